Background: an optimization exercise with open tools, aiming at small area. Do not read the settings as production practice.
Only simulation tests tie the RTL to the original design; equivalence was not proved.
Order is by start time. A run may have started before the one above it ended, and the first run may already hold edits.
Some runs may be left out. An edit can pass the tests and still lose a function that they never use.
Power figures rest on the tool's default switching activity, not on a simulated workload.

### flow/design.v
module reset_generator (
    input clk,
    input rst_n,
    output reg rst_sync_n   
);
    reg rst_reg;
    always @(posedge clk or negedge rst_n) begin
        if (!rst_n) begin
            rst_reg <= 1'b0;
        end
        else begin
            rst_reg <= 1'b1;
        end
    end
    always @(posedge clk or negedge rst_n) begin
        if (!rst_n) begin
            rst_sync_n <= 1'b0;
        end
        else begin
            rst_sync_n <= rst_reg;
        end
    end
endmodule
module scl_generator (
    input clk,
    input rst_n,
    input scl_en,
    input scl_wait,   
    input [7:0] scl_div,   
    output reg scl_stretched,   
    input scl_i,
    output reg scl_o
);
    reg [8:0] scl_cnt;
    always @(posedge clk or negedge rst_n) begin
        if (!rst_n) begin
            scl_cnt <= 9'b0;
        end
        else if (!scl_en) begin   
            scl_cnt <= 9'b0;
        end
        else if (scl_wait || scl_stretched) begin   
            scl_cnt <= scl_cnt;
        end
        else if (scl_cnt == {1'b0, scl_div}) begin   
            scl_cnt <= 9'h100;
        end
        else if (scl_cnt == {1'b1, scl_div}) begin   
            scl_cnt <= 9'b0;
        end
        else begin
            scl_cnt <= scl_cnt + 1;
        end
    end
    always @(*) begin
        scl_o = ~scl_cnt[8];
    end
    always @(posedge clk or negedge rst_n) begin
        if (!rst_n) begin
            scl_stretched <= 1'b0;
        end
        else if (scl_o != scl_i) begin
            scl_stretched <= 1'b1;
        end
        else begin
            scl_stretched <= 1'b0;
        end
    end
endmodule
module I2C_read (
    input clk,
    input rst_n,
    input rd_en,   
    input is_byte,   
    output reg rd_ld,   
    output reg data_o,   
    output reg get_start,   
    output reg get_stop,   
    output reg bus_err,   
    output reg rd_finish,   
    input scl_i,   
    input sda_i   
);
    reg scl_last, scl_fall;
    always @(posedge clk or negedge rst_n) begin
        if (!rst_n) begin
            scl_last <= 1'b1;
        end
        else begin
            scl_last <= scl_i;
        end
    end
    always @(*) begin
        scl_fall = rd_en && scl_last && (~scl_i);
    end
    reg sda_last;
    always @(posedge clk or negedge rst_n) begin
        if (!rst_n) begin
            sda_last <= 1'b1;
        end
        else begin
            sda_last <= sda_i;
        end
    end
    always @(*) begin
        get_start = rd_en && scl_i && sda_last && (~sda_i);
        get_stop  = rd_en && scl_i && (~sda_last) && sda_i;
    end
    reg [2:0] bit_cnt;
    always @(posedge clk or negedge rst_n) begin
        if (!rst_n) begin
            bit_cnt <= 3'b000;
        end
        else if (!rd_en) begin   
            bit_cnt <= 3'b000;
        end
        else if (scl_fall) begin   
            if (!is_byte) begin   
                bit_cnt <= 3'b000;
            end
            else begin   
                if (bit_cnt == 3'b111) begin
                    bit_cnt <= 3'b000;
                end
                else begin
                    bit_cnt <= bit_cnt + 1;
                end
            end
        end
        else begin
            bit_cnt <= bit_cnt;
        end
    end
    always @(posedge clk or negedge rst_n) begin
        if (!rst_n) begin
            data_o <= 1'b0;
        end
        else if (rd_en && scl_i) begin
            data_o <= sda_i;
        end
        else begin
            data_o <= data_o;
        end
    end
    always @(*) begin
        rd_ld = rd_en && scl_fall;
    end
    always @(*) begin
        if (!rd_en) begin   
            bus_err = 1'b0;
        end
        else if (get_start || get_stop) begin
            if (is_byte && (bit_cnt == 3'b000)) begin
                bus_err = 1'b0;
            end
            else begin
                bus_err = 1'b1;
            end
        end
        else begin
            bus_err = 1'b0;
        end
    end
    always @(posedge clk or negedge rst_n) begin
        if (!rst_n) begin
            rd_finish <= 1'b0;
        end
        else if (!rd_en) begin   
            rd_finish <= 1'b0;
        end
        else if (!is_byte) begin
            if ((bit_cnt == 3'b000) && scl_fall) begin
                rd_finish <= 1'b1;
            end
            else begin
                rd_finish <= 1'b0;
            end
        end
        else begin
            if ((bit_cnt == 3'b111) && scl_fall) begin
                rd_finish <= 1'b1;
            end
            else begin
                rd_finish <= 1'b0;
            end
        end
    end
endmodule
module I2C_write (
    input clk,
    input rst_n,
    input wr_en,   
    input is_data,   
    input is_byte,   
    output reg wr_ld,   
    input command_i,   
    input data_i,   
    output reg data_o,   
    output reg get_start,   
    output reg get_stop,   
    output reg bus_err,   
    output reg wr_err,   
    output reg wr_finish,   
    input scl_i,   
    input sda_i,   
    output reg sda_o
);
    reg scl_last, scl_fall, scl_rise;
    always @(posedge clk or negedge rst_n) begin
        if (!rst_n) begin
            scl_last <= 1'b1;
        end
        else begin
            scl_last <= scl_i;
        end
    end
    always @(*) begin
        scl_fall = wr_en && scl_last && (~scl_i);
        scl_rise = wr_en && (~scl_last) && scl_i;
    end
    reg sda_last;
    always @(posedge clk or negedge rst_n) begin
        if (!rst_n) begin
            sda_last <= 1'b1;
        end
        else begin
            sda_last <= sda_i;
        end
    end
    always @(*) begin
        get_start = wr_en && scl_i && sda_last && (~sda_i);
        get_stop  = wr_en && scl_i && (~sda_last) && sda_i;
    end
    reg [2:0] bit_cnt;
    always @(posedge clk or negedge rst_n) begin
        if (!rst_n) begin
            bit_cnt <= 3'b000;
        end
        else if (!wr_en) begin   
            bit_cnt <= 3'b000;
        end
        else if (scl_fall) begin   
            if (is_data && is_byte) begin   
                if (bit_cnt == 3'b111) begin
                    bit_cnt <= 3'b000;
                end
                else begin
                    bit_cnt <= bit_cnt + 1;
                end
            end
            else begin   
                bit_cnt <= 3'b000;
            end
        end
        else begin
            bit_cnt <= bit_cnt;
        end
    end
    always @(posedge clk or negedge rst_n) begin
        if (!rst_n) begin
            sda_o <= 1'b1;
        end
        else if (!wr_en) begin
            sda_o <= 1'b1;
        end
        else if (!scl_i) begin
            if (is_data) begin   
                sda_o <= data_i;
            end
            else begin   
                if (command_i) begin   
                    sda_o <= 1'b1;
                end
                else begin   
                    sda_o <= 1'b0;
                end
            end
        end
        else begin
            if (is_data) begin
                sda_o <= sda_o;
            end
            else begin
                if (command_i) begin   
                    sda_o <= 1'b0;
                end
                else begin   
                    sda_o <= 1'b1;
                end
            end
        end
    end
    reg data_i_reg;
    always @(posedge clk or negedge rst_n) begin
        if (!rst_n) begin
            data_i_reg <= 1'b0;
        end
        else if (wr_ld) begin
            data_i_reg <= data_i;
        end
        else begin
            data_i_reg <= data_i_reg;
        end
    end
    always @(posedge clk or negedge rst_n) begin
        if (!rst_n) begin
            data_o <= 1'b0;
        end
        else if (wr_en && is_data && scl_i) begin
            data_o <= sda_i;
        end
        else begin
            data_o <= data_o;
        end
    end
    always @(*) begin
        wr_ld = wr_en && scl_rise;
    end
    always @(*) begin
        bus_err = wr_en && is_data && (get_start || get_stop);
    end
    always @(posedge clk or negedge rst_n) begin
        if (!rst_n) begin
            wr_err <= 1'b0;
        end
        else if (!wr_en) begin   
            wr_err <= 1'b0;
        end
        else if (is_data && scl_fall && (data_o != data_i_reg)) begin
            wr_err <= 1'b1;
        end
        else begin
            wr_err <= wr_err;
        end
    end
    always @(posedge clk or negedge rst_n) begin
        if (!rst_n) begin
            wr_finish <= 1'b0;
        end
        else if (!wr_en) begin   
            wr_finish <= 1'b0;
        end
        else if (is_data && is_byte) begin
            if ((bit_cnt == 3'b111) && scl_fall) begin
                wr_finish <= 1'b1;
            end
            else begin
                wr_finish <= 1'b0;
            end
        end
        else begin
            if ((bit_cnt == 3'b000) && scl_fall) begin
                wr_finish <= 1'b1;
            end
            else begin
                wr_finish <= 1'b0;
            end
        end
    end
endmodule
module I2C_slave (
    input clk,
    input rst_n,
    input slave_en,
    input rd_clr,   
    input wr_rdy,   
    output reg rd_reg_full,   
    output reg wr_reg_empty,   
    input [6:0] local_addr,   
    input [7:0] byte_wr_i,   
    output reg [7:0] byte_rd_o,   
    output reg addr_match,   
    output reg trans_dir,   
    output reg get_nack,   
    output reg trans_stop,   
    output reg bus_err,   
    output reg byte_wait,   
    input scl_i,   
    output reg scl_o,
    input sda_i,   
    output sda_o
);
    reg rd_en, rd_is_byte;
    wire rd_ld, rd_data_o, rd_get_start, rd_get_stop, rd_bus_err, rd_finish;
    I2C_read U_slave_read (
        .clk      (clk),
        .rst_n    (rst_n),
        .rd_en    (rd_en),
        .is_byte  (rd_is_byte),
        .rd_ld    (rd_ld),
        .data_o   (rd_data_o),
        .get_start(rd_get_start),
        .get_stop (rd_get_stop),
        .bus_err  (rd_bus_err),
        .rd_finish(rd_finish),
        .scl_i    (scl_i),
        .sda_i    (sda_i)
    );
    reg wr_en, wr_is_byte, wr_data_i;
    wire wr_ld, wr_data_o, wr_get_start, wr_get_stop, wr_bus_err, wr_err, wr_finish;
    I2C_write U_slave_write (
        .clk      (clk),
        .rst_n    (rst_n),
        .wr_en    (wr_en),
        .is_data  (1'b1),
        .is_byte  (wr_is_byte),
        .wr_ld    (wr_ld),
        .command_i(1'b0),
        .data_i   (wr_data_i),
        .data_o   (wr_data_o),
        .get_start(wr_get_start),
        .get_stop (wr_get_stop),
        .bus_err  (wr_bus_err),
        .wr_err   (wr_err),
        .wr_finish(wr_finish),
        .scl_i    (scl_i),
        .sda_i    (sda_i),
        .sda_o    (sda_o)
    );
    reg scl_last, scl_fall;
    always @(posedge clk or negedge rst_n) begin
        if (!rst_n) begin
            scl_last <= 1'b1;
        end
        else begin
            scl_last <= scl_i;
        end
    end
    always @(*) begin
        scl_fall = slave_en && scl_last && (~scl_i);
    end
    reg sda_last, get_start, get_stop;
    always @(posedge clk or negedge rst_n) begin
        if (!rst_n) begin
            sda_last <= 1'b1;
        end
        else begin
            sda_last <= sda_i;
        end
    end
    always @(*) begin
        get_start = slave_en && scl_i && sda_last && (~sda_i);
        get_stop  = slave_en && scl_i && (~sda_last) && sda_i;
    end
    reg [7:0] rd_shifter, wr_shifter;
    reg rd_copy;
    always @(posedge clk or negedge rst_n) begin
        if (!rst_n) begin
            rd_reg_full <= 1'b0;
            rd_shifter  <= 8'b0;
            byte_rd_o   <= 8'b0;
        end
        else if (!slave_en) begin
            rd_reg_full <= 1'b0;
            rd_shifter  <= 8'b0;
            byte_rd_o   <= 8'b0;
        end
        else if (rd_copy) begin   
            rd_reg_full <= 1'b1;
            rd_shifter  <= rd_shifter;
            byte_rd_o   <= rd_shifter;
        end
        else if (rd_clr) begin   
            rd_reg_full <= 1'b0;
            rd_shifter  <= rd_shifter;
            byte_rd_o   <= byte_rd_o;
        end
        else if (rd_ld) begin
            rd_shifter <= {rd_shifter[6:0], rd_data_o};
        end
        else begin
            rd_reg_full <= rd_reg_full;
            rd_shifter  <= rd_shifter;
            byte_rd_o   <= byte_rd_o;
        end
    end
    reg [7:0] byte_wr_reg;
    reg       wr_copy;
    always @(posedge clk or negedge rst_n) begin
        if (!rst_n) begin
            wr_reg_empty <= 1'b1;
            wr_shifter   <= 8'b0;
            byte_wr_reg  <= 8'b0;
        end
        else if ((~slave_en) || get_start || get_stop) begin
            wr_reg_empty <= 1'b1;
            wr_shifter   <= 8'b0;
            byte_wr_reg  <= 8'b0;
        end
        else if (wr_rdy) begin   
            wr_reg_empty <= 1'b0;
            wr_shifter   <= wr_shifter;
            byte_wr_reg  <= byte_wr_i;
        end
        else if (wr_copy) begin   
            wr_reg_empty <= 1'b1;
            wr_shifter   <= byte_wr_reg;
            byte_wr_reg  <= byte_wr_reg;
        end
        else if (wr_ld) begin
            wr_shifter <= {wr_shifter[6:0], 1'b0};
        end
        else begin
            wr_reg_empty <= wr_reg_empty;
            wr_shifter   <= wr_shifter;
            byte_wr_reg  <= byte_wr_reg;
        end
    end
    always @(*) begin
        if (wr_is_byte) begin
            wr_data_i = wr_shifter[7];
        end
        else begin
            wr_data_i = 1'b0;   
        end
    end
    parameter IDLE = 10'h000;
    parameter START = 10'h001;
    parameter ADDRESS = 10'h002;
    parameter ADDRESS_ACK = 10'h004;
    parameter READ_DATA = 10'h008;
    parameter WRITE_ACK = 10'h010;
    parameter WAIT_READ = 10'h020;
    parameter WAIT_WRITE = 10'h040;
    parameter WRITE_DATA = 10'h080;
    parameter CHECK_ACK = 10'h100;
    parameter WAIT_STOP = 10'h200;
    reg [9:0] state_next;
    reg [9:0] state_current;
    always @(posedge clk or negedge rst_n) begin
        if (!rst_n) begin
            state_current <= IDLE;
        end
        else begin
            state_current <= state_next;
        end
    end
    always @(*) begin
        case (state_current)
            IDLE: begin
                if (slave_en && get_start) begin
                    state_next = START;
                end
                else begin
                    state_next = IDLE;
                end
            end
            START: begin
                if (get_start) begin
                    state_next = START;
                end
                else if (get_stop) begin
                    state_next = IDLE;
                end
                else if (scl_fall) begin
                    state_next = ADDRESS;
                end
                else begin
                    state_next = START;
                end
            end
            ADDRESS: begin
                if (rd_get_start) begin
                    state_next = START;
                end
                else if (rd_get_stop) begin
                    state_next = IDLE;
                end
                else if (!rd_finish) begin
                    state_next = ADDRESS;
                end
                else if (addr_match) begin
                    state_next = ADDRESS_ACK;
                end
                else begin
                    state_next = WAIT_STOP;
                end
            end
            ADDRESS_ACK: begin
                if (!wr_finish) begin
                    state_next = ADDRESS_ACK;
                end
                else if (trans_dir) begin
                    state_next = WAIT_WRITE;
                end
                else begin
                    state_next = READ_DATA;
                end
            end
            READ_DATA: begin
                if (rd_get_start) begin
                    state_next = START;
                end
                else if (rd_get_stop) begin
                    state_next = IDLE;
                end
                else if (!rd_finish) begin
                    state_next = READ_DATA;
                end
                else begin
                    state_next = WRITE_ACK;
                end
            end
            WRITE_ACK: begin   
                if (!wr_finish) begin
                    state_next = WRITE_ACK;
                end
                else if (!rd_reg_full) begin
                    state_next = READ_DATA;
                end
                else begin
                    state_next = WAIT_READ;
                end
            end
            WAIT_READ: begin   
                if (!rd_reg_full) begin
                    state_next = READ_DATA;
                end
                else begin
                    state_next = WAIT_READ;
                end
            end
            WAIT_WRITE: begin   
                if (!wr_reg_empty) begin
                    state_next = WRITE_DATA;
                end
                else begin
                    state_next = WAIT_WRITE;
                end
            end
            WRITE_DATA: begin   
                if (wr_get_start) begin
                    state_next = START;
                end
                else if (wr_get_stop) begin
                    state_next = IDLE;
                end
                else if (!wr_finish) begin
                    state_next = WRITE_DATA;
                end
                else begin
                    state_next = CHECK_ACK;
                end
            end
            CHECK_ACK: begin
                if (rd_get_start) begin
                    state_next = START;
                end
                else if (rd_get_stop) begin
                    state_next = IDLE;
                end
                else if (!rd_finish) begin
                    state_next = CHECK_ACK;
                end
                else if (get_nack) begin
                    state_next = WAIT_STOP;
                end
                else if (!wr_reg_empty) begin
                    state_next = WRITE_DATA;
                end
                else begin
                    state_next = WAIT_WRITE;
                end
            end
            WAIT_STOP: begin
                if (get_stop) begin
                    state_next = IDLE;
                end
                else begin
                    state_next = WAIT_STOP;
                end
            end
            default: begin
                state_next = IDLE;
            end
        endcase
    end
    always @(*) begin
        case (state_current)
            IDLE, START, WAIT_READ, WAIT_WRITE, WAIT_STOP: begin
                {rd_en, rd_is_byte, wr_en, wr_is_byte} = 4'b00_00;
            end
            ADDRESS, READ_DATA: begin
                {rd_en, rd_is_byte, wr_en, wr_is_byte} = 4'b11_00;
            end
            ADDRESS_ACK, WRITE_ACK: begin
                {rd_en, rd_is_byte, wr_en, wr_is_byte} = 4'b00_10;
            end
            WRITE_DATA: begin
                {rd_en, rd_is_byte, wr_en, wr_is_byte} = 4'b00_11;
            end
            CHECK_ACK: begin
                {rd_en, rd_is_byte, wr_en, wr_is_byte} = 4'b10_00;
            end
            default: begin
                {rd_en, rd_is_byte, wr_en, wr_is_byte} = 4'b00_00;
            end
        endcase
    end
    always @(*) begin
        if (((state_current == WRITE_ACK) && wr_finish)
            || (state_current == WAIT_READ)) begin
            if (!rd_reg_full) begin
                rd_copy = 1'b1;
            end
            else begin
                rd_copy = 1'b0;
            end
        end
        else begin
            rd_copy = 1'b0;
        end
    end
    always @(*) begin
        if (((state_current == CHECK_ACK) && rd_finish && (~get_nack))
            || (state_current == WAIT_WRITE)) begin
            if (!wr_reg_empty) begin
                wr_copy = 1'b1;
            end
            else begin
                wr_copy = 1'b0;
            end
        end
        else begin
            wr_copy = 1'b0;
        end
    end
    always @(*) begin
        if (state_current == ADDRESS) begin
            if (rd_shifter[7:1] == local_addr) begin
                addr_match = 1'b1;
            end
            else begin
                addr_match = 1'b0;
            end
        end
        else begin
            addr_match = 1'b0;
        end
    end
    always @(posedge clk or negedge rst_n) begin
        if (!rst_n) begin
            trans_dir <= 1'b0;
        end
        else if ((~slave_en) || get_start || get_stop) begin
            trans_dir <= 1'b0;
        end
        else if (addr_match) begin
            trans_dir <= rd_shifter[0];
        end
        else begin
            trans_dir <= trans_dir;
        end
    end
    always @(*) begin
        if ((state_current == CHECK_ACK) && rd_finish) begin
            if (rd_shifter[0]) begin
                get_nack = 1'b1;
            end
            else begin
                get_nack = 1'b0;
            end
        end
        else begin
            get_nack = 1'b0;
        end
    end
    always @(*) begin
        trans_stop = get_stop;
    end
    always @(*) begin
        bus_err = wr_bus_err || rd_bus_err;
    end
    always @(*) begin
        if ((state_current == WAIT_READ) || (state_current == WAIT_WRITE)) begin
            byte_wait = 1'b1;
        end
        else begin
            byte_wait = 1'b0;
        end
    end
    always @(*) begin
        if ((state_current == WAIT_READ) || (state_current == WAIT_WRITE)) begin
            scl_o = 1'b0;
        end
        else begin
            scl_o = 1'b1;
        end
    end
endmodule
module I2C_master (
    input clk,
    input rst_n,
    input master_en,
    input [7:0] scl_div,   
    input start_trans,   
    input stop_trans,   
    input rd_clr,   
    input wr_rdy,   
    output reg rd_reg_full,   
    output reg wr_reg_empty,   
    input [7:0] byte_wr_i,   
    output reg [7:0] byte_rd_o,   
    output reg trans_start,   
    output reg addr_match,   
    output reg trans_dir,   
    output reg get_nack,   
    output reg trans_stop,   
    output reg bus_err,   
    output reg byte_wait,   
    output reg arbit_fail,   
    input scl_i,   
    output scl_o,
    input sda_i,   
    output sda_o
);
    reg scl_en, scl_wait;
    wire scl_stretched;
    scl_generator U_master_scl (
        .clk          (clk),
        .rst_n        (rst_n),
        .scl_en       (scl_en),
        .scl_wait     (scl_wait),
        .scl_div      (scl_div),
        .scl_stretched(scl_stretched),
        .scl_i        (scl_i),
        .scl_o        (scl_o)
    );
    reg rd_en, rd_is_byte;
    wire rd_ld, rd_data_o, rd_get_start, rd_get_stop, rd_bus_err, rd_finish;
    I2C_read U_master_read (
        .clk      (clk),
        .rst_n    (rst_n),
        .rd_en    (rd_en),
        .is_byte  (rd_is_byte),
        .rd_ld    (rd_ld),
        .data_o   (rd_data_o),
        .get_start(rd_get_start),
        .get_stop (rd_get_stop),
        .bus_err  (rd_bus_err),
        .rd_finish(rd_finish),
        .scl_i    (scl_i),
        .sda_i    (sda_i)
    );
    reg wr_en, wr_is_data, wr_is_byte, wr_data_i, wr_command_i;
    wire wr_ld, wr_data_o, wr_get_start, wr_get_stop, wr_bus_err, wr_err, wr_finish;
    I2C_write U_master_write (
        .clk      (clk),
        .rst_n    (rst_n),
        .wr_en    (wr_en),
        .is_data  (wr_is_data),
        .is_byte  (wr_is_byte),
        .wr_ld    (wr_ld),
        .command_i(wr_command_i),
        .data_i   (wr_data_i),
        .data_o   (wr_data_o),
        .get_start(wr_get_start),
        .get_stop (wr_get_stop),
        .bus_err  (wr_bus_err),
        .wr_err   (wr_err),
        .wr_finish(wr_finish),
        .scl_i    (scl_i),
        .sda_i    (sda_i),
        .sda_o    (sda_o)
    );
    reg [7:0] rd_shifter, wr_shifter;
    reg rd_copy;
    always @(posedge clk or negedge rst_n) begin
        if (!rst_n) begin
            rd_reg_full <= 1'b0;
            rd_shifter  <= 8'b0;
            byte_rd_o   <= 8'b0;
        end
        else if (!master_en) begin
            rd_reg_full <= 1'b0;
            rd_shifter  <= 8'b0;
            byte_rd_o   <= 8'b0;
        end
        else if (rd_copy) begin   
            rd_reg_full <= 1'b1;
            rd_shifter  <= rd_shifter;
            byte_rd_o   <= rd_shifter;
        end
        else if (rd_clr) begin   
            rd_reg_full <= 1'b0;
            rd_shifter  <= rd_shifter;
            byte_rd_o   <= byte_rd_o;
        end
        else if (rd_ld) begin
            rd_shifter <= {rd_shifter[6:0], rd_data_o};
        end
        else begin
            rd_reg_full <= rd_reg_full;
            rd_shifter  <= rd_shifter;
            byte_rd_o   <= byte_rd_o;
        end
    end
    reg [7:0] byte_wr_reg;
    reg       wr_copy;
    always @(posedge clk or negedge rst_n) begin
        if (!rst_n) begin
            wr_reg_empty <= 1'b1;
            wr_shifter   <= 8'b0;
            byte_wr_reg  <= 8'b0;
        end
        else if ((~master_en) || trans_start || trans_stop) begin
            wr_reg_empty <= 1'b1;
            wr_shifter   <= 8'b0;
            byte_wr_reg  <= 8'b0;
        end
        else if (wr_rdy) begin   
            wr_reg_empty <= 1'b0;
            wr_shifter   <= wr_shifter;
            byte_wr_reg  <= byte_wr_i;
        end
        else if (wr_copy) begin   
            wr_reg_empty <= 1'b1;
            wr_shifter   <= byte_wr_reg;
            byte_wr_reg  <= byte_wr_reg;
        end
        else if (wr_ld) begin
            wr_shifter <= {wr_shifter[6:0], 1'b0};
        end
        else begin
            wr_reg_empty <= wr_reg_empty;
            wr_shifter   <= wr_shifter;
            byte_wr_reg  <= byte_wr_reg;
        end
    end
    reg wr_bit;
    always @(*) begin
        if (wr_is_byte) begin
            wr_data_i = wr_shifter[7];
        end
        else begin
            wr_data_i = wr_bit;
        end
    end
    parameter IDLE = 14'h0000;
    parameter START = 14'h0001;
    parameter WAIT_ADDRESS = 14'h0002;
    parameter LOAD_ADDRESS = 14'h0004;
    parameter ADDRESS = 14'h0008;
    parameter ADDRESS_ACK = 14'h0010;
    parameter READ_DATA = 14'h0020;
    parameter WRITE_ACK = 14'h0040;
    parameter WRITE_NACK = 14'h0080;
    parameter WAIT_READ = 14'h0100;
    parameter WAIT_WRITE = 14'h0200;
    parameter WRITE_DATA = 14'h0400;
    parameter CHECK_ACK = 14'h0800;
    parameter WAIT = 14'h1000;
    parameter STOP = 14'h2000;
    reg [13:0] state_next;
    reg [13:0] state_current;
    always @(posedge clk or negedge rst_n) begin
        if (!rst_n) begin
            state_current <= IDLE;
        end
        else begin
            state_current <= state_next;
        end
    end
    always @(*) begin
        case (state_current)
            IDLE: begin
                if (master_en) begin
                    state_next = START;
                end
                else begin
                    state_next = IDLE;
                end
            end
            START: begin
                if (!wr_finish) begin
                    state_next = START;
                end
                else begin
                    state_next = WAIT_ADDRESS;
                end
            end
            WAIT_ADDRESS: begin   
                if (!wr_reg_empty) begin
                    state_next = LOAD_ADDRESS;
                end
                else begin
                    state_next = WAIT_ADDRESS;
                end
            end
            LOAD_ADDRESS: begin
                state_next = ADDRESS;
            end
            ADDRESS: begin
                if (wr_bus_err || wr_err) begin   
                    state_next = IDLE;
                end
                else if (!wr_finish) begin
                    state_next = ADDRESS;
                end
                else begin
                    state_next = ADDRESS_ACK;
                end
            end
            ADDRESS_ACK: begin
                if (rd_bus_err) begin
                    state_next = IDLE;
                end
                else if (!rd_finish) begin
                    state_next = ADDRESS_ACK;
                end
                else if (get_nack) begin
                    state_next = WAIT;
                end
                else if (trans_dir) begin
                    state_next = READ_DATA;
                end
                else begin
                    state_next = WAIT_WRITE;
                end
            end
            READ_DATA: begin
                if (rd_bus_err) begin
                    state_next = IDLE;
                end
                else if (!rd_finish) begin
                    state_next = READ_DATA;
                end
                else if (start_trans || stop_trans) begin
                    state_next = WRITE_NACK;
                end
                else begin
                    state_next = WRITE_ACK;
                end
            end
            WRITE_ACK: begin   
                if (!wr_finish) begin
                    state_next = WRITE_ACK;
                end
                else if (!rd_reg_full) begin
                    state_next = READ_DATA;
                end
                else begin
                    state_next = WAIT_READ;
                end
            end
            WRITE_NACK: begin
                if (!wr_finish) begin
                    state_next = WRITE_NACK;
                end
                else if (start_trans) begin
                    state_next = START;
                end
                else if (stop_trans) begin
                    state_next = STOP;
                end
                else begin
                    state_next = WAIT;
                end
            end
            WAIT_READ: begin   
                if (!rd_reg_full) begin
                    state_next = READ_DATA;
                end
                else begin
                    state_next = WAIT_READ;
                end
            end
            WAIT_WRITE: begin   
                if (start_trans) begin
                    state_next = START;
                end
                else if (stop_trans) begin
                    state_next = STOP;
                end
                else if (!wr_reg_empty) begin
                    state_next = WRITE_DATA;
                end
                else begin
                    state_next = WAIT_WRITE;
                end
            end
            WRITE_DATA: begin
                if (wr_bus_err || wr_err) begin   
                    state_next = IDLE;
                end
                else if (!wr_finish) begin
                    state_next = WRITE_DATA;
                end
                else begin
                    state_next = CHECK_ACK;
                end
            end
            CHECK_ACK: begin
                if (rd_bus_err) begin
                    state_next = IDLE;
                end
                else if (!rd_finish) begin
                    state_next = CHECK_ACK;
                end
                else if (get_nack) begin
                    state_next = WAIT;
                end
                else if (!wr_reg_empty) begin
                    state_next = WRITE_DATA;
                end
                else begin
                    state_next = WAIT_WRITE;
                end
            end
            WAIT: begin
                if (start_trans) begin
                    state_next = START;
                end
                else if (stop_trans) begin
                    state_next = STOP;
                end
                else begin
                    state_next = WAIT;
                end
            end
            STOP: begin
                if (!wr_finish) begin
                    state_next = STOP;
                end
                else begin
                    state_next = IDLE;
                end
            end
            default: begin
                state_next = IDLE;
            end
        endcase
    end
    always @(*) begin
        case (state_current)
            IDLE, WAIT_ADDRESS, LOAD_ADDRESS, WAIT_READ, WAIT_WRITE, WAIT: begin
                {rd_en, rd_is_byte, wr_en, wr_is_data, wr_is_byte} = 5'b00_000;
                wr_command_i = 1'b0;
                wr_bit = 1'b0;
            end
            START: begin
                {rd_en, rd_is_byte, wr_en, wr_is_data, wr_is_byte} = 5'b00_100;
                wr_command_i = 1'b1;
                wr_bit = 1'b0;
            end
            ADDRESS, WRITE_DATA: begin
                {rd_en, rd_is_byte, wr_en, wr_is_data, wr_is_byte} = 5'b00_111;
                wr_command_i = 1'b0;
                wr_bit = 1'b0;
            end
            ADDRESS_ACK, CHECK_ACK: begin
                {rd_en, rd_is_byte, wr_en, wr_is_data, wr_is_byte} = 5'b10_000;
                wr_command_i = 1'b0;
                wr_bit = 1'b0;
            end
            READ_DATA: begin
                {rd_en, rd_is_byte, wr_en, wr_is_data, wr_is_byte} = 5'b11_000;
                wr_command_i = 1'b0;
                wr_bit = 1'b0;
            end
            WRITE_ACK: begin
                {rd_en, rd_is_byte, wr_en, wr_is_data, wr_is_byte} = 5'b00_110;
                wr_command_i = 1'b0;
                wr_bit = 1'b0;
            end
            WRITE_NACK: begin
                {rd_en, rd_is_byte, wr_en, wr_is_data, wr_is_byte} = 5'b00_110;
                wr_command_i = 1'b0;
                wr_bit = 1'b1;
            end
            STOP: begin
                {rd_en, rd_is_byte, wr_en, wr_is_data, wr_is_byte} = 5'b00_100;
                wr_command_i = 1'b0;
                wr_bit = 1'b0;
            end
            default: begin
                {rd_en, rd_is_byte, wr_en, wr_is_data, wr_is_byte} = 5'b00_000;
                wr_command_i = 1'b0;
                wr_bit = 1'b0;
            end
        endcase
    end
    always @(*) begin
        if (((state_current == WRITE_ACK) && wr_finish)
            || (state_current == WAIT_READ)) begin
            if (!rd_reg_full) begin
                rd_copy = 1'b1;
            end
            else begin
                rd_copy = 1'b0;
            end
        end
        else begin
            rd_copy = 1'b0;
        end
    end
    always @(*) begin
        if (((state_current == CHECK_ACK) && rd_finish && (~get_nack))
            || (state_current == WAIT_WRITE)
            || (state_current == WAIT_ADDRESS)) begin
            if (!wr_reg_empty) begin
                wr_copy = 1'b1;
            end
            else begin
                wr_copy = 1'b0;
            end
        end
        else if (state_current == LOAD_ADDRESS) begin
            wr_copy = 1'b1;
        end
        else begin
            wr_copy = 1'b0;
        end
    end
    always @(*) begin
        if ((state_current == START) && wr_finish) begin
            trans_start = 1'b1;
        end
        else begin
            trans_start = 1'b0;
        end
    end
    always @(*) begin
        if ((state_current == ADDRESS_ACK) && rd_finish && (~get_nack)) begin
            addr_match = 1'b1;
        end
        else begin
            addr_match = 1'b0;
        end
    end
    always @(posedge clk or negedge rst_n) begin
        if (!rst_n) begin
            trans_dir <= 1'b0;
        end
        else if ((~master_en) || trans_start || trans_stop) begin
            trans_dir <= 1'b0;
        end
        else if (state_current == LOAD_ADDRESS) begin
            trans_dir <= wr_shifter[0];
        end
        else begin
            trans_dir <= trans_dir;
        end
    end
    always @(*) begin
        if (((state_current == CHECK_ACK) || (state_current == ADDRESS_ACK))
            && rd_finish) begin
            if (rd_shifter[0]) begin
                get_nack = 1'b1;
            end
            else begin
                get_nack = 1'b0;
            end
        end
        else begin
            get_nack = 1'b0;
        end
    end
    always @(*) begin
        if ((state_current == STOP) && wr_finish) begin
            trans_stop = 1'b1;
        end
        else begin
            trans_stop = 1'b0;
        end
    end
    always @(*) begin
        bus_err = wr_bus_err || rd_bus_err;
    end
    always @(*) begin
        if ((state_current == WAIT_READ)
        || (state_current == WAIT_WRITE)
        || (state_current == WAIT_ADDRESS)) begin
            byte_wait = 1'b1;
        end
        else begin
            byte_wait = 1'b0;
        end
    end
    always @(posedge clk or negedge rst_n) begin
        if (!rst_n) begin
            arbit_fail <= 1'b0;
        end
        else if (!master_en) begin   
            arbit_fail <= 1'b0;
        end
        else if (wr_err) begin
            arbit_fail <= 1'b1;
        end
        else begin
            arbit_fail <= arbit_fail;
        end
    end
    always @(*) begin
        scl_en = master_en;
    end
    always @(*) begin
        if ((state_current == WAIT_READ)
        || (state_current == WAIT_WRITE)
        || (state_current == WAIT_ADDRESS)
        || (state_current == LOAD_ADDRESS)) begin
            scl_wait = 1'b1;
        end
        else begin
            scl_wait = 1'b0;
        end
    end
endmodule
module I2C_controller (
    input clk,
    input rst_n,
    input enable,
    input [7:0] set_scl_div,   
    output reg [7:0] scl_div,   
    input start_trans,   
    input stop_trans,   
    input rd_clr,   
    input wr_rdy,   
    output reg rd_reg_full,   
    output reg wr_reg_empty,   
    input [6:0] set_local_addr,
    output reg [6:0] local_addr,
    input [7:0] byte_wr_i,   
    output reg [7:0] byte_rd_o,   
    output reg bus_busy,   
    output reg is_master,   
    output reg trans_start,   
    output reg addr_match,   
    output reg trans_dir,   
    output reg get_nack,   
    output reg bus_err,   
    output reg byte_wait,   
    output reg arbit_fail,   
    output reg trans_stop,   
    input scl_i,
    output reg scl_o,
    input sda_i,
    output reg sda_o
);
    wire rst_sync_n;
    reset_generator U_reset (
        .clk       (clk),
        .rst_n     (rst_n),
        .rst_sync_n(rst_sync_n)
    );
    reg        slave_en;
    wire [7:0] s_byte_rd_o;
    wire s_rd_reg_full, s_wr_reg_empty;
    wire s_addr_match, s_trans_dir, s_get_nack, s_trans_stop, s_bus_err, s_byte_wait;
    wire s_scl_o, s_sda_o;
    I2C_slave U_slave (
        .clk         (clk),
        .rst_n       (rst_sync_n),
        .slave_en    (slave_en),
        .rd_clr      (rd_clr),
        .wr_rdy      (wr_rdy),
        .rd_reg_full (s_rd_reg_full),
        .wr_reg_empty(s_wr_reg_empty),
        .local_addr  (local_addr),
        .byte_wr_i   (byte_wr_i),
        .byte_rd_o   (s_byte_rd_o),
        .addr_match  (s_addr_match),
        .trans_dir   (s_trans_dir),
        .get_nack    (s_get_nack),
        .trans_stop  (s_trans_stop),
        .bus_err     (s_bus_err),
        .byte_wait   (s_byte_wait),
        .scl_i       (scl_i),
        .scl_o       (s_scl_o),
        .sda_i       (sda_i),
        .sda_o       (s_sda_o)
    );
    reg        master_en;
    wire [7:0] m_byte_rd_o;
    wire m_rd_reg_full, m_wr_reg_empty;
    wire m_trans_start, m_addr_match, m_trans_dir, m_get_nack, m_trans_stop, m_bus_err,
         m_byte_wait, m_arbit_fail;
    wire m_scl_o, m_sda_o;
    I2C_master u_master (
        .clk         (clk),
        .rst_n       (rst_sync_n),
        .master_en   (master_en),
        .scl_div     (scl_div),
        .start_trans (start_trans),
        .stop_trans  (stop_trans),
        .rd_clr      (rd_clr),
        .wr_rdy      (wr_rdy),
        .rd_reg_full (m_rd_reg_full),
        .wr_reg_empty(m_wr_reg_empty),
        .byte_wr_i   (byte_wr_i),
        .byte_rd_o   (m_byte_rd_o),
        .trans_start (m_trans_start),
        .addr_match  (m_addr_match),
        .trans_dir   (m_trans_dir),
        .get_nack    (m_get_nack),
        .trans_stop  (m_trans_stop),
        .bus_err     (m_bus_err),
        .byte_wait   (m_byte_wait),
        .arbit_fail  (m_arbit_fail),
        .scl_i       (scl_i),
        .scl_o       (m_scl_o),
        .sda_i       (sda_i),
        .sda_o       (m_sda_o)
    );
    always @(*) begin
        trans_start = m_trans_start;
        arbit_fail  = m_arbit_fail;
    end
    always @(*) begin
        if (is_master) begin
            byte_rd_o = m_byte_rd_o;
            rd_reg_full = m_rd_reg_full;
            wr_reg_empty = m_wr_reg_empty;
            addr_match = m_addr_match;
            trans_dir = m_trans_dir;
            get_nack = m_get_nack;
            trans_stop = m_trans_stop;
            bus_err = m_bus_err;
            byte_wait = m_byte_wait;
            scl_o = m_scl_o;
            sda_o = m_sda_o;
        end
        else begin
            byte_rd_o = s_byte_rd_o;
            rd_reg_full = s_rd_reg_full;
            wr_reg_empty = s_wr_reg_empty;
            addr_match = s_addr_match;
            trans_dir = s_trans_dir;
            get_nack = s_get_nack;
            trans_stop = s_trans_stop;
            bus_err = s_bus_err;
            byte_wait = s_byte_wait;
            scl_o = s_scl_o;
            sda_o = s_sda_o;
        end
    end
    reg sda_last, get_start, get_stop;
    always @(posedge clk or negedge rst_sync_n) begin
        if (!rst_sync_n) begin
            sda_last <= 1'b1;
        end
        else begin
            sda_last <= sda_i;
        end
    end
    always @(*) begin
        get_start = scl_i && sda_last && (~sda_i);
        get_stop  = scl_i && (~sda_last) && sda_i;
    end
    reg [6:0] addr_reg;
    always @(posedge clk or negedge rst_sync_n) begin
        if (!rst_sync_n) begin
            addr_reg <= 7'b100_1001;
        end
        else begin
            addr_reg <= set_local_addr;
        end
    end
    always @(posedge clk or negedge rst_sync_n) begin
        if (!rst_sync_n) begin
            local_addr <= 7'b100_1001;
        end
        else if (!enable) begin   
            local_addr <= addr_reg;
        end
        else begin
            local_addr <= local_addr;
        end
    end
    reg [7:0] scl_div_reg;
    always @(posedge clk or negedge rst_sync_n) begin
        if (!rst_sync_n) begin
            scl_div_reg <= 7'h01;
        end
        else begin
            scl_div_reg <= set_scl_div;
        end
    end
    always @(posedge clk or negedge rst_sync_n) begin
        if (!rst_sync_n) begin
            scl_div <= 8'h01;
        end
        else if (!enable) begin   
            if (scl_div_reg == 8'b0) begin
                scl_div <= 8'h01;
            end
            else begin
                scl_div <= scl_div_reg;
            end
        end
        else begin
            scl_div <= scl_div;
        end
    end
    parameter IDLE = 2'b00;
    parameter SLAVE = 2'b01;
    parameter MASTER = 2'b10;
    reg [1:0] state_next;
    reg [1:0] state_current;
    always @(posedge clk or negedge rst_sync_n) begin
        if (!rst_sync_n) begin
            state_current <= IDLE;
        end
        else begin
            state_current <= state_next;
        end
    end
    always @(*) begin
        case (state_current)
            IDLE: begin
                if (!enable) begin
                    state_next = IDLE;
                end
                else begin
                    state_next = SLAVE;
                end
            end
            SLAVE: begin
                if (!enable) begin
                    state_next = IDLE;
                end
                else if ((~bus_busy) && start_trans) begin
                    state_next = MASTER;
                end
                else begin
                    state_next = SLAVE;
                end
            end
            MASTER: begin
                if (!enable) begin
                    state_next = IDLE;
                end
                else if (arbit_fail || trans_stop) begin
                    state_next = SLAVE;
                end
                else begin
                    state_next = MASTER;
                end
            end
            default: begin
                state_next = IDLE;
            end
        endcase
    end
    always @(*) begin
        case (state_current)
            IDLE: begin
                {master_en, slave_en} = 2'b00;
            end
            SLAVE: begin
                {master_en, slave_en} = 2'b01;
            end
            MASTER: begin
                {master_en, slave_en} = 2'b10;
            end
            default: begin
                {master_en, slave_en} = 2'b00;
            end
        endcase
    end
    always @(posedge clk or negedge rst_sync_n) begin
        if (!rst_sync_n) begin
            bus_busy <= 1'b0;
        end
        else if (get_start) begin
            bus_busy <= 1'b1;
        end
        else if (get_stop) begin
            bus_busy <= 1'b0;
        end
        else begin
            bus_busy <= bus_busy;
        end
    end
    always @(*) begin
        is_master = master_en;
    end
endmodule
### flow/run.sh
#!/bin/bash
# synth_recipe.tcl (not shown) runs the flow's synth.tcl, then flattens the netlist and writes it again
# the make line also repeats each setting of config.mk as NAME=value (left out here)
make -C /OpenROAD-flow-scripts/flow DESIGN_CONFIG=/design/flow/config.mk WORK_HOME=/design/flow/orfs CLKGATE_MAP_FILE= SYNTH_SCRIPT=/design/flow/synth_recipe.tcl finish
### flow/config.mk
export PLATFORM = sky130hd
export DESIGN_NAME = I2C_controller
export DESIGN_NICKNAME = I2C_controller
export VERILOG_FILES = /design/flow/design.v
export SDC_FILE = /design/flow/constraint.sdc
export NUM_CORES = 4
export LEC_CHECK = 0
export CAP_MARGIN = 20
export CORE_MARGIN = 2
export CORE_UTILIZATION = 40
export SLEW_MARGIN = 20
### flow/constraint.sdc
create_clock -name core_clock -period 10.0 [get_ports {clk}]
set_input_delay 2.0000 -clock core_clock [delete_from_list [all_inputs] [get_ports {clk}]]
set_output_delay 2.0000 -clock core_clock [all_outputs]
set_load 0.01 [all_outputs]
==> reports/qor.yml, run 1 <==
outcome:
  outcome: "complete, no violations"
setup_path:
  crit_buf_inv: 2
  critical-path-top-delay-family: "buffers and inverters"
  end_kind: "output port"
  worstPathCellList: "clkdlybuf4s50_1 > nand2_1 > a211oi_2 > a21oi_1 > o21ai_0 > clkdlybuf4s50_1"
  cp_data_required_time_ps: 8000
  crit_top_cell: "clkdlybuf4s50_1"
  crit_type: "input pin to output port"
  worstPathMaxFanout: 18
  critPathMaxStageDelay_ps: 870
  critical_path_arrival_ps: 4680
  critPathLaunchType: "input pin"
  crit_slowest_cell: "clkdlybuf4s50_1"
synthesis:
  synth_cell_types: 72
  syn_area_per_cell_um2: 9.84
  syn-num-nets: 895
  ys_warn_count: 7
  ys_seq_area_share_pct: 49.6
  synthesis.area_um2: 8370
  synth_top_flop_cell: "dfrtp_1"
  synthArstFlopShare_pct: 100
  syn_inst: 850
  synth_edf_count: 0
  ys_ff_latch: 165
drt:
  drtPass1Iterations: 5
  wl_per_cell_um: 18.2
  dr_total_vias: 6646
  drc_errors: 0
  avgViaCountPerCell: 5.61
  drt-initial-drc-count: 550
  drt-total-wl_mm: 21.5
  ant_nets: 0
sta:
  max-slew-margin-rel_pct: 30.7
  max_freq_mhz: 150
  drv_slew: 0
  rsz0062_at_grt: "false"
  finalCriticalPeriod_ps: 6680
  final-hold-violation-count: 0
  fin_skew_ps: 14.9
  worstMarginPinSlew_ps: 1040
  setup_tns_ps: 0
  setup_viol: 0
  holdWs_ps: 312
  period_share_pct: 66.8
cts:
  clk_pin_slew_ps: 70
  htreeDepth: 4
  cts_tree: "yes"
  cts_buffers: 17
  numClockSinks: 165
  cts_root_buf: "clkbuf_16"
  cts_hold_buf: 0
  cts_resized: 0
  post_cts_buffers: 0
  clock_latency_ps: 440
  clockBufferDepth: 2
floorplanning:
  die_w_um: 149
  initial_utilization_pct: 41.1
  fp-row-count: 52
  io-pin-count: 69
  die_y_um: 149
  core_area_um2: 20400
  die_area_um2: 22100
job:
  cap_viol_max_count: 0
hold_path:
  hp-class: "flop to async pin"
power:
  pwr-share-comb_pct: 14.0
  seqPwrFrac_pct: 45.0
  swShare_pct: 30.3
  vdd_drop_max_mv: 0.107
  clock_power_share_pct: 40.9
  p_int_mw: 1.13
  powerDensity_nw_per_um2: 165
  switching_power_mw: 0.492
  power_leakage_nw: 4.29
layout:
  largest_register_ffs: 16
  drive_above_1_share_pct: 10.7
  ff_latch_area_um2: 4150
  antenna_cells: 0
  multi_input_area_um2: 3950
  areaGrowthSynthToFinish_pct: 17.9
  nets: 947
  fillCellCount: 1910
grt:
  grt_first_pass_wirelength_mm: 34.9
  antenna_found_initial: 0
  grt_overflow_total: 0
  grt_max_degree: 75
  grt_usage_pct: 20.2
  grt_pass1_vias: 6297
place:
  io_buffers: 68
  dpl.hpwl_mm: 15.2
  place_congestion: 0.908
-- worst register-to-register path: cells and delay by family, from the launching register on --
kind	cells	cell delay, ps
AOI/OAI and AO/OA	2	420
DFF	1	470
and+or+nand+nor	4	1880
-- cell usage in the layout, fill, tap and decap left out, types with 4 or more instances in the layout --
cell | synthesis | final
a211oi_1 | 5 | 5
nand3_1 | 33 | 33
dfstp_2 | 14 | 14
a211o_1 | 4 | 4
clkdlybuf4s50_1 | 0 | 68
nor2_1 | 72 | 72
clkbuf_16 | 0 | 17
mux2_2 | 17 | 17
and3_1 | 7 | 7
inv_1 | 19 | 19
o41ai_1 | 5 | 5
or3_1 | 4 | 4
nor3b_1 | 5 | 5
nor3_1 | 11 | 11
a31oi_1 | 9 | 9
nand2b_1 | 23 | 23
nor4b_1 | 10 | 10
ha_1 | 13 | 13
nor4_1 | 10 | 9
buf_4 | 0 | 8
nand4_1 | 13 | 13
inv_8 | 0 | 5
a22oi_1 | 4 | 4
a21oi_1 | 57 | 57
dfrtp_1 | 151 | 150
nor2b_1 | 15 | 15
o21ai_1 | 5 | 5
o21ai_0 | 51 | 51
o21a_1 | 4 | 4
or2_2 | 4 | 4
mux2i_1 | 35 | 35
nand2_1 | 109 | 109
xor2_1 | 11 | 11
clkinv_8 | 0 | 4
and2_1 | 5 | 5
xnor2_1 | 15 | 15
-- metrics by stage --
stage	power [mW]	utilization (%)	worst slack, ps	instances	instance area, um2
after detailed placement	0.970	45.4	3320	1153	9250
after CTS	1.64	48.4	3310	1185	9860
after floorplan	0.898	-	4840	850	8370
after global routing	1.70	48.4	3130	1185	9860
after global placement	0.970	45.4	3400	1153	9250
final	1.63	48.4	3320	1185	9860
-- final cells by class --
class / instances / share of cell area, %
Inverter: 19 / 0.723
Clock buffer: 18 / 4.45
Multi-Input combinational cell: 623 / 40.0
Sequential cell: 165 / 42.1
Clock inverter: 14 / 1.75
Tap cell: 270 / 3.43
Timing Repair Buffer: 76 / 7.51
-- metal layers --
metal  GRT usage, %  vias to the layer above  routed length (um)
met5              0                        -                   0
met4           7.71                        0                 572
met3           3.47                       39                1030
met2           28.5                      208                9340
met1           31.0                     3246               10600
li1               -                     3153                   -
-- synthesized netlist by cell type (3+ instances only) --
| library cell | instances | area (um2) |
|---|---|---|
| nor4_4 | 3 | 63.8 |
| o211a_1 | 3 | 30.0 |
| o21ai_1 | 5 | 25.0 |
| nor2b_1 | 15 | 93.8 |
| a211oi_1 | 5 | 37.5 |
| o31ai_1 | 3 | 22.5 |
| buf_6 | 3 | 33.8 |
| or4_1 | 3 | 22.5 |
| inv_1 | 19 | 71.3 |
| and3_1 | 7 | 43.8 |
| a31oi_1 | 9 | 56.3 |
| a22oi_1 | 4 | 30.0 |
| dfrtp_1 | 151 | 3780 |
| buf_1 | 3 | 11.3 |
| ha_1 | 13 | 163 |
| buf_2 | 9 | 45.0 |
| nand3_1 | 33 | 165 |
| nand4_1 | 13 | 81.3 |
| nand2_1 | 109 | 409 |
| clkbuf_1 | 27 | 101 |
| mux2i_1 | 35 | 350 |
| dfstp_2 | 14 | 368 |
| nor4b_1 | 10 | 87.6 |
| o32ai_1 | 3 | 26.3 |
| o21ai_0 | 51 | 255 |
| or4_4 | 3 | 33.8 |
| nor3_1 | 11 | 55.1 |
| nor2_1 | 72 | 270 |
| o21a_1 | 4 | 30.0 |
| a32oi_1 | 3 | 26.3 |
| xor2_1 | 11 | 96.3 |
| o41ai_1 | 5 | 43.8 |
| nand4b_1 | 3 | 26.3 |
| mux2_2 | 17 | 191 |
| nor3b_1 | 5 | 37.5 |
| xnor2_1 | 15 | 131 |
| a211o_1 | 4 | 35.0 |
| a21oi_1 | 57 | 285 |
| nand2b_1 | 23 | 144 |
| and2_1 | 5 | 31.3 |
| o211ai_1 | 3 | 22.5 |
| a32o_1 | 3 | 30.0 |
| or3_1 | 4 | 25.0 |
| or2_2 | 4 | 25.0 |
| nor4_1 | 10 | 62.6 |
-- logic make-up (layout without fill, tap and decap cells) --
logic type / count (synthesis) / in the layout / synth area share [%]
other: 1 / 1 / 0.0448
xor gates and xnor gates: 26 / 26 / 2.72
DFF: 165 / 165 / 49.6
buffers and inverters: 62 / 127 / 3.32
adders and majority gates: 13 / 13 / 1.94
AOI/OAI and AO/OA: 181 / 181 / 13.8
and+or+nand+nor: 350 / 350 / 22.1
muxes: 52 / 52 / 6.48
-- path summary, 6_finish.rpt --
kind | depth (start not counted) | slack (ps) | from | to
worst max-delay path | 6 | 3320 | scl_i | bus_err
worst min-delay path | 0 | 310 | U_reset.rst_sync_n | U_slave.byte_wr_reg[5]
worst max register to register | 6 | 7160 | U_slave.state_current[4] | U_slave.wr_shifter[6]
worst min register to register | 0 | 310 | U_reset.rst_sync_n | U_slave.byte_wr_reg[5]
max in group asynchronous | 2 | 7680 | U_reset.rst_sync_n | U_slave.byte_rd_o[1]
min in group core_clock | 0 | 350 | U_reset.rst_reg | U_reset.rst_sync_n
-- power by group through the flow --
stage	Combinational, mW	Sequential, mW	Clock [mW]
floorplan	0.161	0.737	0
global placement	0.226	0.744	0
detailed placement	0.226	0.744	0
CTS	0.226	0.732	0.681
global route	0.248	0.737	0.713
finish	0.228	0.732	0.665
==> inputs of run 2 (changes only) <==
--- a/flow/config.mk
+++ b/flow/config.mk
@@ -6,4 +6,5 @@
 export NUM_CORES = 4
 export LEC_CHECK = 0
+export ABC_AREA = 1
 export CAP_MARGIN = 20
 export CORE_MARGIN = 2
==> reports/qor.yml, run 2 <==
setup_path:
  worstPathMaxFanout: 11
  critical-path-top-delay-family: "buffers and inverters"
  crit_type: "input pin to output port"
  crit_buf_inv: 3
  critPathLaunchType: "input pin"
  crit_slowest_cell: "clkdlybuf4s50_1"
  critPathMaxStageDelay_ps: 730
  critical_path_arrival_ps: 4280
  cp_data_required_time_ps: 8000
  end_kind: "output port"
  worstPathCellList: "clkdlybuf4s50_1 > nand3_1 > nand2_1 > nand2_1 > o21ai_0 > nand2_1 > inv_1 > clkdlybuf4s50_1"
  crit_top_cell: "nand2_1"
layout:
  drive_above_1_share_pct: 10.7
  largest_register_ffs: 16
  nets: 1115
  final_cell_mix: "nand2_1 (213), dfrtp_1 (150), inv_1 (148)"
  finish.instance_area_um2: 9810
  areaGrowthSynthToFinish_pct: 18.1
  final_common_cell: "nand2_1"
  fin_cells: 1353
  antenna_cells: 0
sta:
  rsz0062_at_grt: "false"
  final-hold-violation-count: 0
  worstMarginPinSlew_ps: 1020
  setup_tns_ps: 0
  max_freq_mhz: 159
  setup_viol: 0
  fin_skew_ps: 15.5
  finalWorstSetupSlack_ps: 3720
  period_share_pct: 62.8
  finalCriticalPeriod_ps: 6280
  drv_slew: 0
  max-slew-margin-rel_pct: 32.1
power:
  finalPower_mw: 1.61
  clock_power_share_pct: 39.4
  power_leakage_nw: 4.82
  seqPwrFrac_pct: 45.2
  powerDensity_nw_per_um2: 164
  vdd_drop_max_mv: 0.119
  switching_power_mw: 0.498
  pwr-share-comb_pct: 15.5
  p_int_mw: 1.11
  swShare_pct: 31.0
floorplanning:
  initial_utilization_pct: 40.9
  fp-row-count: 52
  io-pin-count: 69
  die_y_um: 148
  core_area_um2: 20300
  die_area_um2: 21900
  die_w_um: 148
drt:
  ant_nets: 0
  drtPass1Iterations: 5
  drt-initial-drc-count: 490
  wl_per_cell_um: 14.8
  dr_total_vias: 6742
  avgViaCountPerCell: 4.98
  drc_errors: 0
  drt-total-wl_mm: 20.0
place:
  pre_cts_slack_ps: 3740
  place_congestion: 0.865
  io_buffers: 68
  dpl.hpwl_mm: 14.8
  dp_cells: 1321
  placed_area_um2: 9250
synthesis:
  synth_xor_area_share_pct: 2.00
  synth_top_family_by_area: "simple AND/OR/NAND/NOR gates"
  synth.area.top_cells: "dfrtp_1 (45%), nand2_1 (9.6%), inv_1 (6.7%), nand3_1 (5.0%), o21ai_0 (4.5%)"
  synth_edf_count: 0
  ys_warn_count: 7
  synth_top_flop_cell: "dfrtp_1"
  ys_ff_latch: 165
  synth_simple_gate_area_share_pct: 26.1
  synthesis.area_um2: 8310
  synthArstFlopShare_pct: 100
  synthMuxAreaShare_pct: 1.48
  ys_seq_area_share_pct: 49.9
  synth_cell_types: 48
  yosysTopAreaCellShare_pct: 45.5
  syn_area_per_cell_um2: 8.31
  synthMostInstantiatedCell: "nand2_1"
  syn_inst: 999
  synth_area_leader_cell: "dfrtp_1"
  synth-compound-area-share_pct: 10.1
  synth_commonest_cells: "nand2_1 (213), dfrtp_1 (151), inv_1 (148), nor2_1 (91), nand3_1 (83)"
  syn-num-nets: 1044
  synth_fa_ha_area_share_pct: 1.96
grt:
  grt_usage_pct: 19.1
  grt_max_degree: 69
  grt_overflow_total: 0
  grt_first_pass_wirelength_mm: 33.0
  antenna_found_initial: 0
  grt_pass1_vias: 6459
cts:
  clockBufferDepth: 2
  cts_root_buf: "clkbuf_16"
  cts_resized: 0
  clk_pin_slew_ps: 70
  clock_latency_ps: 440
  post_cts_buffers: 0
  cts_tree: "yes"
  cts_hold_buf: 0
  cts_buffers: 17
  numClockSinks: 165
  htreeDepth: 4
job:
  cap_viol_max_count: 0
outcome:
  outcome: "complete, no violations"
hold_path:
  hp-class: "flop to flop"
-- run 2: cell families after synthesis --
group	Yosys count
muxes	11
AOI/OAI and AO/OA	148
adders and majority gates	13
DFF	165
xor gates and xnor gates	19
buffers and inverters	176
and+or+nand+nor	466
other	1
-- run 2: worst paths after layout --
| check | start | to | slack (ps) | cells past startpoint |
|---|---|---|---|---|
| max reg2reg | state_current[0] | U_slave.wr_shifter[3] | 7440 | 11 |
| max | scl_i | bus_err | 3720 | 8 |
| min reg2reg | U_reset.rst_reg | U_reset.rst_sync_n | 350 | 0 |
| max in group asynchronous | U_reset.rst_sync_n | U_slave.U_slave_read.data_o | 7700 | 2 |
| min | U_reset.rst_reg | U_reset.rst_sync_n | 350 | 0 |
| min in group asynchronous | U_reset.rst_sync_n | u_master.wr_shifter[4] | 460 | 0 |
-- run 2: layout make-up --
type / count / area, um2
fill: 2032 / 10500
sequential: 165 / 4150
multi-input combinational: 658 / 3470
timing repair buffer: 71 / 703
inverter: 157 / 589
clock buffer: 18 / 429
tap: 270 / 338
clock inverter: 14 / 134
-- run 2: through the flow --
step | utilization, % | hold WS [ps]
floorplan | - | 331
global placement | 45.5 | 334
detailed placement | 45.5 | 339
CTS | 48.3 | 356
global route | 48.3 | 357
finish | 48.3 | 352
-- run 2: per-layer routing --
metal / track usage, % / vias to the layer above / share of wire [%]
met5: 0 / - / 0
met4: 5.10 / 0 / 0.82
met3: 4.29 / 15 / 4.5
met2: 28.7 / 152 / 45
met1: 27.8 / 3197 / 50
li1: - / 3378 / -
-- run 2: power groups by stage --
stage / registers, mW / clock network [mW] / logic (mW)
3_3_place_gp: 0.740 / 0 / 0.248
5_1_grt: 0.732 / 0.679 / 0.278
3_5_place_dp: 0.740 / 0 / 0.249
6_report: 0.727 / 0.633 / 0.249
4_1_cts: 0.728 / 0.645 / 0.250
2_1_floorplan: 0.738 / 0 / 0.161
==> inputs of run 3 (changes only) <==
==> flow/design.v (replaced) <==
module reset_generator (
    input clk,
    input rst_n,
    output reg rst_sync_n   
);
    reg rst_reg;
    always @(posedge clk or negedge rst_n) begin
        if (!rst_n) begin
            rst_reg <= 1'b0;
        end
        else begin
            rst_reg <= 1'b1;
        end
    end
    always @(posedge clk or negedge rst_n) begin
        if (!rst_n) begin
            rst_sync_n <= 1'b0;
        end
        else begin
            rst_sync_n <= rst_reg;
        end
    end
endmodule
module I2C_controller (
    input clk,
    input rst_n,
    input enable,
    input [7:0] set_scl_div,
    output reg [7:0] scl_div,
    input start_trans,
    input stop_trans,
    input rd_clr,
    input wr_rdy,
    output rd_reg_full,
    output wr_reg_empty,
    input [6:0] set_local_addr,
    output reg [6:0] local_addr,
    input [7:0] byte_wr_i,
    output [7:0] byte_rd_o,
    output reg bus_busy,
    output is_master,
    output trans_start,
    output addr_match,
    output trans_dir,
    output get_nack,
    output bus_err,
    output byte_wait,
    output reg arbit_fail,
    output trans_stop,
    input scl_i,
    output scl_o,
    input sda_i,
    output sda_o
);
    wire rst_sync_n;
    reset_generator U_reset (
        .clk       (clk),
        .rst_n     (rst_n),
        .rst_sync_n(rst_sync_n)
    );
    reg scl_last, sda_last;
    always @(posedge clk or negedge rst_sync_n) begin
        if (!rst_sync_n) begin
            scl_last <= 1'b1;
            sda_last <= 1'b1;
        end
        else begin
            scl_last <= scl_i;
            sda_last <= sda_i;
        end
    end
    wire fall  = scl_last & ~scl_i;
    wire rise  = ~scl_last & scl_i;
    wire cond_start = scl_i & sda_last & ~sda_i;
    wire cond_stop  = scl_i & ~sda_last & sda_i;
    wire cond_any   = cond_start | cond_stop;
    reg [6:0] addr_reg;
    reg [7:0] scl_div_reg;
    always @(posedge clk or negedge rst_sync_n) begin
        if (!rst_sync_n) begin
            addr_reg    <= 7'b100_1001;
            local_addr  <= 7'b100_1001;
            scl_div_reg <= 8'h01;
            scl_div     <= 8'h01;
        end
        else begin
            addr_reg    <= set_local_addr;
            scl_div_reg <= set_scl_div;
            if (!enable) begin
                local_addr <= addr_reg;
                scl_div    <= (scl_div_reg == 8'b0) ? 8'h01 : scl_div_reg;
            end
        end
    end
    reg M, S, pM;
    wire m_trans_stop;
    wire go_master = S & ~bus_busy & start_trans;
    wire m_leave   = arbit_fail | m_trans_stop;
    always @(posedge clk or negedge rst_sync_n) begin
        if (!rst_sync_n) begin
            M  <= 1'b0;
            S  <= 1'b0;
            pM <= 1'b0;
        end
        else begin
            M  <= enable & (go_master | (M & ~m_leave));
            S  <= enable & ((~M & ~S) | (S & ~go_master) | (M & m_leave));
            pM <= M;
        end
    end
    assign is_master = M;
    always @(posedge clk or negedge rst_sync_n) begin
        if (!rst_sync_n) bus_busy <= 1'b0;
        else if (cond_start) bus_busy <= 1'b1;
        else if (cond_stop) bus_busy <= 1'b0;
    end
    reg       rrf, wre, td;
    reg [7:0] rs, bro, ws, bwr;
    wire m_rrf = pM & rrf;
    wire s_rrf = ~pM & rrf;
    wire m_wre = ~pM | wre;
    wire s_wre = pM | wre;
    wire [7:0] m_rs = pM ? rs : 8'b0;
    wire [7:0] s_rs = pM ? 8'b0 : rs;
    wire [7:0] m_ws = pM ? ws : 8'b0;
    wire [7:0] s_ws = pM ? 8'b0 : ws;
    localparam [3:0] S_IDLE = 4'd0, S_START = 4'd1, S_ADDRESS = 4'd2, S_ADDRESS_ACK = 4'd3,
                     S_READ_DATA = 4'd4, S_WRITE_ACK = 4'd5, S_WAIT_READ = 4'd6,
                     S_WAIT_WRITE = 4'd7, S_WRITE_DATA = 4'd8, S_CHECK_ACK = 4'd9,
                     S_WAIT_STOP = 4'd10;
    reg [3:0] ss, ss_next;
    wire s_rd_en   = (ss == S_ADDRESS) | (ss == S_READ_DATA) | (ss == S_CHECK_ACK);
    wire s_rd_byte = (ss == S_ADDRESS) | (ss == S_READ_DATA);
    wire s_wr_en   = (ss == S_ADDRESS_ACK) | (ss == S_WRITE_ACK) | (ss == S_WRITE_DATA);
    wire s_wr_byte = (ss == S_WRITE_DATA);
    wire s_wait    = (ss == S_WAIT_READ) | (ss == S_WAIT_WRITE);
    reg [2:0] s_cnt;
    reg s_rd_data, s_rd_fin, s_wr_fin, s_sda;
    wire s_cnt0 = (s_cnt == 3'd0);
    wire s_cnt7 = (s_cnt == 3'd7);
    always @(posedge clk or negedge rst_sync_n) begin
        if (!rst_sync_n) begin
            s_cnt     <= 3'd0;
            s_rd_data <= 1'b0;
            s_rd_fin  <= 1'b0;
            s_wr_fin  <= 1'b0;
            s_sda     <= 1'b1;
        end
        else begin
            if (!(s_rd_en | s_wr_en)) s_cnt <= 3'd0;
            else if (fall) s_cnt <= (s_rd_byte | s_wr_byte) ? s_cnt + 3'd1 : 3'd0;
            if (s_rd_en & scl_i) s_rd_data <= sda_i;
            s_rd_fin <= s_rd_en & fall & (s_rd_byte ? s_cnt7 : s_cnt0);
            s_wr_fin <= s_wr_en & fall & (s_wr_byte ? s_cnt7 : s_cnt0);
            if (!s_wr_en) s_sda <= 1'b1;
            else if (!scl_i) s_sda <= s_wr_byte & s_ws[7];
        end
    end
    wire s_rd_start = s_rd_en & cond_start;
    wire s_rd_stop  = s_rd_en & cond_stop;
    wire s_rd_berr  = s_rd_en & cond_any & ~(s_rd_byte & s_cnt0);
    wire s_wr_start = s_wr_en & cond_start;
    wire s_wr_stop  = s_wr_en & cond_stop;
    wire s_wr_berr  = s_wr_en & cond_any;
    wire s_get_start = S & cond_start;
    wire s_get_stop  = S & cond_stop;
    wire s_addr_match = (ss == S_ADDRESS) & (pM ? (local_addr == 7'd0) : (rs[7:1] == local_addr));
    wire s_get_nack   = (ss == S_CHECK_ACK) & s_rd_fin & s_rs[0];
    wire s_trans_dir  = ~pM & td;
    always @(*) begin
        ss_next = ss;
        case (ss)
            S_IDLE: if (S & cond_start) ss_next = S_START;
            S_START: begin
                if (s_get_start) ss_next = S_START;
                else if (s_get_stop) ss_next = S_IDLE;
                else if (S & fall) ss_next = S_ADDRESS;
            end
            S_ADDRESS: begin
                if (s_rd_start) ss_next = S_START;
                else if (s_rd_stop) ss_next = S_IDLE;
                else if (s_rd_fin) ss_next = s_addr_match ? S_ADDRESS_ACK : S_WAIT_STOP;
            end
            S_ADDRESS_ACK: if (s_wr_fin) ss_next = s_trans_dir ? S_WAIT_WRITE : S_READ_DATA;
            S_READ_DATA: begin
                if (s_rd_start) ss_next = S_START;
                else if (s_rd_stop) ss_next = S_IDLE;
                else if (s_rd_fin) ss_next = S_WRITE_ACK;
            end
            S_WRITE_ACK: if (s_wr_fin) ss_next = s_rrf ? S_WAIT_READ : S_READ_DATA;
            S_WAIT_READ: if (!s_rrf) ss_next = S_READ_DATA;
            S_WAIT_WRITE: if (!s_wre) ss_next = S_WRITE_DATA;
            S_WRITE_DATA: begin
                if (s_wr_start) ss_next = S_START;
                else if (s_wr_stop) ss_next = S_IDLE;
                else if (s_wr_fin) ss_next = S_CHECK_ACK;
            end
            S_CHECK_ACK: begin
                if (s_rd_start) ss_next = S_START;
                else if (s_rd_stop) ss_next = S_IDLE;
                else if (s_rd_fin) ss_next = s_get_nack ? S_WAIT_STOP :
                                             (!s_wre ? S_WRITE_DATA : S_WAIT_WRITE);
            end
            S_WAIT_STOP: if (s_get_stop) ss_next = S_IDLE;
            default: ss_next = S_IDLE;
        endcase
    end
    always @(posedge clk or negedge rst_sync_n) begin
        if (!rst_sync_n) ss <= S_IDLE;
        else ss <= ss_next;
    end
    wire s_rd_copy = (((ss == S_WRITE_ACK) & s_wr_fin) | (ss == S_WAIT_READ)) & ~s_rrf;
    wire s_wr_copy = (((ss == S_CHECK_ACK) & s_rd_fin & ~s_get_nack) | (ss == S_WAIT_WRITE)) & ~s_wre;
    wire s_rd_ld = s_rd_en & fall;
    wire s_wr_ld = s_wr_en & rise;
    localparam [3:0] M_IDLE = 4'd0, M_START = 4'd1, M_WAIT_ADDRESS = 4'd2, M_LOAD_ADDRESS = 4'd3,
                     M_ADDRESS = 4'd4, M_ADDRESS_ACK = 4'd5, M_READ_DATA = 4'd6,
                     M_WRITE_ACK = 4'd7, M_WRITE_NACK = 4'd8, M_WAIT_READ = 4'd9,
                     M_WAIT_WRITE = 4'd10, M_WRITE_DATA = 4'd11, M_CHECK_ACK = 4'd12,
                     M_WAIT = 4'd13, M_STOP = 4'd14;
    reg [3:0] ms, ms_next;
    wire m_rd_en   = (ms == M_ADDRESS_ACK) | (ms == M_CHECK_ACK) | (ms == M_READ_DATA);
    wire m_rd_byte = (ms == M_READ_DATA);
    wire m_wr_byte = (ms == M_ADDRESS) | (ms == M_WRITE_DATA);
    wire m_wr_data = m_wr_byte | (ms == M_WRITE_ACK) | (ms == M_WRITE_NACK);
    wire m_wr_cmd  = (ms == M_START) | (ms == M_STOP);
    wire m_wr_en   = m_wr_data | m_wr_cmd;
    wire m_command = (ms == M_START);
    wire m_wr_bit  = (ms == M_WRITE_NACK);
    wire m_wait    = (ms == M_WAIT_READ) | (ms == M_WAIT_WRITE) | (ms == M_WAIT_ADDRESS);
    wire m_scl_wait = m_wait | (ms == M_LOAD_ADDRESS);
    reg [8:0] scl_cnt;
    reg scl_stretched;
    wire m_scl_o = ~scl_cnt[8];
    always @(posedge clk or negedge rst_sync_n) begin
        if (!rst_sync_n) begin
            scl_cnt <= 9'b0;
            scl_stretched <= 1'b0;
        end
        else begin
            if (!M) scl_cnt <= 9'b0;
            else if (m_scl_wait | scl_stretched) scl_cnt <= scl_cnt;
            else if (scl_cnt == {1'b0, scl_div}) scl_cnt <= 9'h100;
            else if (scl_cnt == {1'b1, scl_div}) scl_cnt <= 9'b0;
            else scl_cnt <= scl_cnt + 9'd1;
            scl_stretched <= m_scl_o ^ scl_i;
        end
    end
    reg [2:0] m_cnt;
    reg m_rd_data, m_rd_fin, m_wr_fin, m_sda, m_data_i_reg, m_wr_dato, m_wr_err;
    wire m_cnt0 = (m_cnt == 3'd0);
    wire m_cnt7 = (m_cnt == 3'd7);
    wire m_data_i = m_wr_byte ? m_ws[7] : m_wr_bit;
    always @(posedge clk or negedge rst_sync_n) begin
        if (!rst_sync_n) begin
            m_cnt        <= 3'd0;
            m_rd_data    <= 1'b0;
            m_rd_fin     <= 1'b0;
            m_wr_fin     <= 1'b0;
            m_sda        <= 1'b1;
            m_data_i_reg <= 1'b0;
            m_wr_dato    <= 1'b0;
            m_wr_err     <= 1'b0;
        end
        else begin
            if (!(m_rd_en | m_wr_en)) m_cnt <= 3'd0;
            else if (fall) m_cnt <= (m_rd_byte | m_wr_byte) ? m_cnt + 3'd1 : 3'd0;
            if (m_rd_en & scl_i) m_rd_data <= sda_i;
            m_rd_fin <= m_rd_en & fall & (m_rd_byte ? m_cnt7 : m_cnt0);
            m_wr_fin <= m_wr_en & fall & (m_wr_byte ? m_cnt7 : m_cnt0);
            if (!m_wr_en) m_sda <= 1'b1;
            else if (m_wr_data) begin
                if (!scl_i) m_sda <= m_data_i;
            end
            else m_sda <= m_command ^ scl_i;
            if (m_wr_en & rise) m_data_i_reg <= m_data_i;
            if (m_wr_data & scl_i) m_wr_dato <= sda_i;
            if (!m_wr_en) m_wr_err <= 1'b0;
            else if (m_wr_data & fall & (m_wr_dato != m_data_i_reg)) m_wr_err <= 1'b1;
        end
    end
    wire m_rd_berr = m_rd_en & cond_any & ~(m_rd_byte & m_cnt0);
    wire m_wr_berr = m_wr_data & cond_any;
    wire m_get_nack = ((ms == M_CHECK_ACK) | (ms == M_ADDRESS_ACK)) & m_rd_fin & m_rs[0];
    wire m_trans_start = (ms == M_START) & m_wr_fin;
    assign m_trans_stop = (ms == M_STOP) & m_wr_fin;
    wire m_addr_match = (ms == M_ADDRESS_ACK) & m_rd_fin & ~m_get_nack;
    wire m_trans_dir = pM & td;
    always @(*) begin
        ms_next = ms;
        case (ms)
            M_IDLE: if (M) ms_next = M_START;
            M_START: if (m_wr_fin) ms_next = M_WAIT_ADDRESS;
            M_WAIT_ADDRESS: if (!m_wre) ms_next = M_LOAD_ADDRESS;
            M_LOAD_ADDRESS: ms_next = M_ADDRESS;
            M_ADDRESS: begin
                if (m_wr_berr | m_wr_err) ms_next = M_IDLE;
                else if (m_wr_fin) ms_next = M_ADDRESS_ACK;
            end
            M_ADDRESS_ACK: begin
                if (m_rd_berr) ms_next = M_IDLE;
                else if (m_rd_fin) ms_next = m_get_nack ? M_WAIT :
                                             (m_trans_dir ? M_READ_DATA : M_WAIT_WRITE);
            end
            M_READ_DATA: begin
                if (m_rd_berr) ms_next = M_IDLE;
                else if (m_rd_fin) ms_next = (start_trans | stop_trans) ? M_WRITE_NACK : M_WRITE_ACK;
            end
            M_WRITE_ACK: if (m_wr_fin) ms_next = m_rrf ? M_WAIT_READ : M_READ_DATA;
            M_WRITE_NACK: if (m_wr_fin) ms_next = start_trans ? M_START : (stop_trans ? M_STOP : M_WAIT);
            M_WAIT_READ: if (!m_rrf) ms_next = M_READ_DATA;
            M_WAIT_WRITE: begin
                if (start_trans) ms_next = M_START;
                else if (stop_trans) ms_next = M_STOP;
                else if (!m_wre) ms_next = M_WRITE_DATA;
            end
            M_WRITE_DATA: begin
                if (m_wr_berr | m_wr_err) ms_next = M_IDLE;
                else if (m_wr_fin) ms_next = M_CHECK_ACK;
            end
            M_CHECK_ACK: begin
                if (m_rd_berr) ms_next = M_IDLE;
                else if (m_rd_fin) ms_next = m_get_nack ? M_WAIT :
                                             (!m_wre ? M_WRITE_DATA : M_WAIT_WRITE);
            end
            M_WAIT: begin
                if (start_trans) ms_next = M_START;
                else if (stop_trans) ms_next = M_STOP;
            end
            M_STOP: if (m_wr_fin) ms_next = M_IDLE;
            default: ms_next = M_IDLE;
        endcase
    end
    always @(posedge clk or negedge rst_sync_n) begin
        if (!rst_sync_n) ms <= M_IDLE;
        else ms <= ms_next;
    end
    wire m_rd_copy = (((ms == M_WRITE_ACK) & m_wr_fin) | (ms == M_WAIT_READ)) & ~m_rrf;
    wire m_wr_copy = ((((ms == M_CHECK_ACK) & m_rd_fin & ~m_get_nack) | (ms == M_WAIT_WRITE) |
                       (ms == M_WAIT_ADDRESS)) & ~m_wre)
                     | (ms == M_LOAD_ADDRESS);
    wire m_rd_ld = m_rd_en & fall;
    wire m_wr_ld = m_wr_en & rise;
    always @(posedge clk or negedge rst_sync_n) begin
        if (!rst_sync_n) arbit_fail <= 1'b0;
        else if (!M) arbit_fail <= 1'b0;
        else if (m_wr_err) arbit_fail <= 1'b1;
    end
    wire       c_rrf  = M ? m_rrf : s_rrf;
    wire       c_wre  = M ? m_wre : s_wre;
    wire       c_td   = M ? m_trans_dir : s_trans_dir;
    wire       c_keep = M ? pM : ~pM;
    wire [7:0] c_rs   = c_keep ? rs  : 8'b0;
    wire [7:0] c_bro  = c_keep ? bro : 8'b0;
    wire [7:0] c_ws   = c_keep ? ws  : 8'b0;
    wire [7:0] c_bwr  = c_keep ? bwr : 8'b0;
    wire c_rd_copy = M ? m_rd_copy : s_rd_copy;
    wire c_rd_ld   = M ? m_rd_ld : s_rd_ld;
    wire c_rd_data = M ? m_rd_data : s_rd_data;
    wire c_wr_clr  = M ? (m_trans_start | m_trans_stop) : cond_any;
    wire c_wr_copy = M ? m_wr_copy : s_wr_copy;
    wire c_wr_ld   = M ? m_wr_ld : s_wr_ld;
    wire c_td_clr  = M ? (m_trans_start | m_trans_stop) : cond_any;
    wire c_td_ld   = M ? (ms == M_LOAD_ADDRESS) : s_addr_match;
    wire c_td_val  = M ? c_ws[0] : c_rs[0];
    wire en = M | S;
    always @(posedge clk or negedge rst_sync_n) begin
        if (!rst_sync_n) begin
            rrf <= 1'b0;
            rs  <= 8'b0;
            bro <= 8'b0;
            wre <= 1'b1;
            ws  <= 8'b0;
            bwr <= 8'b0;
            td  <= 1'b0;
        end
        else if (!en) begin
            rrf <= 1'b0;
            rs  <= 8'b0;
            bro <= 8'b0;
            wre <= 1'b1;
            ws  <= 8'b0;
            bwr <= 8'b0;
            td  <= 1'b0;
        end
        else begin
            if (c_rd_copy) begin
                rrf <= 1'b1;
                rs  <= c_rs;
                bro <= c_rs;
            end
            else if (rd_clr) begin
                rrf <= 1'b0;
                rs  <= c_rs;
                bro <= c_bro;
            end
            else begin
                rrf <= c_rrf;
                rs  <= c_rd_ld ? {c_rs[6:0], c_rd_data} : c_rs;
                bro <= c_bro;
            end
            if (c_wr_clr) begin
                wre <= 1'b1;
                ws  <= 8'b0;
                bwr <= 8'b0;
            end
            else if (wr_rdy) begin
                wre <= 1'b0;
                ws  <= c_ws;
                bwr <= byte_wr_i;
            end
            else if (c_wr_copy) begin
                wre <= 1'b1;
                ws  <= c_bwr;
                bwr <= c_bwr;
            end
            else begin
                wre <= c_wre;
                ws  <= c_wr_ld ? {c_ws[6:0], 1'b0} : c_ws;
                bwr <= c_bwr;
            end
            if (c_td_clr) td <= 1'b0;
            else if (c_td_ld) td <= c_td_val;
            else td <= c_td;
        end
    end
    wire vis = M ? pM : ~pM;   
    assign byte_rd_o    = vis ? bro : 8'b0;
    assign rd_reg_full  = vis & rrf;
    assign wr_reg_empty = ~vis | wre;
    assign trans_dir    = vis & td;
    assign trans_start  = m_trans_start;
    assign addr_match   = M ? m_addr_match : s_addr_match;
    assign get_nack     = M ? m_get_nack : s_get_nack;
    assign trans_stop   = M ? m_trans_stop : s_get_stop;
    assign bus_err      = M ? (m_wr_berr | m_rd_berr) : (s_wr_berr | s_rd_berr);
    assign byte_wait    = M ? m_wait : s_wait;
    assign scl_o        = M ? m_scl_o : ~s_wait;
    assign sda_o        = M ? m_sda : s_sda;
endmodule
--- a/flow/config.mk
+++ b/flow/config.mk
@@ -6,5 +6,4 @@
 export NUM_CORES = 4
 export LEC_CHECK = 0
-export ABC_AREA = 1
 export CAP_MARGIN = 20
 export CORE_MARGIN = 2
==> reports/qor.yml, run 3 <==
place:
  placed_area_um2: 6990
  pre_cts_slack_ps: 3740
  place_congestion: 0.941
  dp_cells: 874
  io_buffers: 68
  dpl.hpwl_mm: 11.7
setup_path:
  worstPathMaxFanout: 16
  cp_data_required_time_ps: 8000
  critical_path_arrival_ps: 4300
  end_kind: "output port"
  critPathMaxStageDelay_ps: 880
  crit_top_cell: "clkdlybuf4s50_1"
  worstPathCellList: "clkdlybuf4s50_1 > o311ai_1 > nor2_1 > a21oi_1 > o21ai_0 > clkdlybuf4s50_1"
  critPathLaunchType: "input pin"
  crit_slowest_cell: "clkdlybuf4s50_1"
  crit_type: "input pin to output port"
synthesis:
  synth_commonest_cells: "dfrtp_1 (96), nor2_1 (88), nand2_1 (40), a21oi_1 (39), o21ai_0 (30)"
  synth.area.top_cells: "dfrtp_1 (39%), dfstp_2 (5.5%), nor2_1 (5.3%), mux2_2 (3.6%), a21oi_1 (3.1%)"
  yosysTopAreaCellShare_pct: 38.6
  syn_area_per_cell_um2: 9.49
  synthArstFlopShare_pct: 100
  synth_edf_count: 0
  synth_area_leader_cell: "dfrtp_1"
  synthesis.area_um2: 6220
  syn_inst: 656
  syn-num-nets: 695
  synthMostInstantiatedCell: "dfrtp_1"
  synth_top_flop_cell: "dfrtp_1"
  ys_ff_latch: 109
  synth_cell_types: 84
  ys_seq_area_share_pct: 44.1
  ys_warn_count: 2
sta:
  max_freq_mhz: 159
  worstMarginPinSlew_ps: 954
  finalWorstSetupSlack_ps: 3700
  period_share_pct: 63.0
  finalCriticalPeriod_ps: 6300
  setup_viol: 0
  rsz0062_at_grt: "false"
  drv_slew: 0
  final-hold-violation-count: 0
  fin_skew_ps: 5.59
  setup_tns_ps: 0
  max-slew-margin-rel_pct: 36.2
  holdWs_ps: 318
drt:
  drt-initial-drc-count: 472
  drtPass1Iterations: 5
  wl_per_cell_um: 18.5
  avgViaCountPerCell: 5.78
  ant_nets: 0
  dr_total_vias: 5146
  drt-total-wl_mm: 16.5
  drc_errors: 0
layout:
  final_cell_mix: "dfrtp_1 (95), nor2_1 (88), clkdlybuf4s50_1 (68)"
  finish.instance_area_um2: 7310
  finish.utilization_pct: 48.1
  areaGrowthSynthToFinish_pct: 17.4
  drive_above_1_share_pct: 11.8
  nets: 737
  antenna_cells: 0
  fillCellCount: 1452
  largest_register_ffs: 16
  fin_cells: 891
  final_common_cell: "dfrtp_1"
power:
  vdd_drop_max_mv: 0.117
  powerDensity_nw_per_um2: 213
  finalPower_mw: 1.56
  power_leakage_nw: 2.90
outcome:
  outcome: "complete, no violations"
grt:
  grt_usage_pct: 20.7
  grt_max_degree: 63
  grt_first_pass_wirelength_mm: 27.0
  grt_overflow_total: 0
  antenna_found_initial: 0
  grt_pass1_vias: 4987
floorplanning:
  initial_utilization_pct: 40.9
  die_y_um: 129
  core_area_um2: 15200
  io-pin-count: 69
  die_area_um2: 16600
  die_w_um: 129
  fp-row-count: 45
cts:
  clockBufferDepth: 2
  htreeDepth: 3
  cts_hold_buf: 0
  numClockSinks: 109
  cts_resized: 0
  cts_tree: "yes"
  cts_root_buf: "clkbuf_16"
  cts_buffers: 9
  clk_pin_slew_ps: 80
  clock_latency_ps: 350
  post_cts_buffers: 0
hold_path:
  hp-class: "flop to async pin"
job:
  cap_viol_max_count: 0
==> run 3: layer usage <==
metal  wire length (um)  up-vias  global-route usage (%)  share of wire (%)
li1                   -     2447                       -                  -
met1               7820     2535                    29.9                 47
met2               7480      151                    31.6                 45
met3               1020       13                    5.36                6.2
met4                200        0                    4.28                1.2
met5                  0        -                       0                  0
==> run 3: where the power goes <==
group	total [mW]	leakage [nW]	internal [mW]	switching, mW
Clock	0.360	0.150	0.178	0.182
Sequential	0.604	1.39	0.491	0.113
Combinational	0.595	1.36	0.256	0.339
==> run 3: cells by family after synthesis <==
family | count (synthesis) | synth area share (%)
adders and majority gates | 7 | 1.41
buffers and inverters | 60 | 4.10
other | 1 | 0.0602
xor gates and xnor gates | 24 | 3.50
DFF | 109 | 44.1
AOI/OAI and AO/OA | 156 | 18.1
and+or+nand+nor | 258 | 21.5
muxes | 41 | 7.26
==> run 3: layout make-up <==
type | instances | area, um2 | share of cell area, %
inverters | 16 | 60.1 | 0.822
flip-flops and latches | 109 | 2750 | 37.6
clock buffers | 9 | 225 | 3.08
multi-input cells | 487 | 3230 | 44.2
well taps | 188 | 235 | 3.22
repair buffers | 75 | 733 | 10.0
clock inverters | 7 | 75.1 | 1.03
==> run 3: worst max-delay path, delay by kind of cell <==
family	cells	cell delay [ps]
buf+inv	2	1460
compound gates	3	570
simple gates	1	250
==> run 3: path summary, 6_finish.rpt <==
path / start / endpoint / slack, ps / cells past startpoint
worst min register to register: U_reset.rst_sync_n / bro[6] / 320 / 0
max in group asynchronous: rst_n / U_reset.rst_sync_n / 8060 / 1
worst max register to register: ms[1] / td / 7170 / 7
worst min-delay path: U_reset.rst_sync_n / bro[6] / 320 / 0
min in group core_clock: U_reset.rst_reg / U_reset.rst_sync_n / 360 / 0
worst max-delay path: scl_i / bus_err / 3700 / 6
==> inputs of run 4 (changes only) <==
--- a/flow/design.v
+++ b/flow/design.v
@@ -136,5 +136,7 @@
     wire s_wait    = (ss == S_WAIT_READ) | (ss == S_WAIT_WRITE);
     reg [2:0] s_cnt;
-    reg s_rd_data, s_rd_fin, s_wr_fin, s_sda;
+    reg s_rd_data, s_fin, s_sda;
+    wire s_rd_fin = s_fin;
+    wire s_wr_fin = s_fin;
     wire s_cnt0 = (s_cnt == 3'd0);
     wire s_cnt7 = (s_cnt == 3'd7);
@@ -143,6 +145,5 @@
             s_cnt     <= 3'd0;
             s_rd_data <= 1'b0;
-            s_rd_fin  <= 1'b0;
-            s_wr_fin  <= 1'b0;
+            s_fin     <= 1'b0;
             s_sda     <= 1'b1;
         end
@@ -151,6 +152,5 @@
             else if (fall) s_cnt <= (s_rd_byte | s_wr_byte) ? s_cnt + 3'd1 : 3'd0;
             if (s_rd_en & scl_i) s_rd_data <= sda_i;
-            s_rd_fin <= s_rd_en & fall & (s_rd_byte ? s_cnt7 : s_cnt0);
-            s_wr_fin <= s_wr_en & fall & (s_wr_byte ? s_cnt7 : s_cnt0);
+            s_fin <= (s_rd_en | s_wr_en) & fall & ((s_rd_byte | s_wr_byte) ? s_cnt7 : s_cnt0);
             if (!s_wr_en) s_sda <= 1'b1;
             else if (!scl_i) s_sda <= s_wr_byte & s_ws[7];
@@ -248,5 +248,7 @@
     end
     reg [2:0] m_cnt;
-    reg m_rd_data, m_rd_fin, m_wr_fin, m_sda, m_data_i_reg, m_wr_dato, m_wr_err;
+    reg m_rd_data, m_fin, m_sda, m_data_i_reg, m_wr_dato, m_wr_err;
+    wire m_rd_fin = m_fin;
+    wire m_wr_fin = m_fin;
     wire m_cnt0 = (m_cnt == 3'd0);
     wire m_cnt7 = (m_cnt == 3'd7);
@@ -256,6 +258,5 @@
             m_cnt        <= 3'd0;
             m_rd_data    <= 1'b0;
-            m_rd_fin     <= 1'b0;
-            m_wr_fin     <= 1'b0;
+            m_fin        <= 1'b0;
             m_sda        <= 1'b1;
             m_data_i_reg <= 1'b0;
@@ -267,6 +268,5 @@
             else if (fall) m_cnt <= (m_rd_byte | m_wr_byte) ? m_cnt + 3'd1 : 3'd0;
             if (m_rd_en & scl_i) m_rd_data <= sda_i;
-            m_rd_fin <= m_rd_en & fall & (m_rd_byte ? m_cnt7 : m_cnt0);
-            m_wr_fin <= m_wr_en & fall & (m_wr_byte ? m_cnt7 : m_cnt0);
+            m_fin <= (m_rd_en | m_wr_en) & fall & ((m_rd_byte | m_wr_byte) ? m_cnt7 : m_cnt0);
             if (!m_wr_en) m_sda <= 1'b1;
             else if (m_wr_data) begin
--- a/flow/config.mk
+++ b/flow/config.mk
@@ -6,4 +6,5 @@
 export NUM_CORES = 4
 export LEC_CHECK = 0
+export ABC_AREA = 1
 export CAP_MARGIN = 20
 export CORE_MARGIN = 2
==> reports/qor.yml, run 4 <==
power:
  power_leakage_nw: 3.52
  powerDensity_nw_per_um2: 199
  clock_power_share_pct: 26.0
  seqPwrFrac_pct: 37.5
  switching_power_mw: 0.599
  p_int_mw: 0.852
  swShare_pct: 41.3
  pwr-share-comb_pct: 36.5
  vdd_drop_max_mv: 0.111
synthesis:
  synthMostInstantiatedCell: "nand2_1"
  synth.area.top_cells: "dfrtp_1 (38%), nand2_1 (14%), nor2_1 (6.4%), dfstp_2 (5.6%), inv_1 (5.5%)"
  syn_area_per_cell_um2: 7.36
  synth_edf_count: 0
  synth_commonest_cells: "nand2_1 (230), nor2_1 (105), dfrtp_1 (94), inv_1 (89)"
  synth_simple_gate_area_share_pct: 32.4
  synthesis.area_um2: 6120
  ys_seq_area_share_pct: 44.0
  synthArstFlopShare_pct: 100
  syn-num-nets: 871
  yosysTopAreaCellShare_pct: 38.4
  synth_area_leader_cell: "dfrtp_1"
  ys_ff_latch: 107
  synth_top_flop_cell: "dfrtp_1"
  synth_top_family_by_area: "simple AND/OR/NAND/NOR gates"
  synthMuxAreaShare_pct: 0
  synth-compound-area-share_pct: 12.4
  synth_cell_types: 49
  synth_xor_area_share_pct: 2.00
  synth_fa_ha_area_share_pct: 1.43
  ys_warn_count: 2
  syn_inst: 832
cts:
  clock_latency_ps: 360
  htreeDepth: 3
  numClockSinks: 107
  post_cts_buffers: 0
  cts_resized: 0
  cts_root_buf: "clkbuf_16"
  clk_pin_slew_ps: 80
  cts_buffers: 9
  cts_tree: "yes"
  clockBufferDepth: 2
  cts_hold_buf: 0
layout:
  nets: 935
  areaGrowthSynthToFinish_pct: 19.3
  antenna_cells: 0
  multi_input_area_um2: 2960
  final_cell_mix: "nand2_1 (230), nor2_1 (105), dfrtp_1 (93)"
  largest_register_ffs: 16
  ff_latch_area_um2: 2700
  drive_above_1_share_pct: 10.2
  finish.instance_area_um2: 7300
  fillCellCount: 1531
  final_common_cell: "nand2_1"
place:
  dpl.hpwl_mm: 11.9
  place_congestion: 0.953
  pre_cts_slack_ps: 3750
  placed_area_um2: 6980
  io_buffers: 68
drt:
  drc_errors: 0
  ant_nets: 0
  wl_per_cell_um: 14.6
  drtPass1Iterations: 7
  dr_total_vias: 5517
  drt-total-wl_mm: 15.9
  drt-initial-drc-count: 472
  avgViaCountPerCell: 5.07
job:
  cap_viol_max_count: 0
grt:
  grt_usage_pct: 20.3
  grt_max_degree: 57
  grt_overflow_total: 0
  antenna_found_initial: 0
  grt_pass1_vias: 5196
  grt_first_pass_wirelength_mm: 26.1
outcome:
  outcome: "complete, no violations"
setup_path:
  critPathLaunchType: "input pin"
  worstPathMaxFanout: 10
  r2r_end: "ws[7]"
  rr_worst_depth: 12
  cp-startpoint: "scl_i"
  cp-endpoint: "bus_err"
  crit_type: "input pin to output port"
  end_kind: "output port"
  cp_data_required_time_ps: 8000
  reg2reg_from: "pM"
  r2r_slack_ps: 7440
  critical_path_arrival_ps: 4290
sta:
  period_share_pct: 62.9
  final-hold-violation-count: 0
  rsz0062_at_grt: "false"
  finalWorstSetupSlack_ps: 3710
  drv_slew: 0
  setup_tns_ps: 0
  worstMarginPinSlew_ps: 712
  setup_viol: 0
  fin_skew_ps: 8.79
  finalCriticalPeriod_ps: 6290
  max-slew-margin-rel_pct: 52.5
  max_freq_mhz: 159
floorplanning:
  fp-row-count: 45
  initial_utilization_pct: 40.6
  core_area_um2: 15100
  die_y_um: 128
  die_w_um: 128
  io-pin-count: 69
  die_area_um2: 16300
hold_path:
  hp-class: "flop to flop"
run 4: routing by layer:
metal	track usage, %	up-vias	wire length, um
met4	4.85	0	244
met2	31.6	135	7170
li1	-	2791	-
met5	0	-	0
met1	28.7	2575	7680
met3	5.13	16	829
run 4: per-stage QoR:
step	hold slack, ps	total power [mW]	utilization [%]	instances
2_1_floorplan	331	0.919	-	832
3_3_place_gp	335	1.08	46.2	1073
3_5_place_dp	346	1.08	46.2	1073
4_1_cts	366	1.46	48.4	1089
5_1_grt	370	1.55	48.4	1089
6_report	359	1.45	48.4	1089
run 4: final cells by class:
cell class | instances | share of cell area, %
clock buffers | 9 | 3.09
clock inverters | 7 | 1.35
inverters | 103 | 5.33
multi-input cells | 605 | 40.5
flip-flops and latches | 107 | 37.0
well taps | 188 | 3.22
repair buffers | 70 | 9.53
run 4: critical path, cell delays in order:
cell and delay (ps):
clkdlybuf4s50_1 750, nand3_1 220, nand2_2 190, inv_1 110, nor2_2 150, nor3_1 70
a21oi_1 210, clkdlybuf4s50_1 570
run 4: worst min-delay path by stage:
stage / startpoint / to / slack [ps] / cells after the start
after CTS: U_reset.rst_reg / U_reset.rst_sync_n / 370 / 0
after global routing: U_reset.rst_reg / U_reset.rst_sync_n / 370 / 0
after global placement: U_reset.rst_reg / U_reset.rst_sync_n / 330 / 0
final: U_reset.rst_reg / U_reset.rst_sync_n / 360 / 0
after detailed placement: U_reset.rst_reg / U_reset.rst_sync_n / 350 / 0
after floorplan: U_reset.rst_reg / U_reset.rst_sync_n / 330 / 0
run 4: cells by family (layout without fill, tap and decap cells):
family | Yosys count | count (layout)
xor+xnor | 14 | 14
buf+inv | 120 | 189
fa+ha+maj | 7 | 7
compound gates | 133 | 133
flops | 107 | 107
simple gates | 450 | 450
other cells | 1 | 1
run 4: power by group through the flow:
stage,registers [mW],logic (mW),clock network (mW)
5_1_grt,0.553,0.594,0.407
3_5_place_dp,0.552,0.526,0
2_1_floorplan,0.538,0.381,0
6_report,0.544,0.529,0.378
4_1_cts,0.545,0.528,0.389
3_3_place_gp,0.552,0.528,0
==> inputs of run 5 (changes only) <==
==> flow/flow/run.sh (new file) <==
#!/bin/bash
set -euo pipefail
cd "$(dirname "$0")/.."
bash standard.sh \
  BUFFER_PORTS_ARGS="-buffer_cell sky130_fd_sc_hd__buf_1" \
  CTS_ARGS="-sink_clustering_enable -repair_clock_nets -dont_use_dummy_load -buf_list sky130_fd_sc_hd__clkbuf_8" \
  finish > flow_make.log 2>&1
==> flow/standard.sh (new file) <==
#!/bin/bash
# synth_recipe.tcl (not shown) runs the flow's synth.tcl, then flattens the netlist and writes it again
# the make line also repeats each setting of config.mk as NAME=value (left out here)
make -C /OpenROAD-flow-scripts/flow DESIGN_CONFIG=/design/flow/config.mk WORK_HOME=/design/flow/orfs CLKGATE_MAP_FILE= SYNTH_SCRIPT=/design/flow/synth_recipe.tcl "${@:-finish}"
--- a/flow/config.mk
+++ b/flow/config.mk
@@ -6,5 +6,4 @@
 export NUM_CORES = 4
 export LEC_CHECK = 0
-export ABC_AREA = 1
 export CAP_MARGIN = 20
 export CORE_MARGIN = 2
removed: flow/run.sh
==> reports/qor.yml, run 5 <==
synthesis:
  synth_xor_area_share_pct: 3.46
  synth_top_flop_cell: "dfrtp_1"
  synth-compound-area-share_pct: 19.3
  synth_top_family_by_area: "compound AO/OA/AOI/OAI gates"
  synth_cell_types: 74
  synth_edf_count: 0
  synth_simple_gate_area_share_pct: 19.1
  yosysTopAreaCellShare_pct: 38.7
  ys_ff_latch: 107
  syn_inst: 633
  synthMostInstantiatedCell: "dfrtp_1"
  syn_area_per_cell_um2: 9.61
  syn-num-nets: 672
  ys_seq_area_share_pct: 44.3
  synth.area.top_cells: "dfrtp_1 (39%), dfstp_2 (5.6%), mux2_2 (4.3%), nor2_1 (4.3%), mux2i_1 (3.9%)"
  synthesis.area_um2: 6080
  synthArstFlopShare_pct: 100
  synth_commonest_cells: "dfrtp_1 (94), nor2_1 (69), o21ai_0 (34), nand2_1 (31)"
  synth_fa_ha_area_share_pct: 1.44
  synthMuxAreaShare_pct: 8.39
  synth_area_leader_cell: "dfrtp_1"
  ys_warn_count: 2
layout:
  finish.utilization_pct: 43.7
  antenna_cells: 0
  areaGrowthSynthToFinish_pct: 7.92
  largest_register_ffs: 16
  fillCellCount: 1503
  final_common_cell: "dfrtp_1"
  drive_above_1_share_pct: 9.96
  nets: 714
  final_cell_mix: "dfrtp_1 (93), nor2_1 (69), buf_1 (68)"
grt:
  grt_first_pass_wirelength_mm: 24.5
  antenna_found_initial: 0
  grt_max_degree: 83
  grt_overflow_total: 0
  grt_pass1_vias: 4723
  grt_usage_pct: 18.9
cts:
  cts_root_buf: "clkbuf_8"
  clock_latency_ps: 370
  cts_buffers: 9
  cts_hold_buf: 0
  cts_tree: "yes"
  htreeDepth: 3
  cts_resized: 0
  clk_pin_slew_ps: 90
  numClockSinks: 107
  clockBufferDepth: 2
  post_cts_buffers: 0
setup_path:
  crit_type: "input pin to output port"
  reg2reg_from: "ms[2]"
  critPathLaunchType: "input pin"
  cp-startpoint: "scl_i"
  end_kind: "output port"
  cp_data_required_time_ps: 8000
  critical_path_arrival_ps: 3550
  worstPathMaxFanout: 15
sta:
  final-hold-violation-count: 0
  drv_slew: 0
  finalCriticalPeriod_ps: 5550
  rsz0062_at_grt: "false"
  finalWorstSetupSlack_ps: 4450
  fin_skew_ps: 22.7
  max-slew-margin-rel_pct: 35.1
  worstMarginPinSlew_ps: 966
  setup_viol: 0
  period_share_pct: 55.5
  max_freq_mhz: 180
  setup_tns_ps: 0
floorplanning:
  die_y_um: 127
  die_w_um: 127
  die_area_um2: 16200
  core_area_um2: 15000
  fp-row-count: 45
  initial_utilization_pct: 40.5
  io-pin-count: 69
drt:
  drtPass1Iterations: 5
  dr_wl_met2_mm: 7.08
  ant_nets: 0
  dr_wl_met3_um: 806
  top_layer: "met4"
  wl_met1_mm: 6.91
  avgViaCountPerCell: 5.80
  dr_total_vias: 4992
  drt-initial-drc-count: 646
  drt-total-wl_mm: 15.1
  wl_per_cell_um: 17.5
  drc_errors: 0
place:
  place_congestion: 0.905
  io_buffers: 68
  pre_cts_slack_ps: 4460
  dpl.hpwl_mm: 10.8
power:
  vdd_drop_max_mv: 0.109
  power_leakage_nw: 2.68
  finalPower_mw: 1.25
  powerDensity_nw_per_um2: 191
job:
  cap_viol_max_count: 0
outcome:
  outcome: "complete, no violations"
hold_path:
  hp-class: "flop to async pin"
-- run 5: changes by cell type after synthesis, sizes merged, moves of 18 or more --
cell    before  now
mux2         0   24
a21oi       49   26
nand3       58   18
nor2b        0   19
inv        102   15
nor2       116   71
nand2      250   31
mux2i        0   24
o21ai       61   38
clkbuf       7   25
-- run 5: routing by layer --
metal | up-vias | GRT usage [%]
li1 | 2366 | -
met1 | 2450 | 26.1
met2 | 155 | 30.2
met3 | 21 | 3.73
met4 | 0 | 6.21
met5 | - | 0
-- run 5: power by group --
group	switching (mW)	internal, mW	total, mW
Combinational	0.291	0.194	0.485
Sequential	0.0799	0.482	0.562
Clock	0.125	0.0811	0.206
-- run 5: path summary, 6_finish.rpt --
kind | cells past startpoint | end | slack, ps
min reg2reg | 0 | bwr[7] | 230
min in group core_clock | 0 | U_reset.rst_sync_n | 350
min | 0 | bwr[7] | 230
max | 5 | bus_err | 4450
max reg2reg | 6 | ws[6] | 7130
max in group asynchronous | 1 | U_reset.rst_sync_n | 8440
-- run 5: final cells by class --
| class | instances | area [um2] | share of cell area [%] |
|---|---|---|---|
| Timing Repair Buffer | 73 | 297 | 4.52 |
| Inverter | 15 | 56.3 | 0.858 |
| Sequential cell | 107 | 2700 | 41.1 |
| Tap cell | 188 | 235 | 3.58 |
| Multi-Input combinational cell | 469 | 3150 | 48.1 |
| Clock buffer | 9 | 124 | 1.89 |
-- run 5: kinds of logic (layout without fill, tap and decap cells) --
kind of cell / after synthesis / count (layout)
buf+inv: 57 / 97
fa+ha+maj: 7 / 7
other cells: 1 / 1
simple gates: 225 / 225
flops: 107 / 107
mux: 48 / 48
compound gates: 164 / 164
xor+xnor: 24 / 24
-- run 5: worst max-delay path: stages --
cell     delay, ps
buf_1          460
and3b_1        450
or2_2          270
o311a_1        200
buf_1          160
-- run 5: metrics by stage --
stage                     hold slack (ps)  instances  instance area (um2)
after floorplan                       331        633                 6080
final                                 229        861                 6560
after global routing                  265        861                 6560
after detailed placement              232        852                 6430
after global placement                228        852                 6430
after CTS                             236        861                 6560
==> inputs of run 6 (changes only) <==
==> flow/flow/run.sh (replaced) <==
#!/bin/bash
# The standard layout (standard.sh), with three changes that only affect
# cell sizes, never the registers:
#  - synthesis maps the logic with an area-oriented ABC script (flow/abc_area.script)
#    instead of ORFS's delay-oriented one: a copy of ORFS's scripts folder whose
#    abc_speed.script is replaced is used for the synth step only
#  - port buffers use sky130_fd_sc_hd__buf_1
#  - clock tree synthesis uses clkbuf_8 and no dummy loads
# Each step's full output goes to its own log file in the work folder.
set -euo pipefail
cd "$(dirname "$0")/.."
WORK=$PWD
rm -rf "$WORK/synth_scripts"
cp -r "$FLOW_HOME/scripts" "$WORK/synth_scripts"
cp "$WORK/flow/abc_area.script" "$WORK/synth_scripts/abc_speed.script"
bash standard.sh SCRIPTS_DIR="$WORK/synth_scripts" synth > "$WORK/log_synth.log" 2>&1
bash standard.sh \
  BUFFER_PORTS_ARGS="-buffer_cell sky130_fd_sc_hd__buf_1" \
  CTS_ARGS="${CTS_ARGS_OVERRIDE:--sink_clustering_enable -repair_clock_nets -dont_use_dummy_load -buf_list sky130_fd_sc_hd__clkbuf_8}" \
  finish > "$WORK/log_layout.log" 2>&1
==> flow/flow/abc_area.script (new file) <==
strash
ifraig
scorr
dc2
strash
&get -n
&dch -f
&nf -R 1000 -p
&put
==> reports/qor.yml, run 6 <==
layout:
  final_cell_mix: "dfrtp_1 (93), nor2_1 (78), buf_1 (68)"
  final_common_cell: "dfrtp_1"
  fin_cells: 850
  antenna_cells: 0
  nets: 715
  largest_register_ffs: 16
  drive_above_1_share_pct: 4.60
  areaGrowthSynthToFinish_pct: 12.2
  finish.instance_area_um2: 6110
synthesis:
  synth_top_family_by_area: "simple AND/OR/NAND/NOR gates"
  synth.area.top_cells: "dfrtp_1 (43%), dfstp_2 (6.3%), a21oi_1 (5.5%), nor2_1 (5.4%), nand2_1 (4.5%)"
  synth_commonest_cells: "dfrtp_1 (94), nor2_1 (78), nand2_1 (66), a21oi_1 (60)"
  synth_edf_count: 0
  synth_top_flop_cell: "dfrtp_1"
  synth_xor_area_share_pct: 2.09
  synthesis.area_um2: 5450
  ys_ff_latch: 107
  synth-compound-area-share_pct: 19.4
  synthArstFlopShare_pct: 100
  synthMostInstantiatedCell: "dfrtp_1"
  ys_warn_count: 2
  synth_simple_gate_area_share_pct: 22.5
  syn_inst: 590
  syn-num-nets: 629
  syn_area_per_cell_um2: 9.24
  yosysTopAreaCellShare_pct: 43.2
  synthMuxAreaShare_pct: 3.86
  synth_fa_ha_area_share_pct: 1.61
  ys_seq_area_share_pct: 49.4
  synth_area_leader_cell: "dfrtp_1"
  synth_cell_types: 51
cts:
  htreeDepth: 3
  cts_buffers: 9
  clock_latency_ps: 380
  clockBufferDepth: 2
  numClockSinks: 107
  cts_hold_buf: 0
  clk_pin_slew_ps: 100
  cts_resized: 0
  post_cts_buffers: 0
  cts_root_buf: "clkbuf_8"
  cts_tree: "yes"
grt:
  grt_pass1_vias: 4522
  grt_usage_pct: 21.4
  grt_overflow_total: 0
  antenna_found_initial: 0
  grt_max_degree: 67
  grt_first_pass_wirelength_mm: 24.3
drt:
  drc_errors: 0
  drt-total-wl_mm: 14.7
  wl_per_cell_um: 17.3
  drtPass1Iterations: 5
  avgViaCountPerCell: 5.62
  drt-initial-drc-count: 345
  dr_total_vias: 4778
  ant_nets: 0
setup_path:
  rr_worst_depth: 9
  crit_type: "input pin to output port"
  critPathLaunchType: "input pin"
  r2r_slack_ps: 6850
  critical_path_arrival_ps: 4050
  cp_data_required_time_ps: 8000
  critical-path-top-delay-family: "simple AND/OR/NAND/NOR gates"
  crit_slowest_cell: "buf_1"
  crit_buf_inv: 2
  worstPathMaxFanout: 14
  critPathMaxStageDelay_ps: 430
  reg2reg_from: "ms[0]"
  end_kind: "output port"
  worstPathCellList: "buf_1 > nand2_1 > or2_0 > and2_0 > a21oi_1 > nand2_1 > a21oi_1 > a21o_1 > buf_1"
  r2r_end: "ws[5]"
floorplanning:
  initial_utilization_pct: 41.0
  fp-row-count: 42
  die_y_um: 121
  die_area_um2: 14600
  core_area_um2: 13300
  io-pin-count: 69
  die_w_um: 121
sta:
  setup_tns_ps: 0
  fin_skew_ps: 28.1
  worstMarginPinSlew_ps: 968
  setup_viol: 0
  holdWs_ps: 313
  max_freq_mhz: 165
  drv_slew: 0
  rsz0062_at_grt: "false"
  finalCriticalPeriod_ps: 6050
  final-hold-violation-count: 0
  period_share_pct: 60.5
  max-slew-margin-rel_pct: 35.4
power:
  power_leakage_nw: 2.47
  vdd_drop_max_mv: 0.103
  clock_power_share_pct: 17.0
  powerDensity_nw_per_um2: 205
  switching_power_mw: 0.507
  p_int_mw: 0.748
  pwr-share-comb_pct: 38.5
  finalPower_mw: 1.26
  swShare_pct: 40.4
  seqPwrFrac_pct: 44.4
place:
  place_congestion: 0.949
  dpl.hpwl_mm: 10.9
  placed_area_um2: 5990
  dp_cells: 841
  io_buffers: 68
outcome:
  outcome: "complete, no violations"
hold_path:
  hp-class: "flop to async pin"
job:
  cap_viol_max_count: 0
## run 6: cell types whose count changed after synthesis, sizes merged, moves of 16 or more
cell	change
nand2	+35
a21oi	+34
buf	-17
clkbuf	-25
clkinv	+16
mux2i	-21
## run 6: per-layer routing
| metal | vias to the layer above | share of wire, % | track usage [%] |
|---|---|---|---|
| met5 | - | 0 | 0 |
| met2 | 128 | 48 | 33.9 |
| li1 | 2305 | - | - |
| met3 | 17 | 4.5 | 4.81 |
| met4 | 0 | 1.7 | 7.19 |
| met1 | 2328 | 46 | 29.2 |
## run 6: stage by stage
step                utilization (%)  setup WS, ps
floorplan                         -          4960
global placement               45.0          4160
detailed placement             45.0          3970
CTS                            46.0          3970
global route                   46.0          3750
finish                         46.0          3950
## run 6: power by group through the flow
stage          Sequential [mW]  Combinational (mW)  Clock, mW
2_1_floorplan            0.555               0.336          0
5_1_grt                  0.568               0.540      0.243
4_1_cts                  0.557               0.481      0.225
3_5_place_dp             0.565               0.479          0
6_report                 0.558               0.484      0.214
3_3_place_gp             0.564               0.480          0
## run 6: cell type report
type,instances,area [um2]
Fill cell,1321,7180
Clock buffer,9,124
Inverter,16,60.1
Timing Repair Buffer,75,308
Tap cell,176,220
Multi-Input combinational cell,467,2700
Sequential cell,107,2700
## run 6: worst max path at each step
| stage | startpoint | endpoint | slack, ps | cells past startpoint |
|---|---|---|---|---|
| finish | scl_i | bus_err | 3950 | 9 |
| global route | scl_i | bus_err | 3750 | 9 |
| CTS | scl_i | bus_err | 3970 | 9 |
| detailed placement | scl_i | bus_err | 3970 | 9 |
| global placement | scl_i | bus_err | 4160 | 9 |
| floorplan | sda_i | bus_err | 4960 | 7 |
## run 6: kinds of logic after synthesis
kind of cell | Yosys count
simple gates | 260
compound gates | 167
flops | 107
mux | 19
buf+inv | 16
xor+xnor | 13
fa+ha+maj | 7
other cells | 1
==> inputs of run 7 (changes only) <==
--- a/flow/flow/run.sh
+++ b/flow/flow/run.sh
@@ -11,4 +11,6 @@
 cd "$(dirname "$0")/.."
 WORK=$PWD
+mkdir -p "$WORK/tmp"
+export TMPDIR="$WORK/tmp"
 rm -rf "$WORK/synth_scripts"
 cp -r "$FLOW_HOME/scripts" "$WORK/synth_scripts"
--- a/flow/config.mk
+++ b/flow/config.mk
@@ -9,3 +9,4 @@
 export CORE_MARGIN = 2
 export CORE_UTILIZATION = 40
+export GPL_TIMING_DRIVEN = 0
 export SLEW_MARGIN = 20
==> reports/qor.yml, run 7 <==
sta:
  worstMarginPinSlew_ps: 982
  finalCriticalPeriod_ps: 6160
  setup_viol: 0
  final-hold-violation-count: 0
  fin_skew_ps: 46.6
  max_freq_mhz: 162
  drv_slew: 0
  period_share_pct: 61.6
  rsz0062_at_grt: "false"
  max-slew-margin-rel_pct: 34.6
  setup_tns_ps: 0
cts:
  numClockSinks: 107
  clk_pin_slew_ps: 120
  post_cts_buffers: 0
  clock_latency_ps: 390
  cts_hold_buf: 0
  clockBufferDepth: 2
  cts_root_buf: "clkbuf_8"
  htreeDepth: 3
  cts_resized: 0
  cts_buffers: 9
  cts_tree: "yes"
drt:
  drc_errors: 0
  wl_met1_mm: 6.51
  wl_per_cell_um: 16.8
  dr_wl_met2_mm: 6.74
  dr_wl_met3_um: 787
  drt-total-wl_mm: 14.2
  top_layer: "met4"
  ant_nets: 0
  drt-initial-drc-count: 475
  dr_total_vias: 4809
  avgViaCountPerCell: 5.66
  drtPass1Iterations: 5
synthesis:
  synthesis.area_um2: 5450
  syn-num-nets: 629
  synthArstFlopShare_pct: 100
  ys_warn_count: 2
  synth_edf_count: 0
  synth_area_leader_cell: "dfrtp_1"
  synth_commonest_cells: "dfrtp_1 (94), nor2_1 (78), nand2_1 (66), a21oi_1 (60)"
  synth_top_flop_cell: "dfrtp_1"
  ys_ff_latch: 107
  synth.area.top_cells: "dfrtp_1 (43%), dfstp_2 (6.3%), a21oi_1 (5.5%), nor2_1 (5.4%), nand2_1 (4.5%)"
  ys_seq_area_share_pct: 49.4
  syn_area_per_cell_um2: 9.24
  synth_cell_types: 51
  syn_inst: 590
  yosysTopAreaCellShare_pct: 43.2
  synthMostInstantiatedCell: "dfrtp_1"
layout:
  nets: 715
  antenna_cells: 0
  drive_above_1_share_pct: 5.04
  areaGrowthSynthToFinish_pct: 13.3
  final_cell_mix: "dfrtp_1 (92), nor2_1 (78), buf_1 (68)"
  fillCellCount: 1336
  final_common_cell: "dfrtp_1"
  finish.utilization_pct: 46.4
  largest_register_ffs: 16
setup_path:
  critical_path_arrival_ps: 4160
  critPathLaunchType: "input pin"
  r2r_slack_ps: 6670
  crit_type: "input pin to output port"
  worstPathMaxFanout: 14
  cp_data_required_time_ps: 8000
  end_kind: "output port"
  rr_worst_depth: 8
power:
  swShare_pct: 39.9
  power_leakage_nw: 2.49
  clock_power_share_pct: 17.1
  powerDensity_nw_per_um2: 202
  finalPower_mw: 1.25
  pwr-share-comb_pct: 38.0
  switching_power_mw: 0.497
  vdd_drop_max_mv: 0.0902
  p_int_mw: 0.750
  seqPwrFrac_pct: 45.0
grt:
  grt_first_pass_wirelength_mm: 23.8
  grt_overflow_total: 0
  grt_max_degree: 47
  grt_usage_pct: 20.6
  antenna_found_initial: 0
  grt_pass1_vias: 4636
job:
  cap_viol_max_count: 0
floorplanning:
  core_area_um2: 13300
  io-pin-count: 69
  die_w_um: 121
  die_area_um2: 14600
  fp-row-count: 42
  initial_utilization_pct: 41.0
  die_y_um: 121
place:
  io_buffers: 68
  place_congestion: 0.926
  dpl.hpwl_mm: 10.5
outcome:
  outcome: "complete, no violations"
hold_path:
  hp-class: "flop to async pin"
## run 7: per-stage QoR
| stage | hold slack [ps] | worst slack [ps] | instance area [um2] | instances |
|---|---|---|---|---|
| floorplan | 331 | 4960 | 5450 | 590 |
| global placement | 341 | 3770 | 5930 | 834 |
| detailed placement | 291 | 3840 | 6050 | 841 |
| CTS | 303 | 3830 | 6170 | 850 |
| global route | 330 | 3610 | 6170 | 850 |
| finish | 286 | 3840 | 6170 | 850 |
## run 7: power groups by stage
stage | sequential (mW) | clock, mW | combinational (mW)
floorplan | 0.555 | 0 | 0.336
finish | 0.561 | 0.213 | 0.474
CTS | 0.560 | 0.222 | 0.471
detailed placement | 0.568 | 0 | 0.469
global placement | 0.571 | 0 | 0.450
global route | 0.570 | 0.237 | 0.530
## run 7: path summary, 6_finish.rpt
kind / startpoint / to
worst max-delay path: scl_i / bus_err
worst min-delay path: U_reset.rst_sync_n / addr_reg[4]
worst max register to register: ms[0] / ws[5]
worst min register to register: U_reset.rst_sync_n / addr_reg[4]
max in group asynchronous: rst_n / U_reset.rst_sync_n
min in group core_clock: U_reset.rst_reg / U_reset.rst_sync_n
## run 7: worst max-delay path: stages
cell     delay [ps]
buf_1           490
nand2_1         140
or2_0           380
and2_0          300
a21oi_1         200
nand2_1         150
a21oi_1         220
a21o_1          130
buf_1           150
## run 7: logic make-up (layout without fill, tap and decap cells)
logic type                 after synthesis  count (layout)  share of synthesized area, %
other                                    1               1                        0.0688
xor gates and xnor gates                13              13                          2.09
muxes                                   19              19                          3.86
adders and majority gates                7               7                          1.61
and+or+nand+nor                        260             260                          22.5
DFF                                    107             107                          49.4
AOI/OAI and AO/OA                      167             167                          19.4
buffers and inverters                   16             100                          1.10
## run 7: per-layer routing
metal	track usage (%)	up-vias
met4	6.03	0
met5	0	-
li1	-	2314
met1	27.9	2309
met2	33.2	168
met3	4.48	18
## run 7: cell type report
class                   instances  area, um2  area share (%)
well taps                     176        220            3.57
clock buffers                   9        124            2.01
flip-flops and latches        107       2700            43.7
multi-input cells             467       2720            44.0
repair buffers                 75        355            5.76
inverters                      16       60.1           0.973
==> inputs of run 8 (changes only) <==
--- a/flow/config.mk
+++ b/flow/config.mk
@@ -6,7 +6,7 @@
 export NUM_CORES = 4
 export LEC_CHECK = 0
-export CAP_MARGIN = 20
+export CAP_MARGIN = 0
 export CORE_MARGIN = 2
 export CORE_UTILIZATION = 40
 export GPL_TIMING_DRIVEN = 0
-export SLEW_MARGIN = 20
+export SLEW_MARGIN = 0
==> reports/qor.yml, run 8 <==
layout:
  areaGrowthSynthToFinish_pct: 12.3
  antenna_cells: 0
  final_common_cell: "dfrtp_1"
  drive_above_1_share_pct: 4.33
  multi_input_area_um2: 2720
  finish.utilization_pct: 46.0
  fillCellCount: 1312
  largest_register_ffs: 16
  final_cell_mix: "dfrtp_1 (93), nor2_1 (78), buf_1 (68)"
  nets: 711
  ff_latch_area_um2: 2700
drt:
  dr_total_vias: 4822
  drt-initial-drc-count: 518
  wl_per_cell_um: 16.8
  avgViaCountPerCell: 5.70
  drc_errors: 0
  drt-total-wl_mm: 14.2
  drtPass1Iterations: 5
  ant_nets: 0
cts:
  numClockSinks: 107
  cts_root_buf: "clkbuf_8"
  cts_tree: "yes"
  post_cts_buffers: 0
  htreeDepth: 3
  cts_resized: 0
  clk_pin_slew_ps: 110
  clockBufferDepth: 2
  cts_hold_buf: 0
  cts_buffers: 9
  clock_latency_ps: 380
synthesis:
  synthArstFlopShare_pct: 100
  synth_area_leader_cell: "dfrtp_1"
  syn_inst: 590
  yosysTopAreaCellShare_pct: 43.2
  synth_top_flop_cell: "dfrtp_1"
  syn_area_per_cell_um2: 9.24
  synth.area.top_cells: "dfrtp_1 (43%), dfstp_2 (6.3%), a21oi_1 (5.5%), nor2_1 (5.4%), nand2_1 (4.5%)"
  ys_seq_area_share_pct: 49.4
  ys_warn_count: 2
  ys_ff_latch: 107
  syn-num-nets: 629
  synth_edf_count: 0
  synth_commonest_cells: "dfrtp_1 (94), nor2_1 (78), nand2_1 (66), a21oi_1 (60)"
  synth_cell_types: 51
  synthesis.area_um2: 5450
  synthMostInstantiatedCell: "dfrtp_1"
floorplanning:
  io-pin-count: 69
  initial_utilization_pct: 41.0
  fp-row-count: 42
  die_w_um: 121
  core_area_um2: 13300
  die_y_um: 121
  die_area_um2: 14600
grt:
  grt_pass1_vias: 4536
  grt_usage_pct: 20.5
  grt_overflow_total: 0
  use_met1_pct: 28.5
  grt_max_degree: 61
  antenna_found_initial: 0
  use_met2_pct: 32.3
  grt_first_pass_wirelength_mm: 23.6
  use_met3_pct: 4.29
  grt_busiest_layer: "met2"
outcome:
  outcome: "complete, no violations"
setup_path:
  worstPathMaxFanout: 14
  cp-startpoint: "scl_i"
  crit_buf_inv: 2
  critical-path-top-delay-family: "simple AND/OR/NAND/NOR gates"
  cp_data_required_time_ps: 8000
  crit_type: "input pin to output port"
  crit_slowest_cell: "buf_1"
  end_kind: "output port"
  r2r_slack_ps: 6720
  critPathLaunchType: "input pin"
  critical_path_arrival_ps: 4230
  reg2reg_from: "ms[0]"
  critPathMaxStageDelay_ps: 500
  worstPathCellList: "buf_1 > nand2_1 > or2_0 > and2_0 > a21oi_1 > nand2_1 > a21oi_1 > a21o_1 > buf_1"
power:
  vdd_drop_max_mv: 0.0953
  powerDensity_nw_per_um2: 203
  power_leakage_nw: 2.46
place:
  place_congestion: 0.926
  dpl.hpwl_mm: 10.3
  io_buffers: 68
sta:
  rsz0062_at_grt: "false"
  holdWs_ps: 366
  fin_skew_ps: 26.1
  setup_tns_ps: 0
  drv_slew: 0
  finalCriticalPeriod_ps: 6230
  setup_viol: 0
  period_share_pct: 62.3
  final-hold-violation-count: 0
  worstMarginPinSlew_ps: 1230
  max_freq_mhz: 161
  max-slew-margin-rel_pct: 17.8
hold_path:
  min_from: "U_reset.rst_reg"
  hp-class: "flop to flop"
job:
  cap_viol_max_count: 0
==> run 8: changes by cell type in the layout (fill, tap and decap cells not counted) <==
cell / change
buf_4: -1
dfrtp_2: -1
dfrtp_1: +1
buf_12: -1
buf_6: -2
==> run 8: cells by family (layout without fill, tap and decap cells) <==
family	count (synthesis)	count (layout)	synth area share [%]
DFF	107	107	49.4
muxes	19	19	3.86
and+or+nand+nor	260	260	22.5
adders and majority gates	7	7	1.61
buffers and inverters	16	96	1.10
other	1	1	0.0688
AOI/OAI and AO/OA	167	167	19.4
xor gates and xnor gates	13	13	2.09
==> run 8: final timing paths <==
check | end | cells after the start
max | bus_err | 9
min | U_reset.rst_sync_n | 0
max reg2reg | ws[5] | 8
min reg2reg | U_reset.rst_sync_n | 0
max in group asynchronous | U_reset.rst_sync_n | 1
min in group asynchronous | addr_reg[5] | 0
==> run 8: routing by layer <==
metal / part of all wire, % / vias up
met5: 0 / -
met2: 48 / 171
met3: 5.3 / 14
met4: 1.4 / 0
li1: - / 2304
met1: 46 / 2333
==> run 8: layout make-up <==
cell class                 count  area share, %
inverter                      16          0.981
multi-input combinational    467           44.3
timing repair buffer          71           4.99
tap                          176           3.60
clock buffer                   9           2.02
sequential                   107           44.1
==> run 8: per-stage QoR <==
step | instances | total power [mW] | area (um2) | setup slack [ps]
6_report | 846 | 1.25 | 6120 | 3770
5_1_grt | 846 | 1.33 | 6120 | 3550
4_1_cts | 846 | 1.25 | 6120 | 3780
3_5_place_dp | 837 | 1.03 | 5990 | 3790
3_3_place_gp | 834 | 1.02 | 5930 | 3770
2_1_floorplan | 590 | 0.891 | 5450 | 4960
==> run 8: power by group <==
part | internal (mW) | total, mW | switching (mW)
sequential | 0.495 | 0.563 | 0.0680
clock | 0.0812 | 0.214 | 0.133
combinational | 0.170 | 0.468 | 0.297
total | 0.747 | 1.25 | 0.498
==> inputs of run 9 (changes only) <==
--- a/flow/flow/run.sh
+++ b/flow/flow/run.sh
@@ -19,4 +19,4 @@
 bash standard.sh \
   BUFFER_PORTS_ARGS="-buffer_cell sky130_fd_sc_hd__buf_1" \
-  CTS_ARGS="${CTS_ARGS_OVERRIDE:--sink_clustering_enable -repair_clock_nets -dont_use_dummy_load -buf_list sky130_fd_sc_hd__clkbuf_8}" \
+  CTS_ARGS="${CTS_ARGS_OVERRIDE:--sink_clustering_enable -sink_clustering_size 40 -sink_clustering_max_diameter 200 -repair_clock_nets -dont_use_dummy_load -buf_list sky130_fd_sc_hd__clkbuf_8}" \
   finish > "$WORK/log_layout.log" 2>&1
--- a/flow/config.mk
+++ b/flow/config.mk
@@ -6,7 +6,6 @@
 export NUM_CORES = 4
 export LEC_CHECK = 0
-export CAP_MARGIN = 0
+export CAP_MARGIN = 20
 export CORE_MARGIN = 2
 export CORE_UTILIZATION = 40
-export GPL_TIMING_DRIVEN = 0
-export SLEW_MARGIN = 0
+export SLEW_MARGIN = 20
==> reports/qor.yml, run 9 <==
drt:
  drt-total-wl_mm: 14.7
  drtPass1Iterations: 5
  ant_nets: 0
  dr_total_vias: 4778
  drt-initial-drc-count: 345
  drc_errors: 0
  avgViaCountPerCell: 5.62
  wl_per_cell_um: 17.3
power:
  powerDensity_nw_per_um2: 205
  vdd_drop_max_mv: 0.103
  power_leakage_nw: 2.47
layout:
  areaGrowthSynthToFinish_pct: 12.2
  nets: 715
  drive_above_1_share_pct: 4.60
  antenna_cells: 0
  final_cell_mix: "dfrtp_1 (93), nor2_1 (78), buf_1 (68)"
  largest_register_ffs: 16
  fin_cells: 850
  final_common_cell: "dfrtp_1"
synthesis:
  synthArstFlopShare_pct: 100
  synth_commonest_cells: "dfrtp_1 (94), nor2_1 (78), nand2_1 (66), a21oi_1 (60)"
  synth_edf_count: 0
  syn_inst: 590
  synthesis.area_um2: 5450
  synthMostInstantiatedCell: "dfrtp_1"
  synth_area_leader_cell: "dfrtp_1"
  synth_cell_types: 51
  ys_warn_count: 2
  syn-num-nets: 629
  ys_seq_area_share_pct: 49.4
  synth.area.top_cells: "dfrtp_1 (43%), dfstp_2 (6.3%), a21oi_1 (5.5%), nor2_1 (5.4%), nand2_1 (4.5%)"
  synth_top_flop_cell: "dfrtp_1"
  yosysTopAreaCellShare_pct: 43.2
  ys_ff_latch: 107
  syn_area_per_cell_um2: 9.24
sta:
  setup_tns_ps: 0
  worstMarginPinSlew_ps: 968
  max-slew-margin-rel_pct: 35.4
  rsz0062_at_grt: "false"
  period_share_pct: 60.5
  finalCriticalPeriod_ps: 6050
  drv_slew: 0
  final-hold-violation-count: 0
  setup_viol: 0
  fin_skew_ps: 28.1
  max_freq_mhz: 165
grt:
  grt_usage_pct: 21.4
  grt_max_degree: 67
  antenna_found_initial: 0
  grt_first_pass_wirelength_mm: 24.3
  grt_overflow_total: 0
  grt_pass1_vias: 4522
cts:
  clock_latency_ps: 380
  cts_hold_buf: 0
  htreeDepth: 3
  numClockSinks: 107
  post_cts_buffers: 0
  cts_tree: "yes"
  cts_resized: 0
  cts_buffers: 9
  cts_root_buf: "clkbuf_8"
  clk_pin_slew_ps: 100
  clockBufferDepth: 2
setup_path:
  critPathLaunchType: "input pin"
  reg2reg_from: "ms[0]"
  r2r_end: "ws[5]"
  worstPathMaxFanout: 14
  rr_worst_depth: 9
  cp_data_required_time_ps: 8000
  end_kind: "output port"
  crit_type: "input pin to output port"
  r2r_slack_ps: 6850
  critical_path_arrival_ps: 4050
hold_path:
  hp-class: "flop to async pin"
floorplanning:
  die_w_um: 121
  fp-row-count: 42
  io-pin-count: 69
  die_area_um2: 14600
  die_y_um: 121
  initial_utilization_pct: 41.0
  core_area_um2: 13300
place:
  dpl.hpwl_mm: 10.9
  dp_cells: 841
  io_buffers: 68
  place_congestion: 0.949
job:
  cap_viol_max_count: 0
outcome:
  outcome: "complete, no violations"
## run 9: worst max path at each step
stage | from | endpoint | cells past startpoint
global route | scl_i | bus_err | 9
finish | scl_i | bus_err | 9
detailed placement | scl_i | bus_err | 9
global placement | scl_i | bus_err | 9
floorplan | sda_i | bus_err | 7
CTS | scl_i | bus_err | 9
## run 9: kinds of logic after synthesis
kind of cell               count (synthesis)  synth area share, %
AOI/OAI and AO/OA                        167                 19.4
xor gates and xnor gates                  13                 2.09
adders and majority gates                  7                 1.61
buffers and inverters                     16                 1.10
DFF                                      107                 49.4
muxes                                     19                 3.86
other                                      1               0.0688
and+or+nand+nor                          260                 22.5
## run 9: metrics by stage
| step | hold slack [ps] | instance area [um2] | util [%] | total power [mW] | setup WS (ps) |
|---|---|---|---|---|---|
| 2_1_floorplan | 331 | 5450 | - | 0.891 | 4960 |
| 3_3_place_gp | 314 | 5990 | 45.0 | 1.04 | 4160 |
| 3_5_place_dp | 325 | 5990 | 45.0 | 1.04 | 3970 |
| 4_1_cts | 339 | 6110 | 46.0 | 1.26 | 3970 |
| 5_1_grt | 363 | 6110 | 46.0 | 1.35 | 3750 |
| 6_report | 313 | 6110 | 46.0 | 1.26 | 3950 |
## run 9: layout make-up
| class | instances | area [um2] |
|---|---|---|
| Inverter | 16 | 60.1 |
| Multi-Input combinational cell | 467 | 2700 |
| Sequential cell | 107 | 2700 |
| Tap cell | 176 | 220 |
| Timing Repair Buffer | 75 | 308 |
| Fill cell | 1321 | 7180 |
| Clock buffer | 9 | 124 |
## run 9: power breakdown
part	switching (mW)	internal (mW)	total, mW
sequential	0.0622	0.495	0.558
combinational	0.313	0.171	0.484
clock	0.133	0.0812	0.214
total	0.507	0.748	1.26
## run 9: routing by layer
layer  vias to the layer above  wire, um  global-route usage (%)  share of wire [%]
li1                       2305         -                       -                  -
met3                        17       658                    4.81                4.5
met5                         -         0                       0                  0
met2                       128      7080                    33.9                 48
met1                      2328      6680                    29.2                 46
met4                         0       249                    7.19                1.7
## run 9: critical path: stages
cell     delay (ps)
buf_1           430
nand2_1         130
or2_0           380
and2_0          280
a21oi_1         190
nand2_1         120
a21oi_1         220
a21o_1          130
buf_1           150
==> inputs of run 10 (changes only) <==
--- a/flow/flow/run.sh
+++ b/flow/flow/run.sh
@@ -19,4 +19,4 @@
 bash standard.sh \
   BUFFER_PORTS_ARGS="-buffer_cell sky130_fd_sc_hd__buf_1" \
-  CTS_ARGS="${CTS_ARGS_OVERRIDE:--sink_clustering_enable -sink_clustering_size 40 -sink_clustering_max_diameter 200 -repair_clock_nets -dont_use_dummy_load -buf_list sky130_fd_sc_hd__clkbuf_8}" \
+  CTS_ARGS="${CTS_ARGS_OVERRIDE:--sink_clustering_enable -sink_clustering_size 60 -sink_clustering_max_diameter 300 -repair_clock_nets -dont_use_dummy_load -buf_list sky130_fd_sc_hd__clkbuf_16}" \
   finish > "$WORK/log_layout.log" 2>&1
==> reports/qor.yml, run 10 <==
place:
  dpl.hpwl_mm: 10.9
  place_congestion: 0.949
  dp_cells: 841
  pre_cts_slack_ps: 3970
  io_buffers: 68
power:
  powerDensity_nw_per_um2: 216
  vdd_drop_max_mv: 0.0860
  p_int_mw: 0.826
  swShare_pct: 38.5
  switching_power_mw: 0.517
  clock_power_share_pct: 22.4
  finalPower_mw: 1.34
  seqPwrFrac_pct: 41.6
  pwr-share-comb_pct: 36.0
  power_leakage_nw: 2.52
sta:
  finalCriticalPeriod_ps: 6020
  worstMarginPinSlew_ps: 980
  final-hold-violation-count: 0
  setup_viol: 0
  fin_skew_ps: 18.2
  max_freq_mhz: 166
  setup_tns_ps: 0
  drv_slew: 0
  period_share_pct: 60.2
  max-slew-margin-rel_pct: 34.6
  finalWorstSetupSlack_ps: 3980
  rsz0062_at_grt: "false"
synthesis:
  synth_edf_count: 0
  synth_top_flop_cell: "dfrtp_1"
  synth.area.top_cells: "dfrtp_1 (43%), dfstp_2 (6.3%), a21oi_1 (5.5%), nor2_1 (5.4%), nand2_1 (4.5%)"
  yosysTopAreaCellShare_pct: 43.2
  synthesis.area_um2: 5450
  ys_warn_count: 2
  synthMostInstantiatedCell: "dfrtp_1"
  synth_cell_types: 51
  ys_ff_latch: 107
  ys_seq_area_share_pct: 49.4
  syn_inst: 590
  syn-num-nets: 629
  synth_area_leader_cell: "dfrtp_1"
  synth_commonest_cells: "dfrtp_1 (94), nor2_1 (78), nand2_1 (66), a21oi_1 (60)"
  syn_area_per_cell_um2: 9.24
  synthArstFlopShare_pct: 100
layout:
  drive_above_1_share_pct: 4.60
  fin_cells: 850
  largest_register_ffs: 16
  final_common_cell: "dfrtp_1"
  multi_input_area_um2: 2700
  finish.utilization_pct: 46.7
  nets: 715
  final_cell_mix: "dfrtp_1 (93), nor2_1 (78), buf_1 (68)"
  fillCellCount: 1302
  areaGrowthSynthToFinish_pct: 14.0
  antenna_cells: 0
  ff_latch_area_um2: 2700
cts:
  clk_pin_slew_ps: 70
  htreeDepth: 3
  numClockSinks: 107
  cts_tree: "yes"
  cts_root_buf: "clkbuf_16"
  cts_resized: 0
  clockBufferDepth: 2
  clock_latency_ps: 350
  post_cts_buffers: 0
  cts_hold_buf: 0
  cts_buffers: 9
floorplanning:
  die_y_um: 121
  initial_utilization_pct: 41.0
  die_area_um2: 14600
  fp-row-count: 42
  io-pin-count: 69
  die_w_um: 121
  core_area_um2: 13300
setup_path:
  crit_buf_inv: 2
  worstPathMaxFanout: 14
  crit_slowest_cell: "buf_1"
  critical-path-top-delay-family: "simple AND/OR/NAND/NOR gates"
  worstPathCellList: "buf_1 > nand2_1 > or2_0 > and2_0 > a21oi_1 > nand2_1 > a21oi_1 > a21o_1 > buf_1"
  critPathMaxStageDelay_ps: 430
  rr_worst_depth: 9
  worst-path-stages: 9
  cp_data_required_time_ps: 8000
  end_kind: "output port"
  critPathLaunchType: "input pin"
  crit_type: "input pin to output port"
  critical_path_arrival_ps: 4020
grt:
  grt_max_degree: 67
  grt_usage_pct: 21.4
  grt_overflow_total: 0
  grt_first_pass_wirelength_mm: 24.3
  antenna_found_initial: 0
  grt_pass1_vias: 4519
outcome:
  outcome: "complete, no violations"
drt:
  dr_total_vias: 4790
  drt-total-wl_mm: 14.7
  drtPass1Iterations: 5
  drc_errors: 0
  drt-initial-drc-count: 353
  wl_per_cell_um: 17.3
  avgViaCountPerCell: 5.64
  ant_nets: 0
job:
  cap_viol_max_count: 0
hold_path:
  hp-class: "flop to async pin"
==> run 10: cell counts after synthesis <==
Identical to the previous run, type by type.
==> run 10: cell type report <==
| type | instances | share of cell area [%] |
|---|---|---|
| multi-input cells | 467 | 43.5 |
| flip-flops and latches | 107 | 43.4 |
| repair buffers | 75 | 4.95 |
| clock buffers | 9 | 3.62 |
| well taps | 176 | 3.54 |
| inverters | 16 | 0.966 |
==> run 10: kinds of logic after synthesis <==
group,synth area share (%)
AOI/OAI and AO/OA,19.4
xor gates and xnor gates,2.09
adders and majority gates,1.61
buffers and inverters,1.10
DFF,49.4
muxes,3.86
other,0.0688
and+or+nand+nor,22.5
==> run 10: per-layer routing <==
layer / wire [um] / part of all wire [%] / track usage [%]
met1: 6710 / 46 / 29.3
met4: 308 / 2.1 / 6.98
met5: 0 / 0 / 0
met2: 7020 / 48 / 33.9
met3: 665 / 4.5 / 4.67
==> run 10: per-stage QoR <==
| stage | hold slack (ps) | area, um2 |
|---|---|---|
| 4_1_cts | 336 | 6210 |
| 3_5_place_dp | 325 | 5990 |
| 2_1_floorplan | 331 | 5450 |
| 5_1_grt | 359 | 6210 |
| 3_3_place_gp | 314 | 5990 |
| 6_report | 306 | 6210 |
==> run 10: path summary, 6_finish.rpt <==
| path | to | slack [ps] | startpoint |
|---|---|---|---|
| hold / removal | addr_reg[5] | 310 | U_reset.rst_sync_n |
| max in group asynchronous | U_reset.rst_sync_n | 8440 | rst_n |
| min in group core_clock | U_reset.rst_sync_n | 360 | U_reset.rst_reg |
| setup reg to reg | ws[5] | 6820 | ms[0] |
| setup / recovery | bus_err | 3980 | scl_i |
| hold reg to reg | addr_reg[5] | 310 | U_reset.rst_sync_n |
==> run 10: power by group through the flow <==
stage,Clock [mW],Combinational [mW],Sequential (mW)
2_1_floorplan,0,0.336,0.555
3_3_place_gp,0,0.480,0.564
3_5_place_dp,0,0.479,0.565
4_1_cts,0.313,0.481,0.558
5_1_grt,0.331,0.540,0.568
6_report,0.301,0.484,0.558
==> inputs of run 11 (changes only) <==
--- a/flow/design.v
+++ b/flow/design.v
@@ -61,12 +61,9 @@
     reg scl_last, sda_last;
     always @(posedge clk or negedge rst_sync_n) begin
-        if (!rst_sync_n) begin
-            scl_last <= 1'b1;
-            sda_last <= 1'b1;
-        end
-        else begin
-            scl_last <= scl_i;
-            sda_last <= sda_i;
-        end
+        if (!rst_sync_n) sda_last <= 1'b1;
+        else sda_last <= sda_i;
+    end
+    always @(posedge clk) begin
+        scl_last <= scl_i | ~rst_sync_n;
     end
     wire fall  = scl_last & ~scl_i;
@@ -77,14 +74,20 @@
     reg [6:0] addr_reg;
     reg [7:0] scl_div_reg;
-    always @(posedge clk or negedge rst_sync_n) begin
+    always @(posedge clk) begin
         if (!rst_sync_n) begin
             addr_reg    <= 7'b100_1001;
-            local_addr  <= 7'b100_1001;
             scl_div_reg <= 8'h01;
-            scl_div     <= 8'h01;
         end
         else begin
             addr_reg    <= set_local_addr;
             scl_div_reg <= set_scl_div;
+        end
+    end
+    always @(posedge clk or negedge rst_sync_n) begin
+        if (!rst_sync_n) begin
+            local_addr  <= 7'b100_1001;
+            scl_div     <= 8'h01;
+        end
+        else begin
             if (!enable) begin
                 local_addr <= addr_reg;
@@ -144,5 +147,4 @@
         if (!rst_sync_n) begin
             s_cnt     <= 3'd0;
-            s_rd_data <= 1'b0;
             s_fin     <= 1'b0;
             s_sda     <= 1'b1;
@@ -151,5 +153,4 @@
             if (!(s_rd_en | s_wr_en)) s_cnt <= 3'd0;
             else if (fall) s_cnt <= (s_rd_byte | s_wr_byte) ? s_cnt + 3'd1 : 3'd0;
-            if (s_rd_en & scl_i) s_rd_data <= sda_i;
             s_fin <= (s_rd_en | s_wr_en) & fall & ((s_rd_byte | s_wr_byte) ? s_cnt7 : s_cnt0);
             if (!s_wr_en) s_sda <= 1'b1;
@@ -157,4 +158,8 @@
         end
     end
+    always @(posedge clk) begin
+        if (!rst_sync_n) s_rd_data <= 1'b0;
+        else if (s_rd_en & scl_i) s_rd_data <= sda_i;
+    end
     wire s_rd_start = s_rd_en & cond_start;
     wire s_rd_stop  = s_rd_en & cond_stop;
@@ -233,15 +238,23 @@
     reg scl_stretched;
     wire m_scl_o = ~scl_cnt[8];
+    reg [8:0] scl_cnt_next;
+    always @(*) begin
+        if (!M) scl_cnt_next = 9'b0;
+        else if (m_scl_wait | scl_stretched) scl_cnt_next = scl_cnt;
+        else if (scl_cnt == {1'b0, scl_div}) scl_cnt_next = 9'h100;
+        else if (scl_cnt == {1'b1, scl_div}) scl_cnt_next = 9'b0;
+        else scl_cnt_next = scl_cnt + 9'd1;
+    end
     always @(posedge clk or negedge rst_sync_n) begin
+        if (!rst_sync_n) scl_cnt[8] <= 1'b0;
+        else scl_cnt[8] <= scl_cnt_next[8];
+    end
+    always @(posedge clk) begin
         if (!rst_sync_n) begin
-            scl_cnt <= 9'b0;
+            scl_cnt[7:0] <= 8'b0;
             scl_stretched <= 1'b0;
         end
         else begin
-            if (!M) scl_cnt <= 9'b0;
-            else if (m_scl_wait | scl_stretched) scl_cnt <= scl_cnt;
-            else if (scl_cnt == {1'b0, scl_div}) scl_cnt <= 9'h100;
-            else if (scl_cnt == {1'b1, scl_div}) scl_cnt <= 9'b0;
-            else scl_cnt <= scl_cnt + 9'd1;
+            scl_cnt[7:0] <= scl_cnt_next[7:0];
             scl_stretched <= m_scl_o ^ scl_i;
         end
@@ -257,15 +270,10 @@
         if (!rst_sync_n) begin
             m_cnt        <= 3'd0;
-            m_rd_data    <= 1'b0;
             m_fin        <= 1'b0;
             m_sda        <= 1'b1;
-            m_data_i_reg <= 1'b0;
-            m_wr_dato    <= 1'b0;
-            m_wr_err     <= 1'b0;
         end
         else begin
             if (!(m_rd_en | m_wr_en)) m_cnt <= 3'd0;
             else if (fall) m_cnt <= (m_rd_byte | m_wr_byte) ? m_cnt + 3'd1 : 3'd0;
-            if (m_rd_en & scl_i) m_rd_data <= sda_i;
             m_fin <= (m_rd_en | m_wr_en) & fall & ((m_rd_byte | m_wr_byte) ? m_cnt7 : m_cnt0);
             if (!m_wr_en) m_sda <= 1'b1;
@@ -274,4 +282,15 @@
             end
             else m_sda <= m_command ^ scl_i;
+        end
+    end
+    always @(posedge clk) begin
+        if (!rst_sync_n) begin
+            m_rd_data    <= 1'b0;
+            m_data_i_reg <= 1'b0;
+            m_wr_dato    <= 1'b0;
+            m_wr_err     <= 1'b0;
+        end
+        else begin
+            if (m_rd_en & scl_i) m_rd_data <= sda_i;
             if (m_wr_en & rise) m_data_i_reg <= m_data_i;
             if (m_wr_data & scl_i) m_wr_dato <= sda_i;
@@ -371,6 +390,4 @@
             bro <= 8'b0;
             wre <= 1'b1;
-            ws  <= 8'b0;
-            bwr <= 8'b0;
             td  <= 1'b0;
         end
@@ -380,6 +397,4 @@
             bro <= 8'b0;
             wre <= 1'b1;
-            ws  <= 8'b0;
-            bwr <= 8'b0;
             td  <= 1'b0;
         end
@@ -400,24 +415,8 @@
                 bro <= c_bro;
             end
-            if (c_wr_clr) begin
-                wre <= 1'b1;
-                ws  <= 8'b0;
-                bwr <= 8'b0;
-            end
-            else if (wr_rdy) begin
-                wre <= 1'b0;
-                ws  <= c_ws;
-                bwr <= byte_wr_i;
-            end
-            else if (c_wr_copy) begin
-                wre <= 1'b1;
-                ws  <= c_bwr;
-                bwr <= c_bwr;
-            end
-            else begin
-                wre <= c_wre;
-                ws  <= c_wr_ld ? {c_ws[6:0], 1'b0} : c_ws;
-                bwr <= c_bwr;
-            end
+            if (c_wr_clr) wre <= 1'b1;
+            else if (wr_rdy) wre <= 1'b0;
+            else if (c_wr_copy) wre <= 1'b1;
+            else wre <= c_wre;
             if (c_td_clr) td <= 1'b0;
             else if (c_td_ld) td <= c_td_val;
@@ -425,4 +424,22 @@
         end
     end
+    always @(posedge clk) begin
+        if (!rst_sync_n || !en || c_wr_clr) begin
+            ws  <= 8'b0;
+            bwr <= 8'b0;
+        end
+        else if (wr_rdy) begin
+            ws  <= c_ws;
+            bwr <= byte_wr_i;
+        end
+        else if (c_wr_copy) begin
+            ws  <= c_bwr;
+            bwr <= c_bwr;
+        end
+        else begin
+            ws  <= c_wr_ld ? {c_ws[6:0], 1'b0} : c_ws;
+            bwr <= c_bwr;
+        end
+    end
     wire vis = M ? pM : ~pM;   
     assign byte_rd_o    = vis ? bro : 8'b0;
--- a/flow/flow/run.sh
+++ b/flow/flow/run.sh
@@ -19,4 +19,4 @@
 bash standard.sh \
   BUFFER_PORTS_ARGS="-buffer_cell sky130_fd_sc_hd__buf_1" \
-  CTS_ARGS="${CTS_ARGS_OVERRIDE:--sink_clustering_enable -sink_clustering_size 60 -sink_clustering_max_diameter 300 -repair_clock_nets -dont_use_dummy_load -buf_list sky130_fd_sc_hd__clkbuf_16}" \
+  CTS_ARGS="${CTS_ARGS_OVERRIDE:--sink_clustering_enable -repair_clock_nets -dont_use_dummy_load -buf_list sky130_fd_sc_hd__clkbuf_8}" \
   finish > "$WORK/log_layout.log" 2>&1
==> reports/qor.yml, run 11 <==
outcome:
  outcome: "complete, no violations"
drt:
  drtPass1Iterations: 5
  dr_total_vias: 4841
  avgViaCountPerCell: 5.63
  drt-total-wl_mm: 14.4
  drt-initial-drc-count: 507
  ant_nets: 0
  drc_errors: 0
  wl_per_cell_um: 16.7
synthesis:
  synth_top_family_by_area: "simple AND/OR/NAND/NOR gates"
  ys_warn_count: 2
  ys_ff_latch: 107
  syn_inst: 601
  synth-compound-area-share_pct: 19.4
  synth_fa_ha_area_share_pct: 1.65
  synth_commonest_cells: "nor2_1 (77), nand2_1 (57), dfrtp_1 (53), a21oi_1 (51), dfxtp_1 (46)"
  synth_area_leader_cell: "dfrtp_1"
  synthArstFlopShare_pct: 57.0
  synth_edf_count: 0
  synthesis.area_um2: 5300
  synth_xor_area_share_pct: 2.15
  yosysTopAreaCellShare_pct: 25.0
  synthMostInstantiatedCell: "nor2_1"
  syn-num-nets: 640
  ys_seq_area_share_pct: 46.3
  synth.area.top_cells: "dfrtp_1 (25%), dfxtp_1 (17%), nor2_1 (5.5%), a21oi_1 (4.8%), nand2_1 (4.0%)"
  synth_top_flop_cell: "dfrtp_1"
  synthMuxAreaShare_pct: 3.78
  synth_cell_types: 49
  syn_area_per_cell_um2: 8.82
  synth_simple_gate_area_share_pct: 25.5
grt:
  grt_pass1_vias: 4639
  use_met2_pct: 32.9
  grt_usage_pct: 21.1
  grt_first_pass_wirelength_mm: 23.8
  antenna_found_initial: 0
  use_met3_pct: 4.07
  grt_busiest_layer: "met2"
  grt_overflow_total: 0
  grt_max_degree: 52
  use_met1_pct: 28.2
place:
  io_buffers: 68
  placed_area_um2: 5830
  place_congestion: 0.928
  dpl.hpwl_mm: 10.7
hold_path:
  hp-class: "flop to async pin"
cts:
  cts_hold_buf: 0
  clock_latency_ps: 400
  clockBufferDepth: 2
  cts_tree: "yes"
  cts_resized: 0
  htreeDepth: 3
  cts_buffers: 9
  post_cts_buffers: 0
  cts_root_buf: "clkbuf_8"
  clk_pin_slew_ps: 120
  numClockSinks: 107
floorplanning:
  io-pin-count: 69
  core_area_um2: 13100
  die_w_um: 119
  die_area_um2: 14200
  fp-row-count: 42
  die_y_um: 119
  initial_utilization_pct: 40.5
setup_path:
  crit_type: "input pin to output port"
  worstPathMaxFanout: 12
  cp_data_required_time_ps: 8000
  end_kind: "output port"
  r2r_end: "ss[3]"
  critPathLaunchType: "input pin"
  rr_worst_depth: 10
  r2r_slack_ps: 6980
  critical_path_arrival_ps: 3860
  reg2reg_from: "ss[2]"
sta:
  period_share_pct: 58.6
  final-hold-violation-count: 0
  rsz0062_at_grt: "false"
  setup_viol: 0
  drv_slew: 0
  max_freq_mhz: 171
  max-slew-margin-rel_pct: 33.7
  finalCriticalPeriod_ps: 5860
  worstMarginPinSlew_ps: 994
  fin_skew_ps: 43.5
  setup_tns_ps: 0
layout:
  final_common_cell: "nor2_1"
  drive_above_1_share_pct: 3.65
  finish.instance_area_um2: 5960
  largest_register_ffs: 16
  areaGrowthSynthToFinish_pct: 12.3
  antenna_cells: 0
  final_cell_mix: "nor2_1 (77), buf_1 (68), nand2_1 (57)"
  nets: 725
  fillCellCount: 1359
  ff_latch_area_um2: 2460
  multi_input_area_um2: 2800
power:
  vdd_drop_max_mv: 0.0954
  powerDensity_nw_per_um2: 208
  power_leakage_nw: 2.31
job:
  cap_viol_max_count: 0
[run 11: per-stage QoR]
step           std cells  hold slack (ps)  power, mW  util (%)  worst slack (ps)
3_3_place_gp         851              294       1.03      44.6              4210
6_report             860              295       1.24      45.5              4140
2_1_floorplan        601              331      0.879         -              4960
3_5_place_dp         851              300       1.03      44.6              4150
5_1_grt              860              351       1.34      45.5              3950
4_1_cts              860              313       1.25      45.5              4140
[run 11: worst max-delay path by stage]
stage | from | endpoint | slack [ps]
6_report | scl_i | bus_err | 4140
5_1_grt | scl_i | bus_err | 3950
4_1_cts | scl_i | bus_err | 4140
3_5_place_dp | scl_i | bus_err | 4150
3_3_place_gp | scl_i | bus_err | 4210
2_1_floorplan | scl_i | bus_err | 4960
[run 11: final cells by class]
type                            instances  area share [%]
Tap cell                              176            3.70
Clock buffer                            9            2.08
Timing Repair Buffer                   74            5.04
Multi-Input combinational cell        479            47.0
Inverter                               15           0.945
Sequential cell                       107            41.3
[run 11: cells by family (layout without fill, tap and decap cells)]
group / count (synthesis) / in the layout
AOI/OAI and AO/OA: 161 / 161
xor gates and xnor gates: 13 / 13
adders and majority gates: 7 / 7
buffers and inverters: 15 / 98
DFF: 107 / 107
muxes: 18 / 18
other: 1 / 1
and+or+nand+nor: 279 / 279
[run 11: critical path: stages]
cell and delay, ps:
buf_1 350, nand2_1 120, nor2_1 360, nor2_1 190, a21o_1 230, nor2_1 220
a21o_1 120, a21o_1 110, buf_1 150
[run 11: metal layers]
layer | share of wire (%) | up-vias | routed length, um
li1 | - | 2343 | -
met1 | 46 | 2315 | 6590
met2 | 46 | 148 | 6570
met3 | 4.5 | 35 | 649
met4 | 3.9 | 0 | 563
met5 | 0 | - | 0
[run 11: power by group]
group | internal, mW | total (mW) | leakage, nW | switching (mW)
combinational | 0.166 | 0.467 | 1.09 | 0.300
sequential | 0.491 | 0.560 | 1.16 | 0.0688
clock | 0.0811 | 0.215 | 0.0647 | 0.134
total | 0.739 | 1.24 | 2.31 | 0.503
==> inputs of run 12 (changes only) <==
--- a/flow/config.mk
+++ b/flow/config.mk
@@ -8,4 +8,4 @@
 export CAP_MARGIN = 20
 export CORE_MARGIN = 2
-export CORE_UTILIZATION = 40
+export CORE_UTILIZATION = 65
 export SLEW_MARGIN = 20
==> reports/qor.yml, run 12 <==
outcome:
  outcome: "complete, no violations"
drt:
  wl_per_cell_um: 17.3
  drt-total-wl_mm: 13.6
  wl_met1_mm: 5.63
  ant_nets: 0
  drt-initial-drc-count: 438
  top_layer: "met4"
  avgViaCountPerCell: 6.38
  dr_wl_met2_mm: 6.66
  dr_wl_met3_um: 963
  drc_errors: 0
  drtPass1Iterations: 5
  dr_total_vias: 5019
grt:
  antenna_found_initial: 0
  grt_usage_pct: 31.7
  grt_first_pass_wirelength_mm: 21.9
  grt_pass1_vias: 4631
  grt_max_degree: 47
  grt_overflow_total: 0
sta:
  finalCriticalPeriod_ps: 5900
  rsz0062_at_grt: "false"
  max-slew-margin-rel_pct: 32.4
  drv_slew: 0
  worstMarginPinSlew_ps: 1000
  setup_tns_ps: 0
  max_freq_mhz: 169
  period_share_pct: 59.0
  final-hold-violation-count: 0
  fin_skew_ps: 32.2
  setup_viol: 0
setup_path:
  crit_type: "input pin to output port"
  cp-startpoint: "scl_i"
  reg2reg_from: "pM"
  cp_data_required_time_ps: 8000
  critical_path_arrival_ps: 3900
  end_kind: "output port"
  critPathLaunchType: "input pin"
  worstPathMaxFanout: 12
floorplanning:
  core_area_um2: 7810
  fp-row-count: 32
  die_y_um: 94.3
  die_w_um: 94.3
  initial_utilization_pct: 67.9
  die_area_um2: 8900
  io-pin-count: 69
synthesis:
  synth_area_leader_cell: "dfrtp_1"
  synth_top_flop_cell: "dfrtp_1"
  syn_inst: 601
  syn-num-nets: 640
  synthesis.area_um2: 5300
  ys_seq_area_share_pct: 46.3
  synth_cell_types: 49
  synthArstFlopShare_pct: 57.0
  yosysTopAreaCellShare_pct: 25.0
  synthMostInstantiatedCell: "nor2_1"
  ys_ff_latch: 107
  syn_area_per_cell_um2: 8.82
  synth_commonest_cells: "nor2_1 (77), nand2_1 (57), dfrtp_1 (53), a21oi_1 (51), dfxtp_1 (46)"
  synth_edf_count: 0
  ys_warn_count: 2
  synth.area.top_cells: "dfrtp_1 (25%), dfxtp_1 (17%), nor2_1 (5.5%), a21oi_1 (4.8%), nand2_1 (4.0%)"
job:
  cap_viol_max_count: 0
layout:
  drive_above_1_share_pct: 3.80
  final_common_cell: "nor2_1"
  fin_cells: 787
  final_cell_mix: "nor2_1 (77), buf_1 (68), nand2_1 (57)"
  nets: 726
  finish.utilization_pct: 75.2
  largest_register_ffs: 16
  areaGrowthSynthToFinish_pct: 10.7
  antenna_cells: 0
cts:
  clk_pin_slew_ps: 110
  cts_hold_buf: 0
  htreeDepth: 3
  post_cts_buffers: 0
  cts_root_buf: "clkbuf_8"
  clock_latency_ps: 370
  numClockSinks: 107
  cts_resized: 0
  cts_buffers: 9
  cts_tree: "yes"
  clockBufferDepth: 2
place:
  dp_cells: 777
  io_buffers: 68
  place_congestion: 0.983
  dpl.hpwl_mm: 10.0
power:
  p_int_mw: 0.739
  finalPower_mw: 1.23
  pwr-share-comb_pct: 37.4
  switching_power_mw: 0.492
  swShare_pct: 40.0
  powerDensity_nw_per_um2: 210
  seqPwrFrac_pct: 45.5
  clock_power_share_pct: 17.1
  power_leakage_nw: 2.31
  vdd_drop_max_mv: 0.127
hold_path:
  hp-class: "flop to async pin"
[run 12: cell counts after synthesis]
No cell type changed its count.
[run 12: area by class of cell]
type	instances	area, um2
Timing Repair Buffer	75	308
Multi-Input combinational cell	479	2800
Sequential cell	107	2460
Fill cell	586	1940
Clock buffer	9	124
Tap cell	102	128
Inverter	15	56.3
[run 12: power by group through the flow]
stage,Clock [mW],Combinational (mW),Sequential [mW]
final,0.210,0.460,0.560
after floorplan,0,0.326,0.553
after global routing,0.226,0.516,0.567
after global placement,0,0.439,0.562
after CTS,0.214,0.451,0.557
after detailed placement,0,0.449,0.566
[run 12: path summary, 6_finish.rpt]
kind / end / slack [ps] / cells past startpoint
min reg2reg: bro[5] / 120 / 0
max: bus_err / 4100 / 9
max in group asynchronous: U_reset.rst_sync_n / 8470 / 1
max reg2reg: ws[1] / 7120 / 10
min: bro[5] / 120 / 0
min in group core_clock: U_reset.rst_sync_n / 380 / 0
[run 12: logic make-up after synthesis]
logic type	Yosys count	synth area share (%)
AO/OA/AOI/OAI	161	19.4
XOR/XNOR	13	2.15
adder cells (fa/ha/maj)	7	1.65
buffers and inverters	15	1.06
flip-flops	107	46.3
multiplexers	18	3.78
other	1	0.0707
AND/OR/NAND/NOR	279	25.5
[run 12: per-layer routing]
layer	GRT usage (%)	up-vias
li1	-	2343
met1	41.8	2390
met2	53.0	246
met3	5.70	40
met4	11.0	0
met5	0	-
[run 12: critical path: stages]
cell     delay, ps
buf_1          360
nand2_1        120
nor2_1         350
nor2_1         200
a21o_1         240
nor2_1         230
a21o_1         130
a21o_1         100
buf_1          160
[run 12: through the flow]
step | cell area [um2] | hold WS [ps] | setup WS, ps
floorplan | 5300 | 331 | 4960
global placement | 5740 | 111 | 4240
detailed placement | 5740 | 115 | 4150
CTS | 5860 | 125 | 4140
global route | 5870 | 147 | 3940
finish | 5870 | 120 | 4100
==> inputs of run 13 (changes only) <==
--- a/flow/design.v
+++ b/flow/design.v
@@ -37,5 +37,5 @@
     output reg [6:0] local_addr,
     input [7:0] byte_wr_i,
-    output [7:0] byte_rd_o,
+    output reg [7:0] byte_rd_o,
     output reg bus_busy,
     output is_master,
@@ -60,9 +60,9 @@
     );
     reg scl_last, sda_last;
-    always @(posedge clk or negedge rst_sync_n) begin
+    always @(posedge clk or negedge rst_sync_n) begin   
         if (!rst_sync_n) sda_last <= 1'b1;
         else sda_last <= sda_i;
     end
-    always @(posedge clk) begin
+    always @(posedge clk) begin   
         scl_last <= scl_i | ~rst_sync_n;
     end
@@ -74,5 +74,5 @@
     reg [6:0] addr_reg;
     reg [7:0] scl_div_reg;
-    always @(posedge clk) begin
+    always @(posedge clk) begin   
         if (!rst_sync_n) begin
             addr_reg    <= 7'b100_1001;
@@ -84,14 +84,12 @@
         end
     end
-    always @(posedge clk or negedge rst_sync_n) begin
+    always @(posedge clk or negedge rst_sync_n) begin   
         if (!rst_sync_n) begin
-            local_addr  <= 7'b100_1001;
-            scl_div     <= 8'h01;
+            local_addr <= 7'b100_1001;
+            scl_div    <= 8'h01;
         end
-        else begin
-            if (!enable) begin
-                local_addr <= addr_reg;
-                scl_div    <= (scl_div_reg == 8'b0) ? 8'h01 : scl_div_reg;
-            end
+        else if (!enable) begin
+            local_addr <= addr_reg;
+            scl_div    <= (scl_div_reg == 8'b0) ? 8'h01 : scl_div_reg;
         end
     end
@@ -100,18 +98,20 @@
     wire go_master = S & ~bus_busy & start_trans;
     wire m_leave   = arbit_fail | m_trans_stop;
-    always @(posedge clk or negedge rst_sync_n) begin
+    wire M_next    = enable & (go_master | (M & ~m_leave));
+    always @(posedge clk or negedge rst_sync_n) begin   
         if (!rst_sync_n) begin
-            M  <= 1'b0;
-            S  <= 1'b0;
-            pM <= 1'b0;
+            M <= 1'b0;
+            S <= 1'b0;
         end
         else begin
-            M  <= enable & (go_master | (M & ~m_leave));
-            S  <= enable & ((~M & ~S) | (S & ~go_master) | (M & m_leave));
-            pM <= M;
+            M <= M_next;
+            S <= enable & ((~M & ~S) | (S & ~go_master) | (M & m_leave));
         end
     end
+    always @(posedge clk) begin   
+        pM <= M;
+    end
     assign is_master = M;
-    always @(posedge clk or negedge rst_sync_n) begin
+    always @(posedge clk or negedge rst_sync_n) begin   
         if (!rst_sync_n) bus_busy <= 1'b0;
         else if (cond_start) bus_busy <= 1'b1;
@@ -119,5 +119,5 @@
     end
     reg       rrf, wre, td;
-    reg [7:0] rs, bro, ws, bwr;
+    reg [7:0] rs, ws, bwr;
     wire m_rrf = pM & rrf;
     wire s_rrf = ~pM & rrf;
@@ -144,22 +144,18 @@
     wire s_cnt0 = (s_cnt == 3'd0);
     wire s_cnt7 = (s_cnt == 3'd7);
-    always @(posedge clk or negedge rst_sync_n) begin
-        if (!rst_sync_n) begin
-            s_cnt     <= 3'd0;
-            s_fin     <= 1'b0;
-            s_sda     <= 1'b1;
-        end
-        else begin
-            if (!(s_rd_en | s_wr_en)) s_cnt <= 3'd0;
-            else if (fall) s_cnt <= (s_rd_byte | s_wr_byte) ? s_cnt + 3'd1 : 3'd0;
-            s_fin <= (s_rd_en | s_wr_en) & fall & ((s_rd_byte | s_wr_byte) ? s_cnt7 : s_cnt0);
-            if (!s_wr_en) s_sda <= 1'b1;
-            else if (!scl_i) s_sda <= s_wr_byte & s_ws[7];
-        end
+    always @(posedge clk) begin   
+        if (!(s_rd_en | s_wr_en)) s_cnt <= 3'd0;
+        else if (fall) s_cnt <= (s_rd_byte | s_wr_byte) ? s_cnt + 3'd1 : 3'd0;
+        s_fin <= (s_rd_en | s_wr_en) & fall & ((s_rd_byte | s_wr_byte) ? s_cnt7 : s_cnt0);
     end
-    always @(posedge clk) begin
+    always @(posedge clk) begin   
         if (!rst_sync_n) s_rd_data <= 1'b0;
         else if (s_rd_en & scl_i) s_rd_data <= sda_i;
     end
+    always @(posedge clk or negedge rst_sync_n) begin   
+        if (!rst_sync_n) s_sda <= 1'b1;
+        else if (!s_wr_en) s_sda <= 1'b1;
+        else if (!scl_i) s_sda <= s_wr_byte & s_ws[7];
+    end
     wire s_rd_start = s_rd_en & cond_start;
     wire s_rd_stop  = s_rd_en & cond_stop;
@@ -211,5 +207,5 @@
         endcase
     end
-    always @(posedge clk or negedge rst_sync_n) begin
+    always @(posedge clk or negedge rst_sync_n) begin   
         if (!rst_sync_n) ss <= S_IDLE;
         else ss <= ss_next;
@@ -238,25 +234,13 @@
     reg scl_stretched;
     wire m_scl_o = ~scl_cnt[8];
-    reg [8:0] scl_cnt_next;
-    always @(*) begin
-        if (!M) scl_cnt_next = 9'b0;
-        else if (m_scl_wait | scl_stretched) scl_cnt_next = scl_cnt;
-        else if (scl_cnt == {1'b0, scl_div}) scl_cnt_next = 9'h100;
-        else if (scl_cnt == {1'b1, scl_div}) scl_cnt_next = 9'b0;
-        else scl_cnt_next = scl_cnt + 9'd1;
-    end
-    always @(posedge clk or negedge rst_sync_n) begin
-        if (!rst_sync_n) scl_cnt[8] <= 1'b0;
-        else scl_cnt[8] <= scl_cnt_next[8];
+    always @(posedge clk) begin   
+        if (!M) scl_cnt <= 9'b0;
+        else if (m_scl_wait | scl_stretched) scl_cnt <= scl_cnt;
+        else if (scl_cnt == {1'b0, scl_div}) scl_cnt <= 9'h100;
+        else if (scl_cnt == {1'b1, scl_div}) scl_cnt <= 9'b0;
+        else scl_cnt <= scl_cnt + 9'd1;
     end
-    always @(posedge clk) begin
-        if (!rst_sync_n) begin
-            scl_cnt[7:0] <= 8'b0;
-            scl_stretched <= 1'b0;
-        end
-        else begin
-            scl_cnt[7:0] <= scl_cnt_next[7:0];
-            scl_stretched <= m_scl_o ^ scl_i;
-        end
+    always @(posedge clk) begin   
+        scl_stretched <= rst_sync_n & (m_scl_o ^ scl_i);
     end
     reg [2:0] m_cnt;
@@ -267,27 +251,21 @@
     wire m_cnt7 = (m_cnt == 3'd7);
     wire m_data_i = m_wr_byte ? m_ws[7] : m_wr_bit;
-    always @(posedge clk or negedge rst_sync_n) begin
-        if (!rst_sync_n) begin
-            m_cnt        <= 3'd0;
-            m_fin        <= 1'b0;
-            m_sda        <= 1'b1;
-        end
-        else begin
-            if (!(m_rd_en | m_wr_en)) m_cnt <= 3'd0;
-            else if (fall) m_cnt <= (m_rd_byte | m_wr_byte) ? m_cnt + 3'd1 : 3'd0;
-            m_fin <= (m_rd_en | m_wr_en) & fall & ((m_rd_byte | m_wr_byte) ? m_cnt7 : m_cnt0);
-            if (!m_wr_en) m_sda <= 1'b1;
-            else if (m_wr_data) begin
-                if (!scl_i) m_sda <= m_data_i;
-            end
-            else m_sda <= m_command ^ scl_i;
-        end
+    always @(posedge clk) begin   
+        if (!(m_rd_en | m_wr_en)) m_cnt <= 3'd0;
+        else if (fall) m_cnt <= (m_rd_byte | m_wr_byte) ? m_cnt + 3'd1 : 3'd0;
+        m_fin <= (m_rd_en | m_wr_en) & fall & ((m_rd_byte | m_wr_byte) ? m_cnt7 : m_cnt0);
+        if (!m_wr_en) m_sda <= 1'b1;
+        else if (m_wr_data) begin
+            if (!scl_i) m_sda <= m_data_i;
+        end
+        else m_sda <= m_command ^ scl_i;
+        if (!m_wr_en) m_wr_err <= 1'b0;
+        else if (m_wr_data & fall & (m_wr_dato != m_data_i_reg)) m_wr_err <= 1'b1;
     end
-    always @(posedge clk) begin
+    always @(posedge clk) begin   
         if (!rst_sync_n) begin
             m_rd_data    <= 1'b0;
             m_data_i_reg <= 1'b0;
             m_wr_dato    <= 1'b0;
-            m_wr_err     <= 1'b0;
         end
         else begin
@@ -295,6 +273,4 @@
             if (m_wr_en & rise) m_data_i_reg <= m_data_i;
             if (m_wr_data & scl_i) m_wr_dato <= sda_i;
-            if (!m_wr_en) m_wr_err <= 1'b0;
-            else if (m_wr_data & fall & (m_wr_dato != m_data_i_reg)) m_wr_err <= 1'b1;
         end
     end
@@ -351,5 +327,5 @@
         endcase
     end
-    always @(posedge clk or negedge rst_sync_n) begin
+    always @(posedge clk or negedge rst_sync_n) begin   
         if (!rst_sync_n) ms <= M_IDLE;
         else ms <= ms_next;
@@ -357,9 +333,8 @@
     wire m_rd_copy = (((ms == M_WRITE_ACK) & m_wr_fin) | (ms == M_WAIT_READ)) & ~m_rrf;
     wire m_wr_copy = ((((ms == M_CHECK_ACK) & m_rd_fin & ~m_get_nack) | (ms == M_WAIT_WRITE) |
-                       (ms == M_WAIT_ADDRESS)) & ~m_wre)
-                     | (ms == M_LOAD_ADDRESS);
+                       (ms == M_WAIT_ADDRESS)) & ~m_wre) | (ms == M_LOAD_ADDRESS);
     wire m_rd_ld = m_rd_en & fall;
     wire m_wr_ld = m_wr_en & rise;
-    always @(posedge clk or negedge rst_sync_n) begin
+    always @(posedge clk or negedge rst_sync_n) begin   
         if (!rst_sync_n) arbit_fail <= 1'b0;
         else if (!M) arbit_fail <= 1'b0;
@@ -371,5 +346,4 @@
     wire       c_keep = M ? pM : ~pM;
     wire [7:0] c_rs   = c_keep ? rs  : 8'b0;
-    wire [7:0] c_bro  = c_keep ? bro : 8'b0;
     wire [7:0] c_ws   = c_keep ? ws  : 8'b0;
     wire [7:0] c_bwr  = c_keep ? bwr : 8'b0;
@@ -384,9 +358,7 @@
     wire c_td_val  = M ? c_ws[0] : c_rs[0];
     wire en = M | S;
-    always @(posedge clk or negedge rst_sync_n) begin
+    always @(posedge clk or negedge rst_sync_n) begin   
         if (!rst_sync_n) begin
             rrf <= 1'b0;
-            rs  <= 8'b0;
-            bro <= 8'b0;
             wre <= 1'b1;
             td  <= 1'b0;
@@ -394,25 +366,11 @@
         else if (!en) begin
             rrf <= 1'b0;
-            rs  <= 8'b0;
-            bro <= 8'b0;
             wre <= 1'b1;
             td  <= 1'b0;
         end
         else begin
-            if (c_rd_copy) begin
-                rrf <= 1'b1;
-                rs  <= c_rs;
-                bro <= c_rs;
-            end
-            else if (rd_clr) begin
-                rrf <= 1'b0;
-                rs  <= c_rs;
-                bro <= c_bro;
-            end
-            else begin
-                rrf <= c_rrf;
-                rs  <= c_rd_ld ? {c_rs[6:0], c_rd_data} : c_rs;
-                bro <= c_bro;
-            end
+            if (c_rd_copy) rrf <= 1'b1;
+            else if (rd_clr) rrf <= 1'b0;
+            else rrf <= c_rrf;
             if (c_wr_clr) wre <= 1'b1;
             else if (wr_rdy) wre <= 1'b0;
@@ -424,6 +382,9 @@
         end
     end
-    always @(posedge clk) begin
-        if (!rst_sync_n || !en || c_wr_clr) begin
+    always @(posedge clk) begin   
+        if (!en) rs <= 8'b0;
+        else if (!c_rd_copy & !rd_clr & c_rd_ld) rs <= {c_rs[6:0], c_rd_data};
+        else rs <= c_rs;
+        if (!en || c_wr_clr) begin
             ws  <= 8'b0;
             bwr <= 8'b0;
@@ -442,6 +403,11 @@
         end
     end
+    wire bro_keep = (enable & M & ~m_leave) | (S & ~(enable & go_master));
+    always @(posedge clk or negedge rst_sync_n) begin   
+        if (!rst_sync_n) byte_rd_o <= 8'b0;
+        else if (!bro_keep) byte_rd_o <= 8'b0;
+        else if (c_rd_copy) byte_rd_o <= c_rs;
+    end
     wire vis = M ? pM : ~pM;   
-    assign byte_rd_o    = vis ? bro : 8'b0;
     assign rd_reg_full  = vis & rrf;
     assign wr_reg_empty = ~vis | wre;
--- a/flow/config.mk
+++ b/flow/config.mk
@@ -8,4 +8,4 @@
 export CAP_MARGIN = 20
 export CORE_MARGIN = 2
-export CORE_UTILIZATION = 65
+export CORE_UTILIZATION = 40
 export SLEW_MARGIN = 20
==> reports/qor.yml, run 13 <==
setup_path:
  reg2reg_from: "ms[0]"
  rr_worst_depth: 8
  crit_type: "input pin to output port"
  critPathLaunchType: "input pin"
  critical_path_arrival_ps: 3750
  r2r_end: "ws[1]"
  cp_data_required_time_ps: 8000
  r2r_slack_ps: 6870
  cp-endpoint: "bus_err"
  end_kind: "output port"
  worstPathMaxFanout: 15
  cp-startpoint: "scl_i"
cts:
  numClockSinks: 107
  cts_hold_buf: 0
  clockBufferDepth: 2
  clk_pin_slew_ps: 100
  post_cts_buffers: 0
  cts_buffers: 9
  cts_tree: "yes"
  cts_root_buf: "clkbuf_8"
  clock_latency_ps: 390
  cts_resized: 0
  htreeDepth: 3
grt:
  grt_usage_pct: 21.5
  grt_overflow_total: 0
  grt_max_degree: 53
  antenna_found_initial: 0
  grt_pass1_vias: 4490
  grt_first_pass_wirelength_mm: 22.5
sta:
  setup_viol: 0
  period_share_pct: 57.5
  drv_slew: 0
  fin_skew_ps: 30.7
  rsz0062_at_grt: "false"
  setup_tns_ps: 0
  max-slew-margin-rel_pct: 40.5
  finalCriticalPeriod_ps: 5750
  worstMarginPinSlew_ps: 885
  max_freq_mhz: 174
  final-hold-violation-count: 0
floorplanning:
  io-pin-count: 69
  fp-row-count: 41
  initial_utilization_pct: 40.6
  die_w_um: 117
  core_area_um2: 12500
  die_y_um: 117
  die_area_um2: 13600
drt:
  avgViaCountPerCell: 5.56
  drt-initial-drc-count: 512
  drc_errors: 0
  dr_total_vias: 4726
  drt-total-wl_mm: 13.8
  ant_nets: 0
  drtPass1Iterations: 5
  wl_per_cell_um: 16.3
place:
  place_congestion: 0.920
  dpl.hpwl_mm: 10.3
  placed_area_um2: 5620
  io_buffers: 68
synthesis:
  ys_seq_area_share_pct: 46.5
  syn-num-nets: 634
  synthesis.area_um2: 5080
  ys_warn_count: 2
  synth_cell_types: 50
  synth_top_flop_cell: "dfxtp_1"
  yosysTopAreaCellShare_pct: 25.6
  syn_area_per_cell_um2: 8.53
  synthArstFlopShare_pct: 39.3
  synthMostInstantiatedCell: "nor2_1"
  synth.area.top_cells: "dfxtp_1 (26%), dfrtp_1 (17%), nor2_1 (5.8%), nand2_1 (5.3%), a21oi_1 (4.9%)"
  synth_area_leader_cell: "dfxtp_1"
  ys_ff_latch: 107
  synth_edf_count: 0
  synth_commonest_cells: "nor2_1 (79), nand2_1 (71), dfxtp_1 (65), a21oi_1 (50), dfrtp_1 (35)"
  syn_inst: 595
job:
  cap_viol_max_count: 0
hold_path:
  hp-class: "flop to async pin"
layout:
  final_cell_mix: "nor2_1 (79), nand2_1 (71), buf_1 (68)"
  drive_above_1_share_pct: 3.69
  nets: 719
  largest_register_ffs: 16
  fillCellCount: 1296
  multi_input_area_um2: 2690
  finish.instance_area_um2: 5740
  antenna_cells: 0
  ff_latch_area_um2: 2360
  areaGrowthSynthToFinish_pct: 13.1
  final_common_cell: "nor2_1"
power:
  finalPower_mw: 1.31
  vdd_drop_max_mv: 0.107
  powerDensity_nw_per_um2: 228
  power_leakage_nw: 2.10
outcome:
  outcome: "complete, no violations"
## run 13: changes by cell type in the layout (fill, tap and decap cells not counted), sizes merged, moves of 5 or more
cell    previous run  this run
a21o               9         0
a31oi             18        23
and2              24        17
o21ai             22        28
dfrtp             53        35
nand2             57        71
nor3              20        25
a211oi            19        13
dfxtp             46        65
## run 13: worst min-delay path by stage
stage	end	slack, ps
5_1_grt	local_addr[4]	130
3_5_place_dp	local_addr[4]	110
4_1_cts	local_addr[4]	120
2_1_floorplan	U_reset.rst_sync_n	330
6_report	local_addr[4]	110
3_3_place_gp	local_addr[4]	110
## run 13: layout make-up
class | count | share of cell area (%)
flip-flops and latches | 107 | 41.2
multi-input cells | 476 | 46.9
clock buffers | 9 | 2.16
repair buffers | 74 | 5.23
inverters | 12 | 0.785
well taps | 172 | 3.75
## run 13: metal layers
| metal | up-vias | global-route usage [%] | wire length, um |
|---|---|---|---|
| li1 | 2306 | - | - |
| met1 | 2224 | 29.0 | 6230 |
| met2 | 163 | 33.4 | 6330 |
| met3 | 33 | 5.81 | 858 |
| met4 | 0 | 8.00 | 393 |
| met5 | - | 0 | 0 |
## run 13: critical path, cell delays in order
cell     delay, ps
buf_1          420
nand2_1        130
nor2_1         190
nor2_1         150
a21oi_1        140
nand2_1        190
nand2_1        170
nand2_1         60
o41ai_1         90
buf_1          200
## run 13: cells by family after synthesis
family / count (synthesis) / synth area share (%)
other: 1 / 0.0739
flip-flops: 107 / 46.5
buffers and inverters: 12 / 0.887
AO/OA/AOI/OAI: 147 / 17.6
adder cells (fa/ha/maj): 7 / 1.73
XOR/XNOR: 14 / 2.42
AND/OR/NAND/NOR: 292 / 27.5
multiplexers: 15 / 3.25
## run 13: through the flow
step | worst slack (ps) | utilization (%) | hold WS, ps | cells
finish | 4250 | 45.9 | 111 | 850
global route | 3890 | 45.9 | 129 | 850
CTS | 4250 | 45.9 | 120 | 850
detailed placement | 4250 | 44.9 | 111 | 841
global placement | 4320 | 44.8 | 105 | 841
floorplan | 5150 | - | 331 | 595
## run 13: power breakdown
part | leakage [nW] | internal [mW] | switching [mW]
Sequential | 1.06 | 0.493 | 0.0674
Combinational | 0.978 | 0.184 | 0.351
Clock | 0.0647 | 0.0811 | 0.131
Total | 2.10 | 0.758 | 0.550
==> inputs of run 14 (changes only) <==
--- a/flow/design.v
+++ b/flow/design.v
@@ -341,8 +341,8 @@
         else if (m_wr_err) arbit_fail <= 1'b1;
     end
-    wire       c_rrf  = M ? m_rrf : s_rrf;
-    wire       c_wre  = M ? m_wre : s_wre;
-    wire       c_td   = M ? m_trans_dir : s_trans_dir;
     wire       c_keep = M ? pM : ~pM;
+    wire       c_rrf  = c_keep & rrf;
+    wire       c_wre  = ~c_keep | wre;
+    wire       c_td   = c_keep & td;
     wire [7:0] c_rs   = c_keep ? rs  : 8'b0;
     wire [7:0] c_ws   = c_keep ? ws  : 8'b0;
@@ -356,6 +356,10 @@
     wire c_td_clr  = M ? (m_trans_start | m_trans_stop) : cond_any;
     wire c_td_ld   = M ? (ms == M_LOAD_ADDRESS) : s_addr_match;
-    wire c_td_val  = M ? c_ws[0] : c_rs[0];
+    wire c_td_val  = c_keep & (M ? ws[0] : rs[0]);
     wire en = M | S;
+    wire ws_go    = en & ~c_wr_clr & c_keep;
+    wire ws_copy  = ws_go & ~wr_rdy & c_wr_copy;
+    wire ws_shift = ws_go & ~wr_rdy & ~c_wr_copy & c_wr_ld;
+    wire ws_hold  = ws_go & ~ws_copy & ~ws_shift;
     always @(posedge clk or negedge rst_sync_n) begin   
         if (!rst_sync_n) begin
@@ -386,28 +390,16 @@
         else if (!c_rd_copy & !rd_clr & c_rd_ld) rs <= {c_rs[6:0], c_rd_data};
         else rs <= c_rs;
-        if (!en || c_wr_clr) begin
-            ws  <= 8'b0;
-            bwr <= 8'b0;
-        end
-        else if (wr_rdy) begin
-            ws  <= c_ws;
-            bwr <= byte_wr_i;
-        end
-        else if (c_wr_copy) begin
-            ws  <= c_bwr;
-            bwr <= c_bwr;
-        end
-        else begin
-            ws  <= c_wr_ld ? {c_ws[6:0], 1'b0} : c_ws;
-            bwr <= c_bwr;
-        end
+        ws  <= ({8{ws_copy}} & bwr) | ({8{ws_shift}} & {ws[6:0], 1'b0}) | ({8{ws_hold}} & ws);
+        if (!en || c_wr_clr) bwr <= 8'b0;
+        else if (wr_rdy) bwr <= byte_wr_i;
+        else bwr <= c_bwr;
     end
     wire bro_keep = (enable & M & ~m_leave) | (S & ~(enable & go_master));
     always @(posedge clk or negedge rst_sync_n) begin   
         if (!rst_sync_n) byte_rd_o <= 8'b0;
-        else if (!bro_keep) byte_rd_o <= 8'b0;
-        else if (c_rd_copy) byte_rd_o <= c_rs;
+        else byte_rd_o <= ({8{bro_keep & c_rd_copy & c_keep}} & rs) |
+                          ({8{bro_keep & ~c_rd_copy}} & byte_rd_o);
     end
-    wire vis = M ? pM : ~pM;   
+    wire vis = c_keep;   
     assign rd_reg_full  = vis & rrf;
     assign wr_reg_empty = ~vis | wre;
--- a/flow/flow/run.sh
+++ b/flow/flow/run.sh
@@ -19,4 +19,4 @@
 bash standard.sh \
   BUFFER_PORTS_ARGS="-buffer_cell sky130_fd_sc_hd__buf_1" \
-  CTS_ARGS="${CTS_ARGS_OVERRIDE:--sink_clustering_enable -repair_clock_nets -dont_use_dummy_load -buf_list sky130_fd_sc_hd__clkbuf_8}" \
+  CTS_ARGS="-sink_clustering_enable -repair_clock_nets -dont_use_dummy_load -buf_list sky130_fd_sc_hd__clkbuf_8" \
   finish > "$WORK/log_layout.log" 2>&1
==> flow/flow/abc_area.script (replaced) <==
strash
ifraig
scorr
dc2
dc2
strash
&get -n
&dch -f
&nf -R 1000 -p
&put
==> reports/qor.yml, run 14 <==
grt:
  grt_overflow_total: 0
  antenna_found_initial: 0
  grt_first_pass_wirelength_mm: 21.9
  grt_pass1_vias: 4327
  grt_usage_pct: 21.1
  grt_max_degree: 59
cts:
  clockBufferDepth: 2
  numClockSinks: 107
  clock_latency_ps: 390
  clk_pin_slew_ps: 110
  cts_hold_buf: 0
  post_cts_buffers: 0
  cts_resized: 0
  cts_buffers: 9
  htreeDepth: 3
  cts_tree: "yes"
  cts_root_buf: "clkbuf_8"
sta:
  max_freq_mhz: 156
  setup_viol: 0
  finalCriticalPeriod_ps: 6410
  rsz0062_at_grt: "false"
  final-hold-violation-count: 0
  fin_skew_ps: 28.9
  worstMarginPinSlew_ps: 981
  max-slew-margin-rel_pct: 34.5
  drv_slew: 0
  setup_tns_ps: 0
  period_share_pct: 64.1
layout:
  nets: 679
  final_cell_mix: "buf_1 (68), nor2_1 (66), dfxtp_1 (65)"
  drive_above_1_share_pct: 3.76
  finish.instance_area_um2: 5630
  final_common_cell: "buf_1"
  antenna_cells: 0
  multi_input_area_um2: 2560
  fin_cells: 806
  ff_latch_area_um2: 2360
  fillCellCount: 1219
  largest_register_ffs: 16
  areaGrowthSynthToFinish_pct: 12.9
floorplanning:
  fp-row-count: 40
  die_w_um: 116
  core_area_um2: 12100
  die_area_um2: 13400
  initial_utilization_pct: 41.3
  die_y_um: 116
  io-pin-count: 69
drt:
  avgViaCountPerCell: 5.57
  dr_total_vias: 4492
  drt-total-wl_mm: 13.2
  drc_errors: 0
  drt-initial-drc-count: 418
  drtPass1Iterations: 5
  wl_per_cell_um: 16.4
  ant_nets: 0
setup_path:
  cp_data_required_time_ps: 8000
  worstPathMaxFanout: 17
  critPathLaunchType: "input pin"
  end_kind: "output port"
  crit_type: "input pin to output port"
  critical_path_arrival_ps: 4410
synthesis:
  synth_xor_area_share_pct: 2.64
  syn-num-nets: 594
  synthesis.area_um2: 4980
  synthArstFlopShare_pct: 39.3
  ys_seq_area_share_pct: 47.4
  syn_inst: 555
  synth_top_flop_cell: "dfxtp_1"
  synth_simple_gate_area_share_pct: 24.2
  synth.area.top_cells: "dfxtp_1 (26%), dfrtp_1 (18%), nor2_1 (5.0%), nand2_1 (4.6%), a21oi_1 (4.0%)"
  synth_edf_count: 0
  synth_commonest_cells: "nor2_1 (66), dfxtp_1 (65), nand2_1 (61), a21oi_1 (40), dfrtp_1 (35)"
  synth-compound-area-share_pct: 19.0
  synth_area_leader_cell: "dfxtp_1"
  ys_ff_latch: 107
  synthMuxAreaShare_pct: 3.54
  synth_fa_ha_area_share_pct: 1.76
  yosysTopAreaCellShare_pct: 26.1
  syn_area_per_cell_um2: 8.98
  ys_warn_count: 2
  synth_top_family_by_area: "simple AND/OR/NAND/NOR gates"
  synthMostInstantiatedCell: "nor2_1"
  synth_cell_types: 50
power:
  powerDensity_nw_per_um2: 227
  power_leakage_nw: 2.17
  vdd_drop_max_mv: 0.123
place:
  io_buffers: 68
  dpl.hpwl_mm: 9.86
  place_congestion: 0.960
  placed_area_um2: 5500
  dp_cells: 797
outcome:
  outcome: "complete, no violations"
job:
  cap_viol_max_count: 0
hold_path:
  hp-class: "flop to async pin"
[run 14: cell types whose count changed in the layout (fill, tap and decap cells not counted), moves of 10 or more]
cell	before	now
a22o_1	0	17
a21oi_1	50	40
nand3_1	33	12
nand2_1	71	61
nor2_1	79	66
o21ai_0	28	18
[run 14: metrics by stage]
step	hold slack, ps	power, mW	utilization, %	worst slack, ps
after global placement	49.9	1.07	45.6	3700
after CTS	103	1.28	46.6	3620
after detailed placement	60.4	1.06	45.6	3620
after global routing	113	1.38	46.6	3270
after floorplan	331	0.911	-	4690
final	94.8	1.28	46.6	3590
[run 14: final timing paths]
check / from / to / slack (ps) / cells after the start
min: U_reset.rst_sync_n / ss[1] / 90 / 0
min in group core_clock: U_reset.rst_reg / U_reset.rst_sync_n / 370 / 0
min reg2reg: U_reset.rst_sync_n / ss[1] / 90 / 0
max in group asynchronous: rst_n / U_reset.rst_sync_n / 8500 / 1
max reg2reg: ms[1] / ws[4] / 6210 / 12
max: scl_i / bus_err / 3590 / 7
[run 14: where the power goes]
part / internal (mW) / switching [mW] / total, mW
Sequential: 0.491 / 0.0731 / 0.564
Combinational: 0.176 / 0.320 / 0.496
Clock: 0.0812 / 0.136 / 0.217
[run 14: kinds of logic after synthesis]
logic type	Yosys count
AO/OA/AOI/OAI	143
XOR/XNOR	15
adder cells (fa/ha/maj)	7
buffers and inverters	18
flip-flops	107
multiplexers	16
other	1
AND/OR/NAND/NOR	248
[run 14: worst max-delay path, cell delays in order]
cell and delay [ps]:
buf_1 550, nand2_1 140, o21ai_0 650, nand3_1 400, a21boi_0 240, o22ai_1 240, buf_1 180
[run 14: layout make-up]
cell class              count  area share (%)
repair buffers             74            5.34
well taps                 168            3.74
clock buffers               9            2.20
inverters                  18            1.20
multi-input cells         430            45.5
flip-flops and latches    107            42.0
[run 14: per-layer routing]
layer | up-vias | GRT usage [%] | part of all wire [%]
met5 | - | 0 | 0
met4 | 0 | 6.67 | 2.2
met3 | 25 | 5.65 | 5.1
met2 | 126 | 33.3 | 45
met1 | 2150 | 28.3 | 47
li1 | 2191 | - | -
==> inputs of run 15 (changes only) <==
--- a/flow/config.mk
+++ b/flow/config.mk
@@ -6,6 +6,6 @@
 export NUM_CORES = 4
 export LEC_CHECK = 0
-export CAP_MARGIN = 20
+export CAP_MARGIN = 0
 export CORE_MARGIN = 2
 export CORE_UTILIZATION = 40
-export SLEW_MARGIN = 20
+export SLEW_MARGIN = 0
==> reports/qor.yml, run 15 <==
drt:
  dr_total_vias: 4492
  drtPass1Iterations: 5
  drt-total-wl_mm: 13.2
  ant_nets: 0
  drc_errors: 0
  drt-initial-drc-count: 418
  wl_per_cell_um: 16.4
  avgViaCountPerCell: 5.57
setup_path:
  r2r_slack_ps: 6210
  reg2reg_from: "ms[1]"
  worstPathMaxFanout: 17
  critPathLaunchType: "input pin"
  crit_slowest_cell: "o21ai_0"
  crit_buf_inv: 2
  end_kind: "output port"
  crit_top_cell: "buf_1"
  cp_data_required_time_ps: 8000
  critPathMaxStageDelay_ps: 650
  r2r_end: "ws[4]"
  rr_worst_depth: 12
  worstPathCellList: "buf_1 > nand2_1 > o21ai_0 > nand3_1 > a21boi_0 > o22ai_1 > buf_1"
  critical-path-top-delay-family: "compound AO/OA/AOI/OAI gates"
  critical_path_arrival_ps: 4410
  crit_type: "input pin to output port"
sta:
  finalWorstSetupSlack_ps: 3590
  worstMarginPinSlew_ps: 981
  setup_tns_ps: 0
  final-hold-violation-count: 0
  finalCriticalPeriod_ps: 6410
  rsz0062_at_grt: "false"
  drv_slew: 0
  period_share_pct: 64.1
  max-slew-margin-rel_pct: 34.5
  setup_viol: 0
  max_freq_mhz: 156
  fin_skew_ps: 28.9
floorplanning:
  fp-row-count: 40
  io-pin-count: 69
  initial_utilization_pct: 41.3
  die_y_um: 116
  core_area_um2: 12100
  die_area_um2: 13400
  die_w_um: 116
synthesis:
  synth_cell_types: 50
  synth.area.top_cells: "dfxtp_1 (26%), dfrtp_1 (18%), nor2_1 (5.0%), nand2_1 (4.6%), a21oi_1 (4.0%)"
  syn-num-nets: 594
  synthMostInstantiatedCell: "nor2_1"
  ys_seq_area_share_pct: 47.4
  synth_edf_count: 0
  synthArstFlopShare_pct: 39.3
  syn_area_per_cell_um2: 8.98
  synth_commonest_cells: "nor2_1 (66), dfxtp_1 (65), nand2_1 (61), a21oi_1 (40), dfrtp_1 (35)"
  syn_inst: 555
  yosysTopAreaCellShare_pct: 26.1
  ys_ff_latch: 107
  synth_top_flop_cell: "dfxtp_1"
  synth_area_leader_cell: "dfxtp_1"
  ys_warn_count: 2
  synthesis.area_um2: 4980
layout:
  drive_above_1_share_pct: 3.76
  final_common_cell: "buf_1"
  nets: 679
  largest_register_ffs: 16
  antenna_cells: 0
  fillCellCount: 1219
  areaGrowthSynthToFinish_pct: 12.9
  final_cell_mix: "buf_1 (68), nor2_1 (66), dfxtp_1 (65)"
cts:
  numClockSinks: 107
  cts_tree: "yes"
  cts_root_buf: "clkbuf_8"
  htreeDepth: 3
  clock_latency_ps: 390
  cts_resized: 0
  cts_buffers: 9
  clockBufferDepth: 2
  post_cts_buffers: 0
  clk_pin_slew_ps: 110
  cts_hold_buf: 0
job:
  cap_viol_max_count: 0
place:
  dpl.hpwl_mm: 9.86
  io_buffers: 68
  place_congestion: 0.960
  pre_cts_slack_ps: 3620
grt:
  grt_max_degree: 59
  grt_pass1_vias: 4327
  antenna_found_initial: 0
  grt_usage_pct: 21.1
  grt_first_pass_wirelength_mm: 21.9
  grt_overflow_total: 0
power:
  power_leakage_nw: 2.17
  powerDensity_nw_per_um2: 227
  vdd_drop_max_mv: 0.123
hold_path:
  hp-class: "flop to async pin"
outcome:
  outcome: "complete, no violations"
-- run 15: cell counts after synthesis --
Identical to the previous run, type by type.
-- run 15: worst max-delay path by stage --
stage | depth (start not counted) | startpoint | to | slack, ps
3_5_place_dp | 7 | scl_i | bus_err | 3620
2_1_floorplan | 12 | scl_i | ws[4] | 4690
6_report | 7 | scl_i | bus_err | 3590
4_1_cts | 7 | scl_i | bus_err | 3620
5_1_grt | 7 | scl_i | bus_err | 3270
3_3_place_gp | 7 | scl_i | bus_err | 3700
-- run 15: kinds of logic after synthesis --
kind of cell | share of synthesized area (%)
DFF | 47.4
xor gates and xnor gates | 2.64
buffers and inverters | 1.36
AOI/OAI and AO/OA | 19.0
other | 0.0753
adders and majority gates | 1.76
muxes | 3.54
and+or+nand+nor | 24.2
-- run 15: layer usage --
layer	up-vias	GRT usage [%]	share of wire, %
met5	-	0	0
met1	2150	28.3	47
met2	126	33.3	45
met3	25	5.65	5.1
met4	0	6.67	2.2
li1	2191	-	-
-- run 15: power by group --
group          internal, mW  switching [mW]
Combinational         0.176           0.320
Clock                0.0812           0.136
Sequential            0.491          0.0731
-- run 15: layout make-up --
cell class / instances / area, um2 / area share (%)
timing repair buffer: 74 / 300 / 5.34
inverter: 18 / 67.6 / 1.20
sequential: 107 / 2360 / 42.0
clock buffer: 9 / 124 / 2.20
multi-input combinational: 430 / 2560 / 45.5
tap: 168 / 210 / 3.74
-- run 15: through the flow --
stage | util (%) | hold slack [ps] | instances | power, mW | instance area [um2]
after global routing | 46.6 | 113 | 806 | 1.38 | 5630
final | 46.6 | 94.8 | 806 | 1.28 | 5630
after CTS | 46.6 | 103 | 806 | 1.28 | 5630
after floorplan | - | 331 | 555 | 0.911 | 4980
after detailed placement | 45.6 | 60.4 | 797 | 1.06 | 5500
after global placement | 45.6 | 49.9 | 797 | 1.07 | 5500
==> inputs of run 16 (changes only) <==
--- a/flow/flow/run.sh
+++ b/flow/flow/run.sh
@@ -17,4 +17,5 @@
 cp "$WORK/flow/abc_area.script" "$WORK/synth_scripts/abc_speed.script"
 bash standard.sh SCRIPTS_DIR="$WORK/synth_scripts" synth > "$WORK/log_synth.log" 2>&1
+DONT_USE_CELLS="sky130_fd_sc_hd__buf_4 sky130_fd_sc_hd__buf_6 sky130_fd_sc_hd__buf_8 sky130_fd_sc_hd__buf_12 sky130_fd_sc_hd__buf_16" \
 bash standard.sh \
   BUFFER_PORTS_ARGS="-buffer_cell sky130_fd_sc_hd__buf_1" \
--- a/flow/config.mk
+++ b/flow/config.mk
@@ -6,6 +6,6 @@
 export NUM_CORES = 4
 export LEC_CHECK = 0
-export CAP_MARGIN = 0
+export CAP_MARGIN = 20
 export CORE_MARGIN = 2
 export CORE_UTILIZATION = 40
-export SLEW_MARGIN = 0
+export SLEW_MARGIN = 20
==> reports/qor.yml, run 16 <==
cts:
  cts_tree: "yes"
  clk_pin_slew_ps: 110
  cts_root_buf: "clkbuf_8"
  numClockSinks: 107
  clock_latency_ps: 390
  htreeDepth: 3
  cts_resized: 0
  cts_buffers: 9
  cts_hold_buf: 0
  clockBufferDepth: 2
  post_cts_buffers: 0
power:
  powerDensity_nw_per_um2: 227
  power_leakage_nw: 2.17
  vdd_drop_max_mv: 0.123
floorplanning:
  core_area_um2: 12100
  die_area_um2: 13400
  die_y_um: 116
  io-pin-count: 69
  initial_utilization_pct: 41.3
  die_w_um: 116
  fp-row-count: 40
layout:
  nets: 679
  finish.utilization_pct: 46.6
  drive_above_1_share_pct: 3.76
  areaGrowthSynthToFinish_pct: 12.9
  antenna_cells: 0
  final_cell_mix: "buf_1 (68), nor2_1 (66), dfxtp_1 (65)"
  finish.instance_area_um2: 5630
  largest_register_ffs: 16
  final_common_cell: "buf_1"
  fillCellCount: 1219
  fin_cells: 806
grt:
  grt_usage_pct: 21.1
  grt_overflow_total: 0
  grt_pass1_vias: 4327
  grt_first_pass_wirelength_mm: 21.9
  grt_max_degree: 59
  antenna_found_initial: 0
setup_path:
  worstPathMaxFanout: 17
  worstPathCellList: "buf_1 > nand2_1 > o21ai_0 > nand3_1 > a21boi_0 > o22ai_1 > buf_1"
  crit_slowest_cell: "o21ai_0"
  crit_type: "input pin to output port"
  critical-path-top-delay-family: "compound AO/OA/AOI/OAI gates"
  end_kind: "output port"
  cp_data_required_time_ps: 8000
  r2r_end: "ws[4]"
  crit_buf_inv: 2
  r2r_slack_ps: 6210
  critPathMaxStageDelay_ps: 650
  crit_top_cell: "buf_1"
  rr_worst_depth: 12
  critical_path_arrival_ps: 4410
  critPathLaunchType: "input pin"
  reg2reg_from: "ms[1]"
synthesis:
  synth_cell_types: 50
  synth_top_flop_cell: "dfxtp_1"
  synthesis.area_um2: 4980
  syn_inst: 555
  synth_area_leader_cell: "dfxtp_1"
  synth_edf_count: 0
  ys_seq_area_share_pct: 47.4
  synthArstFlopShare_pct: 39.3
  yosysTopAreaCellShare_pct: 26.1
  synthMostInstantiatedCell: "nor2_1"
  synth_commonest_cells: "nor2_1 (66), dfxtp_1 (65), nand2_1 (61), a21oi_1 (40), dfrtp_1 (35)"
  syn-num-nets: 594
  ys_warn_count: 2
  syn_area_per_cell_um2: 8.98
  ys_ff_latch: 107
  synth.area.top_cells: "dfxtp_1 (26%), dfrtp_1 (18%), nor2_1 (5.0%), nand2_1 (4.6%), a21oi_1 (4.0%)"
drt:
  ant_nets: 0
  drt-total-wl_mm: 13.2
  avgViaCountPerCell: 5.57
  drt-initial-drc-count: 418
  wl_per_cell_um: 16.4
  drtPass1Iterations: 5
  dr_total_vias: 4492
  drc_errors: 0
sta:
  finalCriticalPeriod_ps: 6410
  max-slew-margin-rel_pct: 34.5
  period_share_pct: 64.1
  max_freq_mhz: 156
  fin_skew_ps: 28.9
  finalWorstSetupSlack_ps: 3590
  final-hold-violation-count: 0
  setup_viol: 0
  rsz0062_at_grt: "false"
  drv_slew: 0
  setup_tns_ps: 0
  worstMarginPinSlew_ps: 981
job:
  cap_viol_max_count: 0
place:
  pre_cts_slack_ps: 3620
  dpl.hpwl_mm: 9.86
  dp_cells: 797
  place_congestion: 0.960
  placed_area_um2: 5500
  io_buffers: 68
hold_path:
  hp-class: "flop to async pin"
outcome:
  outcome: "complete, no violations"
## run 16: area by class of cell
class / count / area (um2) / area share [%]
Clock buffer: 9 / 124 / 2.20
Inverter: 18 / 67.6 / 1.20
Multi-Input combinational cell: 430 / 2560 / 45.5
Sequential cell: 107 / 2360 / 42.0
Tap cell: 168 / 210 / 3.74
Timing Repair Buffer: 74 / 300 / 5.34
## run 16: cell families (layout without fill, tap and decap cells)
family	Yosys count	in the layout	share of synthesized area, %
AO/OA/AOI/OAI	143	143	19.0
XOR/XNOR	15	15	2.64
adder cells (fa/ha/maj)	7	7	1.76
buffers and inverters	18	101	1.36
flip-flops	107	107	47.4
multiplexers	16	16	3.54
other	1	1	0.0753
AND/OR/NAND/NOR	248	248	24.2
## run 16: metal layers
layer  GRT usage (%)  vias up  share of wire, %
met5               0        -                 0
met4            6.67        0               2.2
met3            5.65       25               5.1
met2            33.3      126                45
met1            28.3     2150                47
li1                -     2191                 -
## run 16: through the flow
step	hold slack, ps	power [mW]
after CTS	103	1.28
after floorplan	331	0.911
after global routing	113	1.38
after detailed placement	60.4	1.06
final	94.8	1.28
after global placement	49.9	1.07
## run 16: how the worst max path moves through the flow
stage | from | to | slack, ps | cells after the start
after floorplan | scl_i | ws[4] | 4690 | 12
final | scl_i | bus_err | 3590 | 7
after global routing | scl_i | bus_err | 3270 | 7
after CTS | scl_i | bus_err | 3620 | 7
after detailed placement | scl_i | bus_err | 3620 | 7
after global placement | scl_i | bus_err | 3700 | 7
## run 16: power by group
| group | internal, mW | switching, mW |
|---|---|---|
| clock | 0.0812 | 0.136 |
| sequential | 0.491 | 0.0731 |
| combinational | 0.176 | 0.320 |
==> inputs of run 17 (changes only) <==
--- a/flow/design.v
+++ b/flow/design.v
@@ -128,8 +128,8 @@
     wire [7:0] m_ws = pM ? ws : 8'b0;
     wire [7:0] s_ws = pM ? 8'b0 : ws;
-    localparam [3:0] S_IDLE = 4'd0, S_START = 4'd1, S_ADDRESS = 4'd2, S_ADDRESS_ACK = 4'd3,
-                     S_READ_DATA = 4'd4, S_WRITE_ACK = 4'd5, S_WAIT_READ = 4'd6,
-                     S_WAIT_WRITE = 4'd7, S_WRITE_DATA = 4'd8, S_CHECK_ACK = 4'd9,
-                     S_WAIT_STOP = 4'd10;
+    localparam [3:0] S_IDLE = 4'd0, S_START = 4'd8, S_ADDRESS = 4'd1, S_ADDRESS_ACK = 4'd14,
+                     S_READ_DATA = 4'd3, S_WRITE_ACK = 4'd12, S_WAIT_READ = 4'd9,
+                     S_WAIT_WRITE = 4'd11, S_WRITE_DATA = 4'd7, S_CHECK_ACK = 4'd13,
+                     S_WAIT_STOP = 4'd4;
     reg [3:0] ss, ss_next;
     wire s_rd_en   = (ss == S_ADDRESS) | (ss == S_READ_DATA) | (ss == S_CHECK_ACK);
@@ -215,9 +215,9 @@
     wire s_rd_ld = s_rd_en & fall;
     wire s_wr_ld = s_wr_en & rise;
-    localparam [3:0] M_IDLE = 4'd0, M_START = 4'd1, M_WAIT_ADDRESS = 4'd2, M_LOAD_ADDRESS = 4'd3,
-                     M_ADDRESS = 4'd4, M_ADDRESS_ACK = 4'd5, M_READ_DATA = 4'd6,
-                     M_WRITE_ACK = 4'd7, M_WRITE_NACK = 4'd8, M_WAIT_READ = 4'd9,
-                     M_WAIT_WRITE = 4'd10, M_WRITE_DATA = 4'd11, M_CHECK_ACK = 4'd12,
-                     M_WAIT = 4'd13, M_STOP = 4'd14;
+    localparam [3:0] M_IDLE = 4'd0, M_START = 4'd4, M_WAIT_ADDRESS = 4'd3, M_LOAD_ADDRESS = 4'd1,
+                     M_ADDRESS = 4'd10, M_ADDRESS_ACK = 4'd6, M_READ_DATA = 4'd11,
+                     M_WRITE_ACK = 4'd12, M_WRITE_NACK = 4'd7, M_WAIT_READ = 4'd8,
+                     M_WAIT_WRITE = 4'd15, M_WRITE_DATA = 4'd14, M_CHECK_ACK = 4'd2,
+                     M_WAIT = 4'd13, M_STOP = 4'd5;
     reg [3:0] ms, ms_next;
     wire m_rd_en   = (ms == M_ADDRESS_ACK) | (ms == M_CHECK_ACK) | (ms == M_READ_DATA);
--- a/flow/flow/run.sh
+++ b/flow/flow/run.sh
@@ -17,5 +17,4 @@
 cp "$WORK/flow/abc_area.script" "$WORK/synth_scripts/abc_speed.script"
 bash standard.sh SCRIPTS_DIR="$WORK/synth_scripts" synth > "$WORK/log_synth.log" 2>&1
-DONT_USE_CELLS="sky130_fd_sc_hd__buf_4 sky130_fd_sc_hd__buf_6 sky130_fd_sc_hd__buf_8 sky130_fd_sc_hd__buf_12 sky130_fd_sc_hd__buf_16" \
 bash standard.sh \
   BUFFER_PORTS_ARGS="-buffer_cell sky130_fd_sc_hd__buf_1" \
==> reports/qor.yml, run 17 <==
layout:
  nets: 668
  final_common_cell: "buf_1"
  drive_above_1_share_pct: 3.67
  largest_register_ffs: 16
  final_cell_mix: "buf_1 (68), nor2_1 (67), dfxtp_1 (65)"
  areaGrowthSynthToFinish_pct: 12.6
  finish.utilization_pct: 46.1
  antenna_cells: 0
sta:
  max_freq_mhz: 166
  setup_viol: 0
  final-hold-violation-count: 0
  worstMarginPinSlew_ps: 1050
  finalCriticalPeriod_ps: 6020
  fin_skew_ps: 23.6
  drv_slew: 0
  max-slew-margin-rel_pct: 29.2
  setup_tns_ps: 0
  rsz0062_at_grt: "false"
  period_share_pct: 60.2
power:
  seqPwrFrac_pct: 47.2
  swShare_pct: 39.6
  power_leakage_nw: 2.13
  powerDensity_nw_per_um2: 213
  clock_power_share_pct: 18.3
  switching_power_mw: 0.464
  pwr-share-comb_pct: 34.5
  vdd_drop_max_mv: 0.0849
  p_int_mw: 0.708
synthesis:
  ys_warn_count: 2
  synthMostInstantiatedCell: "nor2_1"
  syn_area_per_cell_um2: 8.99
  synth_top_flop_cell: "dfxtp_1"
  syn-num-nets: 584
  syn_inst: 545
  ys_seq_area_share_pct: 48.2
  synth_commonest_cells: "nor2_1 (67), dfxtp_1 (65), nand2_1 (57), a21oi_1 (44), dfrtp_1 (35)"
  synth_edf_count: 0
  synthesis.area_um2: 4900
  synth.area.top_cells: "dfxtp_1 (27%), dfrtp_1 (18%), nor2_1 (5.1%), a21oi_1 (4.5%), nand2_1 (4.4%)"
  ys_ff_latch: 107
  synthArstFlopShare_pct: 39.3
  synth_area_leader_cell: "dfxtp_1"
  synth_cell_types: 49
  yosysTopAreaCellShare_pct: 26.6
cts:
  cts_tree: "yes"
  htreeDepth: 3
  clk_pin_slew_ps: 100
  post_cts_buffers: 0
  cts_buffers: 9
  cts_root_buf: "clkbuf_8"
  numClockSinks: 107
  cts_resized: 0
  clockBufferDepth: 2
  clock_latency_ps: 380
  cts_hold_buf: 0
place:
  place_congestion: 0.944
  dpl.hpwl_mm: 9.24
  io_buffers: 68
grt:
  grt_usage_pct: 19.9
  grt_max_degree: 46
  grt_first_pass_wirelength_mm: 20.6
  antenna_found_initial: 0
  grt_overflow_total: 0
  grt_pass1_vias: 4243
outcome:
  outcome: "complete, no violations"
floorplanning:
  die_w_um: 115
  die_area_um2: 13200
  io-pin-count: 69
  die_y_um: 115
  fp-row-count: 40
  initial_utilization_pct: 41.0
  core_area_um2: 12000
drt:
  drc_errors: 0
  drt-initial-drc-count: 326
  drt-total-wl_mm: 12.4
  ant_nets: 0
  drtPass1Iterations: 6
  dr_total_vias: 4390
  dr_wl_met3_um: 527
  wl_per_cell_um: 16.1
  avgViaCountPerCell: 5.67
  dr_wl_met2_mm: 5.61
  top_layer: "met4"
  wl_met1_mm: 5.81
setup_path:
  cp-endpoint: "bus_err"
  crit_type: "input pin to output port"
  critical_path_arrival_ps: 4020
  crit_slowest_cell: "buf_1"
  end_kind: "output port"
  r2r_end: "ws[6]"
  worstPathCellList: "buf_1 > nand2_1 > nor2_1 > nor2_1 > or4_1 > o21ai_0 > buf_1"
  critPathLaunchType: "input pin"
  worstPathMaxFanout: 18
  cp_data_required_time_ps: 8000
  rr_worst_depth: 12
  cp-startpoint: "scl_i"
  critical-path-top-delay-family: "simple AND/OR/NAND/NOR gates"
  critPathMaxStageDelay_ps: 560
  crit_buf_inv: 2
  worst-path-stages: 7
  reg2reg_from: "sda_last"
  r2r_slack_ps: 5890
job:
  cap_viol_max_count: 0
hold_path:
  hp-class: "flop to async pin"
## run 17: final cells by class
class,count,area [um2]
fillers,1180,6440
multi-input cells,417,2480
flip-flops and latches,107,2360
repair buffers,73,293
well taps,147,184
clock buffers,9,124
inverters,21,78.8
## run 17: worst min-delay path by stage
stage / endpoint / slack [ps] / cells past startpoint
after global placement: scl_div[4] / 160 / 0
after floorplan: U_reset.rst_sync_n / 330 / 0
after CTS: scl_div[4] / 160 / 0
after global routing: scl_div[4] / 160 / 0
final: scl_div[4] / 140 / 0
after detailed placement: scl_div[4] / 160 / 0
## run 17: per-stage QoR
stage          hold WS [ps]  power (mW)  worst slack (ps)  area, um2  std cells
4_1_cts                 158        1.17              4000       5510        774
2_1_floorplan           331       0.832              4300       4900        545
5_1_grt                 163        1.25              3770       5520        774
3_5_place_dp            160       0.958              3880       5390        765
6_report                137        1.17              3980       5520        774
3_3_place_gp            156       0.958              4070       5390        765
## run 17: cells by family after synthesis
| kind of cell | count (synthesis) | share of synthesized area (%) |
|---|---|---|
| muxes | 13 | 2.91 |
| DFF | 107 | 48.2 |
| and+or+nand+nor | 242 | 24.1 |
| other | 1 | 0.0765 |
| adders and majority gates | 7 | 1.79 |
| buffers and inverters | 21 | 1.61 |
| xor gates and xnor gates | 13 | 2.32 |
| AOI/OAI and AO/OA | 141 | 19.0 |
## run 17: worst reg2reg max path, delay by kind of cell (launching register included)
kind	cells	cell delay, ps
and+or+nand+nor	5	1520
buffers and inverters	3	490
AOI/OAI and AO/OA	4	1460
DFF	1	550
## run 17: per-layer routing
| metal | global-route usage (%) | up-vias |
|---|---|---|
| li1 | - | 2157 |
| met1 | 26.2 | 2067 |
| met2 | 30.9 | 133 |
| met3 | 3.02 | 33 |
| met4 | 11.9 | 0 |
| met5 | 0 | - |
## run 17: power groups by stage
stage	Combinational [mW]	Sequential, mW	Clock [mW]
after floorplan	0.287	0.545	0
after global placement	0.398	0.561	0
after detailed placement	0.397	0.560	0
after CTS	0.399	0.552	0.224
after global routing	0.450	0.563	0.239
final	0.404	0.554	0.215

afterwards: timing with drivers on the ports:
The flow's constraints put no driver on any port. The routed layouts listed below were extracted and timed again, unchanged, in two steps. Step 1, drivers: a clkbuf_16 drives clk and a buf_2 each remaining input, both assumed. Step 2 moves the port delays by t, midway between the first and last clock arrival at a register: inputs arrive t later, outputs are due t later. That takes back most of the time a late clock gives input paths. a / b / c = ideal / step 1 / step 2; a / b = the first two.
| run | t (ns) | slack for setup (ns) | pins driven straight from the clock port |
|---|---|---|---|
| run 1 | 0.473 | 3.322 / 3.296 / 3.296 | 1 |
| run 2 | 0.474 | 3.716 / 3.691 / 3.691 | 1 |
| run 3 | 0.390 | 3.705 / 3.674 / 3.674 | 1 |
| run 4 | 0.399 | 3.710 / 3.688 / 3.688 | 1 |
| run 5 | 0.396 | 4.454 / 4.430 / 4.430 | 1 |
| run 6 | 0.406 | 3.953 / 3.930 / 3.930 | 1 |
| run 7 | 0.403 | 3.842 / 3.814 / 3.814 | 1 |
| run 8 | 0.403 | 3.774 / 3.744 / 3.744 | 1 |
| run 9 | 0.406 | 3.953 / 3.930 / 3.930 | 1 |
| run 10 | 0.383 | 3.976 / 3.953 / 3.953 | 1 |
| run 11 | 0.410 | 4.138 / 4.115 / 4.115 | 1 |
| run 12 | 0.389 | 4.097 / 4.071 / 4.071 | 1 |
| run 13 | 0.405 | 4.247 / 4.222 / 4.222 | 1 |
| run 14 | 0.410 | 3.593 / 3.567 / 3.567 | 1 |
| run 15 | 0.410 | 3.593 / 3.567 / 3.567 | 1 |
| run 16 | 0.410 | 3.593 / 3.567 / 3.567 | 1 |
| run 17 | 0.401 | 3.985 / 3.960 / 3.892 | 1 |
After both steps setup and hold are still met in every run listed. For run 17, which loses most, drivers alone change the setup slack by -0.025 ns; drivers and shift together by -0.093 ns.
